This design comes from an exercise in tuning for small area on the open sky130 flow, not from production work. Where RTL was checked, it was by simulation tests only, not by an equivalence proof against the original. Order is by start time. A run may have started before the one above it ended, and the first run may already hold edits. Some runs may be left out. An edit can pass the tests and still lose a function that they never use. For run 1, only the layout was checked, not whether the RTL still works. Power is estimated from default activity; no workload was simulated.

### flow/run.sh
#!/bin/bash
# synth_recipe.tcl (not shown) runs the flow's synth.tcl, then flattens the netlist and writes it again
# the make line also repeats each setting of config.mk as NAME=value (left out here)
make -C /OpenROAD-flow-scripts/flow DESIGN_CONFIG=/design/flow/config.mk WORK_HOME=/design/flow/orfs CLKGATE_MAP_FILE= SYNTH_SCRIPT=/design/flow/synth_recipe.tcl finish
### flow/config.mk
export PLATFORM = sky130hd
export DESIGN_NAME = LaneFAdd
export DESIGN_NICKNAME = LaneFAdd
export VERILOG_FILES = /design/flow/design.v
export SDC_FILE = /design/flow/constraint.sdc
export NUM_CORES = 8
export LEC_CHECK = 0
export CAP_MARGIN = 20
export CORE_MARGIN = 2
export CORE_UTILIZATION = 40
export SLEW_MARGIN = 20
### flow/constraint.sdc
create_clock -name core_clock -period 9.0 [get_ports {clock}]
set_input_delay 1.8000 -clock core_clock [delete_from_list [all_inputs] [get_ports {clock}]]
set_output_delay 1.8000 -clock core_clock [all_outputs]
set_load 0.01 [all_outputs]
### flow/design.v
module ShiftRightJam(
  input  [13:0] io_in,  
  input  [3:0]  io_shamt,  
  output [13:0] io_out,  
  output        io_sticky  
);
  wire  exceed_max_shift = io_shamt > 4'he;  
  wire [15:0] _sticky_mask_T = 16'h1 << io_shamt;  
  wire [15:0] _sticky_mask_T_2 = _sticky_mask_T - 16'h1;  
  wire [13:0] _sticky_mask_T_5 = exceed_max_shift ? 14'h3fff : 14'h0;  
  wire [13:0] sticky_mask = _sticky_mask_T_2[13:0] | _sticky_mask_T_5;  
  wire [13:0] _io_out_T = io_in >> io_shamt;  
  wire [13:0] _io_sticky_T = io_in & sticky_mask;  
  assign io_out = exceed_max_shift ? 14'h0 : _io_out_T;  
  assign io_sticky = |_io_sticky_T;  
endmodule
module FAdd_extSig(
  input         clock,
  input         reset,
  input         io_valid_in,  
  input         io_is_fp16,  
  input         io_a_sign,  
  input  [7:0]  io_a_exp,  
  input  [13:0] io_a_sig,  
  input         io_b_sign,  
  input  [7:0]  io_b_exp,  
  input  [13:0] io_b_sig,  
  input         io_a_is_posInf,  
  input         io_b_is_posInf,  
  input         io_a_is_negInf,  
  input         io_b_is_negInf,  
  input         io_a_is_nan,  
  input         io_b_is_nan,  
  output        io_res_sign,  
  output [7:0]  io_res_exp,  
  output [14:0] io_res_sig,  
  output        io_res_is_posInf,  
  output        io_res_is_negInf,  
  output        io_res_is_nan,  
  output        io_valid_out  
);
  wire [13:0] shiftRight_out_shiftRightJam_io_in;  
  wire [3:0] shiftRight_out_shiftRightJam_io_shamt;  
  wire [13:0] shiftRight_out_shiftRightJam_io_out;  
  wire  shiftRight_out_shiftRightJam_io_sticky;  
  wire [8:0] exp_diff_a_minus_b = io_a_exp - io_b_exp;  
  wire [8:0] exp_diff_b_minus_a = io_b_exp - io_a_exp;  
  wire  exp_a_gte_b = ~exp_diff_a_minus_b[8];  
  wire  a_dominates = exp_a_gte_b & |exp_diff_a_minus_b[8:4];  
  wire  b_dominates = ~exp_diff_b_minus_a[8] & |exp_diff_b_minus_a[8:4];  
  wire [3:0] _GEN_0 = exp_a_gte_b ? exp_diff_a_minus_b[3:0] : 4'h0;  
  wire [3:0] _GEN_1 = exp_a_gte_b ? 4'h0 : exp_diff_b_minus_a[3:0];  
  wire [3:0] _GEN_2 = b_dominates ? 4'h0 : _GEN_0;  
  wire [3:0] _GEN_3 = b_dominates ? 4'hf : _GEN_1;  
  wire [3:0] shift_amount_b = a_dominates ? 4'hf : _GEN_2;  
  wire [3:0] shift_amount_a = a_dominates ? 4'h0 : _GEN_3;  
  wire  _shiftRight_out_T_2 = shiftRight_out_shiftRightJam_io_out[0] | shiftRight_out_shiftRightJam_io_sticky;  
  wire [13:0] shiftRight_out = {shiftRight_out_shiftRightJam_io_out[13:1],_shiftRight_out_T_2};  
  wire [10:0] sigPart_a = io_a_sig[13:3];  
  wire [10:0] sigPart_b = io_b_sig[13:3];  
  wire  exp_a_eq_b = exp_diff_a_minus_b == 9'h0;  
  wire  sigPart_a_gt_b = sigPart_a > sigPart_b;  
  wire  abs_expSigPart_a_gt_b = exp_diff_b_minus_a[8] | exp_a_eq_b & sigPart_a_gt_b;  
  wire  res_is_nan_S0 = io_a_is_nan | io_b_is_nan | io_a_is_posInf & io_b_is_negInf | io_a_is_negInf & io_b_is_posInf;  
  wire  _res_is_posInf_S0_T = ~res_is_nan_S0;  
  wire  res_is_posInf_S0 = ~res_is_nan_S0 & (io_a_is_posInf | io_b_is_posInf);  
  wire  res_is_negInf_S0 = _res_is_posInf_S0_T & (io_a_is_negInf | io_b_is_negInf);  
  reg  io_valid_out_REG;  
  reg  is_fp16_S1;  
  reg  sign_a_S1;  
  reg  sign_b_S1;  
  reg [7:0] exp_a_S1;  
  reg [7:0] exp_b_S1;  
  reg  abs_a_gt_b_S1;  
  reg [13:0] adderIn_a_S1_r;  
  wire [14:0] adderIn_a_S1 = {1'h0,adderIn_a_S1_r};  
  reg [13:0] adderIn_b_S1_r;  
  wire [14:0] adderIn_b_S1 = {1'h0,adderIn_b_S1_r};  
  reg  exp_a_gte_b_S1;  
  wire  a_n_b_n = sign_a_S1 & sign_b_S1;  
  wire  a_p_b_n = ~sign_a_S1 & sign_b_S1;  
  wire  a_n_b_p = sign_a_S1 & ~sign_b_S1;  
  wire  a_b_diffSign = a_n_b_p | a_p_b_n;  
  wire [14:0] _adderIn_a_inv_T_2 = ~adderIn_a_S1;  
  wire [14:0] adderIn_a_inv = a_b_diffSign & ~abs_a_gt_b_S1 ? _adderIn_a_inv_T_2 : adderIn_a_S1;  
  wire [14:0] _adderIn_b_inv_T_1 = ~adderIn_b_S1;  
  wire [14:0] adderIn_b_inv = a_b_diffSign & abs_a_gt_b_S1 ? _adderIn_b_inv_T_1 : adderIn_b_S1;  
  wire [15:0] _adderOut_temp_T = {adderIn_a_inv,a_b_diffSign};  
  wire [15:0] _adderOut_temp_T_1 = {adderIn_b_inv,a_b_diffSign};  
  wire [15:0] adderOut_temp = _adderOut_temp_T + _adderOut_temp_T_1;  
  wire [14:0] adderOut = adderOut_temp[15:1];  
  wire  _sign_adderOut_T = abs_a_gt_b_S1 ? sign_a_S1 : sign_b_S1;  
  wire  sign_adderOut = a_b_diffSign ? _sign_adderOut_T : a_n_b_n;  
  wire [7:0] exp_adderOut = exp_a_gte_b_S1 ? exp_a_S1 : exp_b_S1;  
  wire [1:0] adderOut_int_part = adderOut[14:13];  
  wire [7:0] exp_adderOut_over_1 = exp_adderOut - 8'h1;  
  wire [13:0] _lzd_adderOut_T_1 = {adderOut[12:0],1'h1};  
  wire [7:0] _GEN_41 = {{4'd0}, _lzd_adderOut_T_1[7:4]};  
  wire [7:0] _lzd_adderOut_T_6 = _GEN_41 & 8'hf;  
  wire [7:0] _lzd_adderOut_T_8 = {_lzd_adderOut_T_1[3:0], 4'h0};  
  wire [7:0] _lzd_adderOut_T_10 = _lzd_adderOut_T_8 & 8'hf0;  
  wire [7:0] _lzd_adderOut_T_11 = _lzd_adderOut_T_6 | _lzd_adderOut_T_10;  
  wire [7:0] _GEN_42 = {{2'd0}, _lzd_adderOut_T_11[7:2]};  
  wire [7:0] _lzd_adderOut_T_16 = _GEN_42 & 8'h33;  
  wire [7:0] _lzd_adderOut_T_18 = {_lzd_adderOut_T_11[5:0], 2'h0};  
  wire [7:0] _lzd_adderOut_T_20 = _lzd_adderOut_T_18 & 8'hcc;  
  wire [7:0] _lzd_adderOut_T_21 = _lzd_adderOut_T_16 | _lzd_adderOut_T_20;  
  wire [7:0] _GEN_43 = {{1'd0}, _lzd_adderOut_T_21[7:1]};  
  wire [7:0] _lzd_adderOut_T_26 = _GEN_43 & 8'h55;  
  wire [7:0] _lzd_adderOut_T_28 = {_lzd_adderOut_T_21[6:0], 1'h0};  
  wire [7:0] _lzd_adderOut_T_30 = _lzd_adderOut_T_28 & 8'haa;  
  wire [7:0] _lzd_adderOut_T_31 = _lzd_adderOut_T_26 | _lzd_adderOut_T_30;  
  wire [13:0] _lzd_adderOut_T_48 = {_lzd_adderOut_T_31,_lzd_adderOut_T_1[8],_lzd_adderOut_T_1[9],_lzd_adderOut_T_1[10],
    _lzd_adderOut_T_1[11],_lzd_adderOut_T_1[12],_lzd_adderOut_T_1[13]};  
  wire [3:0] _lzd_adderOut_T_63 = _lzd_adderOut_T_48[12] ? 4'hc : 4'hd;  
  wire [3:0] _lzd_adderOut_T_64 = _lzd_adderOut_T_48[11] ? 4'hb : _lzd_adderOut_T_63;  
  wire [3:0] _lzd_adderOut_T_65 = _lzd_adderOut_T_48[10] ? 4'ha : _lzd_adderOut_T_64;  
  wire [3:0] _lzd_adderOut_T_66 = _lzd_adderOut_T_48[9] ? 4'h9 : _lzd_adderOut_T_65;  
  wire [3:0] _lzd_adderOut_T_67 = _lzd_adderOut_T_48[8] ? 4'h8 : _lzd_adderOut_T_66;  
  wire [3:0] _lzd_adderOut_T_68 = _lzd_adderOut_T_48[7] ? 4'h7 : _lzd_adderOut_T_67;  
  wire [3:0] _lzd_adderOut_T_69 = _lzd_adderOut_T_48[6] ? 4'h6 : _lzd_adderOut_T_68;  
  wire [3:0] _lzd_adderOut_T_70 = _lzd_adderOut_T_48[5] ? 4'h5 : _lzd_adderOut_T_69;  
  wire [3:0] _lzd_adderOut_T_71 = _lzd_adderOut_T_48[4] ? 4'h4 : _lzd_adderOut_T_70;  
  wire [3:0] _lzd_adderOut_T_72 = _lzd_adderOut_T_48[3] ? 4'h3 : _lzd_adderOut_T_71;  
  wire [3:0] _lzd_adderOut_T_73 = _lzd_adderOut_T_48[2] ? 4'h2 : _lzd_adderOut_T_72;  
  wire [3:0] _lzd_adderOut_T_74 = _lzd_adderOut_T_48[1] ? 4'h1 : _lzd_adderOut_T_73;  
  wire [3:0] lzd_adderOut = _lzd_adderOut_T_48[0] ? 4'h0 : _lzd_adderOut_T_74;  
  wire [7:0] _adderOut_is_inf_T_1 = is_fp16_S1 ? 8'h1e : 8'hfe;  
  wire [7:0] _GEN_44 = {{4'd0}, lzd_adderOut};  
  wire [7:0] _shiftLeft_amount_T_1 = exp_adderOut_over_1 + 8'h1;  
  wire [3:0] _shiftLeft_amount_T_3 = lzd_adderOut + 4'h2;  
  wire [3:0] _exp_adderOut_tobe_subtracted_T_2 = lzd_adderOut + 4'h1;  
  wire [7:0] _GEN_22 = exp_adderOut_over_1 <= _GEN_44 ? _shiftLeft_amount_T_1 : {{4'd0}, _shiftLeft_amount_T_3};  
  wire [7:0] _GEN_23 = exp_adderOut_over_1 <= _GEN_44 ? exp_adderOut_over_1 : {{4'd0}, _exp_adderOut_tobe_subtracted_T_2
    };  
  wire  _GEN_24 = exp_adderOut_over_1 <= _GEN_44 ? 1'h0 : lzd_adderOut == 4'hd;  
  wire [7:0] _GEN_27 = adderOut_int_part[0] ? 8'h1 : _GEN_22;  
  wire [7:0] _GEN_28 = adderOut_int_part[0] ? 8'h0 : _GEN_23;  
  wire  _GEN_29 = adderOut_int_part[0] ? 1'h0 : _GEN_24;  
  wire  adderOut_is_inf = adderOut_int_part[1] & exp_adderOut == _adderOut_is_inf_T_1;  
  wire [7:0] _GEN_32 = adderOut_int_part[1] ? 8'h0 : _GEN_27;  
  wire [7:0] exp_adderOut_tobe_subtracted = adderOut_int_part[1] ? 8'hff : _GEN_28;  
  wire  adderOut_isZero = adderOut_int_part[1] ? 1'h0 : _GEN_29;  
  wire [3:0] shiftLeft_amount = _GEN_32[3:0];  
  wire [29:0] _GEN_4 = {{15'd0}, adderOut};  
  wire [29:0] _sig_adderOut_shifted_T = _GEN_4 << shiftLeft_amount;  
  wire [14:0] sig_adderOut_shifted = _sig_adderOut_shifted_T[14:0];  
  wire [7:0] exp_adderOut_shifted = exp_adderOut - exp_adderOut_tobe_subtracted;  
  reg  io_res_is_nan_r;  
  reg  io_res_is_posInf_r;  
  reg  io_res_is_negInf_r;  
  ShiftRightJam shiftRight_out_shiftRightJam (  
    .io_in(shiftRight_out_shiftRightJam_io_in),
    .io_shamt(shiftRight_out_shiftRightJam_io_shamt),
    .io_out(shiftRight_out_shiftRightJam_io_out),
    .io_sticky(shiftRight_out_shiftRightJam_io_sticky)
  );
  assign io_res_sign = adderOut_isZero ? 1'h0 : sign_adderOut;  
  assign io_res_exp = adderOut_isZero ? 8'h0 : exp_adderOut_shifted;  
  assign io_res_sig = adderOut_isZero ? 15'h0 : sig_adderOut_shifted;  
  assign io_res_is_posInf = io_res_is_posInf_r | adderOut_is_inf & ~sign_adderOut;  
  assign io_res_is_negInf = io_res_is_negInf_r | adderOut_is_inf & sign_adderOut;  
  assign io_res_is_nan = io_res_is_nan_r;  
  assign io_valid_out = io_valid_out_REG;  
  assign shiftRight_out_shiftRightJam_io_in = exp_a_gte_b ? io_b_sig : io_a_sig;  
  assign shiftRight_out_shiftRightJam_io_shamt = exp_a_gte_b ? shift_amount_b : shift_amount_a;  
  always @(posedge clock) begin
    if (reset) begin  
      io_valid_out_REG <= 1'h0;  
    end else begin
      io_valid_out_REG <= io_valid_in;  
    end
    if (io_valid_in) begin  
      is_fp16_S1 <= io_is_fp16;  
    end
    if (io_valid_in) begin  
      sign_a_S1 <= io_a_sign;  
    end
    if (io_valid_in) begin  
      sign_b_S1 <= io_b_sign;  
    end
    if (io_valid_in) begin  
      exp_a_S1 <= io_a_exp;  
    end
    if (io_valid_in) begin  
      exp_b_S1 <= io_b_exp;  
    end
    if (io_valid_in) begin  
      abs_a_gt_b_S1 <= abs_expSigPart_a_gt_b;  
    end
    if (io_valid_in) begin  
      if (exp_a_gte_b) begin  
        adderIn_a_S1_r <= io_a_sig;
      end else begin
        adderIn_a_S1_r <= shiftRight_out;
      end
    end
    if (io_valid_in) begin  
      if (~exp_a_gte_b) begin  
        adderIn_b_S1_r <= io_b_sig;
      end else begin
        adderIn_b_S1_r <= shiftRight_out;
      end
    end
    if (io_valid_in) begin  
      exp_a_gte_b_S1 <= exp_a_gte_b;  
    end
    if (io_valid_in) begin  
      io_res_is_nan_r <= res_is_nan_S0;  
    end
    if (io_valid_in) begin  
      io_res_is_posInf_r <= res_is_posInf_S0;  
    end
    if (io_valid_in) begin  
      io_res_is_negInf_r <= res_is_negInf_S0;  
    end
  end
endmodule
module ShiftRightJam_1(
  input  [26:0] io_in,  
  input  [4:0]  io_shamt,  
  output [26:0] io_out,  
  output        io_sticky  
);
  wire  exceed_max_shift = io_shamt > 5'h1b;  
  wire [31:0] _sticky_mask_T = 32'h1 << io_shamt;  
  wire [31:0] _sticky_mask_T_2 = _sticky_mask_T - 32'h1;  
  wire [26:0] _sticky_mask_T_5 = exceed_max_shift ? 27'h7ffffff : 27'h0;  
  wire [26:0] sticky_mask = _sticky_mask_T_2[26:0] | _sticky_mask_T_5;  
  wire [26:0] _io_out_T = io_in >> io_shamt;  
  wire [26:0] _io_sticky_T = io_in & sticky_mask;  
  assign io_out = exceed_max_shift ? 27'h0 : _io_out_T;  
  assign io_sticky = |_io_sticky_T;  
endmodule
module FAdd_extSig_1(
  input         clock,
  input         io_valid_in,  
  input         io_is_fp16,  
  input         io_a_sign,  
  input  [7:0]  io_a_exp,  
  input  [26:0] io_a_sig,  
  input         io_b_sign,  
  input  [7:0]  io_b_exp,  
  input  [26:0] io_b_sig,  
  input         io_a_is_posInf,  
  input         io_b_is_posInf,  
  input         io_a_is_negInf,  
  input         io_b_is_negInf,  
  input         io_a_is_nan,  
  input         io_b_is_nan,  
  output        io_res_sign,  
  output [7:0]  io_res_exp,  
  output [27:0] io_res_sig,  
  output        io_res_is_posInf,  
  output        io_res_is_negInf,  
  output        io_res_is_nan  
);
  wire [26:0] shiftRight_out_shiftRightJam_io_in;  
  wire [4:0] shiftRight_out_shiftRightJam_io_shamt;  
  wire [26:0] shiftRight_out_shiftRightJam_io_out;  
  wire  shiftRight_out_shiftRightJam_io_sticky;  
  wire [8:0] exp_diff_a_minus_b = io_a_exp - io_b_exp;  
  wire [8:0] exp_diff_b_minus_a = io_b_exp - io_a_exp;  
  wire  exp_a_gte_b = ~exp_diff_a_minus_b[8];  
  wire  a_dominates = exp_a_gte_b & |exp_diff_a_minus_b[8:5];  
  wire  b_dominates = ~exp_diff_b_minus_a[8] & |exp_diff_b_minus_a[8:5];  
  wire [4:0] _GEN_0 = exp_a_gte_b ? exp_diff_a_minus_b[4:0] : 5'h0;  
  wire [4:0] _GEN_1 = exp_a_gte_b ? 5'h0 : exp_diff_b_minus_a[4:0];  
  wire [4:0] _GEN_2 = b_dominates ? 5'h0 : _GEN_0;  
  wire [4:0] _GEN_3 = b_dominates ? 5'h1f : _GEN_1;  
  wire [4:0] shift_amount_b = a_dominates ? 5'h1f : _GEN_2;  
  wire [4:0] shift_amount_a = a_dominates ? 5'h0 : _GEN_3;  
  wire  _shiftRight_out_T_2 = shiftRight_out_shiftRightJam_io_out[0] | shiftRight_out_shiftRightJam_io_sticky;  
  wire [26:0] shiftRight_out = {shiftRight_out_shiftRightJam_io_out[26:1],_shiftRight_out_T_2};  
  wire [23:0] sigPart_a = io_a_sig[26:3];  
  wire [23:0] sigPart_b = io_b_sig[26:3];  
  wire  exp_a_eq_b = exp_diff_a_minus_b == 9'h0;  
  wire  sigPart_a_gt_b = sigPart_a > sigPart_b;  
  wire  abs_expSigPart_a_gt_b = exp_diff_b_minus_a[8] | exp_a_eq_b & sigPart_a_gt_b;  
  wire  res_is_nan_S0 = io_a_is_nan | io_b_is_nan | io_a_is_posInf & io_b_is_negInf | io_a_is_negInf & io_b_is_posInf;  
  wire  _res_is_posInf_S0_T = ~res_is_nan_S0;  
  wire  res_is_posInf_S0 = ~res_is_nan_S0 & (io_a_is_posInf | io_b_is_posInf);  
  wire  res_is_negInf_S0 = _res_is_posInf_S0_T & (io_a_is_negInf | io_b_is_negInf);  
  reg  is_fp16_S1;  
  reg  sign_a_S1;  
  reg  sign_b_S1;  
  reg [7:0] exp_a_S1;  
  reg [7:0] exp_b_S1;  
  reg  abs_a_gt_b_S1;  
  reg [26:0] adderIn_a_S1_r;  
  wire [27:0] adderIn_a_S1 = {1'h0,adderIn_a_S1_r};  
  reg [26:0] adderIn_b_S1_r;  
  wire [27:0] adderIn_b_S1 = {1'h0,adderIn_b_S1_r};  
  reg  exp_a_gte_b_S1;  
  wire  a_n_b_n = sign_a_S1 & sign_b_S1;  
  wire  a_p_b_n = ~sign_a_S1 & sign_b_S1;  
  wire  a_n_b_p = sign_a_S1 & ~sign_b_S1;  
  wire  a_b_diffSign = a_n_b_p | a_p_b_n;  
  wire [27:0] _adderIn_a_inv_T_2 = ~adderIn_a_S1;  
  wire [27:0] adderIn_a_inv = a_b_diffSign & ~abs_a_gt_b_S1 ? _adderIn_a_inv_T_2 : adderIn_a_S1;  
  wire [27:0] _adderIn_b_inv_T_1 = ~adderIn_b_S1;  
  wire [27:0] adderIn_b_inv = a_b_diffSign & abs_a_gt_b_S1 ? _adderIn_b_inv_T_1 : adderIn_b_S1;  
  wire [28:0] _adderOut_temp_T = {adderIn_a_inv,a_b_diffSign};  
  wire [28:0] _adderOut_temp_T_1 = {adderIn_b_inv,a_b_diffSign};  
  wire [28:0] adderOut_temp = _adderOut_temp_T + _adderOut_temp_T_1;  
  wire [27:0] adderOut = adderOut_temp[28:1];  
  wire  _sign_adderOut_T = abs_a_gt_b_S1 ? sign_a_S1 : sign_b_S1;  
  wire  sign_adderOut = a_b_diffSign ? _sign_adderOut_T : a_n_b_n;  
  wire [7:0] exp_adderOut = exp_a_gte_b_S1 ? exp_a_S1 : exp_b_S1;  
  wire [1:0] adderOut_int_part = adderOut[27:26];  
  wire [7:0] exp_adderOut_over_1 = exp_adderOut - 8'h1;  
  wire [26:0] _lzd_adderOut_T_1 = {adderOut[25:0],1'h1};  
  wire [15:0] _GEN_41 = {{8'd0}, _lzd_adderOut_T_1[15:8]};  
  wire [15:0] _lzd_adderOut_T_6 = _GEN_41 & 16'hff;  
  wire [15:0] _lzd_adderOut_T_8 = {_lzd_adderOut_T_1[7:0], 8'h0};  
  wire [15:0] _lzd_adderOut_T_10 = _lzd_adderOut_T_8 & 16'hff00;  
  wire [15:0] _lzd_adderOut_T_11 = _lzd_adderOut_T_6 | _lzd_adderOut_T_10;  
  wire [15:0] _GEN_42 = {{4'd0}, _lzd_adderOut_T_11[15:4]};  
  wire [15:0] _lzd_adderOut_T_16 = _GEN_42 & 16'hf0f;  
  wire [15:0] _lzd_adderOut_T_18 = {_lzd_adderOut_T_11[11:0], 4'h0};  
  wire [15:0] _lzd_adderOut_T_20 = _lzd_adderOut_T_18 & 16'hf0f0;  
  wire [15:0] _lzd_adderOut_T_21 = _lzd_adderOut_T_16 | _lzd_adderOut_T_20;  
  wire [15:0] _GEN_43 = {{2'd0}, _lzd_adderOut_T_21[15:2]};  
  wire [15:0] _lzd_adderOut_T_26 = _GEN_43 & 16'h3333;  
  wire [15:0] _lzd_adderOut_T_28 = {_lzd_adderOut_T_21[13:0], 2'h0};  
  wire [15:0] _lzd_adderOut_T_30 = _lzd_adderOut_T_28 & 16'hcccc;  
  wire [15:0] _lzd_adderOut_T_31 = _lzd_adderOut_T_26 | _lzd_adderOut_T_30;  
  wire [15:0] _GEN_44 = {{1'd0}, _lzd_adderOut_T_31[15:1]};  
  wire [15:0] _lzd_adderOut_T_36 = _GEN_44 & 16'h5555;  
  wire [15:0] _lzd_adderOut_T_38 = {_lzd_adderOut_T_31[14:0], 1'h0};  
  wire [15:0] _lzd_adderOut_T_40 = _lzd_adderOut_T_38 & 16'haaaa;  
  wire [15:0] _lzd_adderOut_T_41 = _lzd_adderOut_T_36 | _lzd_adderOut_T_40;  
  wire [7:0] _GEN_45 = {{4'd0}, _lzd_adderOut_T_1[23:20]};  
  wire [7:0] _lzd_adderOut_T_47 = _GEN_45 & 8'hf;  
  wire [7:0] _lzd_adderOut_T_49 = {_lzd_adderOut_T_1[19:16], 4'h0};  
  wire [7:0] _lzd_adderOut_T_51 = _lzd_adderOut_T_49 & 8'hf0;  
  wire [7:0] _lzd_adderOut_T_52 = _lzd_adderOut_T_47 | _lzd_adderOut_T_51;  
  wire [7:0] _GEN_46 = {{2'd0}, _lzd_adderOut_T_52[7:2]};  
  wire [7:0] _lzd_adderOut_T_57 = _GEN_46 & 8'h33;  
  wire [7:0] _lzd_adderOut_T_59 = {_lzd_adderOut_T_52[5:0], 2'h0};  
  wire [7:0] _lzd_adderOut_T_61 = _lzd_adderOut_T_59 & 8'hcc;  
  wire [7:0] _lzd_adderOut_T_62 = _lzd_adderOut_T_57 | _lzd_adderOut_T_61;  
  wire [7:0] _GEN_47 = {{1'd0}, _lzd_adderOut_T_62[7:1]};  
  wire [7:0] _lzd_adderOut_T_67 = _GEN_47 & 8'h55;  
  wire [7:0] _lzd_adderOut_T_69 = {_lzd_adderOut_T_62[6:0], 1'h0};  
  wire [7:0] _lzd_adderOut_T_71 = _lzd_adderOut_T_69 & 8'haa;  
  wire [7:0] _lzd_adderOut_T_72 = _lzd_adderOut_T_67 | _lzd_adderOut_T_71;  
  wire [26:0] _lzd_adderOut_T_81 = {_lzd_adderOut_T_41,_lzd_adderOut_T_72,_lzd_adderOut_T_1[24],_lzd_adderOut_T_1[25],
    _lzd_adderOut_T_1[26]};  
  wire [4:0] _lzd_adderOut_T_109 = _lzd_adderOut_T_81[25] ? 5'h19 : 5'h1a;  
  wire [4:0] _lzd_adderOut_T_110 = _lzd_adderOut_T_81[24] ? 5'h18 : _lzd_adderOut_T_109;  
  wire [4:0] _lzd_adderOut_T_111 = _lzd_adderOut_T_81[23] ? 5'h17 : _lzd_adderOut_T_110;  
  wire [4:0] _lzd_adderOut_T_112 = _lzd_adderOut_T_81[22] ? 5'h16 : _lzd_adderOut_T_111;  
  wire [4:0] _lzd_adderOut_T_113 = _lzd_adderOut_T_81[21] ? 5'h15 : _lzd_adderOut_T_112;  
  wire [4:0] _lzd_adderOut_T_114 = _lzd_adderOut_T_81[20] ? 5'h14 : _lzd_adderOut_T_113;  
  wire [4:0] _lzd_adderOut_T_115 = _lzd_adderOut_T_81[19] ? 5'h13 : _lzd_adderOut_T_114;  
  wire [4:0] _lzd_adderOut_T_116 = _lzd_adderOut_T_81[18] ? 5'h12 : _lzd_adderOut_T_115;  
  wire [4:0] _lzd_adderOut_T_117 = _lzd_adderOut_T_81[17] ? 5'h11 : _lzd_adderOut_T_116;  
  wire [4:0] _lzd_adderOut_T_118 = _lzd_adderOut_T_81[16] ? 5'h10 : _lzd_adderOut_T_117;  
  wire [4:0] _lzd_adderOut_T_119 = _lzd_adderOut_T_81[15] ? 5'hf : _lzd_adderOut_T_118;  
  wire [4:0] _lzd_adderOut_T_120 = _lzd_adderOut_T_81[14] ? 5'he : _lzd_adderOut_T_119;  
  wire [4:0] _lzd_adderOut_T_121 = _lzd_adderOut_T_81[13] ? 5'hd : _lzd_adderOut_T_120;  
  wire [4:0] _lzd_adderOut_T_122 = _lzd_adderOut_T_81[12] ? 5'hc : _lzd_adderOut_T_121;  
  wire [4:0] _lzd_adderOut_T_123 = _lzd_adderOut_T_81[11] ? 5'hb : _lzd_adderOut_T_122;  
  wire [4:0] _lzd_adderOut_T_124 = _lzd_adderOut_T_81[10] ? 5'ha : _lzd_adderOut_T_123;  
  wire [4:0] _lzd_adderOut_T_125 = _lzd_adderOut_T_81[9] ? 5'h9 : _lzd_adderOut_T_124;  
  wire [4:0] _lzd_adderOut_T_126 = _lzd_adderOut_T_81[8] ? 5'h8 : _lzd_adderOut_T_125;  
  wire [4:0] _lzd_adderOut_T_127 = _lzd_adderOut_T_81[7] ? 5'h7 : _lzd_adderOut_T_126;  
  wire [4:0] _lzd_adderOut_T_128 = _lzd_adderOut_T_81[6] ? 5'h6 : _lzd_adderOut_T_127;  
  wire [4:0] _lzd_adderOut_T_129 = _lzd_adderOut_T_81[5] ? 5'h5 : _lzd_adderOut_T_128;  
  wire [4:0] _lzd_adderOut_T_130 = _lzd_adderOut_T_81[4] ? 5'h4 : _lzd_adderOut_T_129;  
  wire [4:0] _lzd_adderOut_T_131 = _lzd_adderOut_T_81[3] ? 5'h3 : _lzd_adderOut_T_130;  
  wire [4:0] _lzd_adderOut_T_132 = _lzd_adderOut_T_81[2] ? 5'h2 : _lzd_adderOut_T_131;  
  wire [4:0] _lzd_adderOut_T_133 = _lzd_adderOut_T_81[1] ? 5'h1 : _lzd_adderOut_T_132;  
  wire [4:0] lzd_adderOut = _lzd_adderOut_T_81[0] ? 5'h0 : _lzd_adderOut_T_133;  
  wire [7:0] _adderOut_is_inf_T_1 = is_fp16_S1 ? 8'h1e : 8'hfe;  
  wire [7:0] _GEN_48 = {{3'd0}, lzd_adderOut};  
  wire [7:0] _shiftLeft_amount_T_1 = exp_adderOut_over_1 + 8'h1;  
  wire [4:0] _shiftLeft_amount_T_3 = lzd_adderOut + 5'h2;  
  wire [4:0] _exp_adderOut_tobe_subtracted_T_2 = lzd_adderOut + 5'h1;  
  wire [7:0] _GEN_22 = exp_adderOut_over_1 <= _GEN_48 ? _shiftLeft_amount_T_1 : {{3'd0}, _shiftLeft_amount_T_3};  
  wire [7:0] _GEN_23 = exp_adderOut_over_1 <= _GEN_48 ? exp_adderOut_over_1 : {{3'd0}, _exp_adderOut_tobe_subtracted_T_2
    };  
  wire  _GEN_24 = exp_adderOut_over_1 <= _GEN_48 ? 1'h0 : lzd_adderOut == 5'h1a;  
  wire [7:0] _GEN_27 = adderOut_int_part[0] ? 8'h1 : _GEN_22;  
  wire [7:0] _GEN_28 = adderOut_int_part[0] ? 8'h0 : _GEN_23;  
  wire  _GEN_29 = adderOut_int_part[0] ? 1'h0 : _GEN_24;  
  wire  adderOut_is_inf = adderOut_int_part[1] & exp_adderOut == _adderOut_is_inf_T_1;  
  wire [7:0] _GEN_32 = adderOut_int_part[1] ? 8'h0 : _GEN_27;  
  wire [7:0] exp_adderOut_tobe_subtracted = adderOut_int_part[1] ? 8'hff : _GEN_28;  
  wire  adderOut_isZero = adderOut_int_part[1] ? 1'h0 : _GEN_29;  
  wire [4:0] shiftLeft_amount = _GEN_32[4:0];  
  wire [58:0] _GEN_4 = {{31'd0}, adderOut};  
  wire [58:0] _sig_adderOut_shifted_T = _GEN_4 << shiftLeft_amount;  
  wire [27:0] sig_adderOut_shifted = _sig_adderOut_shifted_T[27:0];  
  wire [7:0] exp_adderOut_shifted = exp_adderOut - exp_adderOut_tobe_subtracted;  
  reg  io_res_is_nan_r;  
  reg  io_res_is_posInf_r;  
  reg  io_res_is_negInf_r;  
  ShiftRightJam_1 shiftRight_out_shiftRightJam (  
    .io_in(shiftRight_out_shiftRightJam_io_in),
    .io_shamt(shiftRight_out_shiftRightJam_io_shamt),
    .io_out(shiftRight_out_shiftRightJam_io_out),
    .io_sticky(shiftRight_out_shiftRightJam_io_sticky)
  );
  assign io_res_sign = adderOut_isZero ? 1'h0 : sign_adderOut;  
  assign io_res_exp = adderOut_isZero ? 8'h0 : exp_adderOut_shifted;  
  assign io_res_sig = adderOut_isZero ? 28'h0 : sig_adderOut_shifted;  
  assign io_res_is_posInf = io_res_is_posInf_r | adderOut_is_inf & ~sign_adderOut;  
  assign io_res_is_negInf = io_res_is_negInf_r | adderOut_is_inf & sign_adderOut;  
  assign io_res_is_nan = io_res_is_nan_r;  
  assign shiftRight_out_shiftRightJam_io_in = exp_a_gte_b ? io_b_sig : io_a_sig;  
  assign shiftRight_out_shiftRightJam_io_shamt = exp_a_gte_b ? shift_amount_b : shift_amount_a;  
  always @(posedge clock) begin
    if (io_valid_in) begin  
      is_fp16_S1 <= io_is_fp16;  
    end
    if (io_valid_in) begin  
      sign_a_S1 <= io_a_sign;  
    end
    if (io_valid_in) begin  
      sign_b_S1 <= io_b_sign;  
    end
    if (io_valid_in) begin  
      exp_a_S1 <= io_a_exp;  
    end
    if (io_valid_in) begin  
      exp_b_S1 <= io_b_exp;  
    end
    if (io_valid_in) begin  
      abs_a_gt_b_S1 <= abs_expSigPart_a_gt_b;  
    end
    if (io_valid_in) begin  
      if (exp_a_gte_b) begin  
        adderIn_a_S1_r <= io_a_sig;
      end else begin
        adderIn_a_S1_r <= shiftRight_out;
      end
    end
    if (io_valid_in) begin  
      if (~exp_a_gte_b) begin  
        adderIn_b_S1_r <= io_b_sig;
      end else begin
        adderIn_b_S1_r <= shiftRight_out;
      end
    end
    if (io_valid_in) begin  
      exp_a_gte_b_S1 <= exp_a_gte_b;  
    end
    if (io_valid_in) begin  
      io_res_is_nan_r <= res_is_nan_S0;  
    end
    if (io_valid_in) begin  
      io_res_is_posInf_r <= res_is_posInf_S0;  
    end
    if (io_valid_in) begin  
      io_res_is_negInf_r <= res_is_negInf_S0;  
    end
  end
endmodule
module FAdd_16_32(
  input         clock,
  input         reset,
  input         io_valid_in,  
  input         io_is_bf16,  
  input         io_is_fp16,  
  input         io_is_fp32,  
  input         io_is_widen,  
  input         io_a_already_widen,  
  input  [31:0] io_a,  
  input  [31:0] io_b,  
  output [31:0] io_res,  
  output        io_valid_out,  
  output        io_valid_S1  
);
  wire  fadd_extSig_fp19_clock;  
  wire  fadd_extSig_fp19_reset;  
  wire  fadd_extSig_fp19_io_valid_in;  
  wire  fadd_extSig_fp19_io_is_fp16;  
  wire  fadd_extSig_fp19_io_a_sign;  
  wire [7:0] fadd_extSig_fp19_io_a_exp;  
  wire [13:0] fadd_extSig_fp19_io_a_sig;  
  wire  fadd_extSig_fp19_io_b_sign;  
  wire [7:0] fadd_extSig_fp19_io_b_exp;  
  wire [13:0] fadd_extSig_fp19_io_b_sig;  
  wire  fadd_extSig_fp19_io_a_is_posInf;  
  wire  fadd_extSig_fp19_io_b_is_posInf;  
  wire  fadd_extSig_fp19_io_a_is_negInf;  
  wire  fadd_extSig_fp19_io_b_is_negInf;  
  wire  fadd_extSig_fp19_io_a_is_nan;  
  wire  fadd_extSig_fp19_io_b_is_nan;  
  wire  fadd_extSig_fp19_io_res_sign;  
  wire [7:0] fadd_extSig_fp19_io_res_exp;  
  wire [14:0] fadd_extSig_fp19_io_res_sig;  
  wire  fadd_extSig_fp19_io_res_is_posInf;  
  wire  fadd_extSig_fp19_io_res_is_negInf;  
  wire  fadd_extSig_fp19_io_res_is_nan;  
  wire  fadd_extSig_fp19_io_valid_out;  
  wire  fadd_extSig_fp32_clock;  
  wire  fadd_extSig_fp32_io_valid_in;  
  wire  fadd_extSig_fp32_io_is_fp16;  
  wire  fadd_extSig_fp32_io_a_sign;  
  wire [7:0] fadd_extSig_fp32_io_a_exp;  
  wire [26:0] fadd_extSig_fp32_io_a_sig;  
  wire  fadd_extSig_fp32_io_b_sign;  
  wire [7:0] fadd_extSig_fp32_io_b_exp;  
  wire [26:0] fadd_extSig_fp32_io_b_sig;  
  wire  fadd_extSig_fp32_io_a_is_posInf;  
  wire  fadd_extSig_fp32_io_b_is_posInf;  
  wire  fadd_extSig_fp32_io_a_is_negInf;  
  wire  fadd_extSig_fp32_io_b_is_negInf;  
  wire  fadd_extSig_fp32_io_a_is_nan;  
  wire  fadd_extSig_fp32_io_b_is_nan;  
  wire  fadd_extSig_fp32_io_res_sign;  
  wire [7:0] fadd_extSig_fp32_io_res_exp;  
  wire [27:0] fadd_extSig_fp32_io_res_sig;  
  wire  fadd_extSig_fp32_io_res_is_posInf;  
  wire  fadd_extSig_fp32_io_res_is_negInf;  
  wire  fadd_extSig_fp32_io_res_is_nan;  
  wire  is_16 = io_is_fp16 | io_is_bf16;  
  wire  res_is_32 = io_is_widen | io_is_fp32;  
  wire  _res_is_bf16_T = ~io_is_widen;  
  wire  res_is_fp16 = io_is_fp16 & _res_is_bf16_T;  
  wire  sign_low_a = io_a[15];  
  wire  sign_low_b = io_b[15];  
  wire  sign_high_a = io_a[31];  
  wire  sign_high_b = io_b[31];  
  wire [7:0] exp_high_a = io_is_fp16 & ~io_a_already_widen ? {{3'd0}, io_a[30:26]} : io_a[30:23];  
  wire [7:0] exp_low_a = io_is_fp16 ? {{3'd0}, io_a[14:10]} : io_a[14:7];  
  wire [7:0] exp_high_b = io_is_fp16 ? {{3'd0}, io_b[30:26]} : io_b[30:23];  
  wire [7:0] exp_low_b = io_is_fp16 ? {{3'd0}, io_b[14:10]} : io_b[14:7];  
  wire [9:0] _frac_high_a_16_T_2 = {io_a[22:16],3'h0};  
  wire [9:0] frac_high_a_16 = io_is_fp16 ? io_a[25:16] : _frac_high_a_16_T_2;  
  wire [9:0] _frac_low_a_16_T_2 = {io_a[6:0],3'h0};  
  wire [9:0] frac_low_a_16 = io_is_fp16 ? io_a[9:0] : _frac_low_a_16_T_2;  
  wire [9:0] _frac_high_b_16_T_2 = {io_b[22:16],3'h0};  
  wire [9:0] frac_high_b_16 = io_is_fp16 ? io_b[25:16] : _frac_high_b_16_T_2;  
  wire [9:0] _frac_low_b_16_T_2 = {io_b[6:0],3'h0};  
  wire [9:0] frac_low_b_16 = io_is_fp16 ? io_b[9:0] : _frac_low_b_16_T_2;  
  wire [22:0] frac_a_32 = io_a[22:0];  
  wire [22:0] frac_b_32 = io_b[22:0];  
  wire  exp_is_0_0 = exp_low_a == 8'h0;  
  wire  exp_is_0_1 = exp_low_b == 8'h0;  
  wire  exp_is_0_2 = exp_high_a == 8'h0;  
  wire  exp_is_0_3 = exp_high_b == 8'h0;  
  wire  frac_is_0_16_0 = frac_low_a_16 == 10'h0;  
  wire  frac_is_0_16_1 = frac_low_b_16 == 10'h0;  
  wire  frac_is_0_16_2 = frac_high_a_16 == 10'h0;  
  wire  frac_is_0_16_3 = frac_high_b_16 == 10'h0;  
  wire [7:0] _exp_is_all1s_0_T = io_is_fp16 ? 8'h1f : 8'hff;  
  wire  exp_is_all1s_0 = exp_low_a == _exp_is_all1s_0_T;  
  wire  exp_is_all1s_1 = exp_low_b == _exp_is_all1s_0_T;  
  wire  exp_is_all1s_2 = exp_high_a == (io_is_fp16 & ~io_a_already_widen ? 8'h1f : 8'hff);  
  wire  exp_is_all1s_3 = exp_high_b == _exp_is_all1s_0_T;  
  wire  frac_is_0_32_0 = frac_a_32 == 23'h0;  
  wire  frac_is_0_32_1 = frac_b_32 == 23'h0;  
  wire  is_inf_16_0 = exp_is_all1s_0 & frac_is_0_16_0;  
  wire  is_inf_16_1 = exp_is_all1s_1 & frac_is_0_16_1;  
  wire  is_inf_16_2 = exp_is_all1s_2 & frac_is_0_16_2;  
  wire  is_inf_16_3 = exp_is_all1s_3 & frac_is_0_16_3;  
  wire  is_inf_32_0 = exp_is_all1s_2 & frac_is_0_32_0;  
  wire  is_inf_32_1 = exp_is_all1s_3 & frac_is_0_32_1;  
  wire  is_nan_16_2 = exp_is_all1s_2 & ~frac_is_0_16_2;  
  wire  is_nan_16_3 = exp_is_all1s_3 & ~frac_is_0_16_3;  
  wire  is_nan_32_0 = exp_is_all1s_2 & ~frac_is_0_32_0;  
  wire  is_nan_32_1 = exp_is_all1s_3 & ~frac_is_0_32_1;  
  wire  is_subnorm_0 = is_16 & exp_is_0_0;  
  wire  is_subnorm_1 = is_16 & exp_is_0_1;  
  wire  is_fp16_widen = io_is_fp16 & io_is_widen;  
  wire [7:0] _exp_adjust_subnorm_2_T = exp_is_0_2 ? 8'h1 : exp_high_a;  
  wire  _exp_adjust_subnorm_2_T_1 = ~io_a_already_widen;  
  wire [6:0] _exp_adjust_subnorm_2_T_3 = is_fp16_widen & ~io_a_already_widen ? 7'h70 : 7'h0;  
  wire [7:0] _GEN_18 = {{1'd0}, _exp_adjust_subnorm_2_T_3};  
  wire [7:0] _exp_adjust_subnorm_3_T = exp_is_0_3 ? 8'h1 : exp_high_b;  
  wire [6:0] _exp_adjust_subnorm_3_T_1 = is_fp16_widen ? 7'h70 : 7'h0;  
  wire [7:0] _GEN_19 = {{1'd0}, _exp_adjust_subnorm_3_T_1};  
  wire  _sig_adjust_subnorm_16_0_T = is_subnorm_0 ? 1'h0 : 1'h1;  
  wire [10:0] sig_adjust_subnorm_16_0 = {_sig_adjust_subnorm_16_0_T,frac_low_a_16};  
  wire  _sig_adjust_subnorm_16_1_T = is_subnorm_1 ? 1'h0 : 1'h1;  
  wire [10:0] sig_adjust_subnorm_16_1 = {_sig_adjust_subnorm_16_1_T,frac_low_b_16};  
  wire  _sig_adjust_subnorm_16_2_T = exp_is_0_2 ? 1'h0 : 1'h1;  
  wire  _sig_adjust_subnorm_16_3_T = exp_is_0_3 ? 1'h0 : 1'h1;  
  wire [23:0] sig_adjust_subnorm_32_0 = {_sig_adjust_subnorm_16_2_T,frac_a_32};  
  wire [23:0] sig_adjust_subnorm_32_1 = {_sig_adjust_subnorm_16_3_T,frac_b_32};  
  wire [23:0] _sig_adjust_subnorm_high_a_T_2 = {_sig_adjust_subnorm_16_2_T,frac_high_a_16,13'h0};  
  wire [23:0] sig_adjust_subnorm_high_a = is_16 & _exp_adjust_subnorm_2_T_1 ? _sig_adjust_subnorm_high_a_T_2 :
    sig_adjust_subnorm_32_0;  
  wire [23:0] _sig_adjust_subnorm_high_b_T = {_sig_adjust_subnorm_16_3_T,frac_high_b_16,13'h0};  
  wire [23:0] sig_adjust_subnorm_high_b = is_16 ? _sig_adjust_subnorm_high_b_T : sig_adjust_subnorm_32_1;  
  wire [3:0] lz_high_a_16 = frac_high_a_16[9] ? 4'd0 : frac_high_a_16[8] ? 4'd1 : frac_high_a_16[7] ? 4'd2 :
    frac_high_a_16[6] ? 4'd3 : frac_high_a_16[5] ? 4'd4 : frac_high_a_16[4] ? 4'd5 : frac_high_a_16[3] ? 4'd6 :
    frac_high_a_16[2] ? 4'd7 : frac_high_a_16[1] ? 4'd8 : 4'd9;
  wire [3:0] lz_high_b_16 = frac_high_b_16[9] ? 4'd0 : frac_high_b_16[8] ? 4'd1 : frac_high_b_16[7] ? 4'd2 :
    frac_high_b_16[6] ? 4'd3 : frac_high_b_16[5] ? 4'd4 : frac_high_b_16[4] ? 4'd5 : frac_high_b_16[3] ? 4'd6 :
    frac_high_b_16[2] ? 4'd7 : frac_high_b_16[1] ? 4'd8 : 4'd9;
  wire [10:0] norm_frac_high_a_16 = {1'h0, frac_high_a_16} << (lz_high_a_16 + 4'd1);
  wire [10:0] norm_frac_high_b_16 = {1'h0, frac_high_b_16} << (lz_high_b_16 + 4'd1);
  wire  norm_a_16 = is_fp16_widen & ~io_a_already_widen & exp_is_0_2;
  wire  norm_b_16 = is_fp16_widen & exp_is_0_3;
  wire [7:0] norm_exp_a_16 = frac_is_0_16_2 ? 8'h1 : 8'd112 - {4'd0, lz_high_a_16};
  wire [7:0] norm_exp_b_16 = frac_is_0_16_3 ? 8'h1 : 8'd112 - {4'd0, lz_high_b_16};
  wire  _fadd_extSig_fp32_io_a_is_posInf_T = is_16 & ~io_a_already_widen ? is_inf_16_2 : is_inf_32_0;  
  wire  _fadd_extSig_fp32_io_b_is_posInf_T = is_16 ? is_inf_16_3 : is_inf_32_1;  
  reg  res_is_32_S1;  
  reg  res_is_fp16_S1;  
  reg  valid_S2;  
  reg  res_extSig_fp19_S2_sign;  
  reg [7:0] res_extSig_fp19_S2_exp;  
  reg [14:0] res_extSig_fp19_S2_sig;  
  reg  res_extSig_fp32_S2_sign;  
  reg [7:0] res_extSig_fp32_S2_exp;  
  reg [27:0] res_extSig_fp32_S2_sig;  
  reg  res_is_32_S2;  
  reg  res_is_fp16_S2;  
  reg  res_is_posInf_high_S2;  
  reg  res_is_negInf_high_S2;  
  reg  res_is_nan_high_S2;  
  reg  res_is_posInf_low_S2;  
  reg  res_is_negInf_low_S2;  
  reg  res_is_nan_low_S2;  
  wire  lsb_adderOut_low_fp16 = res_extSig_fp19_S2_sig[4];  
  wire  g_adderOut_low_fp16 = res_extSig_fp19_S2_sig[3];  
  wire  s_adderOut_low_fp16 = |res_extSig_fp19_S2_sig[2:0];  
  wire [10:0] sig_adderOut_low_fp16 = res_extSig_fp19_S2_sig[14:4];  
  wire  lsb_adderOut_low_bf16 = res_extSig_fp19_S2_sig[7];  
  wire  g_adderOut_low_bf16 = res_extSig_fp19_S2_sig[6];  
  wire  s_adderOut_low_bf16 = |res_extSig_fp19_S2_sig[5:3] | s_adderOut_low_fp16;  
  wire  lsb_adderOut_high_fp32 = res_extSig_fp32_S2_sig[4];  
  wire  g_adderOut_high_fp32 = res_extSig_fp32_S2_sig[3];  
  wire  s_adderOut_high_fp32 = |res_extSig_fp32_S2_sig[2:0];  
  wire [23:0] sig_adderOut_high_fp32 = res_extSig_fp32_S2_sig[27:4];  
  wire  lsb_adderOut_high_fp16 = res_extSig_fp32_S2_sig[17];  
  wire  g_adderOut_high_fp16 = res_extSig_fp32_S2_sig[16];  
  wire  s_adderOut_high_fp16 = |res_extSig_fp32_S2_sig[15:3] | s_adderOut_high_fp32;  
  wire  lsb_adderOut_high_bf16 = res_extSig_fp32_S2_sig[20];  
  wire  g_adderOut_high_bf16 = res_extSig_fp32_S2_sig[19];  
  wire  s_adderOut_high_bf16 = |res_extSig_fp32_S2_sig[18:16] | s_adderOut_high_fp16;  
  wire  _rnd_cin_low_fp16_T_1 = s_adderOut_low_fp16 | lsb_adderOut_low_fp16;  
  wire  rnd_cin_low_fp16 = ~g_adderOut_low_fp16 ? 1'h0 : _rnd_cin_low_fp16_T_1;  
  wire  _rnd_cin_low_bf16_T_1 = s_adderOut_low_bf16 | lsb_adderOut_low_bf16;  
  wire  rnd_cin_low_bf16 = ~g_adderOut_low_bf16 ? 1'h0 : _rnd_cin_low_bf16_T_1;  
  wire [3:0] _sig_res_low_tmp_T = {rnd_cin_low_bf16, 3'h0};  
  wire [3:0] _sig_res_low_tmp_T_1 = res_is_fp16_S2 ? {{3'd0}, rnd_cin_low_fp16} : _sig_res_low_tmp_T;  
  wire [10:0] _GEN_20 = {{7'd0}, _sig_res_low_tmp_T_1};  
  wire [11:0] sig_res_low_tmp = sig_adderOut_low_fp16 + _GEN_20;  
  wire [10:0] sig_res_low = sig_res_low_tmp[11] ? sig_res_low_tmp[11:1] : sig_res_low_tmp[10:0];  
  wire [7:0] _GEN_21 = {{7'd0}, sig_res_low_tmp[11]};  
  wire [7:0] exp_adjust_res_low = res_extSig_fp19_S2_exp + _GEN_21;  
  wire  _isInf_res_low_T_1 = ~res_is_fp16_S2;  
  wire  _isInf_res_low_T_4 = ~res_is_fp16_S2 ? res_extSig_fp19_S2_exp == 8'hfe : res_extSig_fp19_S2_exp == 8'h1e;  
  wire  isInf_res_low = sig_res_low_tmp[11] & _isInf_res_low_T_4;  
  wire [7:0] exp_res_low = exp_adjust_res_low == 8'h1 & ~sig_res_low[10] ? 8'h0 : exp_adjust_res_low;  
  wire  _rnd_cin_high_fp32_T_1 = s_adderOut_high_fp32 | lsb_adderOut_high_fp32;  
  wire  rnd_cin_high_fp32 = ~g_adderOut_high_fp32 ? 1'h0 : _rnd_cin_high_fp32_T_1;  
  wire  _rnd_cin_high_fp16_T_1 = s_adderOut_high_fp16 | lsb_adderOut_high_fp16;  
  wire  rnd_cin_high_fp16 = ~g_adderOut_high_fp16 ? 1'h0 : _rnd_cin_high_fp16_T_1;  
  wire  _rnd_cin_high_bf16_T_1 = s_adderOut_high_bf16 | lsb_adderOut_high_bf16;  
  wire  rnd_cin_high_bf16 = ~g_adderOut_high_bf16 ? 1'h0 : _rnd_cin_high_bf16_T_1;  
  wire [13:0] _sig_res_high_tmp_T = {rnd_cin_high_fp16, 13'h0};  
  wire [16:0] _sig_res_high_tmp_T_1 = {rnd_cin_high_bf16, 16'h0};  
  wire [16:0] _sig_res_high_tmp_T_2 = res_is_fp16_S2 ? {{3'd0}, _sig_res_high_tmp_T} : _sig_res_high_tmp_T_1;  
  wire [16:0] _sig_res_high_tmp_T_3 = res_is_32_S2 ? {{16'd0}, rnd_cin_high_fp32} : _sig_res_high_tmp_T_2;  
  wire [23:0] _GEN_22 = {{7'd0}, _sig_res_high_tmp_T_3};  
  wire [24:0] sig_res_high_tmp = sig_adderOut_high_fp32 + _GEN_22;  
  wire [23:0] sig_res_high = sig_res_high_tmp[24] ? sig_res_high_tmp[24:1] : sig_res_high_tmp[23:0];  
  wire [7:0] _GEN_23 = {{7'd0}, sig_res_high_tmp[24]};  
  wire [7:0] exp_adjust_res_high = res_extSig_fp32_S2_exp + _GEN_23;  
  wire  _isInf_res_high_T_4 = _isInf_res_low_T_1 ? res_extSig_fp32_S2_exp == 8'hfe : res_extSig_fp32_S2_exp == 8'h1e;  
  wire  isInf_res_high = sig_res_high_tmp[24] & _isInf_res_high_T_4;  
  wire [7:0] exp_res_high = exp_adjust_res_high == 8'h1 & ~sig_res_high[23] ? 8'h0 : exp_adjust_res_high;  
  wire [15:0] resFinal_fp16_low_tmp = {res_extSig_fp19_S2_sign,exp_res_low[4:0],sig_res_low[9:0]};  
  wire [15:0] resFinal_bf16_low_tmp = {res_extSig_fp19_S2_sign,exp_res_low,sig_res_low[9:3]};  
  wire [31:0] resFinal_32_high_tmp = {res_extSig_fp32_S2_sign,exp_res_high,sig_res_high[22:0]};  
  wire [15:0] resFinal_fp16_high_tmp = {res_extSig_fp32_S2_sign,exp_res_high[4:0],sig_res_high[22:13]};  
  wire [15:0] resFinal_bf16_high_tmp = {res_extSig_fp32_S2_sign,exp_res_high,sig_res_high[22:16]};  
  wire [31:0] _resFinal_32_high_T_2 = {res_extSig_fp32_S2_sign,8'hff,23'h0};  
  wire [31:0] _resFinal_32_high_T_3 = isInf_res_high ? _resFinal_32_high_T_2 : resFinal_32_high_tmp;  
  wire [31:0] _resFinal_32_high_T_4 = res_is_negInf_high_S2 ? 32'hff800000 : _resFinal_32_high_T_3;  
  wire [31:0] _resFinal_32_high_T_5 = res_is_posInf_high_S2 ? 32'h7f800000 : _resFinal_32_high_T_4;  
  wire [31:0] resFinal_32_high = res_is_nan_high_S2 ? 32'h7fc00000 : _resFinal_32_high_T_5;  
  wire [15:0] _resFinal_bf16_high_T_2 = {res_extSig_fp32_S2_sign,8'hff,7'h0};  
  wire [15:0] _resFinal_bf16_high_T_3 = isInf_res_high ? _resFinal_bf16_high_T_2 : resFinal_bf16_high_tmp;  
  wire [15:0] _resFinal_bf16_high_T_4 = res_is_negInf_high_S2 ? 16'hff80 : _resFinal_bf16_high_T_3;  
  wire [15:0] _resFinal_bf16_high_T_5 = res_is_posInf_high_S2 ? 16'h7f80 : _resFinal_bf16_high_T_4;  
  wire [15:0] resFinal_bf16_high = res_is_nan_high_S2 ? 16'h7fc0 : _resFinal_bf16_high_T_5;  
  wire [15:0] _resFinal_fp16_high_T_2 = {res_extSig_fp32_S2_sign,5'h1f,10'h0};  
  wire [15:0] _resFinal_fp16_high_T_3 = isInf_res_high ? _resFinal_fp16_high_T_2 : resFinal_fp16_high_tmp;  
  wire [15:0] _resFinal_fp16_high_T_4 = res_is_negInf_high_S2 ? 16'hfc00 : _resFinal_fp16_high_T_3;  
  wire [15:0] _resFinal_fp16_high_T_5 = res_is_posInf_high_S2 ? 16'h7c00 : _resFinal_fp16_high_T_4;  
  wire [15:0] resFinal_fp16_high = res_is_nan_high_S2 ? 16'h7e00 : _resFinal_fp16_high_T_5;  
  wire [15:0] _resFinal_bf16_low_T_2 = {res_extSig_fp19_S2_sign,8'hff,7'h0};  
  wire [15:0] _resFinal_bf16_low_T_3 = isInf_res_low ? _resFinal_bf16_low_T_2 : resFinal_bf16_low_tmp;  
  wire [15:0] _resFinal_bf16_low_T_4 = res_is_negInf_low_S2 ? 16'hff80 : _resFinal_bf16_low_T_3;  
  wire [15:0] _resFinal_bf16_low_T_5 = res_is_posInf_low_S2 ? 16'h7f80 : _resFinal_bf16_low_T_4;  
  wire [15:0] resFinal_bf16_low = res_is_nan_low_S2 ? 16'h7fc0 : _resFinal_bf16_low_T_5;  
  wire [15:0] _resFinal_fp16_low_T_2 = {res_extSig_fp19_S2_sign,5'h1f,10'h0};  
  wire [15:0] _resFinal_fp16_low_T_3 = isInf_res_low ? _resFinal_fp16_low_T_2 : resFinal_fp16_low_tmp;  
  wire [15:0] _resFinal_fp16_low_T_4 = res_is_negInf_low_S2 ? 16'hfc00 : _resFinal_fp16_low_T_3;  
  wire [15:0] _resFinal_fp16_low_T_5 = res_is_posInf_low_S2 ? 16'h7c00 : _resFinal_fp16_low_T_4;  
  wire [15:0] resFinal_fp16_low = res_is_nan_low_S2 ? 16'h7e00 : _resFinal_fp16_low_T_5;  
  wire [31:0] _io_res_T = {resFinal_fp16_high,resFinal_fp16_low};  
  wire [31:0] _io_res_T_1 = {resFinal_bf16_high,resFinal_bf16_low};  
  wire [31:0] _io_res_T_2 = res_is_fp16_S2 ? _io_res_T : _io_res_T_1;  
  FAdd_extSig fadd_extSig_fp19 (  
    .clock(fadd_extSig_fp19_clock),
    .reset(fadd_extSig_fp19_reset),
    .io_valid_in(fadd_extSig_fp19_io_valid_in),
    .io_is_fp16(fadd_extSig_fp19_io_is_fp16),
    .io_a_sign(fadd_extSig_fp19_io_a_sign),
    .io_a_exp(fadd_extSig_fp19_io_a_exp),
    .io_a_sig(fadd_extSig_fp19_io_a_sig),
    .io_b_sign(fadd_extSig_fp19_io_b_sign),
    .io_b_exp(fadd_extSig_fp19_io_b_exp),
    .io_b_sig(fadd_extSig_fp19_io_b_sig),
    .io_a_is_posInf(fadd_extSig_fp19_io_a_is_posInf),
    .io_b_is_posInf(fadd_extSig_fp19_io_b_is_posInf),
    .io_a_is_negInf(fadd_extSig_fp19_io_a_is_negInf),
    .io_b_is_negInf(fadd_extSig_fp19_io_b_is_negInf),
    .io_a_is_nan(fadd_extSig_fp19_io_a_is_nan),
    .io_b_is_nan(fadd_extSig_fp19_io_b_is_nan),
    .io_res_sign(fadd_extSig_fp19_io_res_sign),
    .io_res_exp(fadd_extSig_fp19_io_res_exp),
    .io_res_sig(fadd_extSig_fp19_io_res_sig),
    .io_res_is_posInf(fadd_extSig_fp19_io_res_is_posInf),
    .io_res_is_negInf(fadd_extSig_fp19_io_res_is_negInf),
    .io_res_is_nan(fadd_extSig_fp19_io_res_is_nan),
    .io_valid_out(fadd_extSig_fp19_io_valid_out)
  );
  FAdd_extSig_1 fadd_extSig_fp32 (  
    .clock(fadd_extSig_fp32_clock),
    .io_valid_in(fadd_extSig_fp32_io_valid_in),
    .io_is_fp16(fadd_extSig_fp32_io_is_fp16),
    .io_a_sign(fadd_extSig_fp32_io_a_sign),
    .io_a_exp(fadd_extSig_fp32_io_a_exp),
    .io_a_sig(fadd_extSig_fp32_io_a_sig),
    .io_b_sign(fadd_extSig_fp32_io_b_sign),
    .io_b_exp(fadd_extSig_fp32_io_b_exp),
    .io_b_sig(fadd_extSig_fp32_io_b_sig),
    .io_a_is_posInf(fadd_extSig_fp32_io_a_is_posInf),
    .io_b_is_posInf(fadd_extSig_fp32_io_b_is_posInf),
    .io_a_is_negInf(fadd_extSig_fp32_io_a_is_negInf),
    .io_b_is_negInf(fadd_extSig_fp32_io_b_is_negInf),
    .io_a_is_nan(fadd_extSig_fp32_io_a_is_nan),
    .io_b_is_nan(fadd_extSig_fp32_io_b_is_nan),
    .io_res_sign(fadd_extSig_fp32_io_res_sign),
    .io_res_exp(fadd_extSig_fp32_io_res_exp),
    .io_res_sig(fadd_extSig_fp32_io_res_sig),
    .io_res_is_posInf(fadd_extSig_fp32_io_res_is_posInf),
    .io_res_is_negInf(fadd_extSig_fp32_io_res_is_negInf),
    .io_res_is_nan(fadd_extSig_fp32_io_res_is_nan)
  );
  assign io_res = res_is_32_S2 ? resFinal_32_high : _io_res_T_2;  
  assign io_valid_out = valid_S2;  
  assign io_valid_S1 = fadd_extSig_fp19_io_valid_out;  
  assign fadd_extSig_fp19_clock = clock;
  assign fadd_extSig_fp19_reset = reset;
  assign fadd_extSig_fp19_io_valid_in = io_valid_in;  
  assign fadd_extSig_fp19_io_is_fp16 = io_is_fp16;  
  assign fadd_extSig_fp19_io_a_sign = io_a[15];  
  assign fadd_extSig_fp19_io_a_exp = is_subnorm_0 ? 8'h1 : exp_low_a;  
  assign fadd_extSig_fp19_io_a_sig = {sig_adjust_subnorm_16_0,3'h0};  
  assign fadd_extSig_fp19_io_b_sign = io_b[15];  
  assign fadd_extSig_fp19_io_b_exp = is_subnorm_1 ? 8'h1 : exp_low_b;  
  assign fadd_extSig_fp19_io_b_sig = {sig_adjust_subnorm_16_1,3'h0};  
  assign fadd_extSig_fp19_io_a_is_posInf = is_inf_16_0 & ~sign_low_a;  
  assign fadd_extSig_fp19_io_b_is_posInf = is_inf_16_1 & ~sign_low_b;  
  assign fadd_extSig_fp19_io_a_is_negInf = is_inf_16_0 & sign_low_a;  
  assign fadd_extSig_fp19_io_b_is_negInf = is_inf_16_1 & sign_low_b;  
  assign fadd_extSig_fp19_io_a_is_nan = exp_is_all1s_0 & ~frac_is_0_16_0;  
  assign fadd_extSig_fp19_io_b_is_nan = exp_is_all1s_1 & ~frac_is_0_16_1;  
  assign fadd_extSig_fp32_clock = clock;
  assign fadd_extSig_fp32_io_valid_in = io_valid_in;  
  assign fadd_extSig_fp32_io_is_fp16 = io_is_fp16 & _res_is_bf16_T;  
  assign fadd_extSig_fp32_io_a_sign = io_a[31];  
  assign fadd_extSig_fp32_io_a_exp = norm_a_16 ? norm_exp_a_16 : _exp_adjust_subnorm_2_T + _GEN_18;  
  assign fadd_extSig_fp32_io_a_sig = norm_a_16 ? {~frac_is_0_16_2,norm_frac_high_a_16[9:0],16'h0} : {sig_adjust_subnorm_high_a,3'h0};  
  assign fadd_extSig_fp32_io_b_sign = io_b[31];  
  assign fadd_extSig_fp32_io_b_exp = norm_b_16 ? norm_exp_b_16 : _exp_adjust_subnorm_3_T + _GEN_19;  
  assign fadd_extSig_fp32_io_b_sig = norm_b_16 ? {~frac_is_0_16_3,norm_frac_high_b_16[9:0],16'h0} : {sig_adjust_subnorm_high_b,3'h0};  
  assign fadd_extSig_fp32_io_a_is_posInf = _fadd_extSig_fp32_io_a_is_posInf_T & ~sign_high_a;  
  assign fadd_extSig_fp32_io_b_is_posInf = _fadd_extSig_fp32_io_b_is_posInf_T & ~sign_high_b;  
  assign fadd_extSig_fp32_io_a_is_negInf = _fadd_extSig_fp32_io_a_is_posInf_T & sign_high_a;  
  assign fadd_extSig_fp32_io_b_is_negInf = _fadd_extSig_fp32_io_b_is_posInf_T & sign_high_b;  
  assign fadd_extSig_fp32_io_a_is_nan = is_16 & ~io_a_already_widen ? is_nan_16_2 : is_nan_32_0;  
  assign fadd_extSig_fp32_io_b_is_nan = is_16 ? is_nan_16_3 : is_nan_32_1;  
  always @(posedge clock) begin
    if (io_valid_in) begin  
      res_is_32_S1 <= res_is_32;  
    end
    if (io_valid_in) begin  
      res_is_fp16_S1 <= res_is_fp16;  
    end
    if (reset) begin  
      valid_S2 <= 1'h0;  
    end else begin
      valid_S2 <= fadd_extSig_fp19_io_valid_out;  
    end
    if (fadd_extSig_fp19_io_valid_out) begin  
      res_extSig_fp19_S2_sign <= fadd_extSig_fp19_io_res_sign;  
    end
    if (fadd_extSig_fp19_io_valid_out) begin  
      res_extSig_fp19_S2_exp <= fadd_extSig_fp19_io_res_exp;  
    end
    if (fadd_extSig_fp19_io_valid_out) begin  
      res_extSig_fp19_S2_sig <= fadd_extSig_fp19_io_res_sig;  
    end
    if (fadd_extSig_fp19_io_valid_out) begin  
      res_extSig_fp32_S2_sign <= fadd_extSig_fp32_io_res_sign;  
    end
    if (fadd_extSig_fp19_io_valid_out) begin  
      res_extSig_fp32_S2_exp <= fadd_extSig_fp32_io_res_exp;  
    end
    if (fadd_extSig_fp19_io_valid_out) begin  
      res_extSig_fp32_S2_sig <= fadd_extSig_fp32_io_res_sig;  
    end
    if (fadd_extSig_fp19_io_valid_out) begin  
      res_is_32_S2 <= res_is_32_S1;  
    end
    if (fadd_extSig_fp19_io_valid_out) begin  
      res_is_fp16_S2 <= res_is_fp16_S1;  
    end
    if (fadd_extSig_fp19_io_valid_out) begin  
      res_is_posInf_high_S2 <= fadd_extSig_fp32_io_res_is_posInf;  
    end
    if (fadd_extSig_fp19_io_valid_out) begin  
      res_is_negInf_high_S2 <= fadd_extSig_fp32_io_res_is_negInf;  
    end
    if (fadd_extSig_fp19_io_valid_out) begin  
      res_is_nan_high_S2 <= fadd_extSig_fp32_io_res_is_nan;  
    end
    if (fadd_extSig_fp19_io_valid_out) begin  
      res_is_posInf_low_S2 <= fadd_extSig_fp19_io_res_is_posInf;  
    end
    if (fadd_extSig_fp19_io_valid_out) begin  
      res_is_negInf_low_S2 <= fadd_extSig_fp19_io_res_is_negInf;  
    end
    if (fadd_extSig_fp19_io_valid_out) begin  
      res_is_nan_low_S2 <= fadd_extSig_fp19_io_res_is_nan;  
    end
  end
endmodule
module LaneFAdd(
  input         clock,
  input         reset,
  input         io_in_valid,  
  input  [4:0]  io_in_bits_uop_ctrl_lsrc_0,  
  input  [4:0]  io_in_bits_uop_ctrl_lsrc_1,  
  input  [4:0]  io_in_bits_uop_ctrl_ldest,  
  input         io_in_bits_uop_ctrl_vm,  
  input  [5:0]  io_in_bits_uop_ctrl_funct6,  
  input  [2:0]  io_in_bits_uop_ctrl_funct3,  
  input         io_in_bits_uop_ctrl_illegal,  
  input         io_in_bits_uop_ctrl_lsrcVal_0,  
  input         io_in_bits_uop_ctrl_lsrcVal_1,  
  input         io_in_bits_uop_ctrl_lsrcVal_2,  
  input         io_in_bits_uop_ctrl_ldestVal,  
  input         io_in_bits_uop_ctrl_rdVal,  
  input         io_in_bits_uop_ctrl_load,  
  input         io_in_bits_uop_ctrl_store,  
  input         io_in_bits_uop_ctrl_arith,  
  input         io_in_bits_uop_ctrl_crossLane,  
  input         io_in_bits_uop_ctrl_alu,  
  input         io_in_bits_uop_ctrl_mul,  
  input         io_in_bits_uop_ctrl_fp,  
  input         io_in_bits_uop_ctrl_div,  
  input         io_in_bits_uop_ctrl_fixP,  
  input         io_in_bits_uop_ctrl_redu,  
  input         io_in_bits_uop_ctrl_mask,  
  input         io_in_bits_uop_ctrl_perm,  
  input         io_in_bits_uop_ctrl_vfadd,  
  input         io_in_bits_uop_ctrl_vfma,  
  input         io_in_bits_uop_ctrl_vfcvt,  
  input         io_in_bits_uop_ctrl_widen,  
  input         io_in_bits_uop_ctrl_widen2,  
  input         io_in_bits_uop_ctrl_narrow,  
  input         io_in_bits_uop_ctrl_narrow_to_1,  
  input  [8:0]  io_in_bits_uop_csr_vstart,  
  input  [9:0]  io_in_bits_uop_csr_vl,  
  input  [1:0]  io_in_bits_uop_csr_vxrm,  
  input  [2:0]  io_in_bits_uop_csr_frm,  
  input  [2:0]  io_in_bits_uop_csr_vlmul,  
  input  [2:0]  io_in_bits_uop_csr_vsew,  
  input         io_in_bits_uop_csr_vill,  
  input         io_in_bits_uop_csr_ma,  
  input         io_in_bits_uop_csr_ta,  
  input         io_in_bits_uop_robIdx_flag,  
  input  [7:0]  io_in_bits_uop_robIdx_value,  
  input  [2:0]  io_in_bits_uop_veewVd,  
  input  [2:0]  io_in_bits_uop_uopIdx,  
  input         io_in_bits_uop_uopEnd,  
  input  [4:0]  io_in_bits_uop_lsrcUop_0,  
  input  [4:0]  io_in_bits_uop_lsrcUop_1,  
  input  [4:0]  io_in_bits_uop_ldestUop,  
  input         io_in_bits_uop_lsrcValUop_0,  
  input         io_in_bits_uop_lsrcValUop_1,  
  input         io_in_bits_uop_lsrcValUop_2,  
  input         io_in_bits_uop_lmaskValUop,  
  input         io_in_bits_uop_ldestValUop,  
  input  [63:0] io_in_bits_vs1,  
  input  [63:0] io_in_bits_vs2,  
  input  [63:0] io_in_bits_vs3,  
  input  [63:0] io_in_bits_rs1,  
  input         io_sewIn_oneHot_0,  
  input         io_sewIn_oneHot_1,  
  input         io_sewIn_oneHot_2,  
  input         io_sewIn_oneHot_3,  
  output        io_out_valid,  
  output [4:0]  io_out_bits_uop_ctrl_lsrc_0,  
  output [4:0]  io_out_bits_uop_ctrl_lsrc_1,  
  output [4:0]  io_out_bits_uop_ctrl_ldest,  
  output        io_out_bits_uop_ctrl_vm,  
  output [5:0]  io_out_bits_uop_ctrl_funct6,  
  output [2:0]  io_out_bits_uop_ctrl_funct3,  
  output        io_out_bits_uop_ctrl_illegal,  
  output        io_out_bits_uop_ctrl_lsrcVal_0,  
  output        io_out_bits_uop_ctrl_lsrcVal_1,  
  output        io_out_bits_uop_ctrl_lsrcVal_2,  
  output        io_out_bits_uop_ctrl_ldestVal,  
  output        io_out_bits_uop_ctrl_rdVal,  
  output        io_out_bits_uop_ctrl_load,  
  output        io_out_bits_uop_ctrl_store,  
  output        io_out_bits_uop_ctrl_arith,  
  output        io_out_bits_uop_ctrl_crossLane,  
  output        io_out_bits_uop_ctrl_alu,  
  output        io_out_bits_uop_ctrl_mul,  
  output        io_out_bits_uop_ctrl_fp,  
  output        io_out_bits_uop_ctrl_div,  
  output        io_out_bits_uop_ctrl_fixP,  
  output        io_out_bits_uop_ctrl_redu,  
  output        io_out_bits_uop_ctrl_mask,  
  output        io_out_bits_uop_ctrl_perm,  
  output        io_out_bits_uop_ctrl_vfadd,  
  output        io_out_bits_uop_ctrl_vfma,  
  output        io_out_bits_uop_ctrl_vfcvt,  
  output        io_out_bits_uop_ctrl_widen,  
  output        io_out_bits_uop_ctrl_widen2,  
  output        io_out_bits_uop_ctrl_narrow,  
  output        io_out_bits_uop_ctrl_narrow_to_1,  
  output [8:0]  io_out_bits_uop_csr_vstart,  
  output [9:0]  io_out_bits_uop_csr_vl,  
  output [1:0]  io_out_bits_uop_csr_vxrm,  
  output [2:0]  io_out_bits_uop_csr_frm,  
  output [2:0]  io_out_bits_uop_csr_vlmul,  
  output [2:0]  io_out_bits_uop_csr_vsew,  
  output        io_out_bits_uop_csr_vill,  
  output        io_out_bits_uop_csr_ma,  
  output        io_out_bits_uop_csr_ta,  
  output        io_out_bits_uop_robIdx_flag,  
  output [7:0]  io_out_bits_uop_robIdx_value,  
  output [2:0]  io_out_bits_uop_veewVd,  
  output [2:0]  io_out_bits_uop_uopIdx,  
  output        io_out_bits_uop_uopEnd,  
  output [4:0]  io_out_bits_uop_lsrcUop_0,  
  output [4:0]  io_out_bits_uop_lsrcUop_1,  
  output [4:0]  io_out_bits_uop_ldestUop,  
  output        io_out_bits_uop_lsrcValUop_0,  
  output        io_out_bits_uop_lsrcValUop_1,  
  output        io_out_bits_uop_lsrcValUop_2,  
  output        io_out_bits_uop_lmaskValUop,  
  output        io_out_bits_uop_ldestValUop,  
  output [63:0] io_out_bits_vd,  
  output [4:0]  io_out_bits_fflags_0,  
  output [4:0]  io_out_bits_fflags_1,  
  output [4:0]  io_out_bits_fflags_2,  
  output [4:0]  io_out_bits_fflags_3,  
  output        io_rd_valid,  
  output [63:0] io_rd_bits  
);
  wire  vfadd0_clock;  
  wire  vfadd0_reset;  
  wire  vfadd0_io_valid_in;  
  wire  vfadd0_io_is_bf16;  
  wire  vfadd0_io_is_fp16;  
  wire  vfadd0_io_is_fp32;  
  wire  vfadd0_io_is_widen;  
  wire  vfadd0_io_a_already_widen;  
  wire [31:0] vfadd0_io_a;  
  wire [31:0] vfadd0_io_b;  
  wire [31:0] vfadd0_io_res;  
  wire  vfadd0_io_valid_out;  
  wire  vfadd0_io_valid_S1;  
  wire  vfadd1_clock;  
  wire  vfadd1_reset;  
  wire  vfadd1_io_valid_in;  
  wire  vfadd1_io_is_bf16;  
  wire  vfadd1_io_is_fp16;  
  wire  vfadd1_io_is_fp32;  
  wire  vfadd1_io_is_widen;  
  wire  vfadd1_io_a_already_widen;  
  wire [31:0] vfadd1_io_a;  
  wire [31:0] vfadd1_io_b;  
  wire [31:0] vfadd1_io_res;  
  wire  vfadd1_io_valid_out;  
  wire  vfadd1_io_valid_S1;  
  wire  _rs1_T = io_sewIn_oneHot_1 | io_sewIn_oneHot_0;  
  wire [63:0] _rs1_T_3 = {io_in_bits_rs1[15:0],io_in_bits_rs1[15:0],io_in_bits_rs1[15:0],io_in_bits_rs1[15:0]};  
  wire [63:0] _rs1_T_5 = {io_in_bits_rs1[31:0],io_in_bits_rs1[31:0]};  
  wire [63:0] rs1 = _rs1_T ? _rs1_T_3 : _rs1_T_5;  
  wire  res_is_16b = _rs1_T & ~io_in_bits_uop_ctrl_widen2 & ~io_in_bits_uop_ctrl_widen;  
  wire [15:0] vs2_32b_0_fadd1_low = io_in_bits_vs2[47:32];  
  wire [15:0] vs2_32b_0_fadd0_low = io_in_bits_vs2[15:0];  
  wire [31:0] vs2_32b_0_vs_32b = io_in_bits_uop_uopIdx[0] ? io_in_bits_vs2[63:32] : io_in_bits_vs2[31:0];  
  wire [15:0] vs2_32b_0_fadd0_high = io_in_bits_uop_ctrl_widen ? vs2_32b_0_vs_32b[15:0] : io_in_bits_vs2[31:16];  
  wire [15:0] vs2_32b_0_fadd1_high = io_in_bits_uop_ctrl_widen ? vs2_32b_0_vs_32b[31:16] : io_in_bits_vs2[63:48];  
  wire [63:0] _vs2_32b_0_T_3 = {vs2_32b_0_fadd1_high,vs2_32b_0_fadd1_low,vs2_32b_0_fadd0_high,vs2_32b_0_fadd0_low};  
  wire [31:0] vs2_32b_0 = io_in_bits_uop_ctrl_widen2 ? io_in_bits_vs2[31:0] : _vs2_32b_0_T_3[31:0];  
  wire [15:0] vs1_32b_0_fadd1_low = io_in_bits_vs1[47:32];  
  wire [15:0] vs1_32b_0_fadd0_low = io_in_bits_vs1[15:0];  
  wire [31:0] vs1_32b_0_vs_32b = io_in_bits_uop_uopIdx[0] ? io_in_bits_vs1[63:32] : io_in_bits_vs1[31:0];  
  wire [15:0] vs1_32b_0_fadd0_high = (io_in_bits_uop_ctrl_widen | io_in_bits_uop_ctrl_widen2) ? vs1_32b_0_vs_32b[15:0] : io_in_bits_vs1[31:16];  
  wire [15:0] vs1_32b_0_fadd1_high = (io_in_bits_uop_ctrl_widen | io_in_bits_uop_ctrl_widen2) ? vs1_32b_0_vs_32b[31:16] : io_in_bits_vs1[63:48];  
  wire [63:0] _vs1_32b_0_T_3 = {vs1_32b_0_fadd1_high,vs1_32b_0_fadd1_low,vs1_32b_0_fadd0_high,vs1_32b_0_fadd0_low};  
  wire [63:0] _vs1_32b_0_T_5 = io_in_bits_uop_ctrl_funct3[2] ? rs1 : {{32'd0}, _vs1_32b_0_T_3[31:0]};  
  wire [31:0] vs2_32b_1 = io_in_bits_uop_ctrl_widen2 ? io_in_bits_vs2[63:32] : _vs2_32b_0_T_3[63:32];  
  wire [63:0] _vs1_32b_1_T_5 = io_in_bits_uop_ctrl_funct3[2] ? rs1 : {{32'd0}, _vs1_32b_0_T_3[63:32]};  
  wire  _isAdd_T_2 = io_in_bits_uop_ctrl_funct6[5:4] == 2'h3;  
  wire  isMinMax = io_in_bits_uop_ctrl_funct6[5:2] == 4'h1;  
  wire  isCmp = io_in_bits_uop_ctrl_funct6[5:3] == 3'h3;  
  wire  _isSub_T_4 = io_in_bits_uop_ctrl_funct6[5:4] == 2'h0 & io_in_bits_uop_ctrl_funct6[1];  
  wire  _isSub_T_5 = isMinMax | isCmp | _isSub_T_4;  
  wire  isSub = _isSub_T_5 | _isAdd_T_2 & io_in_bits_uop_ctrl_funct6[1];  
  wire  isRSub = io_in_bits_uop_ctrl_funct6 == 6'h27;  
  wire  isSgn = io_in_bits_uop_ctrl_funct6[5:3] == 3'h1;  
  wire  isMove = io_in_bits_uop_ctrl_funct6[5:2] == 4'h5 & io_in_bits_uop_ctrl_vm;  
  wire  _isVfmv_f_s_T = io_in_bits_uop_ctrl_funct6 == 6'h10;  
  wire  isVfmv_s_f = _isVfmv_f_s_T & io_in_bits_uop_ctrl_funct3[2];  
  wire [31:0] vs1_32b_0 = _vs1_32b_0_T_5[31:0];  
  wire  vs1_isNaN_32b_0 = vs1_32b_0[30:23] == 8'hff & vs1_32b_0[22:0] != 23'h0;  
  wire [31:0] vs1_32b_1 = _vs1_32b_1_T_5[31:0];  
  wire  vs1_isNaN_32b_1 = vs1_32b_1[30:23] == 8'hff & vs1_32b_1[22:0] != 23'h0;  
  wire  vs2_isNaN_32b_0 = vs2_32b_0[30:23] == 8'hff & vs2_32b_0[22:0] != 23'h0;  
  wire  vs2_isNaN_32b_1 = vs2_32b_1[30:23] == 8'hff & vs2_32b_1[22:0] != 23'h0;  
  wire  _vs1_isNaN_16b_T_13 = vs1_32b_0[14:10] == 5'h1f & vs1_32b_0[9:0] != 10'h0;  
  wire  vs1_isNaN_16b_0 = io_sewIn_oneHot_0 ? vs1_32b_0[14:7] == 8'hff & vs1_32b_0[6:0] != 7'h0 : _vs1_isNaN_16b_T_13;  
  wire  _vs1_isNaN_16b_T_23 = vs1_32b_0[30:26] == 5'h1f & vs1_32b_0[25:16] != 10'h0;  
  wire  vs1_isNaN_16b_1 = io_sewIn_oneHot_0 ? vs1_32b_0[30:23] == 8'hff & vs1_32b_0[22:16] != 7'h0 : _vs1_isNaN_16b_T_23
    ;  
  wire  _vs1_isNaN_16b_T_33 = vs1_32b_1[14:10] == 5'h1f & vs1_32b_1[9:0] != 10'h0;  
  wire  vs1_isNaN_16b_2 = io_sewIn_oneHot_0 ? vs1_32b_1[14:7] == 8'hff & vs1_32b_1[6:0] != 7'h0 : _vs1_isNaN_16b_T_33;  
  wire  _vs1_isNaN_16b_T_43 = vs1_32b_1[30:26] == 5'h1f & vs1_32b_1[25:16] != 10'h0;  
  wire  vs1_isNaN_16b_3 = io_sewIn_oneHot_0 ? vs1_32b_1[30:23] == 8'hff & vs1_32b_1[22:16] != 7'h0 : _vs1_isNaN_16b_T_43
    ;  
  wire  _vs2_isNaN_16b_T_13 = vs2_32b_0[14:10] == 5'h1f & vs2_32b_0[9:0] != 10'h0;  
  wire  vs2_isNaN_16b_0 = io_sewIn_oneHot_0 ? vs2_32b_0[14:7] == 8'hff & vs2_32b_0[6:0] != 7'h0 : _vs2_isNaN_16b_T_13;  
  wire  _vs2_isNaN_16b_T_23 = vs2_32b_0[30:26] == 5'h1f & vs2_32b_0[25:16] != 10'h0;  
  wire  vs2_isNaN_16b_1 = io_sewIn_oneHot_0 ? vs2_32b_0[30:23] == 8'hff & vs2_32b_0[22:16] != 7'h0 : _vs2_isNaN_16b_T_23
    ;  
  wire  _vs2_isNaN_16b_T_33 = vs2_32b_1[14:10] == 5'h1f & vs2_32b_1[9:0] != 10'h0;  
  wire  vs2_isNaN_16b_2 = io_sewIn_oneHot_0 ? vs2_32b_1[14:7] == 8'hff & vs2_32b_1[6:0] != 7'h0 : _vs2_isNaN_16b_T_33;  
  wire  _vs2_isNaN_16b_T_43 = vs2_32b_1[30:26] == 5'h1f & vs2_32b_1[25:16] != 10'h0;  
  wire  vs2_isNaN_16b_3 = io_sewIn_oneHot_0 ? vs2_32b_1[30:23] == 8'hff & vs2_32b_1[22:16] != 7'h0 : _vs2_isNaN_16b_T_43
    ;  
  wire  input_has_NaN_32b_0 = vs1_isNaN_32b_0 | vs2_isNaN_32b_0;  
  wire  input_has_NaN_32b_1 = vs1_isNaN_32b_1 | vs2_isNaN_32b_1;  
  wire  input_has_NaN_16b_0 = vs1_isNaN_16b_0 | vs2_isNaN_16b_0;  
  wire  input_has_NaN_16b_1 = vs1_isNaN_16b_1 | vs2_isNaN_16b_1;  
  wire  input_has_NaN_16b_2 = vs1_isNaN_16b_2 | vs2_isNaN_16b_2;  
  wire  input_has_NaN_16b_3 = vs1_isNaN_16b_3 | vs2_isNaN_16b_3;  
  wire  both_inf_32b_0 = vs1_32b_0 == vs2_32b_0 & vs1_32b_0[30:0] == 31'h7f800000;
  wire  both_inf_32b_1 = vs1_32b_1 == vs2_32b_1 & vs1_32b_1[30:0] == 31'h7f800000;
  wire [14:0] inf_16b = io_sewIn_oneHot_0 ? 15'h7f80 : 15'h7c00;
  wire  both_inf_16b_0 = vs1_32b_0[15:0] == vs2_32b_0[15:0] & vs1_32b_0[14:0] == inf_16b;
  wire  both_inf_16b_1 = vs1_32b_0[31:16] == vs2_32b_0[31:16] & vs1_32b_0[30:16] == inf_16b;
  wire  both_inf_16b_2 = vs1_32b_1[15:0] == vs2_32b_1[15:0] & vs1_32b_1[14:0] == inf_16b;
  wire  both_inf_16b_3 = vs1_32b_1[31:16] == vs2_32b_1[31:16] & vs1_32b_1[30:16] == inf_16b;
  reg [1:0] both_inf_32b_S2_r;
  reg [1:0] both_inf_32b_S2;
  reg [3:0] both_inf_16b_S2_r;
  reg [3:0] both_inf_16b_S2;
  wire  both_inf_32b_S2_0 = both_inf_32b_S2[0];
  wire  both_inf_32b_S2_1 = both_inf_32b_S2[1];
  wire  both_inf_16b_S2_0 = both_inf_16b_S2[0];
  wire  both_inf_16b_S2_1 = both_inf_16b_S2[1];
  wire  both_inf_16b_S2_2 = both_inf_16b_S2[2];
  wire  both_inf_16b_S2_3 = both_inf_16b_S2[3];
  always @(posedge clock) begin
    if (io_in_valid) begin
      both_inf_32b_S2_r <= {both_inf_32b_1,both_inf_32b_0};
      both_inf_16b_S2_r <= {both_inf_16b_3,both_inf_16b_2,both_inf_16b_1,both_inf_16b_0};
    end
    if (vfadd0_io_valid_S1) begin
      both_inf_32b_S2 <= both_inf_32b_S2_r;
      both_inf_16b_S2 <= both_inf_16b_S2_r;
    end
  end
  wire  _vfadd0_io_b_T_3 = isSub ^ vs1_32b_0[31];  
  wire  _vfadd0_io_b_T_8 = isSub ^ vs1_32b_0[15];  
  wire [31:0] _vfadd0_io_b_T_11 = {_vfadd0_io_b_T_3,vs1_32b_0[30:16],_vfadd0_io_b_T_8,vs1_32b_0[14:0]};  
  wire  _vfadd0_io_b_T_13 = isSub ^ vs1_32b_0[31];  
  wire [31:0] _vfadd0_io_b_T_15 = {_vfadd0_io_b_T_13,vs1_32b_0[30:0]};  
  wire  _vfadd0_io_a_T_3 = isRSub ^ vs2_32b_0[31];  
  wire  _vfadd0_io_a_T_8 = isRSub ^ vs2_32b_0[15];  
  wire [31:0] _vfadd0_io_a_T_11 = {_vfadd0_io_a_T_3,vs2_32b_0[30:16],_vfadd0_io_a_T_8,vs2_32b_0[14:0]};  
  wire  _vfadd0_io_a_T_13 = isRSub ^ vs2_32b_0[31];  
  wire [31:0] _vfadd0_io_a_T_15 = {_vfadd0_io_a_T_13,vs2_32b_0[30:0]};  
  wire  _vfadd1_io_b_T_3 = isSub ^ vs1_32b_1[31];  
  wire  _vfadd1_io_b_T_8 = isSub ^ vs1_32b_1[15];  
  wire [31:0] _vfadd1_io_b_T_11 = {_vfadd1_io_b_T_3,vs1_32b_1[30:16],_vfadd1_io_b_T_8,vs1_32b_1[14:0]};  
  wire  _vfadd1_io_b_T_13 = isSub ^ vs1_32b_1[31];  
  wire [31:0] _vfadd1_io_b_T_15 = {_vfadd1_io_b_T_13,vs1_32b_1[30:0]};  
  wire  _vfadd1_io_a_T_3 = isRSub ^ vs2_32b_1[31];  
  wire  _vfadd1_io_a_T_8 = isRSub ^ vs2_32b_1[15];  
  wire [31:0] _vfadd1_io_a_T_11 = {_vfadd1_io_a_T_3,vs2_32b_1[30:16],_vfadd1_io_a_T_8,vs2_32b_1[14:0]};  
  wire  _vfadd1_io_a_T_13 = isRSub ^ vs2_32b_1[31];  
  wire [31:0] _vfadd1_io_a_T_15 = {_vfadd1_io_a_T_13,vs2_32b_1[30:0]};  
  wire [15:0] faddOut_16b_0 = vfadd0_io_res[15:0];  
  wire [15:0] faddOut_16b_1 = vfadd0_io_res[31:16];  
  wire [15:0] faddOut_16b_2 = vfadd1_io_res[15:0];  
  wire [15:0] faddOut_16b_3 = vfadd1_io_res[31:16];  
  wire  cmp_gte_0 = ~faddOut_16b_0[15];  
  wire  cmp_gte_1 = ~faddOut_16b_1[15];  
  wire  cmp_gte_2 = ~faddOut_16b_2[15];  
  wire  cmp_gte_3 = ~faddOut_16b_3[15];  
  reg [4:0] out_bits_uop_r_ctrl_lsrc_0;  
  reg [4:0] out_bits_uop_r_ctrl_lsrc_1;  
  reg [4:0] out_bits_uop_r_ctrl_ldest;  
  reg  out_bits_uop_r_ctrl_vm;  
  reg [5:0] out_bits_uop_r_ctrl_funct6;  
  reg [2:0] out_bits_uop_r_ctrl_funct3;  
  reg  out_bits_uop_r_ctrl_illegal;  
  reg  out_bits_uop_r_ctrl_lsrcVal_0;  
  reg  out_bits_uop_r_ctrl_lsrcVal_1;  
  reg  out_bits_uop_r_ctrl_lsrcVal_2;  
  reg  out_bits_uop_r_ctrl_ldestVal;  
  reg  out_bits_uop_r_ctrl_rdVal;  
  reg  out_bits_uop_r_ctrl_load;  
  reg  out_bits_uop_r_ctrl_store;  
  reg  out_bits_uop_r_ctrl_arith;  
  reg  out_bits_uop_r_ctrl_crossLane;  
  reg  out_bits_uop_r_ctrl_alu;  
  reg  out_bits_uop_r_ctrl_mul;  
  reg  out_bits_uop_r_ctrl_fp;  
  reg  out_bits_uop_r_ctrl_div;  
  reg  out_bits_uop_r_ctrl_fixP;  
  reg  out_bits_uop_r_ctrl_redu;  
  reg  out_bits_uop_r_ctrl_mask;  
  reg  out_bits_uop_r_ctrl_perm;  
  reg  out_bits_uop_r_ctrl_vfadd;  
  reg  out_bits_uop_r_ctrl_vfma;  
  reg  out_bits_uop_r_ctrl_vfcvt;  
  reg  out_bits_uop_r_ctrl_widen;  
  reg  out_bits_uop_r_ctrl_widen2;  
  reg  out_bits_uop_r_ctrl_narrow;  
  reg  out_bits_uop_r_ctrl_narrow_to_1;  
  reg [8:0] out_bits_uop_r_csr_vstart;  
  reg [9:0] out_bits_uop_r_csr_vl;  
  reg [1:0] out_bits_uop_r_csr_vxrm;  
  reg [2:0] out_bits_uop_r_csr_frm;  
  reg [2:0] out_bits_uop_r_csr_vlmul;  
  reg [2:0] out_bits_uop_r_csr_vsew;  
  reg  out_bits_uop_r_csr_vill;  
  reg  out_bits_uop_r_csr_ma;  
  reg  out_bits_uop_r_csr_ta;  
  reg  out_bits_uop_r_robIdx_flag;  
  reg [7:0] out_bits_uop_r_robIdx_value;  
  reg [2:0] out_bits_uop_r_veewVd;  
  reg [2:0] out_bits_uop_r_uopIdx;  
  reg  out_bits_uop_r_uopEnd;  
  reg [4:0] out_bits_uop_r_lsrcUop_0;  
  reg [4:0] out_bits_uop_r_lsrcUop_1;  
  reg [4:0] out_bits_uop_r_ldestUop;  
  reg  out_bits_uop_r_lsrcValUop_0;  
  reg  out_bits_uop_r_lsrcValUop_1;  
  reg  out_bits_uop_r_lsrcValUop_2;  
  reg  out_bits_uop_r_lmaskValUop;  
  reg  out_bits_uop_r_ldestValUop;  
  reg [4:0] out_bits_uop_r_1_ctrl_lsrc_0;  
  reg [4:0] out_bits_uop_r_1_ctrl_lsrc_1;  
  reg [4:0] out_bits_uop_r_1_ctrl_ldest;  
  reg  out_bits_uop_r_1_ctrl_vm;  
  reg [5:0] out_bits_uop_r_1_ctrl_funct6;  
  reg [2:0] out_bits_uop_r_1_ctrl_funct3;  
  reg  out_bits_uop_r_1_ctrl_illegal;  
  reg  out_bits_uop_r_1_ctrl_lsrcVal_0;  
  reg  out_bits_uop_r_1_ctrl_lsrcVal_1;  
  reg  out_bits_uop_r_1_ctrl_lsrcVal_2;  
  reg  out_bits_uop_r_1_ctrl_ldestVal;  
  reg  out_bits_uop_r_1_ctrl_rdVal;  
  reg  out_bits_uop_r_1_ctrl_load;  
  reg  out_bits_uop_r_1_ctrl_store;  
  reg  out_bits_uop_r_1_ctrl_arith;  
  reg  out_bits_uop_r_1_ctrl_crossLane;  
  reg  out_bits_uop_r_1_ctrl_alu;  
  reg  out_bits_uop_r_1_ctrl_mul;  
  reg  out_bits_uop_r_1_ctrl_fp;  
  reg  out_bits_uop_r_1_ctrl_div;  
  reg  out_bits_uop_r_1_ctrl_fixP;  
  reg  out_bits_uop_r_1_ctrl_redu;  
  reg  out_bits_uop_r_1_ctrl_mask;  
  reg  out_bits_uop_r_1_ctrl_perm;  
  reg  out_bits_uop_r_1_ctrl_vfadd;  
  reg  out_bits_uop_r_1_ctrl_vfma;  
  reg  out_bits_uop_r_1_ctrl_vfcvt;  
  reg  out_bits_uop_r_1_ctrl_widen;  
  reg  out_bits_uop_r_1_ctrl_widen2;  
  reg  out_bits_uop_r_1_ctrl_narrow;  
  reg  out_bits_uop_r_1_ctrl_narrow_to_1;  
  reg [8:0] out_bits_uop_r_1_csr_vstart;  
  reg [9:0] out_bits_uop_r_1_csr_vl;  
  reg [1:0] out_bits_uop_r_1_csr_vxrm;  
  reg [2:0] out_bits_uop_r_1_csr_frm;  
  reg [2:0] out_bits_uop_r_1_csr_vlmul;  
  reg [2:0] out_bits_uop_r_1_csr_vsew;  
  reg  out_bits_uop_r_1_csr_vill;  
  reg  out_bits_uop_r_1_csr_ma;  
  reg  out_bits_uop_r_1_csr_ta;  
  reg  out_bits_uop_r_1_robIdx_flag;  
  reg [7:0] out_bits_uop_r_1_robIdx_value;  
  reg [2:0] out_bits_uop_r_1_veewVd;  
  reg [2:0] out_bits_uop_r_1_uopIdx;  
  reg  out_bits_uop_r_1_uopEnd;  
  reg [4:0] out_bits_uop_r_1_lsrcUop_0;  
  reg [4:0] out_bits_uop_r_1_lsrcUop_1;  
  reg [4:0] out_bits_uop_r_1_ldestUop;  
  reg  out_bits_uop_r_1_lsrcValUop_0;  
  reg  out_bits_uop_r_1_lsrcValUop_1;  
  reg  out_bits_uop_r_1_lsrcValUop_2;  
  reg  out_bits_uop_r_1_lmaskValUop;  
  reg  out_bits_uop_r_1_ldestValUop;  
  reg [63:0] vs1_S2_r;  
  reg [63:0] vs1_S2;  
  reg [63:0] vs2_S2_r;  
  reg [63:0] vs2_S2;  
  reg [63:0] rs1_S2_r;  
  reg [63:0] rs1_S2;  
  wire [15:0] vs1_S2_16b_0 = vs1_S2[15:0];  
  wire [15:0] vs1_S2_16b_1 = vs1_S2[31:16];  
  wire [15:0] vs1_S2_16b_2 = vs1_S2[47:32];  
  wire [15:0] vs1_S2_16b_3 = vs1_S2[63:48];  
  wire [15:0] vs2_S2_16b_0 = vs2_S2[15:0];  
  wire [15:0] vs2_S2_16b_1 = vs2_S2[31:16];  
  wire [15:0] vs2_S2_16b_2 = vs2_S2[47:32];  
  wire [15:0] vs2_S2_16b_3 = vs2_S2[63:48];  
  reg  res_is_16b_S2_r;  
  reg  res_is_16b_S2;  
  reg  isMinMax_S2_r;  
  reg  isMinMax_S2;  
  reg  isSgn_S2_r;  
  reg  isSgn_S2;  
  reg  isCmp_S2_r;  
  reg  isCmp_S2;  
  reg  isMove_S2_r;  
  reg  isMove_S2;  
  reg  isVfmv_s_f_S2_r;  
  reg  isVfmv_s_f_S2;  
  wire  isMax_S2 = isMinMax_S2 & out_bits_uop_r_1_ctrl_funct6[1];  
  wire  isMin_S2 = isMinMax_S2 & ~out_bits_uop_r_1_ctrl_funct6[1];  
  wire [15:0] _vd_minmax_0_T_4 = cmp_gte_0 & isMax_S2 | ~cmp_gte_0 & isMin_S2 ? vs2_S2_16b_0 : vs1_S2_16b_0;  
  wire  _vd_sgn_0_T_1 = out_bits_uop_r_1_ctrl_funct6[1:0] == 2'h0;  
  wire  _vd_sgn_0_T_4 = out_bits_uop_r_1_ctrl_funct6[1:0] == 2'h1;  
  wire  _vd_sgn_0_T_9 = vs2_S2_16b_0[15] ^ vs1_S2_16b_0[15];  
  wire  _vd_sgn_0_T_10 = out_bits_uop_r_1_ctrl_funct6[1:0] == 2'h1 ? ~vs1_S2_16b_0[15] : _vd_sgn_0_T_9;  
  wire  _vd_sgn_0_T_11 = out_bits_uop_r_1_ctrl_funct6[1:0] == 2'h0 ? vs1_S2_16b_0[15] : _vd_sgn_0_T_10;  
  wire [15:0] _vd_sgn_0_T_13 = {_vd_sgn_0_T_11,vs2_S2_16b_0[14:0]};  
  wire  _vd_minmax_0_T_8 = cmp_gte_1 & isMax_S2 | ~cmp_gte_1 & isMin_S2;  
  wire [15:0] _vd_minmax_0_T_9 = cmp_gte_1 & isMax_S2 | ~cmp_gte_1 & isMin_S2 ? vs2_S2_16b_0 : vs1_S2_16b_0;  
  wire [15:0] vd_minmax_0 = res_is_16b_S2 ? _vd_minmax_0_T_4 : _vd_minmax_0_T_9;  
  wire [15:0] vd_sgn_0 = res_is_16b_S2 ? _vd_sgn_0_T_13 : vs2_S2_16b_0;  
  wire [15:0] vd_minmax_1 = _vd_minmax_0_T_8 ? vs2_S2_16b_1 : vs1_S2_16b_1;  
  wire  _vd_sgn_1_T_9 = vs2_S2_16b_1[15] ^ vs1_S2_16b_1[15];  
  wire  _vd_sgn_1_T_10 = _vd_sgn_0_T_4 ? ~vs1_S2_16b_1[15] : _vd_sgn_1_T_9;  
  wire  _vd_sgn_1_T_11 = _vd_sgn_0_T_1 ? vs1_S2_16b_1[15] : _vd_sgn_1_T_10;  
  wire [15:0] _vd_minmax_2_T_4 = cmp_gte_2 & isMax_S2 | ~cmp_gte_2 & isMin_S2 ? vs2_S2_16b_2 : vs1_S2_16b_2;  
  wire  _vd_sgn_2_T_9 = vs2_S2_16b_2[15] ^ vs1_S2_16b_2[15];  
  wire  _vd_sgn_2_T_10 = out_bits_uop_r_1_ctrl_funct6[1:0] == 2'h1 ? ~vs1_S2_16b_2[15] : _vd_sgn_2_T_9;  
  wire  _vd_sgn_2_T_11 = out_bits_uop_r_1_ctrl_funct6[1:0] == 2'h0 ? vs1_S2_16b_2[15] : _vd_sgn_2_T_10;  
  wire [15:0] _vd_sgn_2_T_13 = {_vd_sgn_2_T_11,vs2_S2_16b_2[14:0]};  
  wire  _vd_minmax_2_T_8 = cmp_gte_3 & isMax_S2 | ~cmp_gte_3 & isMin_S2;  
  wire [15:0] _vd_minmax_2_T_9 = cmp_gte_3 & isMax_S2 | ~cmp_gte_3 & isMin_S2 ? vs2_S2_16b_2 : vs1_S2_16b_2;  
  wire [15:0] vd_minmax_2 = res_is_16b_S2 ? _vd_minmax_2_T_4 : _vd_minmax_2_T_9;  
  wire [15:0] vd_sgn_2 = res_is_16b_S2 ? _vd_sgn_2_T_13 : vs2_S2_16b_2;  
  wire [15:0] vd_minmax_3 = _vd_minmax_2_T_8 ? vs2_S2_16b_3 : vs1_S2_16b_3;  
  wire  _vd_sgn_3_T_9 = vs2_S2_16b_3[15] ^ vs1_S2_16b_3[15];  
  wire  _vd_sgn_3_T_10 = _vd_sgn_0_T_4 ? ~vs1_S2_16b_3[15] : _vd_sgn_3_T_9;  
  wire  _vd_sgn_3_T_11 = _vd_sgn_0_T_1 ? vs1_S2_16b_3[15] : _vd_sgn_3_T_10;  
  reg  input_has_NaN_32b_S2_r_0;  
  reg  input_has_NaN_32b_S2_r_1;  
  reg  input_has_NaN_32b_S2_0;  
  reg  input_has_NaN_32b_S2_1;  
  reg  input_has_NaN_16b_S2_r_0;  
  reg  input_has_NaN_16b_S2_r_1;  
  reg  input_has_NaN_16b_S2_r_2;  
  reg  input_has_NaN_16b_S2_r_3;  
  reg  input_has_NaN_16b_S2_0;  
  reg  input_has_NaN_16b_S2_1;  
  reg  input_has_NaN_16b_S2_2;  
  reg  input_has_NaN_16b_S2_3;  
  wire  _cmp_eq_32b_T_2 = ~input_has_NaN_32b_S2_0;  
  wire  cmp_eq_32b_0 = (vfadd0_io_res[30:0] == 31'h0 | both_inf_32b_S2_0) & ~input_has_NaN_32b_S2_0;  
  wire  _cmp_eq_32b_T_5 = ~input_has_NaN_32b_S2_1;  
  wire  cmp_eq_32b_1 = (vfadd1_io_res[30:0] == 31'h0 | both_inf_32b_S2_1) & ~input_has_NaN_32b_S2_1;  
  wire  _cmp_eq_16b_T_2 = ~input_has_NaN_16b_S2_0;  
  wire  cmp_eq_16b_0 = (faddOut_16b_0[14:0] == 15'h0 | both_inf_16b_S2_0) & ~input_has_NaN_16b_S2_0;  
  wire  _cmp_eq_16b_T_5 = ~input_has_NaN_16b_S2_1;  
  wire  cmp_eq_16b_1 = (faddOut_16b_1[14:0] == 15'h0 | both_inf_16b_S2_1) & ~input_has_NaN_16b_S2_1;  
  wire  _cmp_eq_16b_T_8 = ~input_has_NaN_16b_S2_2;  
  wire  cmp_eq_16b_2 = (faddOut_16b_2[14:0] == 15'h0 | both_inf_16b_S2_2) & ~input_has_NaN_16b_S2_2;  
  wire  _cmp_eq_16b_T_11 = ~input_has_NaN_16b_S2_3;  
  wire  cmp_eq_16b_3 = (faddOut_16b_3[14:0] == 15'h0 | both_inf_16b_S2_3) & ~input_has_NaN_16b_S2_3;  
  wire  cmp_ge_32b_0 = (cmp_gte_1 | cmp_eq_32b_0) & _cmp_eq_32b_T_2;  
  wire  cmp_ge_32b_1 = (cmp_gte_3 | cmp_eq_32b_1) & _cmp_eq_32b_T_5;  
  wire  cmp_ge_16b_0 = (cmp_gte_0 | cmp_eq_16b_0) & _cmp_eq_16b_T_2;  
  wire  cmp_ge_16b_1 = (cmp_gte_1 | cmp_eq_16b_1) & _cmp_eq_16b_T_5;  
  wire  cmp_ge_16b_2 = (cmp_gte_2 | cmp_eq_16b_2) & _cmp_eq_16b_T_8;  
  wire  cmp_ge_16b_3 = (cmp_gte_3 | cmp_eq_16b_3) & _cmp_eq_16b_T_11;  
  wire  cmp_ne_32b_0 = ~cmp_eq_32b_0 | input_has_NaN_32b_S2_0;  
  wire  cmp_ne_32b_1 = ~cmp_eq_32b_1 | input_has_NaN_32b_S2_1;  
  wire  cmp_ne_16b_0 = ~cmp_eq_16b_0 | input_has_NaN_16b_S2_0;  
  wire  cmp_ne_16b_1 = ~cmp_eq_16b_1 | input_has_NaN_16b_S2_1;  
  wire  cmp_ne_16b_2 = ~cmp_eq_16b_2 | input_has_NaN_16b_S2_2;  
  wire  cmp_ne_16b_3 = ~cmp_eq_16b_3 | input_has_NaN_16b_S2_3;  
  wire  _cmp_lt_32b_T = ~cmp_ge_32b_0;  
  wire  cmp_lt_32b_0 = ~cmp_ge_32b_0 & cmp_ne_32b_0 & _cmp_eq_32b_T_2;  
  wire  _cmp_lt_32b_T_3 = ~cmp_ge_32b_1;  
  wire  cmp_lt_32b_1 = ~cmp_ge_32b_1 & cmp_ne_32b_1 & _cmp_eq_32b_T_5;  
  wire  _cmp_lt_16b_T = ~cmp_ge_16b_0;  
  wire  cmp_lt_16b_0 = ~cmp_ge_16b_0 & cmp_ne_16b_0 & _cmp_eq_16b_T_2;  
  wire  _cmp_lt_16b_T_3 = ~cmp_ge_16b_1;  
  wire  cmp_lt_16b_1 = ~cmp_ge_16b_1 & cmp_ne_16b_1 & _cmp_eq_16b_T_5;  
  wire  _cmp_lt_16b_T_6 = ~cmp_ge_16b_2;  
  wire  cmp_lt_16b_2 = ~cmp_ge_16b_2 & cmp_ne_16b_2 & _cmp_eq_16b_T_8;  
  wire  _cmp_lt_16b_T_9 = ~cmp_ge_16b_3;  
  wire  cmp_lt_16b_3 = ~cmp_ge_16b_3 & cmp_ne_16b_3 & _cmp_eq_16b_T_11;  
  wire  cmp_le_32b_0 = (_cmp_lt_32b_T | cmp_eq_32b_0) & _cmp_eq_32b_T_2;  
  wire  cmp_le_32b_1 = (_cmp_lt_32b_T_3 | cmp_eq_32b_1) & _cmp_eq_32b_T_5;  
  wire  cmp_le_16b_0 = (_cmp_lt_16b_T | cmp_eq_16b_0) & _cmp_eq_16b_T_2;  
  wire  cmp_le_16b_1 = (_cmp_lt_16b_T_3 | cmp_eq_16b_1) & _cmp_eq_16b_T_5;  
  wire  cmp_le_16b_2 = (_cmp_lt_16b_T_6 | cmp_eq_16b_2) & _cmp_eq_16b_T_8;  
  wire  cmp_le_16b_3 = (_cmp_lt_16b_T_9 | cmp_eq_16b_3) & _cmp_eq_16b_T_11;  
  wire  cmp_gt_32b_0 = cmp_ge_32b_0 & cmp_ne_32b_0 & _cmp_eq_32b_T_2;  
  wire  cmp_gt_32b_1 = cmp_ge_32b_1 & cmp_ne_32b_1 & _cmp_eq_32b_T_5;  
  wire  cmp_gt_16b_0 = cmp_ge_16b_0 & cmp_ne_16b_0 & _cmp_eq_16b_T_2;  
  wire  cmp_gt_16b_1 = cmp_ge_16b_1 & cmp_ne_16b_1 & _cmp_eq_16b_T_5;  
  wire  cmp_gt_16b_2 = cmp_ge_16b_2 & cmp_ne_16b_2 & _cmp_eq_16b_T_8;  
  wire  cmp_gt_16b_3 = cmp_ge_16b_3 & cmp_ne_16b_3 & _cmp_eq_16b_T_11;  
  wire  eq = out_bits_uop_r_1_ctrl_funct6[2:0] == 3'h0;  
  wire  le = out_bits_uop_r_1_ctrl_funct6[2:0] == 3'h1;  
  wire  lt = out_bits_uop_r_1_ctrl_funct6[2:0] == 3'h3;  
  wire  ne = out_bits_uop_r_1_ctrl_funct6[2:0] == 3'h4;  
  wire  gt = out_bits_uop_r_1_ctrl_funct6[2:0] == 3'h5;  
  wire  ge = out_bits_uop_r_1_ctrl_funct6[2:0] == 3'h7;  
  wire [1:0] _vd_cmp_32b_T = {cmp_eq_32b_1,cmp_eq_32b_0};  
  wire [1:0] _vd_cmp_32b_T_1 = {cmp_le_32b_1,cmp_le_32b_0};  
  wire [1:0] _vd_cmp_32b_T_2 = {cmp_lt_32b_1,cmp_lt_32b_0};  
  wire [1:0] _vd_cmp_32b_T_3 = {cmp_ne_32b_1,cmp_ne_32b_0};  
  wire [1:0] _vd_cmp_32b_T_4 = {cmp_gt_32b_1,cmp_gt_32b_0};  
  wire [1:0] _vd_cmp_32b_T_5 = {cmp_ge_32b_1,cmp_ge_32b_0};  
  wire [1:0] _vd_cmp_32b_T_6 = eq ? _vd_cmp_32b_T : 2'h0;  
  wire [1:0] _vd_cmp_32b_T_7 = le ? _vd_cmp_32b_T_1 : 2'h0;  
  wire [1:0] _vd_cmp_32b_T_8 = lt ? _vd_cmp_32b_T_2 : 2'h0;  
  wire [1:0] _vd_cmp_32b_T_9 = ne ? _vd_cmp_32b_T_3 : 2'h0;  
  wire [1:0] _vd_cmp_32b_T_10 = gt ? _vd_cmp_32b_T_4 : 2'h0;  
  wire [1:0] _vd_cmp_32b_T_11 = ge ? _vd_cmp_32b_T_5 : 2'h0;  
  wire [1:0] _vd_cmp_32b_T_12 = _vd_cmp_32b_T_6 | _vd_cmp_32b_T_7;  
  wire [1:0] _vd_cmp_32b_T_13 = _vd_cmp_32b_T_12 | _vd_cmp_32b_T_8;  
  wire [1:0] _vd_cmp_32b_T_14 = _vd_cmp_32b_T_13 | _vd_cmp_32b_T_9;  
  wire [1:0] _vd_cmp_32b_T_15 = _vd_cmp_32b_T_14 | _vd_cmp_32b_T_10;  
  wire [1:0] vd_cmp_32b = _vd_cmp_32b_T_15 | _vd_cmp_32b_T_11;  
  wire [3:0] _vd_cmp_16b_T = {cmp_eq_16b_3,cmp_eq_16b_2,cmp_eq_16b_1,cmp_eq_16b_0};  
  wire [3:0] _vd_cmp_16b_T_1 = {cmp_le_16b_3,cmp_le_16b_2,cmp_le_16b_1,cmp_le_16b_0};  
  wire [3:0] _vd_cmp_16b_T_2 = {cmp_lt_16b_3,cmp_lt_16b_2,cmp_lt_16b_1,cmp_lt_16b_0};  
  wire [3:0] _vd_cmp_16b_T_3 = {cmp_ne_16b_3,cmp_ne_16b_2,cmp_ne_16b_1,cmp_ne_16b_0};  
  wire [3:0] _vd_cmp_16b_T_4 = {cmp_gt_16b_3,cmp_gt_16b_2,cmp_gt_16b_1,cmp_gt_16b_0};  
  wire [3:0] _vd_cmp_16b_T_5 = {cmp_ge_16b_3,cmp_ge_16b_2,cmp_ge_16b_1,cmp_ge_16b_0};  
  wire [3:0] _vd_cmp_16b_T_6 = eq ? _vd_cmp_16b_T : 4'h0;  
  wire [3:0] _vd_cmp_16b_T_7 = le ? _vd_cmp_16b_T_1 : 4'h0;  
  wire [3:0] _vd_cmp_16b_T_8 = lt ? _vd_cmp_16b_T_2 : 4'h0;  
  wire [3:0] _vd_cmp_16b_T_9 = ne ? _vd_cmp_16b_T_3 : 4'h0;  
  wire [3:0] _vd_cmp_16b_T_10 = gt ? _vd_cmp_16b_T_4 : 4'h0;  
  wire [3:0] _vd_cmp_16b_T_11 = ge ? _vd_cmp_16b_T_5 : 4'h0;  
  wire [3:0] _vd_cmp_16b_T_12 = _vd_cmp_16b_T_6 | _vd_cmp_16b_T_7;  
  wire [3:0] _vd_cmp_16b_T_13 = _vd_cmp_16b_T_12 | _vd_cmp_16b_T_8;  
  wire [3:0] _vd_cmp_16b_T_14 = _vd_cmp_16b_T_13 | _vd_cmp_16b_T_9;  
  wire [3:0] _vd_cmp_16b_T_15 = _vd_cmp_16b_T_14 | _vd_cmp_16b_T_10;  
  wire [3:0] vd_cmp_16b = _vd_cmp_16b_T_15 | _vd_cmp_16b_T_11;  
  wire [63:0] _vd_cmp_T = {{60'd0}, vd_cmp_16b};  
  wire [63:0] _vd_cmp_T_1 = {{62'd0}, vd_cmp_32b};  
  wire [63:0] vd_cmp = res_is_16b_S2 ? _vd_cmp_T : _vd_cmp_T_1;  
  wire [63:0] _out_bits_vd_T = {vfadd1_io_res,vfadd0_io_res};  
  wire [63:0] _out_bits_vd_T_1 = {vd_minmax_3,vd_minmax_2,vd_minmax_1,vd_minmax_0};  
  wire [63:0] _out_bits_vd_T_2 = {_vd_sgn_3_T_11,vs2_S2_16b_3[14:0],vd_sgn_2,_vd_sgn_1_T_11,vs2_S2_16b_1[14:0],vd_sgn_0}
    ;  
  wire  _out_bits_vd_T_3 = isMove_S2 | isVfmv_s_f_S2;  
  wire [63:0] _out_bits_vd_T_4 = isCmp_S2 ? vd_cmp : _out_bits_vd_T;  
  reg  io_out_valid_REG;  
  reg [4:0] io_out_bits_r_uop_ctrl_lsrc_0;  
  reg [4:0] io_out_bits_r_uop_ctrl_lsrc_1;  
  reg [4:0] io_out_bits_r_uop_ctrl_ldest;  
  reg  io_out_bits_r_uop_ctrl_vm;  
  reg [5:0] io_out_bits_r_uop_ctrl_funct6;  
  reg [2:0] io_out_bits_r_uop_ctrl_funct3;  
  reg  io_out_bits_r_uop_ctrl_illegal;  
  reg  io_out_bits_r_uop_ctrl_lsrcVal_0;  
  reg  io_out_bits_r_uop_ctrl_lsrcVal_1;  
  reg  io_out_bits_r_uop_ctrl_lsrcVal_2;  
  reg  io_out_bits_r_uop_ctrl_ldestVal;  
  reg  io_out_bits_r_uop_ctrl_rdVal;  
  reg  io_out_bits_r_uop_ctrl_load;  
  reg  io_out_bits_r_uop_ctrl_store;  
  reg  io_out_bits_r_uop_ctrl_arith;  
  reg  io_out_bits_r_uop_ctrl_crossLane;  
  reg  io_out_bits_r_uop_ctrl_alu;  
  reg  io_out_bits_r_uop_ctrl_mul;  
  reg  io_out_bits_r_uop_ctrl_fp;  
  reg  io_out_bits_r_uop_ctrl_div;  
  reg  io_out_bits_r_uop_ctrl_fixP;  
  reg  io_out_bits_r_uop_ctrl_redu;  
  reg  io_out_bits_r_uop_ctrl_mask;  
  reg  io_out_bits_r_uop_ctrl_perm;  
  reg  io_out_bits_r_uop_ctrl_vfadd;  
  reg  io_out_bits_r_uop_ctrl_vfma;  
  reg  io_out_bits_r_uop_ctrl_vfcvt;  
  reg  io_out_bits_r_uop_ctrl_widen;  
  reg  io_out_bits_r_uop_ctrl_widen2;  
  reg  io_out_bits_r_uop_ctrl_narrow;  
  reg  io_out_bits_r_uop_ctrl_narrow_to_1;  
  reg [8:0] io_out_bits_r_uop_csr_vstart;  
  reg [9:0] io_out_bits_r_uop_csr_vl;  
  reg [1:0] io_out_bits_r_uop_csr_vxrm;  
  reg [2:0] io_out_bits_r_uop_csr_frm;  
  reg [2:0] io_out_bits_r_uop_csr_vlmul;  
  reg [2:0] io_out_bits_r_uop_csr_vsew;  
  reg  io_out_bits_r_uop_csr_vill;  
  reg  io_out_bits_r_uop_csr_ma;  
  reg  io_out_bits_r_uop_csr_ta;  
  reg  io_out_bits_r_uop_robIdx_flag;  
  reg [7:0] io_out_bits_r_uop_robIdx_value;  
  reg [2:0] io_out_bits_r_uop_veewVd;  
  reg [2:0] io_out_bits_r_uop_uopIdx;  
  reg  io_out_bits_r_uop_uopEnd;  
  reg [4:0] io_out_bits_r_uop_lsrcUop_0;  
  reg [4:0] io_out_bits_r_uop_lsrcUop_1;  
  reg [4:0] io_out_bits_r_uop_ldestUop;  
  reg  io_out_bits_r_uop_lsrcValUop_0;  
  reg  io_out_bits_r_uop_lsrcValUop_1;  
  reg  io_out_bits_r_uop_lsrcValUop_2;  
  reg  io_out_bits_r_uop_lmaskValUop;  
  reg  io_out_bits_r_uop_ldestValUop;  
  reg [63:0] io_out_bits_r_vd;  
  FAdd_16_32 vfadd0 (  
    .clock(vfadd0_clock),
    .reset(vfadd0_reset),
    .io_valid_in(vfadd0_io_valid_in),
    .io_is_bf16(vfadd0_io_is_bf16),
    .io_is_fp16(vfadd0_io_is_fp16),
    .io_is_fp32(vfadd0_io_is_fp32),
    .io_is_widen(vfadd0_io_is_widen),
    .io_a_already_widen(vfadd0_io_a_already_widen),
    .io_a(vfadd0_io_a),
    .io_b(vfadd0_io_b),
    .io_res(vfadd0_io_res),
    .io_valid_out(vfadd0_io_valid_out),
    .io_valid_S1(vfadd0_io_valid_S1)
  );
  FAdd_16_32 vfadd1 (  
    .clock(vfadd1_clock),
    .reset(vfadd1_reset),
    .io_valid_in(vfadd1_io_valid_in),
    .io_is_bf16(vfadd1_io_is_bf16),
    .io_is_fp16(vfadd1_io_is_fp16),
    .io_is_fp32(vfadd1_io_is_fp32),
    .io_is_widen(vfadd1_io_is_widen),
    .io_a_already_widen(vfadd1_io_a_already_widen),
    .io_a(vfadd1_io_a),
    .io_b(vfadd1_io_b),
    .io_res(vfadd1_io_res),
    .io_valid_out(vfadd1_io_valid_out),
    .io_valid_S1(vfadd1_io_valid_S1)
  );
  assign io_out_valid = io_out_valid_REG;  
  assign io_out_bits_uop_ctrl_lsrc_0 = io_out_bits_r_uop_ctrl_lsrc_0;  
  assign io_out_bits_uop_ctrl_lsrc_1 = io_out_bits_r_uop_ctrl_lsrc_1;  
  assign io_out_bits_uop_ctrl_ldest = io_out_bits_r_uop_ctrl_ldest;  
  assign io_out_bits_uop_ctrl_vm = io_out_bits_r_uop_ctrl_vm;  
  assign io_out_bits_uop_ctrl_funct6 = io_out_bits_r_uop_ctrl_funct6;  
  assign io_out_bits_uop_ctrl_funct3 = io_out_bits_r_uop_ctrl_funct3;  
  assign io_out_bits_uop_ctrl_illegal = io_out_bits_r_uop_ctrl_illegal;  
  assign io_out_bits_uop_ctrl_lsrcVal_0 = io_out_bits_r_uop_ctrl_lsrcVal_0;  
  assign io_out_bits_uop_ctrl_lsrcVal_1 = io_out_bits_r_uop_ctrl_lsrcVal_1;  
  assign io_out_bits_uop_ctrl_lsrcVal_2 = io_out_bits_r_uop_ctrl_lsrcVal_2;  
  assign io_out_bits_uop_ctrl_ldestVal = io_out_bits_r_uop_ctrl_ldestVal;  
  assign io_out_bits_uop_ctrl_rdVal = io_out_bits_r_uop_ctrl_rdVal;  
  assign io_out_bits_uop_ctrl_load = io_out_bits_r_uop_ctrl_load;  
  assign io_out_bits_uop_ctrl_store = io_out_bits_r_uop_ctrl_store;  
  assign io_out_bits_uop_ctrl_arith = io_out_bits_r_uop_ctrl_arith;  
  assign io_out_bits_uop_ctrl_crossLane = io_out_bits_r_uop_ctrl_crossLane;  
  assign io_out_bits_uop_ctrl_alu = io_out_bits_r_uop_ctrl_alu;  
  assign io_out_bits_uop_ctrl_mul = io_out_bits_r_uop_ctrl_mul;  
  assign io_out_bits_uop_ctrl_fp = io_out_bits_r_uop_ctrl_fp;  
  assign io_out_bits_uop_ctrl_div = io_out_bits_r_uop_ctrl_div;  
  assign io_out_bits_uop_ctrl_fixP = io_out_bits_r_uop_ctrl_fixP;  
  assign io_out_bits_uop_ctrl_redu = io_out_bits_r_uop_ctrl_redu;  
  assign io_out_bits_uop_ctrl_mask = io_out_bits_r_uop_ctrl_mask;  
  assign io_out_bits_uop_ctrl_perm = io_out_bits_r_uop_ctrl_perm;  
  assign io_out_bits_uop_ctrl_vfadd = io_out_bits_r_uop_ctrl_vfadd;  
  assign io_out_bits_uop_ctrl_vfma = io_out_bits_r_uop_ctrl_vfma;  
  assign io_out_bits_uop_ctrl_vfcvt = io_out_bits_r_uop_ctrl_vfcvt;  
  assign io_out_bits_uop_ctrl_widen = io_out_bits_r_uop_ctrl_widen;  
  assign io_out_bits_uop_ctrl_widen2 = io_out_bits_r_uop_ctrl_widen2;  
  assign io_out_bits_uop_ctrl_narrow = io_out_bits_r_uop_ctrl_narrow;  
  assign io_out_bits_uop_ctrl_narrow_to_1 = io_out_bits_r_uop_ctrl_narrow_to_1;  
  assign io_out_bits_uop_csr_vstart = io_out_bits_r_uop_csr_vstart;  
  assign io_out_bits_uop_csr_vl = io_out_bits_r_uop_csr_vl;  
  assign io_out_bits_uop_csr_vxrm = io_out_bits_r_uop_csr_vxrm;  
  assign io_out_bits_uop_csr_frm = io_out_bits_r_uop_csr_frm;  
  assign io_out_bits_uop_csr_vlmul = io_out_bits_r_uop_csr_vlmul;  
  assign io_out_bits_uop_csr_vsew = io_out_bits_r_uop_csr_vsew;  
  assign io_out_bits_uop_csr_vill = io_out_bits_r_uop_csr_vill;  
  assign io_out_bits_uop_csr_ma = io_out_bits_r_uop_csr_ma;  
  assign io_out_bits_uop_csr_ta = io_out_bits_r_uop_csr_ta;  
  assign io_out_bits_uop_robIdx_flag = io_out_bits_r_uop_robIdx_flag;  
  assign io_out_bits_uop_robIdx_value = io_out_bits_r_uop_robIdx_value;  
  assign io_out_bits_uop_veewVd = io_out_bits_r_uop_veewVd;  
  assign io_out_bits_uop_uopIdx = io_out_bits_r_uop_uopIdx;  
  assign io_out_bits_uop_uopEnd = io_out_bits_r_uop_uopEnd;  
  assign io_out_bits_uop_lsrcUop_0 = io_out_bits_r_uop_lsrcUop_0;  
  assign io_out_bits_uop_lsrcUop_1 = io_out_bits_r_uop_lsrcUop_1;  
  assign io_out_bits_uop_ldestUop = io_out_bits_r_uop_ldestUop;  
  assign io_out_bits_uop_lsrcValUop_0 = io_out_bits_r_uop_lsrcValUop_0;  
  assign io_out_bits_uop_lsrcValUop_1 = io_out_bits_r_uop_lsrcValUop_1;  
  assign io_out_bits_uop_lsrcValUop_2 = io_out_bits_r_uop_lsrcValUop_2;  
  assign io_out_bits_uop_lmaskValUop = io_out_bits_r_uop_lmaskValUop;  
  assign io_out_bits_uop_ldestValUop = io_out_bits_r_uop_ldestValUop;  
  assign io_out_bits_vd = io_out_bits_r_vd;  
  assign io_out_bits_fflags_0 = 5'h0;  
  assign io_out_bits_fflags_1 = 5'h0;  
  assign io_out_bits_fflags_2 = 5'h0;  
  assign io_out_bits_fflags_3 = 5'h0;  
  assign io_rd_valid = io_in_bits_uop_ctrl_funct6 == 6'h10 & ~io_in_bits_uop_ctrl_funct3[2];  
  assign io_rd_bits = io_in_bits_vs2;  
  assign vfadd0_clock = clock;
  assign vfadd0_reset = reset;
  assign vfadd0_io_valid_in = io_in_valid;  
  assign vfadd0_io_is_bf16 = io_sewIn_oneHot_0;  
  assign vfadd0_io_is_fp16 = io_sewIn_oneHot_1;  
  assign vfadd0_io_is_fp32 = io_sewIn_oneHot_2;  
  assign vfadd0_io_is_widen = io_in_bits_uop_ctrl_widen | io_in_bits_uop_ctrl_widen2;  
  assign vfadd0_io_a_already_widen = io_in_bits_uop_ctrl_widen2;  
  assign vfadd0_io_a = _rs1_T ? _vfadd0_io_a_T_11 : _vfadd0_io_a_T_15;  
  assign vfadd0_io_b = _rs1_T ? _vfadd0_io_b_T_11 : _vfadd0_io_b_T_15;  
  assign vfadd1_clock = clock;
  assign vfadd1_reset = reset;
  assign vfadd1_io_valid_in = io_in_valid;  
  assign vfadd1_io_is_bf16 = io_sewIn_oneHot_0;  
  assign vfadd1_io_is_fp16 = io_sewIn_oneHot_1;  
  assign vfadd1_io_is_fp32 = io_sewIn_oneHot_2;  
  assign vfadd1_io_is_widen = io_in_bits_uop_ctrl_widen | io_in_bits_uop_ctrl_widen2;  
  assign vfadd1_io_a_already_widen = io_in_bits_uop_ctrl_widen2;  
  assign vfadd1_io_a = _rs1_T ? _vfadd1_io_a_T_11 : _vfadd1_io_a_T_15;  
  assign vfadd1_io_b = _rs1_T ? _vfadd1_io_b_T_11 : _vfadd1_io_b_T_15;  
  always @(posedge clock) begin
    if (io_in_valid) begin  
      out_bits_uop_r_ctrl_lsrc_0 <= io_in_bits_uop_ctrl_lsrc_0;  
    end
    if (io_in_valid) begin  
      out_bits_uop_r_ctrl_lsrc_1 <= io_in_bits_uop_ctrl_lsrc_1;  
    end
    if (io_in_valid) begin  
      out_bits_uop_r_ctrl_ldest <= io_in_bits_uop_ctrl_ldest;  
    end
    if (io_in_valid) begin  
      out_bits_uop_r_ctrl_vm <= io_in_bits_uop_ctrl_vm;  
    end
    if (io_in_valid) begin  
      out_bits_uop_r_ctrl_funct6 <= io_in_bits_uop_ctrl_funct6;  
    end
    if (io_in_valid) begin  
      out_bits_uop_r_ctrl_funct3 <= io_in_bits_uop_ctrl_funct3;  
    end
    if (io_in_valid) begin  
      out_bits_uop_r_ctrl_illegal <= io_in_bits_uop_ctrl_illegal;  
    end
    if (io_in_valid) begin  
      out_bits_uop_r_ctrl_lsrcVal_0 <= io_in_bits_uop_ctrl_lsrcVal_0;  
    end
    if (io_in_valid) begin  
      out_bits_uop_r_ctrl_lsrcVal_1 <= io_in_bits_uop_ctrl_lsrcVal_1;  
    end
    if (io_in_valid) begin  
      out_bits_uop_r_ctrl_lsrcVal_2 <= io_in_bits_uop_ctrl_lsrcVal_2;  
    end
    if (io_in_valid) begin  
      out_bits_uop_r_ctrl_ldestVal <= io_in_bits_uop_ctrl_ldestVal;  
    end
    if (io_in_valid) begin  
      out_bits_uop_r_ctrl_rdVal <= io_in_bits_uop_ctrl_rdVal;  
    end
    if (io_in_valid) begin  
      out_bits_uop_r_ctrl_load <= io_in_bits_uop_ctrl_load;  
    end
    if (io_in_valid) begin  
      out_bits_uop_r_ctrl_store <= io_in_bits_uop_ctrl_store;  
    end
    if (io_in_valid) begin  
      out_bits_uop_r_ctrl_arith <= io_in_bits_uop_ctrl_arith;  
    end
    if (io_in_valid) begin  
      out_bits_uop_r_ctrl_crossLane <= io_in_bits_uop_ctrl_crossLane;  
    end
    if (io_in_valid) begin  
      out_bits_uop_r_ctrl_alu <= io_in_bits_uop_ctrl_alu;  
    end
    if (io_in_valid) begin  
      out_bits_uop_r_ctrl_mul <= io_in_bits_uop_ctrl_mul;  
    end
    if (io_in_valid) begin  
      out_bits_uop_r_ctrl_fp <= io_in_bits_uop_ctrl_fp;  
    end
    if (io_in_valid) begin  
      out_bits_uop_r_ctrl_div <= io_in_bits_uop_ctrl_div;  
    end
    if (io_in_valid) begin  
      out_bits_uop_r_ctrl_fixP <= io_in_bits_uop_ctrl_fixP;  
    end
    if (io_in_valid) begin  
      out_bits_uop_r_ctrl_redu <= io_in_bits_uop_ctrl_redu;  
    end
    if (io_in_valid) begin  
      out_bits_uop_r_ctrl_mask <= io_in_bits_uop_ctrl_mask;  
    end
    if (io_in_valid) begin  
      out_bits_uop_r_ctrl_perm <= io_in_bits_uop_ctrl_perm;  
    end
    if (io_in_valid) begin  
      out_bits_uop_r_ctrl_vfadd <= io_in_bits_uop_ctrl_vfadd;  
    end
    if (io_in_valid) begin  
      out_bits_uop_r_ctrl_vfma <= io_in_bits_uop_ctrl_vfma;  
    end
    if (io_in_valid) begin  
      out_bits_uop_r_ctrl_vfcvt <= io_in_bits_uop_ctrl_vfcvt;  
    end
    if (io_in_valid) begin  
      out_bits_uop_r_ctrl_widen <= io_in_bits_uop_ctrl_widen;  
    end
    if (io_in_valid) begin  
      out_bits_uop_r_ctrl_widen2 <= io_in_bits_uop_ctrl_widen2;  
    end
    if (io_in_valid) begin  
      out_bits_uop_r_ctrl_narrow <= io_in_bits_uop_ctrl_narrow;  
    end
    if (io_in_valid) begin  
      out_bits_uop_r_ctrl_narrow_to_1 <= io_in_bits_uop_ctrl_narrow_to_1;  
    end
    if (io_in_valid) begin  
      out_bits_uop_r_csr_vstart <= io_in_bits_uop_csr_vstart;  
    end
    if (io_in_valid) begin  
      out_bits_uop_r_csr_vl <= io_in_bits_uop_csr_vl;  
    end
    if (io_in_valid) begin  
      out_bits_uop_r_csr_vxrm <= io_in_bits_uop_csr_vxrm;  
    end
    if (io_in_valid) begin  
      out_bits_uop_r_csr_frm <= io_in_bits_uop_csr_frm;  
    end
    if (io_in_valid) begin  
      out_bits_uop_r_csr_vlmul <= io_in_bits_uop_csr_vlmul;  
    end
    if (io_in_valid) begin  
      out_bits_uop_r_csr_vsew <= io_in_bits_uop_csr_vsew;  
    end
    if (io_in_valid) begin  
      out_bits_uop_r_csr_vill <= io_in_bits_uop_csr_vill;  
    end
    if (io_in_valid) begin  
      out_bits_uop_r_csr_ma <= io_in_bits_uop_csr_ma;  
    end
    if (io_in_valid) begin  
      out_bits_uop_r_csr_ta <= io_in_bits_uop_csr_ta;  
    end
    if (io_in_valid) begin  
      out_bits_uop_r_robIdx_flag <= io_in_bits_uop_robIdx_flag;  
    end
    if (io_in_valid) begin  
      out_bits_uop_r_robIdx_value <= io_in_bits_uop_robIdx_value;  
    end
    if (io_in_valid) begin  
      out_bits_uop_r_veewVd <= io_in_bits_uop_veewVd;  
    end
    if (io_in_valid) begin  
      out_bits_uop_r_uopIdx <= io_in_bits_uop_uopIdx;  
    end
    if (io_in_valid) begin  
      out_bits_uop_r_uopEnd <= io_in_bits_uop_uopEnd;  
    end
    if (io_in_valid) begin  
      out_bits_uop_r_lsrcUop_0 <= io_in_bits_uop_lsrcUop_0;  
    end
    if (io_in_valid) begin  
      out_bits_uop_r_lsrcUop_1 <= io_in_bits_uop_lsrcUop_1;  
    end
    if (io_in_valid) begin  
      out_bits_uop_r_ldestUop <= io_in_bits_uop_ldestUop;  
    end
    if (io_in_valid) begin  
      out_bits_uop_r_lsrcValUop_0 <= io_in_bits_uop_lsrcValUop_0;  
    end
    if (io_in_valid) begin  
      out_bits_uop_r_lsrcValUop_1 <= io_in_bits_uop_lsrcValUop_1;  
    end
    if (io_in_valid) begin  
      out_bits_uop_r_lsrcValUop_2 <= io_in_bits_uop_lsrcValUop_2;  
    end
    if (io_in_valid) begin  
      out_bits_uop_r_lmaskValUop <= io_in_bits_uop_lmaskValUop;  
    end
    if (io_in_valid) begin  
      out_bits_uop_r_ldestValUop <= io_in_bits_uop_ldestValUop;  
    end
    if (vfadd0_io_valid_S1) begin  
      out_bits_uop_r_1_ctrl_lsrc_0 <= out_bits_uop_r_ctrl_lsrc_0;  
    end
    if (vfadd0_io_valid_S1) begin  
      out_bits_uop_r_1_ctrl_lsrc_1 <= out_bits_uop_r_ctrl_lsrc_1;  
    end
    if (vfadd0_io_valid_S1) begin  
      out_bits_uop_r_1_ctrl_ldest <= out_bits_uop_r_ctrl_ldest;  
    end
    if (vfadd0_io_valid_S1) begin  
      out_bits_uop_r_1_ctrl_vm <= out_bits_uop_r_ctrl_vm;  
    end
    if (vfadd0_io_valid_S1) begin  
      out_bits_uop_r_1_ctrl_funct6 <= out_bits_uop_r_ctrl_funct6;  
    end
    if (vfadd0_io_valid_S1) begin  
      out_bits_uop_r_1_ctrl_funct3 <= out_bits_uop_r_ctrl_funct3;  
    end
    if (vfadd0_io_valid_S1) begin  
      out_bits_uop_r_1_ctrl_illegal <= out_bits_uop_r_ctrl_illegal;  
    end
    if (vfadd0_io_valid_S1) begin  
      out_bits_uop_r_1_ctrl_lsrcVal_0 <= out_bits_uop_r_ctrl_lsrcVal_0;  
    end
    if (vfadd0_io_valid_S1) begin  
      out_bits_uop_r_1_ctrl_lsrcVal_1 <= out_bits_uop_r_ctrl_lsrcVal_1;  
    end
    if (vfadd0_io_valid_S1) begin  
      out_bits_uop_r_1_ctrl_lsrcVal_2 <= out_bits_uop_r_ctrl_lsrcVal_2;  
    end
    if (vfadd0_io_valid_S1) begin  
      out_bits_uop_r_1_ctrl_ldestVal <= out_bits_uop_r_ctrl_ldestVal;  
    end
    if (vfadd0_io_valid_S1) begin  
      out_bits_uop_r_1_ctrl_rdVal <= out_bits_uop_r_ctrl_rdVal;  
    end
    if (vfadd0_io_valid_S1) begin  
      out_bits_uop_r_1_ctrl_load <= out_bits_uop_r_ctrl_load;  
    end
    if (vfadd0_io_valid_S1) begin  
      out_bits_uop_r_1_ctrl_store <= out_bits_uop_r_ctrl_store;  
    end
    if (vfadd0_io_valid_S1) begin  
      out_bits_uop_r_1_ctrl_arith <= out_bits_uop_r_ctrl_arith;  
    end
    if (vfadd0_io_valid_S1) begin  
      out_bits_uop_r_1_ctrl_crossLane <= out_bits_uop_r_ctrl_crossLane;  
    end
    if (vfadd0_io_valid_S1) begin  
      out_bits_uop_r_1_ctrl_alu <= out_bits_uop_r_ctrl_alu;  
    end
    if (vfadd0_io_valid_S1) begin  
      out_bits_uop_r_1_ctrl_mul <= out_bits_uop_r_ctrl_mul;  
    end
    if (vfadd0_io_valid_S1) begin  
      out_bits_uop_r_1_ctrl_fp <= out_bits_uop_r_ctrl_fp;  
    end
    if (vfadd0_io_valid_S1) begin  
      out_bits_uop_r_1_ctrl_div <= out_bits_uop_r_ctrl_div;  
    end
    if (vfadd0_io_valid_S1) begin  
      out_bits_uop_r_1_ctrl_fixP <= out_bits_uop_r_ctrl_fixP;  
    end
    if (vfadd0_io_valid_S1) begin  
      out_bits_uop_r_1_ctrl_redu <= out_bits_uop_r_ctrl_redu;  
    end
    if (vfadd0_io_valid_S1) begin  
      out_bits_uop_r_1_ctrl_mask <= out_bits_uop_r_ctrl_mask;  
    end
    if (vfadd0_io_valid_S1) begin  
      out_bits_uop_r_1_ctrl_perm <= out_bits_uop_r_ctrl_perm;  
    end
    if (vfadd0_io_valid_S1) begin  
      out_bits_uop_r_1_ctrl_vfadd <= out_bits_uop_r_ctrl_vfadd;  
    end
    if (vfadd0_io_valid_S1) begin  
      out_bits_uop_r_1_ctrl_vfma <= out_bits_uop_r_ctrl_vfma;  
    end
    if (vfadd0_io_valid_S1) begin  
      out_bits_uop_r_1_ctrl_vfcvt <= out_bits_uop_r_ctrl_vfcvt;  
    end
    if (vfadd0_io_valid_S1) begin  
      out_bits_uop_r_1_ctrl_widen <= out_bits_uop_r_ctrl_widen;  
    end
    if (vfadd0_io_valid_S1) begin  
      out_bits_uop_r_1_ctrl_widen2 <= out_bits_uop_r_ctrl_widen2;  
    end
    if (vfadd0_io_valid_S1) begin  
      out_bits_uop_r_1_ctrl_narrow <= out_bits_uop_r_ctrl_narrow;  
    end
    if (vfadd0_io_valid_S1) begin  
      out_bits_uop_r_1_ctrl_narrow_to_1 <= out_bits_uop_r_ctrl_narrow_to_1;  
    end
    if (vfadd0_io_valid_S1) begin  
      out_bits_uop_r_1_csr_vstart <= out_bits_uop_r_csr_vstart;  
    end
    if (vfadd0_io_valid_S1) begin  
      out_bits_uop_r_1_csr_vl <= out_bits_uop_r_csr_vl;  
    end
    if (vfadd0_io_valid_S1) begin  
      out_bits_uop_r_1_csr_vxrm <= out_bits_uop_r_csr_vxrm;  
    end
    if (vfadd0_io_valid_S1) begin  
      out_bits_uop_r_1_csr_frm <= out_bits_uop_r_csr_frm;  
    end
    if (vfadd0_io_valid_S1) begin  
      out_bits_uop_r_1_csr_vlmul <= out_bits_uop_r_csr_vlmul;  
    end
    if (vfadd0_io_valid_S1) begin  
      out_bits_uop_r_1_csr_vsew <= out_bits_uop_r_csr_vsew;  
    end
    if (vfadd0_io_valid_S1) begin  
      out_bits_uop_r_1_csr_vill <= out_bits_uop_r_csr_vill;  
    end
    if (vfadd0_io_valid_S1) begin  
      out_bits_uop_r_1_csr_ma <= out_bits_uop_r_csr_ma;  
    end
    if (vfadd0_io_valid_S1) begin  
      out_bits_uop_r_1_csr_ta <= out_bits_uop_r_csr_ta;  
    end
    if (vfadd0_io_valid_S1) begin  
      out_bits_uop_r_1_robIdx_flag <= out_bits_uop_r_robIdx_flag;  
    end
    if (vfadd0_io_valid_S1) begin  
      out_bits_uop_r_1_robIdx_value <= out_bits_uop_r_robIdx_value;  
    end
    if (vfadd0_io_valid_S1) begin  
      out_bits_uop_r_1_veewVd <= out_bits_uop_r_veewVd;  
    end
    if (vfadd0_io_valid_S1) begin  
      out_bits_uop_r_1_uopIdx <= out_bits_uop_r_uopIdx;  
    end
    if (vfadd0_io_valid_S1) begin  
      out_bits_uop_r_1_uopEnd <= out_bits_uop_r_uopEnd;  
    end
    if (vfadd0_io_valid_S1) begin  
      out_bits_uop_r_1_lsrcUop_0 <= out_bits_uop_r_lsrcUop_0;  
    end
    if (vfadd0_io_valid_S1) begin  
      out_bits_uop_r_1_lsrcUop_1 <= out_bits_uop_r_lsrcUop_1;  
    end
    if (vfadd0_io_valid_S1) begin  
      out_bits_uop_r_1_ldestUop <= out_bits_uop_r_ldestUop;  
    end
    if (vfadd0_io_valid_S1) begin  
      out_bits_uop_r_1_lsrcValUop_0 <= out_bits_uop_r_lsrcValUop_0;  
    end
    if (vfadd0_io_valid_S1) begin  
      out_bits_uop_r_1_lsrcValUop_1 <= out_bits_uop_r_lsrcValUop_1;  
    end
    if (vfadd0_io_valid_S1) begin  
      out_bits_uop_r_1_lsrcValUop_2 <= out_bits_uop_r_lsrcValUop_2;  
    end
    if (vfadd0_io_valid_S1) begin  
      out_bits_uop_r_1_lmaskValUop <= out_bits_uop_r_lmaskValUop;  
    end
    if (vfadd0_io_valid_S1) begin  
      out_bits_uop_r_1_ldestValUop <= out_bits_uop_r_ldestValUop;  
    end
    if (io_in_valid) begin  
      vs1_S2_r <= io_in_bits_uop_ctrl_funct3[2] ? rs1 : io_in_bits_vs1;  
    end
    if (vfadd0_io_valid_S1) begin  
      vs1_S2 <= vs1_S2_r;  
    end
    if (io_in_valid) begin  
      vs2_S2_r <= io_in_bits_vs2;  
    end
    if (vfadd0_io_valid_S1) begin  
      vs2_S2 <= vs2_S2_r;  
    end
    if (io_in_valid) begin  
      if (_rs1_T) begin  
        rs1_S2_r <= _rs1_T_3;
      end else begin
        rs1_S2_r <= _rs1_T_5;
      end
    end
    if (vfadd0_io_valid_S1) begin  
      rs1_S2 <= rs1_S2_r;  
    end
    if (io_in_valid) begin  
      res_is_16b_S2_r <= res_is_16b;  
    end
    if (vfadd0_io_valid_S1) begin  
      res_is_16b_S2 <= res_is_16b_S2_r;  
    end
    if (io_in_valid) begin  
      isMinMax_S2_r <= isMinMax;  
    end
    if (vfadd0_io_valid_S1) begin  
      isMinMax_S2 <= isMinMax_S2_r;  
    end
    if (io_in_valid) begin  
      isSgn_S2_r <= isSgn;  
    end
    if (vfadd0_io_valid_S1) begin  
      isSgn_S2 <= isSgn_S2_r;  
    end
    if (io_in_valid) begin  
      isCmp_S2_r <= isCmp;  
    end
    if (vfadd0_io_valid_S1) begin  
      isCmp_S2 <= isCmp_S2_r;  
    end
    if (io_in_valid) begin  
      isMove_S2_r <= isMove;  
    end
    if (vfadd0_io_valid_S1) begin  
      isMove_S2 <= isMove_S2_r;  
    end
    if (io_in_valid) begin  
      isVfmv_s_f_S2_r <= isVfmv_s_f;  
    end
    if (vfadd0_io_valid_S1) begin  
      isVfmv_s_f_S2 <= isVfmv_s_f_S2_r;  
    end
    if (io_in_valid) begin  
      input_has_NaN_32b_S2_r_0 <= input_has_NaN_32b_0;  
    end
    if (io_in_valid) begin  
      input_has_NaN_32b_S2_r_1 <= input_has_NaN_32b_1;  
    end
    if (vfadd0_io_valid_S1) begin  
      input_has_NaN_32b_S2_0 <= input_has_NaN_32b_S2_r_0;  
    end
    if (vfadd0_io_valid_S1) begin  
      input_has_NaN_32b_S2_1 <= input_has_NaN_32b_S2_r_1;  
    end
    if (io_in_valid) begin  
      input_has_NaN_16b_S2_r_0 <= input_has_NaN_16b_0;  
    end
    if (io_in_valid) begin  
      input_has_NaN_16b_S2_r_1 <= input_has_NaN_16b_1;  
    end
    if (io_in_valid) begin  
      input_has_NaN_16b_S2_r_2 <= input_has_NaN_16b_2;  
    end
    if (io_in_valid) begin  
      input_has_NaN_16b_S2_r_3 <= input_has_NaN_16b_3;  
    end
    if (vfadd0_io_valid_S1) begin  
      input_has_NaN_16b_S2_0 <= input_has_NaN_16b_S2_r_0;  
    end
    if (vfadd0_io_valid_S1) begin  
      input_has_NaN_16b_S2_1 <= input_has_NaN_16b_S2_r_1;  
    end
    if (vfadd0_io_valid_S1) begin  
      input_has_NaN_16b_S2_2 <= input_has_NaN_16b_S2_r_2;  
    end
    if (vfadd0_io_valid_S1) begin  
      input_has_NaN_16b_S2_3 <= input_has_NaN_16b_S2_r_3;  
    end
    if (reset) begin  
      io_out_valid_REG <= 1'h0;  
    end else begin
      io_out_valid_REG <= vfadd0_io_valid_out;  
    end
    if (vfadd0_io_valid_out) begin  
      io_out_bits_r_uop_ctrl_lsrc_0 <= out_bits_uop_r_1_ctrl_lsrc_0;  
    end
    if (vfadd0_io_valid_out) begin  
      io_out_bits_r_uop_ctrl_lsrc_1 <= out_bits_uop_r_1_ctrl_lsrc_1;  
    end
    if (vfadd0_io_valid_out) begin  
      io_out_bits_r_uop_ctrl_ldest <= out_bits_uop_r_1_ctrl_ldest;  
    end
    if (vfadd0_io_valid_out) begin  
      io_out_bits_r_uop_ctrl_vm <= out_bits_uop_r_1_ctrl_vm;  
    end
    if (vfadd0_io_valid_out) begin  
      io_out_bits_r_uop_ctrl_funct6 <= out_bits_uop_r_1_ctrl_funct6;  
    end
    if (vfadd0_io_valid_out) begin  
      io_out_bits_r_uop_ctrl_funct3 <= out_bits_uop_r_1_ctrl_funct3;  
    end
    if (vfadd0_io_valid_out) begin  
      io_out_bits_r_uop_ctrl_illegal <= out_bits_uop_r_1_ctrl_illegal;  
    end
    if (vfadd0_io_valid_out) begin  
      io_out_bits_r_uop_ctrl_lsrcVal_0 <= out_bits_uop_r_1_ctrl_lsrcVal_0;  
    end
    if (vfadd0_io_valid_out) begin  
      io_out_bits_r_uop_ctrl_lsrcVal_1 <= out_bits_uop_r_1_ctrl_lsrcVal_1;  
    end
    if (vfadd0_io_valid_out) begin  
      io_out_bits_r_uop_ctrl_lsrcVal_2 <= out_bits_uop_r_1_ctrl_lsrcVal_2;  
    end
    if (vfadd0_io_valid_out) begin  
      io_out_bits_r_uop_ctrl_ldestVal <= out_bits_uop_r_1_ctrl_ldestVal;  
    end
    if (vfadd0_io_valid_out) begin  
      io_out_bits_r_uop_ctrl_rdVal <= out_bits_uop_r_1_ctrl_rdVal;  
    end
    if (vfadd0_io_valid_out) begin  
      io_out_bits_r_uop_ctrl_load <= out_bits_uop_r_1_ctrl_load;  
    end
    if (vfadd0_io_valid_out) begin  
      io_out_bits_r_uop_ctrl_store <= out_bits_uop_r_1_ctrl_store;  
    end
    if (vfadd0_io_valid_out) begin  
      io_out_bits_r_uop_ctrl_arith <= out_bits_uop_r_1_ctrl_arith;  
    end
    if (vfadd0_io_valid_out) begin  
      io_out_bits_r_uop_ctrl_crossLane <= out_bits_uop_r_1_ctrl_crossLane;  
    end
    if (vfadd0_io_valid_out) begin  
      io_out_bits_r_uop_ctrl_alu <= out_bits_uop_r_1_ctrl_alu;  
    end
    if (vfadd0_io_valid_out) begin  
      io_out_bits_r_uop_ctrl_mul <= out_bits_uop_r_1_ctrl_mul;  
    end
    if (vfadd0_io_valid_out) begin  
      io_out_bits_r_uop_ctrl_fp <= out_bits_uop_r_1_ctrl_fp;  
    end
    if (vfadd0_io_valid_out) begin  
      io_out_bits_r_uop_ctrl_div <= out_bits_uop_r_1_ctrl_div;  
    end
    if (vfadd0_io_valid_out) begin  
      io_out_bits_r_uop_ctrl_fixP <= out_bits_uop_r_1_ctrl_fixP;  
    end
    if (vfadd0_io_valid_out) begin  
      io_out_bits_r_uop_ctrl_redu <= out_bits_uop_r_1_ctrl_redu;  
    end
    if (vfadd0_io_valid_out) begin  
      io_out_bits_r_uop_ctrl_mask <= out_bits_uop_r_1_ctrl_mask;  
    end
    if (vfadd0_io_valid_out) begin  
      io_out_bits_r_uop_ctrl_perm <= out_bits_uop_r_1_ctrl_perm;  
    end
    if (vfadd0_io_valid_out) begin  
      io_out_bits_r_uop_ctrl_vfadd <= out_bits_uop_r_1_ctrl_vfadd;  
    end
    if (vfadd0_io_valid_out) begin  
      io_out_bits_r_uop_ctrl_vfma <= out_bits_uop_r_1_ctrl_vfma;  
    end
    if (vfadd0_io_valid_out) begin  
      io_out_bits_r_uop_ctrl_vfcvt <= out_bits_uop_r_1_ctrl_vfcvt;  
    end
    if (vfadd0_io_valid_out) begin  
      io_out_bits_r_uop_ctrl_widen <= out_bits_uop_r_1_ctrl_widen;  
    end
    if (vfadd0_io_valid_out) begin  
      io_out_bits_r_uop_ctrl_widen2 <= out_bits_uop_r_1_ctrl_widen2;  
    end
    if (vfadd0_io_valid_out) begin  
      io_out_bits_r_uop_ctrl_narrow <= out_bits_uop_r_1_ctrl_narrow;  
    end
    if (vfadd0_io_valid_out) begin  
      io_out_bits_r_uop_ctrl_narrow_to_1 <= out_bits_uop_r_1_ctrl_narrow_to_1;  
    end
    if (vfadd0_io_valid_out) begin  
      io_out_bits_r_uop_csr_vstart <= out_bits_uop_r_1_csr_vstart;  
    end
    if (vfadd0_io_valid_out) begin  
      io_out_bits_r_uop_csr_vl <= out_bits_uop_r_1_csr_vl;  
    end
    if (vfadd0_io_valid_out) begin  
      io_out_bits_r_uop_csr_vxrm <= out_bits_uop_r_1_csr_vxrm;  
    end
    if (vfadd0_io_valid_out) begin  
      io_out_bits_r_uop_csr_frm <= out_bits_uop_r_1_csr_frm;  
    end
    if (vfadd0_io_valid_out) begin  
      io_out_bits_r_uop_csr_vlmul <= out_bits_uop_r_1_csr_vlmul;  
    end
    if (vfadd0_io_valid_out) begin  
      io_out_bits_r_uop_csr_vsew <= out_bits_uop_r_1_csr_vsew;  
    end
    if (vfadd0_io_valid_out) begin  
      io_out_bits_r_uop_csr_vill <= out_bits_uop_r_1_csr_vill;  
    end
    if (vfadd0_io_valid_out) begin  
      io_out_bits_r_uop_csr_ma <= out_bits_uop_r_1_csr_ma;  
    end
    if (vfadd0_io_valid_out) begin  
      io_out_bits_r_uop_csr_ta <= out_bits_uop_r_1_csr_ta;  
    end
    if (vfadd0_io_valid_out) begin  
      io_out_bits_r_uop_robIdx_flag <= out_bits_uop_r_1_robIdx_flag;  
    end
    if (vfadd0_io_valid_out) begin  
      io_out_bits_r_uop_robIdx_value <= out_bits_uop_r_1_robIdx_value;  
    end
    if (vfadd0_io_valid_out) begin  
      io_out_bits_r_uop_veewVd <= out_bits_uop_r_1_veewVd;  
    end
    if (vfadd0_io_valid_out) begin  
      io_out_bits_r_uop_uopIdx <= out_bits_uop_r_1_uopIdx;  
    end
    if (vfadd0_io_valid_out) begin  
      io_out_bits_r_uop_uopEnd <= out_bits_uop_r_1_uopEnd;  
    end
    if (vfadd0_io_valid_out) begin  
      io_out_bits_r_uop_lsrcUop_0 <= out_bits_uop_r_1_lsrcUop_0;  
    end
    if (vfadd0_io_valid_out) begin  
      io_out_bits_r_uop_lsrcUop_1 <= out_bits_uop_r_1_lsrcUop_1;  
    end
    if (vfadd0_io_valid_out) begin  
      io_out_bits_r_uop_ldestUop <= out_bits_uop_r_1_ldestUop;  
    end
    if (vfadd0_io_valid_out) begin  
      io_out_bits_r_uop_lsrcValUop_0 <= out_bits_uop_r_1_lsrcValUop_0;  
    end
    if (vfadd0_io_valid_out) begin  
      io_out_bits_r_uop_lsrcValUop_1 <= out_bits_uop_r_1_lsrcValUop_1;  
    end
    if (vfadd0_io_valid_out) begin  
      io_out_bits_r_uop_lsrcValUop_2 <= out_bits_uop_r_1_lsrcValUop_2;  
    end
    if (vfadd0_io_valid_out) begin  
      io_out_bits_r_uop_lmaskValUop <= out_bits_uop_r_1_lmaskValUop;  
    end
    if (vfadd0_io_valid_out) begin  
      io_out_bits_r_uop_ldestValUop <= out_bits_uop_r_1_ldestValUop;  
    end
    if (vfadd0_io_valid_out) begin  
      if (isMinMax_S2) begin  
        io_out_bits_r_vd <= _out_bits_vd_T_1;
      end else if (isSgn_S2) begin  
        io_out_bits_r_vd <= _out_bits_vd_T_2;
      end else if (_out_bits_vd_T_3) begin  
        io_out_bits_r_vd <= rs1_S2;
      end else begin
        io_out_bits_r_vd <= _out_bits_vd_T_4;
      end
    end
  end
endmodule
==> qor.log, run 1 <==
[status] result of the run complete, no violations
[synth] mean instance size in the synthesized netlist 9.61 sq um
[power] Leak Pwr 39.0 nW
[clocking] largest buffer count on any clock path 3
[global_route] first-pass GRT wire length 502000 microns
[route] WL met3 29900 microns
[floorplanning] number of I/O pins 651
[route] Metal-1 WL 139000 microns
[clocking] number of buffers inserted during clock tree synthesis 136
[synth] fraction of registers with async set or reset after synthesis 0%
[sta] Setup violations, final 0
[floorplanning] Core Rows 167
[placed_design] count of port buffers added during placement 533
[synth] mapped cell area 83000 sq um
[synth] synthesis warning total 4
[power] highest ir drop seen on vdd 0.000415 V
[synth] Seq cells post-synth 1175
[clocking] CTS tree built
[setup_path] maximum single-stage delay on the critical path 0.49 ns
[route] WL/cell 28.4 microns
[setup_path] internal reg-to-reg setup slack 0.53 ns
[clocking] clock transition time at the flip-flop clock pins of the worst setup and hold paths 0.06 ns
[placed_design] dpl hpwl 283000 microns
[setup_path] data arrival time of the worst path 9.08 ns
[placed_design] weighted congestion at the end of routability-driven global placement 1.01
[synth] fraction of the yosys area taken by sequential cells 42.5%
[power] power per cell area 399 nW/um^2
[route] number of violations reported at the end of detailed-routing iteration 0 8626
[sta] Max Slew Vio Count 0
[layout] # fillers 19100
[route] top layer in use met5
[setup_path] Critical-path top delay cell a22oi_1
[sta] Slew @ Worst Pin 1.27 ns
[layout] final net count 10500
[layout] commonest non-fill, non-tap cell in the layout edfxtp_1
[setup_path] worst-case reg-to-reg path depth 37
[route] detailed route wirelength on metal2 160000 microns
[route] total number of vias 75500
[clocking] cell at the root of the clock tree clkbuf_16
[floorplanning] initial core utilization 40.1%
[sta] hold violation total from the final report 0
[sta] worst hold slack 0.358 ns
[setup_path] Reg-to-Reg Start vfadd1.fadd_extSig_fp32.sign_b_S1$_DFFE_PP_
[global_route] initial antenna violation count 47
[sta] final critical-path required period 8.56 ns
[floorplanning] die width 459 microns
[floorplanning] Core Area 207000 sq um
[route] router iterations before antenna repair 6
[floorplanning] overall die height 459 microns
[clocking] CTS Hold Buffers Added 0
[setup_path] path type of the worst setup path input pin to flip-flop
[layout] layout cells sized above 1 15.2%
[global_route] via count of the first global-routing pass 70400
[setup_path] delay-heaviest family, CP compound AO/OA/AOI/OAI gates
[route] DRC violation count after routing 0
[global_route] total gr overflow 0
[setup_path] Critical path buffers and inverters 11
[min_path] path type of the worst min-delay path flip-flop to flip-flop
[setup_path] timing startpoint of the critical path io_in_bits_uop_ctrl_widen2
[clocking] H-tree levels 4
[synth] post-synthesis cell count 8632
[setup_path] worst flop-to-flop path endpoint vfadd1.res_extSig_fp32_S2_exp[7]$_SDFFCE_PP0P_
[sta] crit path setup slack, layout 0.438 ns
[synth] most used flip-flop cell after synthesis edfxtp_1
[setup_path] crit path capture type flip-flop
[route] ANT nets after route 0
[clocking] Sinks on Clock Net 1175
[min_path] number of cells on the worst hold path 0
[placed_design] placement-stage worst setup slack -0.490 ns
[global_route] global-route usage over all layers 32.6%
[global_route] pin count of the biggest net entering global routing 141
[floorplanning] area enclosed by the die boundary 211000 sq um
[layout] commonest non-fill, non-tap cells in the layout 1172 x edfxtp_1, 917 x buf_4, 790 x nand2_1, 745 x nor2_1, 555 x a21oi_1
[setup_path] critical path capture point vfadd0.fadd_extSig_fp32.adderIn_b_S1_r[12]$_DFFE_PP_
[setup_path] startpoint class of the critical path input pin
[synth] post-synthesis cell type count 124
[flow_run] count of maximum capacitance violations 0
[sta] post-route fraction of the period consumed by the critical path 95.1%
[sta] setup repair after global routing missed its margin no
[setup_path] CP max FO 12
[route] aggregate routed wire length 357000 microns
[synth] Post-synth EDFFs 1172
[route] Vias per Instance 6.01
[sta] top achievable clock speed 117 MHz
[layout] area overhead of the layout relative to synthesis 22.4%
[clocking] latest clock arrival within the worst-skew pair 0.84 ns
[setup_path] most repeated library cell on the critical path buf_4
[sta] worst relative slew slack 14.3%
[sta] final worst clock skew 0.0834 ns
[power] total power 0.0405 W
[setup_path] number of cells on the critical path 32
[setup_path] Worst EP required 9.52 ns
-- metal layers --
| metal | up-vias | global-route usage (%) |
|---|---|---|
| met4 | 28 | 22.1 |
| met5 | - | 0 |
| met1 | 36400 | 40.7 |
| met3 | 843 | 6.43 |
| li1 | 34500 | - |
| met2 | 3705 | 50.9 |
-- kinds of logic after synthesis --
family                   synth area share [%]
flip-flops                               42.5
AO/OA/AOI/OAI                            19.1
other                                 0.00452
buffers and inverters                    4.61
adder cells (fa/ha/maj)                  5.34
AND/OR/NAND/NOR                          16.0
multiplexers                             7.21
XOR/XNOR                                 5.26
-- sequential cells by signal, indices dropped and copies added (netlist names), 28 cells and up --
signal	count
io_out_bits_r_vd	64
vs1_S2	64
vs1_S2_r	64
vs2_S2	64
vs2_S2_r	64
rs1_S2	32
rs1_S2_r	32
vfadd0.res_extSig_fp32_S2_sig	28
vfadd1.res_extSig_fp32_S2_sig	28
-- Yosys cell counts, types with 94 or more instances --
library cell / number / area, sq um
nand2b_1: 108 / 676
edfxtp_1: 1172 / 35200
clkbuf_1: 337 / 1260
xnor2_1: 298 / 2610
ha_1: 326 / 4080
a21o_1: 129 / 968
a21oi_1: 559 / 2800
mux2i_1: 362 / 3620
and2_1: 107 / 669
nor2_1: 750 / 2820
o211ai_1: 121 / 908
nor3_1: 200 / 1000
nand2_1: 790 / 2970
inv_1: 327 / 1230
xor2_1: 198 / 1730
nand3_1: 248 / 1240
a211oi_1: 110 / 826
o21ai_0: 556 / 2780
buf_4: 94 / 706
mux2_2: 171 / 1930
-- per-stage QoR --
stage / area (sq um) / instances / utilization [%] / TNS [ns]
2_1_floorplan: 83100 / 8651 / - / 0
3_3_place_gp: 96900 / 12300 / 46.9 / -3.05
3_5_place_dp: 96900 / 12300 / 46.9 / -3.30
4_1_cts: 101000 / 12500 / 49.1 / 0
5_1_grt: 102000 / 12500 / 49.1 / 0
6_report: 102000 / 12600 / 49.2 / 0
-- how the worst min path moves through the flow --
| stage | startpoint | endpoint |
|---|---|---|
| global placement | out_bits_uop_r_ctrl_lsrc_0[2]$_DFFE_PP_ | out_bits_uop_r_1_ctrl_lsrc_0[2]$_DFFE_PP_ |
| floorplan | both_inf_16b_S2_r[0]$_DFFE_PP_ | both_inf_16b_S2[0]$_DFFE_PP_ |
| CTS | vs2_S2_r[63]$_DFFE_PP_ | vs2_S2[63]$_DFFE_PP_ |
| global route | vs2_S2_r[63]$_DFFE_PP_ | vs2_S2[63]$_DFFE_PP_ |
| finish | vs2_S2_r[63]$_DFFE_PP_ | vs2_S2[63]$_DFFE_PP_ |
| detailed placement | input_has_NaN_32b_S2_r_1$_DFFE_PP_ | input_has_NaN_32b_S2_1$_DFFE_PP_ |
-- timing repair --
action | CTS | global route
setup endpoints to repair | 0 | 23
resized for setup | 0 | 4
buffers inserted | 0 | 3
endpoints found under the hold margin | 0 | 0
-- where the power goes --
group          internal, W  switching (W)  leakage [nW]
sequential         0.00768       0.000618          11.2
clock              0.00317        0.00248          2.16
combinational       0.0106         0.0160          25.7
-- area by class of cell --
| cell class | instances | area, sq um | area share (%) |
|---|---|---|---|
| Antenna cell | 24 | 60.1 | 0.0591 |
| Clock buffer | 160 | 3490 | 3.44 |
| Clock inverter | 80 | 1090 | 1.07 |
| Inverter | 338 | 1270 | 1.26 |
| Multi-Input combinational cell | 6592 | 44100 | 43.4 |
| Sequential cell | 1175 | 35300 | 34.7 |
| Tap cell | 2704 | 3380 | 3.33 |
| Timing Repair Buffer | 1483 | 12900 | 12.7 |
==> inputs of run 2 (changes only) <==
--- a/flow/design.v
+++ b/flow/design.v
@@ -170,48 +170,48 @@
     end else begin
       io_valid_out_REG <= io_valid_in;  
     end
-    if (io_valid_in) begin  
+    begin  
       is_fp16_S1 <= io_is_fp16;  
     end
-    if (io_valid_in) begin  
+    begin  
       sign_a_S1 <= io_a_sign;  
     end
-    if (io_valid_in) begin  
+    begin  
       sign_b_S1 <= io_b_sign;  
     end
-    if (io_valid_in) begin  
+    begin  
       exp_a_S1 <= io_a_exp;  
     end
-    if (io_valid_in) begin  
+    begin  
       exp_b_S1 <= io_b_exp;  
     end
-    if (io_valid_in) begin  
+    begin  
       abs_a_gt_b_S1 <= abs_expSigPart_a_gt_b;  
     end
-    if (io_valid_in) begin  
+    begin  
       if (exp_a_gte_b) begin  
         adderIn_a_S1_r <= io_a_sig;
       end else begin
         adderIn_a_S1_r <= shiftRight_out;
       end
     end
-    if (io_valid_in) begin  
+    begin  
       if (~exp_a_gte_b) begin  
         adderIn_b_S1_r <= io_b_sig;
       end else begin
         adderIn_b_S1_r <= shiftRight_out;
       end
     end
-    if (io_valid_in) begin  
+    begin  
       exp_a_gte_b_S1 <= exp_a_gte_b;  
     end
-    if (io_valid_in) begin  
+    begin  
       io_res_is_nan_r <= res_is_nan_S0;  
     end
-    if (io_valid_in) begin  
+    begin  
       io_res_is_posInf_r <= res_is_posInf_S0;  
     end
-    if (io_valid_in) begin  
+    begin  
       io_res_is_negInf_r <= res_is_negInf_S0;  
     end
   end
@@ -412,48 +412,48 @@
   assign shiftRight_out_shiftRightJam_io_in = exp_a_gte_b ? io_b_sig : io_a_sig;  
   assign shiftRight_out_shiftRightJam_io_shamt = exp_a_gte_b ? shift_amount_b : shift_amount_a;  
   always @(posedge clock) begin
-    if (io_valid_in) begin  
+    begin  
       is_fp16_S1 <= io_is_fp16;  
     end
-    if (io_valid_in) begin  
+    begin  
       sign_a_S1 <= io_a_sign;  
     end
-    if (io_valid_in) begin  
+    begin  
       sign_b_S1 <= io_b_sign;  
     end
-    if (io_valid_in) begin  
+    begin  
       exp_a_S1 <= io_a_exp;  
     end
-    if (io_valid_in) begin  
+    begin  
       exp_b_S1 <= io_b_exp;  
     end
-    if (io_valid_in) begin  
+    begin  
       abs_a_gt_b_S1 <= abs_expSigPart_a_gt_b;  
     end
-    if (io_valid_in) begin  
+    begin  
       if (exp_a_gte_b) begin  
         adderIn_a_S1_r <= io_a_sig;
       end else begin
         adderIn_a_S1_r <= shiftRight_out;
       end
     end
-    if (io_valid_in) begin  
+    begin  
       if (~exp_a_gte_b) begin  
         adderIn_b_S1_r <= io_b_sig;
       end else begin
         adderIn_b_S1_r <= shiftRight_out;
       end
     end
-    if (io_valid_in) begin  
+    begin  
       exp_a_gte_b_S1 <= exp_a_gte_b;  
     end
-    if (io_valid_in) begin  
+    begin  
       io_res_is_nan_r <= res_is_nan_S0;  
     end
-    if (io_valid_in) begin  
+    begin  
       io_res_is_posInf_r <= res_is_posInf_S0;  
     end
-    if (io_valid_in) begin  
+    begin  
       io_res_is_negInf_r <= res_is_negInf_S0;  
     end
   end
@@ -784,10 +784,10 @@
   assign fadd_extSig_fp32_io_a_is_nan = is_16 & ~io_a_already_widen ? is_nan_16_2 : is_nan_32_0;  
   assign fadd_extSig_fp32_io_b_is_nan = is_16 ? is_nan_16_3 : is_nan_32_1;  
   always @(posedge clock) begin
-    if (io_valid_in) begin  
+    begin  
       res_is_32_S1 <= res_is_32;  
     end
-    if (io_valid_in) begin  
+    begin  
       res_is_fp16_S1 <= res_is_fp16;  
     end
     if (reset) begin  
@@ -795,46 +795,46 @@
     end else begin
       valid_S2 <= fadd_extSig_fp19_io_valid_out;  
     end
-    if (fadd_extSig_fp19_io_valid_out) begin  
+    begin  
       res_extSig_fp19_S2_sign <= fadd_extSig_fp19_io_res_sign;  
     end
-    if (fadd_extSig_fp19_io_valid_out) begin  
+    begin  
       res_extSig_fp19_S2_exp <= fadd_extSig_fp19_io_res_exp;  
     end
-    if (fadd_extSig_fp19_io_valid_out) begin  
+    begin  
       res_extSig_fp19_S2_sig <= fadd_extSig_fp19_io_res_sig;  
     end
-    if (fadd_extSig_fp19_io_valid_out) begin  
+    begin  
       res_extSig_fp32_S2_sign <= fadd_extSig_fp32_io_res_sign;  
     end
-    if (fadd_extSig_fp19_io_valid_out) begin  
+    begin  
       res_extSig_fp32_S2_exp <= fadd_extSig_fp32_io_res_exp;  
     end
-    if (fadd_extSig_fp19_io_valid_out) begin  
+    begin  
       res_extSig_fp32_S2_sig <= fadd_extSig_fp32_io_res_sig;  
     end
-    if (fadd_extSig_fp19_io_valid_out) begin  
+    begin  
       res_is_32_S2 <= res_is_32_S1;  
     end
-    if (fadd_extSig_fp19_io_valid_out) begin  
+    begin  
       res_is_fp16_S2 <= res_is_fp16_S1;  
     end
-    if (fadd_extSig_fp19_io_valid_out) begin  
+    begin  
       res_is_posInf_high_S2 <= fadd_extSig_fp32_io_res_is_posInf;  
     end
-    if (fadd_extSig_fp19_io_valid_out) begin  
+    begin  
       res_is_negInf_high_S2 <= fadd_extSig_fp32_io_res_is_negInf;  
     end
-    if (fadd_extSig_fp19_io_valid_out) begin  
+    begin  
       res_is_nan_high_S2 <= fadd_extSig_fp32_io_res_is_nan;  
     end
-    if (fadd_extSig_fp19_io_valid_out) begin  
+    begin  
       res_is_posInf_low_S2 <= fadd_extSig_fp19_io_res_is_posInf;  
     end
-    if (fadd_extSig_fp19_io_valid_out) begin  
+    begin  
       res_is_negInf_low_S2 <= fadd_extSig_fp19_io_res_is_negInf;  
     end
-    if (fadd_extSig_fp19_io_valid_out) begin  
+    begin  
       res_is_nan_low_S2 <= fadd_extSig_fp19_io_res_is_nan;  
     end
   end
@@ -1074,11 +1074,11 @@
   wire  both_inf_16b_S2_2 = both_inf_16b_S2[2];
   wire  both_inf_16b_S2_3 = both_inf_16b_S2[3];
   always @(posedge clock) begin
-    if (io_in_valid) begin
+    begin
       both_inf_32b_S2_r <= {both_inf_32b_1,both_inf_32b_0};
       both_inf_16b_S2_r <= {both_inf_16b_3,both_inf_16b_2,both_inf_16b_1,both_inf_16b_0};
     end
-    if (vfadd0_io_valid_S1) begin
+    begin
       both_inf_32b_S2 <= both_inf_32b_S2_r;
       both_inf_16b_S2 <= both_inf_16b_S2_r;
     end
@@ -1549,416 +1549,416 @@
   assign vfadd1_io_a = _rs1_T ? _vfadd1_io_a_T_11 : _vfadd1_io_a_T_15;  
   assign vfadd1_io_b = _rs1_T ? _vfadd1_io_b_T_11 : _vfadd1_io_b_T_15;  
   always @(posedge clock) begin
-    if (io_in_valid) begin  
+    begin  
       out_bits_uop_r_ctrl_lsrc_0 <= io_in_bits_uop_ctrl_lsrc_0;  
     end
-    if (io_in_valid) begin  
+    begin  
       out_bits_uop_r_ctrl_lsrc_1 <= io_in_bits_uop_ctrl_lsrc_1;  
     end
-    if (io_in_valid) begin  
+    begin  
       out_bits_uop_r_ctrl_ldest <= io_in_bits_uop_ctrl_ldest;  
     end
-    if (io_in_valid) begin  
+    begin  
       out_bits_uop_r_ctrl_vm <= io_in_bits_uop_ctrl_vm;  
     end
-    if (io_in_valid) begin  
+    begin  
       out_bits_uop_r_ctrl_funct6 <= io_in_bits_uop_ctrl_funct6;  
     end
-    if (io_in_valid) begin  
+    begin  
       out_bits_uop_r_ctrl_funct3 <= io_in_bits_uop_ctrl_funct3;  
     end
-    if (io_in_valid) begin  
+    begin  
       out_bits_uop_r_ctrl_illegal <= io_in_bits_uop_ctrl_illegal;  
     end
-    if (io_in_valid) begin  
+    begin  
       out_bits_uop_r_ctrl_lsrcVal_0 <= io_in_bits_uop_ctrl_lsrcVal_0;  
     end
-    if (io_in_valid) begin  
+    begin  
       out_bits_uop_r_ctrl_lsrcVal_1 <= io_in_bits_uop_ctrl_lsrcVal_1;  
     end
-    if (io_in_valid) begin  
+    begin  
       out_bits_uop_r_ctrl_lsrcVal_2 <= io_in_bits_uop_ctrl_lsrcVal_2;  
     end
-    if (io_in_valid) begin  
+    begin  
       out_bits_uop_r_ctrl_ldestVal <= io_in_bits_uop_ctrl_ldestVal;  
     end
-    if (io_in_valid) begin  
+    begin  
       out_bits_uop_r_ctrl_rdVal <= io_in_bits_uop_ctrl_rdVal;  
     end
-    if (io_in_valid) begin  
+    begin  
       out_bits_uop_r_ctrl_load <= io_in_bits_uop_ctrl_load;  
     end
-    if (io_in_valid) begin  
+    begin  
       out_bits_uop_r_ctrl_store <= io_in_bits_uop_ctrl_store;  
     end
-    if (io_in_valid) begin  
+    begin  
       out_bits_uop_r_ctrl_arith <= io_in_bits_uop_ctrl_arith;  
     end
-    if (io_in_valid) begin  
+    begin  
       out_bits_uop_r_ctrl_crossLane <= io_in_bits_uop_ctrl_crossLane;  
     end
-    if (io_in_valid) begin  
+    begin  
       out_bits_uop_r_ctrl_alu <= io_in_bits_uop_ctrl_alu;  
     end
-    if (io_in_valid) begin  
+    begin  
       out_bits_uop_r_ctrl_mul <= io_in_bits_uop_ctrl_mul;  
     end
-    if (io_in_valid) begin  
+    begin  
       out_bits_uop_r_ctrl_fp <= io_in_bits_uop_ctrl_fp;  
     end
-    if (io_in_valid) begin  
+    begin  
       out_bits_uop_r_ctrl_div <= io_in_bits_uop_ctrl_div;  
     end
-    if (io_in_valid) begin  
+    begin  
       out_bits_uop_r_ctrl_fixP <= io_in_bits_uop_ctrl_fixP;  
     end
-    if (io_in_valid) begin  
+    begin  
       out_bits_uop_r_ctrl_redu <= io_in_bits_uop_ctrl_redu;  
     end
-    if (io_in_valid) begin  
+    begin  
       out_bits_uop_r_ctrl_mask <= io_in_bits_uop_ctrl_mask;  
     end
-    if (io_in_valid) begin  
+    begin  
       out_bits_uop_r_ctrl_perm <= io_in_bits_uop_ctrl_perm;  
     end
-    if (io_in_valid) begin  
+    begin  
       out_bits_uop_r_ctrl_vfadd <= io_in_bits_uop_ctrl_vfadd;  
     end
-    if (io_in_valid) begin  
+    begin  
       out_bits_uop_r_ctrl_vfma <= io_in_bits_uop_ctrl_vfma;  
     end
-    if (io_in_valid) begin  
+    begin  
       out_bits_uop_r_ctrl_vfcvt <= io_in_bits_uop_ctrl_vfcvt;  
     end
-    if (io_in_valid) begin  
+    begin  
       out_bits_uop_r_ctrl_widen <= io_in_bits_uop_ctrl_widen;  
     end
-    if (io_in_valid) begin  
+    begin  
       out_bits_uop_r_ctrl_widen2 <= io_in_bits_uop_ctrl_widen2;  
     end
-    if (io_in_valid) begin  
+    begin  
       out_bits_uop_r_ctrl_narrow <= io_in_bits_uop_ctrl_narrow;  
     end
-    if (io_in_valid) begin  
+    begin  
       out_bits_uop_r_ctrl_narrow_to_1 <= io_in_bits_uop_ctrl_narrow_to_1;  
     end
-    if (io_in_valid) begin  
+    begin  
       out_bits_uop_r_csr_vstart <= io_in_bits_uop_csr_vstart;  
     end
-    if (io_in_valid) begin  
+    begin  
       out_bits_uop_r_csr_vl <= io_in_bits_uop_csr_vl;  
     end
-    if (io_in_valid) begin  
+    begin  
       out_bits_uop_r_csr_vxrm <= io_in_bits_uop_csr_vxrm;  
     end
-    if (io_in_valid) begin  
+    begin  
       out_bits_uop_r_csr_frm <= io_in_bits_uop_csr_frm;  
     end
-    if (io_in_valid) begin  
+    begin  
       out_bits_uop_r_csr_vlmul <= io_in_bits_uop_csr_vlmul;  
     end
-    if (io_in_valid) begin  
+    begin  
       out_bits_uop_r_csr_vsew <= io_in_bits_uop_csr_vsew;  
     end
-    if (io_in_valid) begin  
+    begin  
       out_bits_uop_r_csr_vill <= io_in_bits_uop_csr_vill;  
     end
-    if (io_in_valid) begin  
+    begin  
       out_bits_uop_r_csr_ma <= io_in_bits_uop_csr_ma;  
     end
-    if (io_in_valid) begin  
+    begin  
       out_bits_uop_r_csr_ta <= io_in_bits_uop_csr_ta;  
     end
-    if (io_in_valid) begin  
+    begin  
       out_bits_uop_r_robIdx_flag <= io_in_bits_uop_robIdx_flag;  
     end
-    if (io_in_valid) begin  
+    begin  
       out_bits_uop_r_robIdx_value <= io_in_bits_uop_robIdx_value;  
     end
-    if (io_in_valid) begin  
+    begin  
       out_bits_uop_r_veewVd <= io_in_bits_uop_veewVd;  
     end
-    if (io_in_valid) begin  
+    begin  
       out_bits_uop_r_uopIdx <= io_in_bits_uop_uopIdx;  
     end
-    if (io_in_valid) begin  
+    begin  
       out_bits_uop_r_uopEnd <= io_in_bits_uop_uopEnd;  
     end
-    if (io_in_valid) begin  
+    begin  
       out_bits_uop_r_lsrcUop_0 <= io_in_bits_uop_lsrcUop_0;  
     end
-    if (io_in_valid) begin  
+    begin  
       out_bits_uop_r_lsrcUop_1 <= io_in_bits_uop_lsrcUop_1;  
     end
-    if (io_in_valid) begin  
+    begin  
       out_bits_uop_r_ldestUop <= io_in_bits_uop_ldestUop;  
     end
-    if (io_in_valid) begin  
+    begin  
       out_bits_uop_r_lsrcValUop_0 <= io_in_bits_uop_lsrcValUop_0;  
     end
-    if (io_in_valid) begin  
+    begin  
       out_bits_uop_r_lsrcValUop_1 <= io_in_bits_uop_lsrcValUop_1;  
     end
-    if (io_in_valid) begin  
+    begin  
       out_bits_uop_r_lsrcValUop_2 <= io_in_bits_uop_lsrcValUop_2;  
     end
-    if (io_in_valid) begin  
+    begin  
       out_bits_uop_r_lmaskValUop <= io_in_bits_uop_lmaskValUop;  
     end
-    if (io_in_valid) begin  
+    begin  
       out_bits_uop_r_ldestValUop <= io_in_bits_uop_ldestValUop;  
     end
-    if (vfadd0_io_valid_S1) begin  
+    begin  
       out_bits_uop_r_1_ctrl_lsrc_0 <= out_bits_uop_r_ctrl_lsrc_0;  
     end
-    if (vfadd0_io_valid_S1) begin  
+    begin  
       out_bits_uop_r_1_ctrl_lsrc_1 <= out_bits_uop_r_ctrl_lsrc_1;  
     end
-    if (vfadd0_io_valid_S1) begin  
+    begin  
       out_bits_uop_r_1_ctrl_ldest <= out_bits_uop_r_ctrl_ldest;  
     end
-    if (vfadd0_io_valid_S1) begin  
+    begin  
       out_bits_uop_r_1_ctrl_vm <= out_bits_uop_r_ctrl_vm;  
     end
-    if (vfadd0_io_valid_S1) begin  
+    begin  
       out_bits_uop_r_1_ctrl_funct6 <= out_bits_uop_r_ctrl_funct6;  
     end
-    if (vfadd0_io_valid_S1) begin  
+    begin  
       out_bits_uop_r_1_ctrl_funct3 <= out_bits_uop_r_ctrl_funct3;  
     end
-    if (vfadd0_io_valid_S1) begin  
+    begin  
       out_bits_uop_r_1_ctrl_illegal <= out_bits_uop_r_ctrl_illegal;  
     end
-    if (vfadd0_io_valid_S1) begin  
+    begin  
       out_bits_uop_r_1_ctrl_lsrcVal_0 <= out_bits_uop_r_ctrl_lsrcVal_0;  
     end
-    if (vfadd0_io_valid_S1) begin  
+    begin  
       out_bits_uop_r_1_ctrl_lsrcVal_1 <= out_bits_uop_r_ctrl_lsrcVal_1;  
     end
-    if (vfadd0_io_valid_S1) begin  
+    begin  
       out_bits_uop_r_1_ctrl_lsrcVal_2 <= out_bits_uop_r_ctrl_lsrcVal_2;  
     end
-    if (vfadd0_io_valid_S1) begin  
+    begin  
       out_bits_uop_r_1_ctrl_ldestVal <= out_bits_uop_r_ctrl_ldestVal;  
     end
-    if (vfadd0_io_valid_S1) begin  
+    begin  
       out_bits_uop_r_1_ctrl_rdVal <= out_bits_uop_r_ctrl_rdVal;  
     end
-    if (vfadd0_io_valid_S1) begin  
+    begin  
       out_bits_uop_r_1_ctrl_load <= out_bits_uop_r_ctrl_load;  
     end
-    if (vfadd0_io_valid_S1) begin  
+    begin  
       out_bits_uop_r_1_ctrl_store <= out_bits_uop_r_ctrl_store;  
     end
-    if (vfadd0_io_valid_S1) begin  
+    begin  
       out_bits_uop_r_1_ctrl_arith <= out_bits_uop_r_ctrl_arith;  
     end
-    if (vfadd0_io_valid_S1) begin  
+    begin  
       out_bits_uop_r_1_ctrl_crossLane <= out_bits_uop_r_ctrl_crossLane;  
     end
-    if (vfadd0_io_valid_S1) begin  
+    begin  
       out_bits_uop_r_1_ctrl_alu <= out_bits_uop_r_ctrl_alu;  
     end
-    if (vfadd0_io_valid_S1) begin  
+    begin  
       out_bits_uop_r_1_ctrl_mul <= out_bits_uop_r_ctrl_mul;  
     end
-    if (vfadd0_io_valid_S1) begin  
+    begin  
       out_bits_uop_r_1_ctrl_fp <= out_bits_uop_r_ctrl_fp;  
     end
-    if (vfadd0_io_valid_S1) begin  
+    begin  
       out_bits_uop_r_1_ctrl_div <= out_bits_uop_r_ctrl_div;  
     end
-    if (vfadd0_io_valid_S1) begin  
+    begin  
       out_bits_uop_r_1_ctrl_fixP <= out_bits_uop_r_ctrl_fixP;  
     end
-    if (vfadd0_io_valid_S1) begin  
+    begin  
       out_bits_uop_r_1_ctrl_redu <= out_bits_uop_r_ctrl_redu;  
     end
-    if (vfadd0_io_valid_S1) begin  
+    begin  
       out_bits_uop_r_1_ctrl_mask <= out_bits_uop_r_ctrl_mask;  
     end
-    if (vfadd0_io_valid_S1) begin  
+    begin  
       out_bits_uop_r_1_ctrl_perm <= out_bits_uop_r_ctrl_perm;  
     end
-    if (vfadd0_io_valid_S1) begin  
+    begin  
       out_bits_uop_r_1_ctrl_vfadd <= out_bits_uop_r_ctrl_vfadd;  
     end
-    if (vfadd0_io_valid_S1) begin  
+    begin  
       out_bits_uop_r_1_ctrl_vfma <= out_bits_uop_r_ctrl_vfma;  
     end
-    if (vfadd0_io_valid_S1) begin  
+    begin  
       out_bits_uop_r_1_ctrl_vfcvt <= out_bits_uop_r_ctrl_vfcvt;  
     end
-    if (vfadd0_io_valid_S1) begin  
+    begin  
       out_bits_uop_r_1_ctrl_widen <= out_bits_uop_r_ctrl_widen;  
     end
-    if (vfadd0_io_valid_S1) begin  
+    begin  
       out_bits_uop_r_1_ctrl_widen2 <= out_bits_uop_r_ctrl_widen2;  
     end
-    if (vfadd0_io_valid_S1) begin  
+    begin  
       out_bits_uop_r_1_ctrl_narrow <= out_bits_uop_r_ctrl_narrow;  
     end
-    if (vfadd0_io_valid_S1) begin  
+    begin  
       out_bits_uop_r_1_ctrl_narrow_to_1 <= out_bits_uop_r_ctrl_narrow_to_1;  
     end
-    if (vfadd0_io_valid_S1) begin  
+    begin  
       out_bits_uop_r_1_csr_vstart <= out_bits_uop_r_csr_vstart;  
     end
-    if (vfadd0_io_valid_S1) begin  
+    begin  
       out_bits_uop_r_1_csr_vl <= out_bits_uop_r_csr_vl;  
     end
-    if (vfadd0_io_valid_S1) begin  
+    begin  
       out_bits_uop_r_1_csr_vxrm <= out_bits_uop_r_csr_vxrm;  
     end
-    if (vfadd0_io_valid_S1) begin  
+    begin  
       out_bits_uop_r_1_csr_frm <= out_bits_uop_r_csr_frm;  
     end
-    if (vfadd0_io_valid_S1) begin  
+    begin  
       out_bits_uop_r_1_csr_vlmul <= out_bits_uop_r_csr_vlmul;  
     end
-    if (vfadd0_io_valid_S1) begin  
+    begin  
       out_bits_uop_r_1_csr_vsew <= out_bits_uop_r_csr_vsew;  
     end
-    if (vfadd0_io_valid_S1) begin  
+    begin  
       out_bits_uop_r_1_csr_vill <= out_bits_uop_r_csr_vill;  
     end
-    if (vfadd0_io_valid_S1) begin  
+    begin  
       out_bits_uop_r_1_csr_ma <= out_bits_uop_r_csr_ma;  
     end
-    if (vfadd0_io_valid_S1) begin  
+    begin  
       out_bits_uop_r_1_csr_ta <= out_bits_uop_r_csr_ta;  
     end
-    if (vfadd0_io_valid_S1) begin  
+    begin  
       out_bits_uop_r_1_robIdx_flag <= out_bits_uop_r_robIdx_flag;  
     end
-    if (vfadd0_io_valid_S1) begin  
+    begin  
       out_bits_uop_r_1_robIdx_value <= out_bits_uop_r_robIdx_value;  
     end
-    if (vfadd0_io_valid_S1) begin  
+    begin  
       out_bits_uop_r_1_veewVd <= out_bits_uop_r_veewVd;  
     end
-    if (vfadd0_io_valid_S1) begin  
+    begin  
       out_bits_uop_r_1_uopIdx <= out_bits_uop_r_uopIdx;  
     end
-    if (vfadd0_io_valid_S1) begin  
+    begin  
       out_bits_uop_r_1_uopEnd <= out_bits_uop_r_uopEnd;  
     end
-    if (vfadd0_io_valid_S1) begin  
+    begin  
       out_bits_uop_r_1_lsrcUop_0 <= out_bits_uop_r_lsrcUop_0;  
     end
-    if (vfadd0_io_valid_S1) begin  
+    begin  
       out_bits_uop_r_1_lsrcUop_1 <= out_bits_uop_r_lsrcUop_1;  
     end
-    if (vfadd0_io_valid_S1) begin  
+    begin  
       out_bits_uop_r_1_ldestUop <= out_bits_uop_r_ldestUop;  
     end
-    if (vfadd0_io_valid_S1) begin  
+    begin  
       out_bits_uop_r_1_lsrcValUop_0 <= out_bits_uop_r_lsrcValUop_0;  
     end
-    if (vfadd0_io_valid_S1) begin  
+    begin  
       out_bits_uop_r_1_lsrcValUop_1 <= out_bits_uop_r_lsrcValUop_1;  
     end
-    if (vfadd0_io_valid_S1) begin  
+    begin  
       out_bits_uop_r_1_lsrcValUop_2 <= out_bits_uop_r_lsrcValUop_2;  
     end
-    if (vfadd0_io_valid_S1) begin  
+    begin  
       out_bits_uop_r_1_lmaskValUop <= out_bits_uop_r_lmaskValUop;  
     end
-    if (vfadd0_io_valid_S1) begin  
+    begin  
       out_bits_uop_r_1_ldestValUop <= out_bits_uop_r_ldestValUop;  
     end
-    if (io_in_valid) begin  
+    begin  
       vs1_S2_r <= io_in_bits_uop_ctrl_funct3[2] ? rs1 : io_in_bits_vs1;  
     end
-    if (vfadd0_io_valid_S1) begin  
+    begin  
       vs1_S2 <= vs1_S2_r;  
     end
-    if (io_in_valid) begin  
+    begin  
       vs2_S2_r <= io_in_bits_vs2;  
     end
-    if (vfadd0_io_valid_S1) begin  
+    begin  
       vs2_S2 <= vs2_S2_r;  
     end
-    if (io_in_valid) begin  
+    begin  
       if (_rs1_T) begin  
         rs1_S2_r <= _rs1_T_3;
       end else begin
         rs1_S2_r <= _rs1_T_5;
       end
     end
-    if (vfadd0_io_valid_S1) begin  
+    begin  
       rs1_S2 <= rs1_S2_r;  
     end
-    if (io_in_valid) begin  
+    begin  
       res_is_16b_S2_r <= res_is_16b;  
     end
-    if (vfadd0_io_valid_S1) begin  
+    begin  
       res_is_16b_S2 <= res_is_16b_S2_r;  
     end
-    if (io_in_valid) begin  
+    begin  
       isMinMax_S2_r <= isMinMax;  
     end
-    if (vfadd0_io_valid_S1) begin  
+    begin  
       isMinMax_S2 <= isMinMax_S2_r;  
     end
-    if (io_in_valid) begin  
+    begin  
       isSgn_S2_r <= isSgn;  
     end
-    if (vfadd0_io_valid_S1) begin  
+    begin  
       isSgn_S2 <= isSgn_S2_r;  
     end
-    if (io_in_valid) begin  
+    begin  
       isCmp_S2_r <= isCmp;  
     end
-    if (vfadd0_io_valid_S1) begin  
+    begin  
       isCmp_S2 <= isCmp_S2_r;  
     end
-    if (io_in_valid) begin  
+    begin  
       isMove_S2_r <= isMove;  
     end
-    if (vfadd0_io_valid_S1) begin  
+    begin  
       isMove_S2 <= isMove_S2_r;  
     end
-    if (io_in_valid) begin  
+    begin  
       isVfmv_s_f_S2_r <= isVfmv_s_f;  
     end
-    if (vfadd0_io_valid_S1) begin  
+    begin  
       isVfmv_s_f_S2 <= isVfmv_s_f_S2_r;  
     end
-    if (io_in_valid) begin  
+    begin  
       input_has_NaN_32b_S2_r_0 <= input_has_NaN_32b_0;  
     end
-    if (io_in_valid) begin  
+    begin  
       input_has_NaN_32b_S2_r_1 <= input_has_NaN_32b_1;  
     end
-    if (vfadd0_io_valid_S1) begin  
+    begin  
       input_has_NaN_32b_S2_0 <= input_has_NaN_32b_S2_r_0;  
     end
-    if (vfadd0_io_valid_S1) begin  
+    begin  
       input_has_NaN_32b_S2_1 <= input_has_NaN_32b_S2_r_1;  
     end
-    if (io_in_valid) begin  
+    begin  
       input_has_NaN_16b_S2_r_0 <= input_has_NaN_16b_0;  
     end
-    if (io_in_valid) begin  
+    begin  
       input_has_NaN_16b_S2_r_1 <= input_has_NaN_16b_1;  
     end
-    if (io_in_valid) begin  
+    begin  
       input_has_NaN_16b_S2_r_2 <= input_has_NaN_16b_2;  
     end
-    if (io_in_valid) begin  
+    begin  
       input_has_NaN_16b_S2_r_3 <= input_has_NaN_16b_3;  
     end
-    if (vfadd0_io_valid_S1) begin  
+    begin  
       input_has_NaN_16b_S2_0 <= input_has_NaN_16b_S2_r_0;  
     end
-    if (vfadd0_io_valid_S1) begin  
+    begin  
       input_has_NaN_16b_S2_1 <= input_has_NaN_16b_S2_r_1;  
     end
-    if (vfadd0_io_valid_S1) begin  
+    begin  
       input_has_NaN_16b_S2_2 <= input_has_NaN_16b_S2_r_2;  
     end
-    if (vfadd0_io_valid_S1) begin  
+    begin  
       input_has_NaN_16b_S2_3 <= input_has_NaN_16b_S2_r_3;  
     end
     if (reset) begin  
@@ -1966,172 +1966,172 @@
     end else begin
       io_out_valid_REG <= vfadd0_io_valid_out;  
     end
-    if (vfadd0_io_valid_out) begin  
+    begin  
       io_out_bits_r_uop_ctrl_lsrc_0 <= out_bits_uop_r_1_ctrl_lsrc_0;  
     end
-    if (vfadd0_io_valid_out) begin  
+    begin  
       io_out_bits_r_uop_ctrl_lsrc_1 <= out_bits_uop_r_1_ctrl_lsrc_1;  
     end
-    if (vfadd0_io_valid_out) begin  
+    begin  
       io_out_bits_r_uop_ctrl_ldest <= out_bits_uop_r_1_ctrl_ldest;  
     end
-    if (vfadd0_io_valid_out) begin  
+    begin  
       io_out_bits_r_uop_ctrl_vm <= out_bits_uop_r_1_ctrl_vm;  
     end
-    if (vfadd0_io_valid_out) begin  
+    begin  
       io_out_bits_r_uop_ctrl_funct6 <= out_bits_uop_r_1_ctrl_funct6;  
     end
-    if (vfadd0_io_valid_out) begin  
+    begin  
       io_out_bits_r_uop_ctrl_funct3 <= out_bits_uop_r_1_ctrl_funct3;  
     end
-    if (vfadd0_io_valid_out) begin  
+    begin  
       io_out_bits_r_uop_ctrl_illegal <= out_bits_uop_r_1_ctrl_illegal;  
     end
-    if (vfadd0_io_valid_out) begin  
+    begin  
       io_out_bits_r_uop_ctrl_lsrcVal_0 <= out_bits_uop_r_1_ctrl_lsrcVal_0;  
     end
-    if (vfadd0_io_valid_out) begin  
+    begin  
       io_out_bits_r_uop_ctrl_lsrcVal_1 <= out_bits_uop_r_1_ctrl_lsrcVal_1;  
     end
-    if (vfadd0_io_valid_out) begin  
+    begin  
       io_out_bits_r_uop_ctrl_lsrcVal_2 <= out_bits_uop_r_1_ctrl_lsrcVal_2;  
     end
-    if (vfadd0_io_valid_out) begin  
+    begin  
       io_out_bits_r_uop_ctrl_ldestVal <= out_bits_uop_r_1_ctrl_ldestVal;  
     end
-    if (vfadd0_io_valid_out) begin  
+    begin  
       io_out_bits_r_uop_ctrl_rdVal <= out_bits_uop_r_1_ctrl_rdVal;  
     end
-    if (vfadd0_io_valid_out) begin  
+    begin  
       io_out_bits_r_uop_ctrl_load <= out_bits_uop_r_1_ctrl_load;  
     end
-    if (vfadd0_io_valid_out) begin  
+    begin  
       io_out_bits_r_uop_ctrl_store <= out_bits_uop_r_1_ctrl_store;  
     end
-    if (vfadd0_io_valid_out) begin  
+    begin  
       io_out_bits_r_uop_ctrl_arith <= out_bits_uop_r_1_ctrl_arith;  
     end
-    if (vfadd0_io_valid_out) begin  
+    begin  
       io_out_bits_r_uop_ctrl_crossLane <= out_bits_uop_r_1_ctrl_crossLane;  
     end
-    if (vfadd0_io_valid_out) begin  
+    begin  
       io_out_bits_r_uop_ctrl_alu <= out_bits_uop_r_1_ctrl_alu;  
     end
-    if (vfadd0_io_valid_out) begin  
+    begin  
       io_out_bits_r_uop_ctrl_mul <= out_bits_uop_r_1_ctrl_mul;  
     end
-    if (vfadd0_io_valid_out) begin  
+    begin  
       io_out_bits_r_uop_ctrl_fp <= out_bits_uop_r_1_ctrl_fp;  
     end
-    if (vfadd0_io_valid_out) begin  
+    begin  
       io_out_bits_r_uop_ctrl_div <= out_bits_uop_r_1_ctrl_div;  
     end
-    if (vfadd0_io_valid_out) begin  
+    begin  
       io_out_bits_r_uop_ctrl_fixP <= out_bits_uop_r_1_ctrl_fixP;  
     end
-    if (vfadd0_io_valid_out) begin  
+    begin  
       io_out_bits_r_uop_ctrl_redu <= out_bits_uop_r_1_ctrl_redu;  
     end
-    if (vfadd0_io_valid_out) begin  
+    begin  
       io_out_bits_r_uop_ctrl_mask <= out_bits_uop_r_1_ctrl_mask;  
     end
-    if (vfadd0_io_valid_out) begin  
+    begin  
       io_out_bits_r_uop_ctrl_perm <= out_bits_uop_r_1_ctrl_perm;  
     end
-    if (vfadd0_io_valid_out) begin  
+    begin  
       io_out_bits_r_uop_ctrl_vfadd <= out_bits_uop_r_1_ctrl_vfadd;  
     end
-    if (vfadd0_io_valid_out) begin  
+    begin  
       io_out_bits_r_uop_ctrl_vfma <= out_bits_uop_r_1_ctrl_vfma;  
     end
-    if (vfadd0_io_valid_out) begin  
+    begin  
       io_out_bits_r_uop_ctrl_vfcvt <= out_bits_uop_r_1_ctrl_vfcvt;  
     end
-    if (vfadd0_io_valid_out) begin  
+    begin  
       io_out_bits_r_uop_ctrl_widen <= out_bits_uop_r_1_ctrl_widen;  
     end
-    if (vfadd0_io_valid_out) begin  
+    begin  
       io_out_bits_r_uop_ctrl_widen2 <= out_bits_uop_r_1_ctrl_widen2;  
     end
-    if (vfadd0_io_valid_out) begin  
+    begin  
       io_out_bits_r_uop_ctrl_narrow <= out_bits_uop_r_1_ctrl_narrow;  
     end
-    if (vfadd0_io_valid_out) begin  
+    begin  
       io_out_bits_r_uop_ctrl_narrow_to_1 <= out_bits_uop_r_1_ctrl_narrow_to_1;  
     end
-    if (vfadd0_io_valid_out) begin  
+    begin  
       io_out_bits_r_uop_csr_vstart <= out_bits_uop_r_1_csr_vstart;  
     end
-    if (vfadd0_io_valid_out) begin  
+    begin  
       io_out_bits_r_uop_csr_vl <= out_bits_uop_r_1_csr_vl;  
     end
-    if (vfadd0_io_valid_out) begin  
+    begin  
       io_out_bits_r_uop_csr_vxrm <= out_bits_uop_r_1_csr_vxrm;  
     end
-    if (vfadd0_io_valid_out) begin  
+    begin  
       io_out_bits_r_uop_csr_frm <= out_bits_uop_r_1_csr_frm;  
     end
-    if (vfadd0_io_valid_out) begin  
+    begin  
       io_out_bits_r_uop_csr_vlmul <= out_bits_uop_r_1_csr_vlmul;  
     end
-    if (vfadd0_io_valid_out) begin  
+    begin  
       io_out_bits_r_uop_csr_vsew <= out_bits_uop_r_1_csr_vsew;  
     end
-    if (vfadd0_io_valid_out) begin  
+    begin  
       io_out_bits_r_uop_csr_vill <= out_bits_uop_r_1_csr_vill;  
     end
-    if (vfadd0_io_valid_out) begin  
+    begin  
       io_out_bits_r_uop_csr_ma <= out_bits_uop_r_1_csr_ma;  
     end
-    if (vfadd0_io_valid_out) begin  
+    begin  
       io_out_bits_r_uop_csr_ta <= out_bits_uop_r_1_csr_ta;  
     end
-    if (vfadd0_io_valid_out) begin  
+    begin  
       io_out_bits_r_uop_robIdx_flag <= out_bits_uop_r_1_robIdx_flag;  
     end
-    if (vfadd0_io_valid_out) begin  
+    begin  
       io_out_bits_r_uop_robIdx_value <= out_bits_uop_r_1_robIdx_value;  
     end
-    if (vfadd0_io_valid_out) begin  
+    begin  
       io_out_bits_r_uop_veewVd <= out_bits_uop_r_1_veewVd;  
     end
-    if (vfadd0_io_valid_out) begin  
+    begin  
       io_out_bits_r_uop_uopIdx <= out_bits_uop_r_1_uopIdx;  
     end
-    if (vfadd0_io_valid_out) begin  
+    begin  
       io_out_bits_r_uop_uopEnd <= out_bits_uop_r_1_uopEnd;  
     end
-    if (vfadd0_io_valid_out) begin  
+    begin  
       io_out_bits_r_uop_lsrcUop_0 <= out_bits_uop_r_1_lsrcUop_0;  
     end
-    if (vfadd0_io_valid_out) begin  
+    begin  
       io_out_bits_r_uop_lsrcUop_1 <= out_bits_uop_r_1_lsrcUop_1;  
     end
-    if (vfadd0_io_valid_out) begin  
+    begin  
       io_out_bits_r_uop_ldestUop <= out_bits_uop_r_1_ldestUop;  
     end
-    if (vfadd0_io_valid_out) begin  
+    begin  
       io_out_bits_r_uop_lsrcValUop_0 <= out_bits_uop_r_1_lsrcValUop_0;  
     end
-    if (vfadd0_io_valid_out) begin  
+    begin  
       io_out_bits_r_uop_lsrcValUop_1 <= out_bits_uop_r_1_lsrcValUop_1;  
     end
-    if (vfadd0_io_valid_out) begin  
+    begin  
       io_out_bits_r_uop_lsrcValUop_2 <= out_bits_uop_r_1_lsrcValUop_2;  
     end
-    if (vfadd0_io_valid_out) begin  
+    begin  
       io_out_bits_r_uop_lmaskValUop <= out_bits_uop_r_1_lmaskValUop;  
     end
-    if (vfadd0_io_valid_out) begin  
+    begin  
       io_out_bits_r_uop_ldestValUop <= out_bits_uop_r_1_ldestValUop;  
     end
-    if (vfadd0_io_valid_out) begin  
+    begin  
       if (isMinMax_S2) begin  
         io_out_bits_r_vd <= _out_bits_vd_T_1;
       end else if (isSgn_S2) begin  
         io_out_bits_r_vd <= _out_bits_vd_T_2;
       end else if (_out_bits_vd_T_3) begin  
-        io_out_bits_r_vd <= rs1_S2;
+        io_out_bits_r_vd <= vs1_S2;
       end else begin
         io_out_bits_r_vd <= _out_bits_vd_T_4;
       end
==> qor.log, run 2 <==
[power] highest ir drop seen on vdd 0.000506 V [+22%]
[global_route] via count of the first global-routing pass 66500 [-5.6%]
[sta] worst relative slew slack 21.6% [+7.3 points]
[sta] final critical-path required period 8.68 ns [+0.120 ns]
[global_route] pin count of the biggest net entering global routing 97 [-31%]
[route] router iterations before antenna repair 8 [+2]
[synth] synthesis warning total 4 [unchanged]
[setup_path] delay-heaviest family, CP compound AO/OA/AOI/OAI gates
[min_path] hold path startpoint out_bits_uop_r_1_ctrl_arith$_DFF_P_
[floorplanning] overall die height 424 microns [-7.8%]
[placed_design] count of port buffers added during placement 533 [unchanged]
[clocking] largest buffer count on any clock path 3 [unchanged]
[setup_path] CP max FO 13 [+1]
[setup_path] maximum single-stage delay on the critical path 0.65 ns [+0.16 ns]
[sta] Max Slew Vio Count 0 [unchanged]
[setup_path] data arrival time of the worst path 9.42 ns [+0.34 ns]
[setup_path] Reg-to-Reg Start vfadd1.fadd_extSig_fp32.sign_b_S1$_DFF_P_
[setup_path] most repeated library cell on the critical path buf_4
[synth] top cells by area in the synthesized netlist dfxtp_1 32%, ha_1 5.8%, mux2i_1 5.8%
[route] aggregate routed wire length 325000 microns [-8.9%]
[min_path] path type of the worst min-delay path flip-flop to flip-flop
[layout] non-filler cells, final 11900 [-5.4%]
[synth] Post-synth EDFFs 0 [-100%]
[floorplanning] area enclosed by the die boundary 180000 sq um [-15%]
[floorplanning] Core Area 176000 sq um [-15%]
[clocking] latest clock arrival within the worst-skew pair 0.82 ns [-0.02 ns]
[synth] most area-hungry cell type in the Yosys netlist dfxtp_1
[power] power per cell area 476 nW/um^2 [+19%]
[route] WL/cell 27.4 microns [-3.7%]
[clocking] CTS Hold Buffers Added 0 [unchanged]
[clocking] cell at the root of the clock tree clkbuf_16
[route] total number of vias 69700 [-7.7%]
[global_route] global-route usage over all layers 34.7% [+2.1 points]
[setup_path] path type of the worst setup path input pin to flip-flop
[layout] final core utilization 49.4% [+0.24 points]
[synth] post-synthesis cell type count 140 [+13%]
[layout] layout cells sized above 1 14.7% [-0.52 points]
[synth] fraction of registers with async set or reset after synthesis 0% [unchanged]
[synth] fraction of the yosys area taken by sequential cells 31.6% [-11 points]
[layout] commonest non-fill, non-tap cells in the layout 1107 x dfxtp_1, 766 x buf_4, 761 x nor2_1, 747 x nand2_1, 557 x a21oi_1
[layout] commonest non-fill, non-tap cell in the layout dfxtp_1
[setup_path] startpoint class of the critical path input pin
[route] ANT nets after route 0 [unchanged]
[layout] # fillers 17200 [-10%]
[synth] mean instance size in the synthesized netlist 8.28 sq um [-14%]
[synth] Seq cells post-synth 1111 [-5.4%]
[status] result of the run complete, no violations
[sta] final worst clock skew 0.0842 ns [+0.000802 ns]
[sta] top achievable clock speed 115 MHz [-1.4%]
[flow_run] count of maximum capacitance violations 0 [unchanged]
[floorplanning] number of I/O pins 651 [unchanged]
[clocking] number of buffers inserted during clock tree synthesis 116 [-15%]
[global_route] initial antenna violation count 30 [-36%]
[placed_design] placement-stage worst setup slack -0.616 ns [-0.126 ns]
[global_route] total gr overflow 0 [unchanged]
[setup_path] Worst EP required 9.74 ns [+0.22 ns]
[synth] most instantiated cells after synthesis 1111 x dfxtp_1, 765 x nor2_1, 748 x nand2_1, 561 x a21oi_1, 531 x o21ai_0
[setup_path] crit path capture type flip-flop
[sta] hold violation total from the final report 0 [unchanged]
[synth] top-count cell post-synth dfxtp_1
[synth] fraction of post-synthesis cell area in the top cell type by area 31.6% [-11 points]
[power] Leak Pwr 36.5 nW [-6.6%]
[sta] Slew @ Worst Pin 1.14 ns [-0.128 ns]
[clocking] clock transition time at the flip-flop clock pins of the worst setup and hold paths 0.07 ns [about the same]
[placed_design] dpl hpwl 264000 microns [-6.7%]
[sta] Setup violations, final 0 [unchanged]
[global_route] first-pass GRT wire length 461000 microns [-8.1%]
[synth] mapped cell area 70500 sq um [-15%]
[route] DRC violation count after routing 0 [unchanged]
[floorplanning] initial core utilization 40.1% [about the same]
[sta] post-route fraction of the period consumed by the critical path 96.5% [+1.3 points]
[clocking] H-tree levels 3 [-1]
[setup_path] Critical path buffers and inverters 8 [-3]
[clocking] Sinks on Clock Net 1111 [-5.4%]
[synth] post-synthesis cell count 8512 [-1.4%]
[placed_design] weighted congestion at the end of routability-driven global placement 1.03 [+1.2%]
[sta] total negative setup slack 0 ns [unchanged]
[setup_path] Critical-path top delay cell a211oi_1
[route] number of violations reported at the end of detailed-routing iteration 0 6218 [-28%]
[layout] final net count 10100 [-2.9%]
[route] Vias per Instance 5.87 [-2.4%]
[setup_path] timing startpoint of the critical path io_in_bits_uop_ctrl_widen
[power] total power 0.0413 W [+1.9%]
[floorplanning] die width 424 microns [-7.8%]
[layout] area overhead of the layout relative to synthesis 23.0%
[clocking] CTS tree built
[sta] crit path setup slack, layout 0.318 ns [-0.120 ns]
[floorplanning] Core Rows 154 [-7.8%]
[placed_design] number of placed cells counting well taps 11600 [-5.3%]
[synth] most used flip-flop cell after synthesis dfxtp_1
==> run 2: kinds of logic (layout without fill, tap and decap cells) <==
family / after synthesis / count (layout) / synth area share [%]
mux: 610 / 610 / 9.27
fa+ha+maj: 344 / 344 / 6.27
flops: 1111 / 1111 / 31.6
other cells: 1 / 36 / 0.00532
xor+xnor: 508 / 508 / 6.35
simple gates: 2685 / 2685 / 18.3
buf+inv: 854 / 1844 / 5.34
compound gates: 2399 / 2399 / 23.0
==> run 2: power breakdown <==
part           switching, W  internal [W]
clock               0.00218       0.00284
combinational        0.0179        0.0117
sequential         0.000670       0.00605
total                0.0207        0.0206
==> run 2: layout make-up <==
| class | count | area [sq um] | share of cell area [%] |
|---|---|---|---|
| clock buffers | 150 | 3140 | 3.62 |
| diodes | 16 | 40.0 | 0.0462 |
| well taps | 2340 | 2930 | 3.38 |
| inverters | 309 | 1160 | 1.34 |
| multi-input cells | 6566 | 44800 | 51.7 |
| repair buffers | 1320 | 11500 | 13.2 |
| clock inverters | 65 | 893 | 1.03 |
| flip-flops and latches | 1111 | 22200 | 25.7 |
==> run 2: routing by layer <==
| layer | GRT usage [%] | share of wire (%) | up-vias |
|---|---|---|---|
| met5 | 0 | 0.026 | - |
| met4 | 25.8 | 8.7 | 12 |
| met3 | 5.92 | 6.6 | 808 |
| met2 | 56.6 | 45 | 2969 |
| met1 | 40.8 | 39 | 33300 |
| li1 | - | - | 32600 |
==> run 2: path summary, 6_finish.rpt <==
path	to	depth (start not counted)	slack, ns
min	io_out_bits_r_uop_ctrl_arith$_DFF_P_	0	0.31
max reg2reg	vfadd1.res_extSig_fp32_S2_exp[7]$_SDFF_PP0_	36	0.55
min reg2reg	io_out_bits_r_uop_ctrl_arith$_DFF_P_	0	0.31
max	vfadd0.fadd_extSig_fp32.adderIn_b_S1_r[19]$_DFF_P_	28	0.32
==> run 2: stage by stage <==
step                      hold WS, ns  cell area [sq um]
final                           0.309              86700
after global placement          0.309              82500
after floorplan                 0.310              70600
after global routing            0.314              86700
after CTS                       0.304              86500
after detailed placement        0.312              82500
==> run 2: what timing repair did <==
action | in CTS | in global routing
resized for setup | 0 | 13
endpoints found under the setup margin | 0 | 15
buffers inserted | 0 | 3
endpoints found under the hold margin | 0 | 0

port drivers added, routing unchanged:
Ports are ideal in the flow. The routed layouts listed here were re-timed in OpenROAD. Step 1: set_driving_cell puts a clkbuf_16 on clock and a buf_2 on each other input, an assumption about the parent block. Step 2 moves the port delays by t, midway between the first and last clock arrival at a register: inputs arrive t later, outputs are due t later. That takes back most of the time a late clock gives input paths. Three values: ideal ports, drivers, drivers and shift; two values: the first two.
| run | shift t [ns] | slack for setup (ns) | hold WS [ns] |
|---|---|---|---|
| run 1 | 0.886 | 0.438 / 0.502 / -0.384 | 0.358 / 0.358 / 0.358 |
| run 2 | 0.863 | 0.318 / 0.380 / -0.483 | 0.309 / 0.309 / 0.309 |
Met with ideal ports but missed after step 2: setup timing in run 1 and run 2. The setup slack of run 1, which loses most, moves by +0.064 ns with the drivers and by -0.822 ns with both steps.
